Background: an optimization exercise with open tools, aiming at small area and a short achievable clock period. Do not read the settings as production practice. RTL that was checked went through simulation tests only; none was proved equivalent to the original. Order is by start time. A run may have started before the one above it ended, and the first run may already hold edits. Not every run is shown, and edits may drop behaviour that the tests do not exercise. For run 2, only the layout was checked, not whether the RTL still works. No activity file was given, so power comes from the tool's default toggle rates.

==> flow/design.v <==
module datapath_top (
  input  wire        clk,
  input  wire        rst_n,
  input  wire [4:0]  rs1,
  input  wire [4:0]  rs2,
  input  wire [4:0]  rd,
  input  wire        we,
  input  wire        use_imm,
  input  wire [31:0] imm,
  input  wire [3:0]  ctrl,
  output reg  [31:0] result,
  output reg         zero,
  output reg  [31:0] store_data
);
  reg  [4:0]  rs1_q, rs2_q, rd_q;
  reg         we_q, use_imm_q;
  reg  [31:0] imm_q;
  reg  [3:0]  ctrl_q;
  wire [31:0] res_d, sd_d;
  wire        zero_d;
  always @(posedge clk) begin
    rs1_q      <= rs1;
    rs2_q      <= rs2;
    rd_q       <= rd;
    we_q       <= we;
    use_imm_q  <= use_imm;
    imm_q      <= imm;
    ctrl_q     <= ctrl;
    result     <= res_d;
    zero       <= zero_d;
    store_data <= sd_d;
  end
  datapath u_dp (
    .clk(clk),
    .rst_n(rst_n),
    .rs1(rs1_q),
    .rs2(rs2_q),
    .rd(rd_q),
    .we(we_q),
    .use_imm(use_imm_q),
    .imm(imm_q),
    .ctrl(ctrl_q),
    .result(res_d),
    .zero(zero_d),
    .store_data(sd_d)
  );
endmodule

module ALU (X, Y, RESULTADO, ZERO, CONTROL);
input logic signed [31:0] X, Y;
input logic [3:0] CONTROL;
output logic [31:0] RESULTADO;
output logic ZERO;
logic [31:0] Xu,Yu;
assign Xu = X;
assign Yu = Y;
always_comb
begin
case (CONTROL)
	4'b0000: RESULTADO = X + Y;   
	4'b0111: RESULTADO = X - Y;   
	4'b0100: RESULTADO = (X < Y) ? 1 : 0;  
	4'b1100: RESULTADO = (Xu < Yu) ? 1 : 0;  
	4'b0010: RESULTADO = (X & Y);  
	4'b0001: RESULTADO = (X | Y);  
	4'b1001: RESULTADO = (X ^ Y);  
	4'b0110: RESULTADO = Y;  
	4'b1000: RESULTADO = Xu << Yu;  
	4'b1010: RESULTADO = Xu >> Yu;  
	4'b1110: RESULTADO = X >>> Y;  
	4'b1011: RESULTADO = (X >= Y) ? 1 : 0;  
	4'b1111: RESULTADO = X == Y;  
	default: RESULTADO = 0;  
endcase
end
assign ZERO = (RESULTADO == 0) ? 1 : 0;
endmodule 
module registerbank(read_reg1,read_reg2,write_reg,write_data,reg_write,read_data1,read_data2,clock,RST);
input [4:0] read_reg1,read_reg2,write_reg;
input [31:0] write_data;
input reg_write,clock,RST;
output logic [31:0] read_data1,read_data2;
logic [31:0] [31:0] dato ;  
always @(posedge clock)
	if(!RST)
			dato <= 0;
	else
		if(reg_write)	
			dato[write_reg] <= write_data;
assign read_data1 = dato[read_reg1];
assign read_data2 = dato[read_reg2];
endmodule 
module datapath (
  input  logic        clk,
  input  logic        rst_n,
  input  logic [4:0]  rs1,
  input  logic [4:0]  rs2,
  input  logic [4:0]  rd,
  input  logic        we,
  input  logic        use_imm,
  input  logic [31:0] imm,
  input  logic [3:0]  ctrl,
  output logic [31:0] result,
  output logic        zero,
  output logic [31:0] store_data
);
  logic [31:0] rdata1, rdata2, op_b;
  registerbank u_regs (
    .read_reg1(rs1),
    .read_reg2(rs2),
    .write_reg(rd),
    .write_data(result),
    .reg_write(we),
    .read_data1(rdata1),
    .read_data2(rdata2),
    .clock(clk),
    .RST(rst_n)
  );
  assign op_b = use_imm ? imm : rdata2;
  ALU u_alu (
    .X(rdata1),
    .Y(op_b),
    .RESULTADO(result),
    .ZERO(zero),
    .CONTROL(ctrl)
  );
  assign store_data = rdata2;
endmodule
==> flow/run.sh <==
#!/bin/bash
# synth_recipe.tcl (not shown) runs the flow's synth.tcl, then flattens the netlist and writes it again
# the make line also repeats each setting of config.mk as NAME=value (left out here)
make -C /OpenROAD-flow-scripts/flow DESIGN_CONFIG=/design/flow/config.mk WORK_HOME=/design/flow/orfs CLKGATE_MAP_FILE= SYNTH_SCRIPT=/design/flow/synth_recipe.tcl finish
==> flow/config.mk <==
export PLATFORM = sky130hd
export DESIGN_NAME = datapath_top
export DESIGN_NICKNAME = datapath_top
export VERILOG_FILES = /design/flow/design.v
export SDC_FILE = /design/flow/constraint.sdc
export NUM_CORES = 4
export LEC_CHECK = 0
export CAP_MARGIN = 20
export CORE_MARGIN = 2
export CORE_UTILIZATION = 40
export SLEW_MARGIN = 20
==> flow/constraint.sdc <==
create_clock -name core_clock -period 7.5 [get_ports {clk}]
set_input_delay 1.5000 -clock core_clock [delete_from_list [all_inputs] [get_ports {clk}]]
set_output_delay 1.5000 -clock core_clock [all_outputs]
set_load 0.01 [all_outputs]
==> results of run 1 <==
[power groups by stage]
stage,sequential (mW),clock (mW),combinational (mW)
floorplan,6.46,0,1.89
global placement,6.48,0,3.47
detailed placement,6.49,0,3.46
CTS,6.36,6.80,3.47
global route,6.37,7.04,3.73
finish,6.36,6.73,3.62
[Yosys cell counts, drive strengths merged (36+ instances only)]
cell type	n	area [um^2]
dfxtp	1142	22900
nor2	471	1790
o211a	779	7800
inv	126	483
mux2i	828	8320
nor2b	39	251
nor3	52	275
a21oi	296	1510
nand4	36	231
buf	311	2140
ha	106	1330
nand3	107	546
nor4	51	368
clkbuf	462	1740
and2	84	528
nor3b	129	968
o21ai	223	1120
a22oi	394	2970
nand2	1033	3880
o22ai	37	231
mux4	165	3720
[flip-flops by register name, summed over array words and instances (netlist names)]
name,flops
rd_q,5
use_imm_q,1
result,32
rs2_q,5
zero,1
store_data,32
imm_q,32
ctrl_q,4
rs1_q,5
we_q,1
u_dp.u_regs.dato,1024
[layout make-up]
| cell class | instances | area [um^2] | share of cell area, % |
|---|---|---|---|
| multi-input cells | 5319 | 40600 | 52.9 |
| flip-flops and latches | 1142 | 22900 | 29.8 |
| repair buffers | 612 | 5500 | 7.18 |
| clock buffers | 203 | 4030 | 5.26 |
| well taps | 2204 | 2760 | 3.60 |
| inverters | 127 | 487 | 0.635 |
| clock inverters | 37 | 434 | 0.566 |
| diodes | 3 | 7.51 | 0.00979 |
[timing repair]
item                                    in CTS  in global routing
cloned                                       0                  1
resized for setup                            2                 16
setup buffers                                0                  6
pin swaps                                    0                  2
endpoints found under the setup margin      34                 99
[kinds of logic (layout without fill, tap and decap cells)]
| group | after synthesis | count (layout) | share of synthesized area, % |
|---|---|---|---|
| simple gates | 2097 | 2098 | 14.2 |
| compound gates | 2084 | 2084 | 24.8 |
| flops | 1142 | 1142 | 34.0 |
| mux | 1023 | 1023 | 18.4 |
| buf+inv | 900 | 979 | 6.49 |
| fa+ha+maj | 108 | 108 | 2.03 |
| xor+xnor | 6 | 6 | 0.0782 |
| other cells | 0 | 3 | 0 |
[through the flow]
step	instance area (um^2)	setup TNS, ns	power (mW)
final	76700	0	16.7
after global placement	72000	-7.93	9.95
after global routing	76700	0	17.1
after detailed placement	72000	-7.42	9.95
after CTS	76500	0	16.6
after floorplan	67200	0	8.35
[worst max-delay path: cells and delay by family (launching register included)]
kind | cells | cell delay, ns
simple gates | 7 | 1.37
compound gates | 10 | 2.70
mux | 1 | 0.53
flops | 1 | 0.46
fa+ha+maj | 1 | 0.37
xor+xnor | 1 | 0.36
buf+inv | 6 | 1.48
[per-layer routing]
metal / track usage, % / up-vias / part of all wire, %
met2: 52.9 / 4013 / 43
met4: 21.4 / 8 / 7.0
li1: - / 27200 / -
met1: 45.7 / 31800 / 39
met5: 0 / - / 0.015
met3: 8.17 / 900 / 11
[final timing paths]
check,slack (ns),cells past startpoint,from,end
min,0.47,2,u_dp.u_regs.dato[26]$_SDFFE_PN0P_,u_dp.u_regs.dato[26]$_SDFFE_PN0P_
max,0.08,26,rs1_q[2]$_DFF_P_,u_dp.u_regs.dato[30]$_SDFFE_PN0P_
min reg2reg,0.47,2,u_dp.u_regs.dato[26]$_SDFFE_PN0P_,u_dp.u_regs.dato[26]$_SDFFE_PN0P_
max reg2reg,0.08,26,rs1_q[2]$_DFF_P_,u_dp.u_regs.dato[30]$_SDFFE_PN0P_
==> impl_metrics.json, run 1 <==
{
  "leakage_nw": 38.8,
  "cts_tree": "built",
  "final_common_cell": "dfxtp_1",
  "period_share_pct": 98.9,
  "drcViolationCount": 0,
  "hold_path_class": "flop to flop",
  "mostFrequentLayoutCells": "dfxtp_1, nand2_1, mux2i_1",
  "wirelength_mm": 312,
  "grt_max_degree": 246,
  "required_ns": 8.21,
  "synth_cells": 7360,
  "rsz0062_at_grt": "false",
  "nets": 7503,
  "drive_gt1_share_pct": 14.1,
  "period_needed_ns": 7.42,
  "worstSetupEndpointType": "flop",
  "drtIter0Drc": 9007,
  "rows": 150,
  "via_per_inst": 6.62,
  "dp_worst_setup_slack_ns": -0.258,
  "nFillCells": 16000,
  "dp_cells": 9397,
  "p_int_mw": 11.3,
  "dieArea_mm2": 0.171,
  "hpwl_mm": 211,
  "fin_skew_ns": 0.0530,
  "status": "finished clean",
  "clkTransAtPathRegs_ns": 0.06,
  "floorplan.core_area_mm2": 0.167,
  "cpMostUsedCell": "buf_4",
  "yosysSeqAreaShare_pct": 34.0,
  "powerDensity_mw_per_mm2": 218,
  "postLayoutCoreUtil_pct": 45.9,
  "portBuffers": 119,
  "cts-hold-fix-buffers": 0,
  "wl_per_cell_um": 32.4,
  "io_pins": 120,
  "drt_first_pass_iters": 10,
  "cts_buffers": 138,
  "grt_pass1_wl_mm": 439,
  "synth_edf_count": 0,
  "setup_viol": 0,
  "pwr-share-comb_pct": 21.7,
  "finalHoldViolations": 0,
  "area_growth_pct": 14.1,
  "cpPeakStageDelay_ns": 0.59,
  "yosys_warnings": 3,
  "postRouteAntennaNets": 0,
  "overflow": 0,
  "crit_path_max_fanout": 22,
  "yosysUniqueCellTypes": 112,
  "grt_use_total_pct": 35.2,
  "cp.arrival_ns": 8.13,
  "gp_congestion": 1.08,
  "clock_sink_count": 1142,
  "setup.worst_path.class": "flop to flop",
  "syn_area_mm2": 0.0672,
  "synth_area_per_cell_um2": 9.13,
  "synthArstFlopShare_pct": 0,
  "maxSlewViolCount": 0,
  "fp.dieW_um": 414,
  "die_h_um": 414,
  "crit_slowest_cell": "o41a_2",
  "relSlewSlack_pct": 17.0,
  "synthFlopType": "dfxtp_1",
  "hold_ws_ns": 0.474,
  "num_vias": 63800,
  "pwr-share-clk_pct": 40.3,
  "start_kind": "flop",
  "clk_latency_ns": 0.83,
  "fmax_mhz": 135,
  "cap_viol_max_count": 0,
  "instances_no_fill": 9647,
  "switching_share_pct": 32.3,
  "setup_ws_ns": 0.0816,
  "p_sw_mw": 5.40,
  "grt_pass1_vias": 59900,
  "seqPwrFrac_pct": 38.1,
  "start_util_pct": 40.2,
  "htree_levels": 4,
  "ys_ff_latch": 1142,
  "clock_path_buffers": 3,
  "root_buffer": "clkbuf_16",
  "ir_worst_vdd_uv": 178,
  "tightest_slew_ns": 1.24,
  "antenna_found_initial": 13
}
==> run 2, diff against run 1 <==
==> flow/design.v (replaced) <==
module datapath_top (
  input  wire        clk,
  input  wire        rst_n,
  input  wire [4:0]  rs1,
  input  wire [4:0]  rs2,
  input  wire [4:0]  rd,
  input  wire        we,
  input  wire        use_imm,
  input  wire [31:0] imm,
  input  wire [3:0]  ctrl,
  output reg  [31:0] result,
  output reg         zero,
  output reg  [31:0] store_data
);
  reg  [4:0]  rs1_q, rs2_q, rd_q;
  reg         we_q, use_imm_q;
  reg  [31:0] imm_q;
  reg  [3:0]  ctrl_q;
  wire [31:0] res_d, sd_d;
  wire        zero_d;
  always @(posedge clk) begin
    rs1_q      <= rs1;
    rs2_q      <= rs2;
    rd_q       <= rd;
    we_q       <= we;
    use_imm_q  <= use_imm;
    imm_q      <= imm;
    ctrl_q     <= ctrl;
    result     <= res_d;
    zero       <= zero_d;
    store_data <= sd_d;
  end
  datapath u_dp (
    .clk(clk),
    .rst_n(rst_n),
    .rs1(rs1_q),
    .rs2(rs2_q),
    .rd(rd_q),
    .we(we_q),
    .use_imm(use_imm_q),
    .imm(imm_q),
    .ctrl(ctrl_q),
    .result(res_d),
    .zero(zero_d),
    .store_data(sd_d)
  );
endmodule

module ALU (
  input  logic [31:0] a0, a1, a2,
  input  logic [31:0] b0, b1, b2,
  input  logic [31:0] imm,
  input  logic        use_imm,
  input  logic [3:0]  CONTROL,
  output logic [31:0] RESULTADO,
  output logic        ZERO,
  output logic [31:0] STORE
);
  logic op_add, op_sub, op_slt, op_sltu, op_and, op_or, op_xor, op_b;
  logic op_sll, op_srl, op_sra, op_bge, op_eq, sub, sel_sum;
  logic s_imm, s_pos, s_neg;
  logic [31:0] ix, imm_n;
  alu_dec u_dec (
    .ctrl(CONTROL), .use_imm(use_imm), .imm(imm),
    .op_add(op_add), .op_sub(op_sub), .op_slt(op_slt), .op_sltu(op_sltu),
    .op_and(op_and), .op_or(op_or), .op_xor(op_xor), .op_b(op_b),
    .op_sll(op_sll), .op_srl(op_srl), .op_sra(op_sra), .op_bge(op_bge),
    .op_eq(op_eq), .sub(sub), .sel_sum(sel_sum),
    .s_imm(s_imm), .s_pos(s_pos), .s_neg(s_neg), .ix(ix), .imm_n(imm_n)
  );
  logic [31:0] A, A_n, R2, R2_n, B, t_n, p, g, tt;
  for (genvar i = 0; i < 32; i++) begin : g_op
    c_nor3   u_an (.a(a0[i]), .b(a1[i]), .c(a2[i]), .y(A_n[i]));
    c_or3    u_a  (.a(a0[i]), .b(a1[i]), .c(a2[i]), .y(A[i]));
    c_nor3   u_rn (.a(b0[i]), .b(b1[i]), .c(b2[i]), .y(R2_n[i]));
    c_or3    u_r  (.a(b0[i]), .b(b1[i]), .c(b2[i]), .y(R2[i]));
    c_mux2i  u_b  (.a0(R2_n[i]), .a1(imm_n[i]), .s(use_imm), .y(B[i]));
    c_a222oi u_t  (.a1(s_imm), .a2(ix[i]), .b1(s_pos), .b2(R2_n[i]),
                   .c1(s_neg), .c2(R2[i]), .y(t_n[i]));
    c_xor2   u_p  (.a(A_n[i]), .b(t_n[i]), .y(p[i]));
    c_nand2  u_tt (.a(A_n[i]), .b(t_n[i]), .y(tt[i]));
    if (i == 0) begin : g_cin
      c_gcin u_g (.an(A_n[i]), .tn(t_n[i]), .cin(sub), .y(g[i]));
    end else begin : g_nocin
      c_nor2 u_g (.a(A_n[i]), .b(t_n[i]), .y(g[i]));
    end
  end
  assign STORE = R2;
  logic [31:0] G [0:5];
  logic [31:0] T [0:5];
  assign G[0] = g;
  assign T[0] = tt;
  for (genvar l = 1; l <= 5; l++) begin : g_lvl
    localparam int D = 1 << (l - 1);
    for (genvar i = 0; i < 32; i++) begin : g_i
      if (i < D) begin : g_pass
        c_inv u_g (.a(G[l-1][i]), .y(G[l][i]));
        assign T[l][i] = 1'b0;    
      end else if (l % 2 == 1) begin : g_odd
        c_a21oi u_g (.a1(T[l-1][i]), .a2(G[l-1][i-D]), .b1(G[l-1][i]), .y(G[l][i]));
        if (i >= 2 * D) begin : g_t
          c_nand2 u_t (.a(T[l-1][i]), .b(T[l-1][i-D]), .y(T[l][i]));
        end else begin : g_tn
          assign T[l][i] = 1'b0;  
        end
      end else begin : g_even
        c_o21ai u_g (.a1(T[l-1][i]), .a2(G[l-1][i-D]), .b1(G[l-1][i]), .y(G[l][i]));
        if (i >= 2 * D) begin : g_t
          c_nor2 u_t (.a(T[l-1][i]), .b(T[l-1][i-D]), .y(T[l][i]));
        end else begin : g_tn
          assign T[l][i] = 1'b0;  
        end
      end
    end
  end
  logic [31:0] cn;     
  logic        cout_n;
  assign cn = {G[5][30:0], ~sub};
  assign cout_n = G[5][31];
  logic left, fillbit, big, sel_r, sel_l, bigfill, fill, fill_n;
  assign left = op_sll;
  alu_shctl u_shctl (
    .op_sll(op_sll), .op_srl(op_srl), .op_sra(op_sra), .a31(A[31]), .bhi(B[31:5]),
    .fillbit(fillbit), .big(big), .sel_r(sel_r), .sel_l(sel_l), .bigfill(bigfill)
  );
  assign fill = fillbit;
  c_inv u_filln (.a(fillbit), .y(fill_n));
  logic [31:0] S [0:5];    
  for (genvar i = 0; i < 32; i++) begin : g_ain
    c_mux2i u (.a0(A[i]), .a1(A[31-i]), .s(left), .y(S[0][i]));
  end
  for (genvar k = 1; k <= 5; k++) begin : g_sh
    localparam int D = 1 << (k - 1);
    for (genvar i = 0; i < 32; i++) begin : g_i
      logic hi;
      if (i + D < 32) begin : g_in
        assign hi = S[k-1][i+D];
      end else begin : g_fill
        assign hi = (k % 2 == 1) ? fill_n : fill;
      end
      c_mux2i u (.a0(S[k-1][i]), .a1(hi), .s(B[k-1]), .y(S[k][i]));
    end
  end
  logic [31:0] sh;         
  assign sh = S[5];
  logic [31:0] lu_n, shift_n, arith_n, ssp, sspn;
  logic        cmp_n;
  for (genvar i = 0; i < 32; i++) begin : g_res
    alu_lu u_lu (.a(A[i]), .b(B[i]), .op_and(op_and), .op_or(op_or), .op_xor(op_xor),
                 .op_b(op_b), .bigfill(bigfill), .y_n(lu_n[i]));
    c_a22oi u_sh (.a1(sel_r), .a2(sh[i]), .b1(sel_l), .b2(sh[31-i]), .y(shift_n[i]));
    alu_ss  u_ss (.sel(sel_sum), .p(p[i]), .ssp(ssp[i]), .sspn(sspn[i]));
    c_mux2i u_ar (.a0(sspn[i]), .a1(ssp[i]), .s(cn[i]), .y(arith_n[i]));
    if (i == 0) begin : g_r0
      c_nand4 u_r (.a(arith_n[i]), .b(shift_n[i]), .c(lu_n[i]), .d(cmp_n), .y(RESULTADO[i]));
    end else begin : g_r
      c_nand3 u_r (.a(arith_n[i]), .b(shift_n[i]), .c(lu_n[i]), .y(RESULTADO[i]));
    end
  end
  logic z0n, z1n, c0, c1;
  alu_zero u_zero (
    .p(p), .tt(tt), .lu_n(lu_n), .ain_n(S[0]), .samt(B[4:0]), .big(big),
    .fillbit(fillbit), .a31(A[31]),
    .op_add(op_add), .op_sub(op_sub), .op_slt(op_slt), .op_sltu(op_sltu),
    .op_and(op_and), .op_or(op_or), .op_xor(op_xor), .op_b(op_b),
    .op_sll(op_sll), .op_srl(op_srl), .op_sra(op_sra), .op_bge(op_bge), .op_eq(op_eq),
    .z0n(z0n), .z1n(z1n), .c0(c0), .c1(c1)
  );
  c_mux2i u_zero_m (.a0(z1n), .a1(z0n), .s(cout_n), .y(ZERO));
  c_mux2i u_cmp_m  (.a0(c1), .a1(c0), .s(cout_n), .y(cmp_n));
endmodule
module alu_dec (
  input  logic [3:0]  ctrl,
  input  logic        use_imm,
  input  logic [31:0] imm,
  output logic op_add, op_sub, op_slt, op_sltu, op_and, op_or, op_xor, op_b,
  output logic op_sll, op_srl, op_sra, op_bge, op_eq, sub, sel_sum,
  output logic s_imm, s_pos, s_neg,
  output logic [31:0] ix, imm_n
);
  assign op_add  = ctrl == 4'b0000;
  assign op_sub  = ctrl == 4'b0111;
  assign op_slt  = ctrl == 4'b0100;
  assign op_sltu = ctrl == 4'b1100;
  assign op_and  = ctrl == 4'b0010;
  assign op_or   = ctrl == 4'b0001;
  assign op_xor  = ctrl == 4'b1001;
  assign op_b    = ctrl == 4'b0110;
  assign op_sll  = ctrl == 4'b1000;
  assign op_srl  = ctrl == 4'b1010;
  assign op_sra  = ctrl == 4'b1110;
  assign op_bge  = ctrl == 4'b1011;
  assign op_eq   = ctrl == 4'b1111;
  assign sub     = op_sub | op_slt | op_sltu | op_bge | op_eq;
  assign sel_sum = op_add | op_sub;
  assign s_imm   = use_imm;
  assign s_pos   = !use_imm & sub;
  assign s_neg   = !use_imm & !sub;
  assign ix      = imm ^ {32{sub}};
  assign imm_n   = ~imm;
endmodule
module alu_shctl (
  input  logic        op_sll, op_srl, op_sra, a31,
  input  logic [31:5] bhi,
  output logic        fillbit, big, sel_r, sel_l, bigfill
);
  assign fillbit = op_sra & a31;
  assign big     = |bhi;
  assign sel_r   = (op_srl | op_sra) & !big;
  assign sel_l   = op_sll & !big;
  assign bigfill = op_sra & big & a31;
endmodule
module c_gcin (input logic an, tn, cin, output logic y);
  assign y = cin ? !(an & tn) : !(an | tn);
endmodule
module alu_lu (
  input  logic a, b, op_and, op_or, op_xor, op_b, bigfill,
  output logic y_n
);
  assign y_n = !((op_and & a & b) | (op_or & (a | b)) | (op_xor & (a ^ b)) |
                 (op_b & b) | bigfill);
endmodule
module alu_ss (input logic sel, p, output logic ssp, sspn);
  assign ssp  = sel & p;
  assign sspn = sel & !p;
endmodule
module alu_zero (
  input  logic [31:0] p, tt, lu_n, ain_n,
  input  logic [4:0]  samt,
  input  logic        big, fillbit, a31,
  input  logic        op_add, op_sub, op_slt, op_sltu, op_and, op_or, op_xor, op_b,
  input  logic        op_sll, op_srl, op_sra, op_bge, op_eq,
  output logic        z0n, z1n, c0, c1
);
  logic zadd, eq, lz, shz, zsh;
  assign zadd = &(p ~^ {tt[30:0], 1'b0});
  assign eq   = &p;
  assign lz   = &lu_n;
  logic [31:0] th;
  always_comb
    for (int j = 0; j < 32; j++)
      th[j] = samt > j;
  assign shz = &(ain_n | th);
  assign zsh = big ? !fillbit : shz;
  logic lts1, lts0;    
  assign lts1 = p[31] ? 1'b0 : a31;
  assign lts0 = p[31] ? 1'b1 : a31;
  logic zc;            
  assign zc = op_add ? zadd :
              op_sub ? eq :
              op_eq  ? !eq :
              (op_and | op_or | op_xor | op_b) ? lz :
              (op_sll | op_srl | op_sra) ? zsh : 1'b1;
  logic cmpop;
  assign cmpop = op_slt | op_sltu | op_bge;
  assign z1n = !(cmpop ? ((op_slt & !lts1) | (op_sltu & 1'b1) | (op_bge & lts1)) : zc);
  assign z0n = !(cmpop ? ((op_slt & !lts0) | (op_sltu & 1'b0) | (op_bge & lts0)) : zc);
  assign c1  = (op_slt & lts1) | (op_sltu & 1'b0) | (op_bge & !lts1) | (op_eq & eq);
  assign c0  = (op_slt & lts0) | (op_sltu & 1'b1) | (op_bge & !lts0) | (op_eq & eq);
endmodule
module registerbank (
  input  logic        clock,
  input  logic        RST,           
  input  logic [4:0]  read_reg1,
  input  logic [4:0]  read_reg2,
  input  logic [4:0]  write_reg,
  input  logic [31:0] write_data,
  input  logic        reg_write,
  output logic [31:0] rd1_q0, rd1_q1, rd1_q2,
  output logic [31:0] rd2_q0, rd2_q1, rd2_q2
);
  logic [31:0] dato [0:31];
  logic [31:0] pend;
  logic [4:0]  pend_rd;
  logic        pend_v;
  logic [31:0] load, hold;
  always_comb
    for (int i = 0; i < 32; i++) begin
      load[i] = RST &  (pend_v && pend_rd == i);
      hold[i] = RST & !(pend_v && pend_rd == i);
    end
  logic [31:0] nxt [0:31];
  for (genvar r = 0; r < 32; r++) begin : g_wr
    for (genvar b = 0; b < 32; b++) begin : g_b
      c_a22o u (.a1(dato[r][b]), .a2(hold[r]), .b1(pend[b]), .b2(load[r]), .y(nxt[r][b]));
    end
  end
  always_ff @(posedge clock) begin
    for (int i = 0; i < 32; i++)
      dato[i] <= nxt[i];
    pend    <= write_data;
    pend_rd <= write_reg;
    pend_v  <= reg_write & RST;
  end
  logic [32:0] sel1, sel2;
  rdsel u_sel1 (.rs(read_reg1), .pend_rd(pend_rd), .pend_v(pend_v), .sel(sel1));
  rdsel u_sel2 (.rs(read_reg2), .pend_rd(pend_rd), .pend_v(pend_v), .sel(sel2));
  for (genvar b = 0; b < 32; b++) begin : g_bit
    logic [32:0] d;
    for (genvar r = 0; r < 32; r++) begin : g_r
      assign d[r] = dato[r][b];
    end
    assign d[32] = pend[b];
    rdbit u_rd1 (.d(d), .s(sel1), .q0(rd1_q0[b]), .q1(rd1_q1[b]), .q2(rd1_q2[b]));
    rdbit u_rd2 (.d(d), .s(sel2), .q0(rd2_q0[b]), .q1(rd2_q1[b]), .q2(rd2_q2[b]));
  end
endmodule
module rdsel (
  input  logic [4:0]  rs,
  input  logic [4:0]  pend_rd,
  input  logic        pend_v,
  output logic [32:0] sel
);
  logic hit;
  assign hit = pend_v && (pend_rd == rs);
  always_comb begin
    for (int i = 0; i < 32; i++)
      sel[i] = !hit && (rs == i);
    sel[32] = hit;
  end
endmodule
module rdbit (
  input  logic [32:0] d,
  input  logic [32:0] s,
  output logic        q0, q1, q2
);
  logic [10:0] g;
  for (genvar k = 0; k < 11; k++) begin : g_aoi
    c_a222oi u (.a1(d[3*k]), .a2(s[3*k]), .b1(d[3*k+1]), .b2(s[3*k+1]),
                .c1(d[3*k+2]), .c2(s[3*k+2]), .y(g[k]));
  end
  c_nand4 u_n0 (.a(g[0]), .b(g[1]), .c(g[2]),  .d(g[3]), .y(q0));
  c_nand4 u_n1 (.a(g[4]), .b(g[5]), .c(g[6]),  .d(g[7]), .y(q1));
  c_nand3 u_n2 (.a(g[8]), .b(g[9]), .c(g[10]),          .y(q2));
endmodule
module datapath (
  input  logic        clk,
  input  logic        rst_n,
  input  logic [4:0]  rs1,
  input  logic [4:0]  rs2,
  input  logic [4:0]  rd,
  input  logic        we,
  input  logic        use_imm,
  input  logic [31:0] imm,
  input  logic [3:0]  ctrl,
  output logic [31:0] result,
  output logic        zero,
  output logic [31:0] store_data
);
  logic [31:0] a0, a1, a2, b0, b1, b2;
  registerbank u_regs (
    .clock(clk),
    .RST(rst_n),
    .read_reg1(rs1),
    .read_reg2(rs2),
    .write_reg(rd),
    .write_data(result),
    .reg_write(we),
    .rd1_q0(a0), .rd1_q1(a1), .rd1_q2(a2),
    .rd2_q0(b0), .rd2_q1(b1), .rd2_q2(b2)
  );
  ALU u_alu (
    .a0(a0), .a1(a1), .a2(a2),
    .b0(b0), .b1(b1), .b2(b2),
    .imm(imm),
    .use_imm(use_imm),
    .CONTROL(ctrl),
    .RESULTADO(result),
    .ZERO(zero),
    .STORE(store_data)
  );
endmodule
module c_inv    (input logic a, output logic y); assign y = ~a; endmodule
module c_nand2  (input logic a, b, output logic y); assign y = ~(a & b); endmodule
module c_nor2   (input logic a, b, output logic y); assign y = ~(a | b); endmodule
module c_nand3  (input logic a, b, c, output logic y); assign y = ~(a & b & c); endmodule
module c_nor3   (input logic a, b, c, output logic y); assign y = ~(a | b | c); endmodule
module c_or3    (input logic a, b, c, output logic y); assign y = a | b | c; endmodule
module c_nand4  (input logic a, b, c, d, output logic y); assign y = ~(a & b & c & d); endmodule
module c_xnor2  (input logic a, b, output logic y); assign y = ~(a ^ b); endmodule
module c_xor2   (input logic a, b, output logic y); assign y = a ^ b; endmodule
module c_a21oi  (input logic a1, a2, b1, output logic y); assign y = ~((a1 & a2) | b1); endmodule
module c_o21ai  (input logic a1, a2, b1, output logic y); assign y = ~((a1 | a2) & b1); endmodule
module c_a22o   (input logic a1, a2, b1, b2, output logic y); assign y = (a1 & a2) | (b1 & b2); endmodule
module c_a22oi  (input logic a1, a2, b1, b2, output logic y); assign y = ~((a1 & a2) | (b1 & b2)); endmodule
module c_a222oi (input logic a1, a2, b1, b2, c1, c2, output logic y);
  assign y = ~((a1 & a2) | (b1 & b2) | (c1 & c2));
endmodule
module c_mux2i  (input logic a0, a1, s, output logic y); assign y = ~(s ? a1 : a0); endmodule
--- a/flow/config.mk
+++ b/flow/config.mk
@@ -9,3 +9,5 @@
 export CORE_MARGIN = 2
-export CORE_UTILIZATION = 40
+export CORE_UTILIZATION = 50
+export SETUP_SLACK_MARGIN = 3.5
 export SLEW_MARGIN = 20
+export SYNTH_HIERARCHICAL = 1
==> run 2 against run 1 <==
Net effect: synthesized cell count down 35%; clock-buffer cell count shrank 43; still clean on timing, DRC and antenna; critical path type unchanged; final cell count is 28% lower; sequential share of layout area grew 5.6 points; register-to-register slack better by 1.5 ns; utilization is 17 points higher; maximum frequency up 25%; via count is 14% lower.
==> impl_metrics.json, run 2 <==
{
  "clock_sink_count": 1180,
  "regToRegEndpoint": "zero$_DFF_P_",
  "wl_per_cell_um": 39.1,
  "cts-hold-fix-buffers": 0,
  "area_growth_pct": 24.9,
  "regMostFlops": "u_dp.u_regs.dato",
  "start_util_pct": 50.6,
  "endpoint": "zero$_DFF_P_",
  "required_ns": 8.16,
  "fmax_mhz": 169,
  "cts_tree": "built",
  "cts_buffers": 121,
  "start_kind": "flop",
  "mostFrequentLayoutCells": "dfxtp_1, a22o_1, a222oi_1",
  "clk_latency_ns": 0.76,
  "cap_viol_max_count": 0,
  "yosysMostFrequentCell": "dfxtp_1",
  "grt_use_total_pct": 47.2,
  "status": "finished clean",
  "grt_max_degree": 65,
  "clkTransAtPathRegs_ns": 0.06,
  "powerDensity_mw_per_mm2": 212,
  "drive_gt1_share_pct": 22.3,
  "worstSetupEndpointType": "flop",
  "grt_pass1_vias": 49900,
  "fin_setup_tns_ns": 0,
  "largest_reg_flops": 1024,
  "tightest_slew_ns": 1.29,
  "setup_ws_ns": 1.58,
  "synth_commonest_cells": "dfxtp_1, a22o_1, a222oi_1",
  "leakage_nw": 24.7,
  "r2r_slack_ns": 1.58,
  "ys_ff_latch": 1180,
  "rows": 119,
  "setup_viol": 0,
  "startpoint": "u_dp.u_regs.pend_rd[1]$_DFF_P_",
  "fin_skew_ns": 0.0475,
  "yosysUniqueCellTypes": 67,
  "htree_levels": 3,
  "maxSlewViolCount": 0,
  "drcViolationCount": 0,
  "ir_worst_vdd_uv": 204,
  "portBuffers": 119,
  "num_vias": 55200,
  "hold_path_class": "flop to flop",
  "antenna_found_initial": 12,
  "period_share_pct": 79.0,
  "grt_pass1_wl_mm": 375,
  "period_needed_ns": 5.92,
  "root_buffer": "clkbuf_16",
  "synth_cells": 4775,
  "finalHoldViolations": 0,
  "synth_area_leaders": "dfxtp_1, a22o_1, a222oi_1, mux2i_1, nand4_1",
  "die_h_um": 331,
  "synth_edf_count": 0,
  "overflow": 0,
  "synth_area_per_cell_um2": 11.2,
  "yosys_warnings": 19,
  "drt_first_pass_iters": 15,
  "drtIter0Drc": 13700,
  "rsz0062_at_grt": "true",
  "wirelength_mm": 272,
  "dieArea_mm2": 0.110,
  "dp_worst_setup_slack_ns": 0.297,
  "yosysSeqAreaShare_pct": 44.2,
  "synthFlopType": "dfxtp_1",
  "power.total_mw": 14.1,
  "hpwl_mm": 172,
  "synth_top_area_share_pct": 44.2,
  "final_common_cell": "dfxtp_1",
  "fp.dieW_um": 331,
  "clock_path_buffers": 3,
  "floorplan.core_area_mm2": 0.106,
  "reg2regPathDepth": 25,
  "io_pins": 120,
  "syn_area_mm2": 0.0535,
  "synth_area_leader_cell": "dfxtp_1",
  "relSlewSlack_pct": 14.3,
  "postRouteAntennaNets": 0,
  "postLayoutCoreUtil_pct": 63.2,
  "crit_path_max_fanout": 27,
  "via_per_inst": 7.94,
  "cp.arrival_ns": 6.58,
  "worstReg2RegStart": "u_dp.u_regs.pend_rd[1]$_DFF_P_",
  "synthArstFlopShare_pct": 0,
  "setup.worst_path.class": "flop to flop",
  "gp_congestion": 0.993,
  "nets": 5540
}
-- run 2: layout make-up --
cell class | count | area, um^2
diodes | 3 | 7.51
clock buffers | 160 | 3360
clock inverters | 68 | 891
fillers | 8631 | 38900
inverters | 140 | 526
multi-input cells | 3406 | 31100
flip-flops and latches | 1180 | 23700
well taps | 1391 | 1740
repair buffers | 604 | 5530
-- run 2: stage by stage --
stage                     instance area [um^2]  hold WS (ns)  cells
after floorplan                          53900         0.309   4775
after global placement                   58700         0.311   6429
after detailed placement                 58700         0.313   6429
after CTS                                66500         0.326   6929
after global routing                     66800         0.333   6949
final                                    66800         0.326   6952
-- run 2: cell families after synthesis --
kind of cell	share of synthesized area, %
and+or+nand+nor	9.52
buffers and inverters	1.76
DFF	44.2
xor gates and xnor gates	1.72
adders and majority gates	0.770
muxes	4.87
AOI/OAI and AO/OA	37.2
-- run 2: routing by layer --
layer	vias up	part of all wire (%)	GRT usage, %
met2	4977	40	67.3
met5	-	0.053	0
met1	27000	37	61.8
met4	10	7.7	28.3
li1	22300	-	-
met3	1002	15	15.9
-- run 2: Yosys stat by module (local to each module, per instance), excerpt --
| module | cells inside | area [um^2] | times used |
|---|---|---|---|
| alu_lu | 7 | 67.6 | 32 |
| alu_shctl | 16 | 97.6 | 1 |
| c_a22oi | 1 | 12.5 | 32 |
| c_xor2 | 1 | 8.76 | 32 |
| rdsel | 82 | 536 | 2 |
| c_gcin | 3 | 18.8 | 1 |
| c_nor3 | 1 | 10.0 | 64 |
| c_nand3 | 1 | 5.00 | 95 |
| registerbank | 1164 | 21900 | 1 |
| c_or3 | 1 | 6.26 | 64 |
| c_nand2 | 1 | 3.75 | 86 |
| c_inv | 1 | 3.75 | 32 |
| datapath_top | 118 | 2360 | 1 |
-- run 2: where the power goes --
part | leakage, nW | internal, mW | switching [mW] | total, mW
Combinational | 13.1 | 0.373 | 0.890 | 1.26
Clock | 2.09 | 3.75 | 2.76 | 6.51
Sequential | 9.53 | 6.31 | 0.0579 | 6.37
-- run 2: worst min path at each step --
stage / startpoint / to / slack, ns / depth (start not counted)
finish: rd_q[4]$_DFF_P_ / u_dp.u_regs.pend_rd[4]$_DFF_P_ / 0.33 / 0
global route: rd_q[4]$_DFF_P_ / u_dp.u_regs.pend_rd[4]$_DFF_P_ / 0.33 / 0
CTS: rd_q[4]$_DFF_P_ / u_dp.u_regs.pend_rd[4]$_DFF_P_ / 0.33 / 0
detailed placement: rd_q[4]$_DFF_P_ / u_dp.u_regs.pend_rd[4]$_DFF_P_ / 0.31 / 0
global placement: rd_q[1]$_DFF_P_ / u_dp.u_regs.pend_rd[1]$_DFF_P_ / 0.31 / 0
floorplan: rd_q[0]$_DFF_P_ / u_dp.u_regs.pend_rd[0]$_DFF_P_ / 0.31 / 0
-- run 2: critical path, stage by stage (launching register included) --
cell and delay (ns):
dfxtp_1 0.44, xor2_1 0.27, nor2_4 0.06, buf_12 0.15
buf_16 0.15, buf_4 0.14, a2111oi_4 0.57, buf_6 0.40
a222oi_1 0.15, nand4_1 0.13, buf_4 0.26, nor3_2 0.09
mux2i_1 0.49, inv_1 0.10, ha_1 0.29, and2_0 0.17
a2111oi_4 0.26, nand4_1 0.21, nor4_4 0.43, buf_4 0.17
a2111oi_1 0.07, buf_4 0.19, a211o_1 0.23, o21ai_2 0.14
nand3_1 0.09, mux2i_1 0.14
-- run 2: repair_timing --
| action | 4_1_cts | 5_1_grt |
|---|---|---|
| resized for setup | 215 | 24 |
| cloned | 16 | 1 |
| endpoints found under the hold margin | 0 | 0 |
| endpoints found under the setup margin | 65 | 65 |
| pin swaps | 150 | 34 |
| buffers inserted | 256 | 19 |
==> run 3, diff against run 2 <==
==> flow/design.v (replaced) <==
module datapath_top (
  input  wire        clk,
  input  wire        rst_n,
  input  wire [4:0]  rs1,
  input  wire [4:0]  rs2,
  input  wire [4:0]  rd,
  input  wire        we,
  input  wire        use_imm,
  input  wire [31:0] imm,
  input  wire [3:0]  ctrl,
  output reg  [31:0] result,
  output reg         zero,
  output reg  [31:0] store_data
);
  reg  [4:0]  rs1_q, rs2_q, rd_q;
  reg         we_q, use_imm_q;
  reg  [31:0] imm_q;
  reg  [3:0]  ctrl_q;
  wire [31:0] res_d, sd_d;
  wire        zero_d;
  always @(posedge clk) begin
    rs1_q      <= rs1;
    rs2_q      <= rs2;
    rd_q       <= rd;
    we_q       <= we;
    use_imm_q  <= use_imm;
    imm_q      <= imm;
    ctrl_q     <= ctrl;
    result     <= res_d;
    zero       <= zero_d;
    store_data <= sd_d;
  end
  datapath u_dp (
    .clk(clk),
    .rst_n(rst_n),
    .rs1(rs1_q),
    .rs2(rs2_q),
    .rd(rd_q),
    .we(we_q),
    .use_imm(use_imm_q),
    .imm(imm_q),
    .ctrl(ctrl_q),
    .result(res_d),
    .zero(zero_d),
    .store_data(sd_d)
  );
endmodule

module ALU (
  input  logic [31:0] A,           
  input  logic [31:0] R2,          
  input  logic [31:0] imm,
  input  logic        use_imm,
  input  logic [3:0]  CONTROL,
  output logic [31:0] RESULTADO,
  output logic        ZERO
);
  logic op_slt, op_sltu, op_bge, op_eq, sub, sel_sum, op_sll, op_sra;
  logic sel_add, sel_sub, sel_log, sel_sh, cmpop, ncmpop, sel_r, sel_l;
  logic op_and, op_or, op_xor, op_b;
  logic [31:0] imm_n;
  alu_dec u_dec (
    .ctrl(CONTROL), .imm(imm),
    .op_slt(op_slt), .op_sltu(op_sltu), .op_bge(op_bge), .op_eq(op_eq), .op_sll(op_sll), .op_sra(op_sra),
    .op_and(op_and), .op_or(op_or), .op_xor(op_xor), .op_b(op_b),
    .sub(sub), .sel_sum(sel_sum), .sel_add(sel_add), .sel_sub(sel_sub),
    .sel_log(sel_log), .sel_sh(sel_sh), .cmpop(cmpop), .ncmpop(ncmpop),
    .sel_r(sel_r), .sel_l(sel_l), .imm_n(imm_n)
  );
  logic [31:0] Bn, Bxn, Apn, g, t, p, px;
  for (genvar i = 0; i < 32; i++) begin : g_op
    c_mux2i  u_b  (.a0(R2[i]), .a1(imm[i]), .s(use_imm), .y(Bn[i]));
    c_mux2i  u_bx (.a0(R2[i]), .a1(imm[i]), .s(use_imm), .y(Bxn[i]));
    c_xnor2  u_ap (.a(A[i]), .b(sub), .y(Apn[i]));
    c_nor2   u_g  (.a(Apn[i]), .b(Bxn[i]), .y(g[i]));
    c_nand2  u_t  (.a(Apn[i]), .b(Bxn[i]), .y(t[i]));
    c_xor2   u_p  (.a(Apn[i]), .b(Bxn[i]), .y(p[i]));
    c_xor2   u_px (.a(p[i]), .b(sub), .y(px[i]));
  end
  logic [31:0] G [0:5];
  logic [31:0] T [0:5];
  assign G[0] = g;
  assign T[0] = t;
  for (genvar l = 1; l <= 5; l++) begin : g_lvl
    localparam int D = 1 << (l - 1);
    for (genvar i = 0; i < 32; i++) begin : g_i
      if (i < D) begin : g_pass
        c_inv u_g (.a(G[l-1][i]), .y(G[l][i]));
        assign T[l][i] = 1'b0;    
      end else if (l % 2 == 1) begin : g_odd
        c_a21oi u_g (.a1(T[l-1][i]), .a2(G[l-1][i-D]), .b1(G[l-1][i]), .y(G[l][i]));
        if (i >= 2 * D) begin : g_t
          c_nand2 u_t (.a(T[l-1][i]), .b(T[l-1][i-D]), .y(T[l][i]));
        end else begin : g_tn
          assign T[l][i] = 1'b0;  
        end
      end else begin : g_even
        c_o21ai u_g (.a1(T[l-1][i]), .a2(G[l-1][i-D]), .b1(G[l-1][i]), .y(G[l][i]));
        if (i >= 2 * D) begin : g_t
          c_nor2 u_t (.a(T[l-1][i]), .b(T[l-1][i-D]), .y(T[l][i]));
        end else begin : g_tn
          assign T[l][i] = 1'b0;  
        end
      end
    end
  end
  logic [31:0] cn;       
  logic        cout_n;   
  assign cn     = {G[5][30:0], 1'b1};
  assign cout_n = G[5][31];
  logic fillbit, big, fill, fill_n, shr, shl, bigfill;
  alu_big u_big (.r(R2[31:5]), .imm(imm[31:5]), .use_imm(use_imm), .big(big));
  alu_shctl u_shctl (
    .op_sra(op_sra), .a31(A[31]), .big(big), .sel_r(sel_r), .sel_l(sel_l),
    .fillbit(fillbit), .shr(shr), .shl(shl), .bigfill(bigfill)
  );
  assign fill = fillbit;
  c_inv u_filln (.a(fillbit), .y(fill_n));
  logic [31:0] S [0:5];    
  for (genvar i = 0; i < 32; i++) begin : g_ain
    c_mux2i u (.a0(A[i]), .a1(A[31-i]), .s(op_sll), .y(S[0][i]));
  end
  for (genvar k = 1; k <= 5; k++) begin : g_sh
    localparam int D = 1 << (k - 1);
    for (genvar i = 0; i < 32; i++) begin : g_i
      logic hi;
      if (i + D < 32) begin : g_in
        assign hi = S[k-1][i+D];
      end else begin : g_fill
        assign hi = (k % 2 == 1) ? fill_n : fill;
      end
      c_mux2i u (.a0(hi), .a1(S[k-1][i]), .s(Bn[k-1]), .y(S[k][i]));
    end
  end
  logic [31:0] sh;         
  assign sh = S[5];
  logic k01, k10, k11;
  assign k01 = op_or | op_xor | op_b;
  assign k10 = op_or | op_xor;
  assign k11 = op_and | op_or | op_b;
  logic [31:0] lu_n, shift_n, arith_n, ssp, sspn;
  logic        cmp_n;
  for (genvar i = 0; i < 32; i++) begin : g_res
    logic lu_a1, lu_a0;
    c_mux2  u_lua (.a0(k01), .a1(k11), .s(A[i]), .y(lu_a1));
    c_and2  u_lub (.a(A[i]), .b(k10), .y(lu_a0));
    c_mux2i u_lu  (.a0(lu_a1), .a1(lu_a0), .s(Bn[i]), .y(lu_n[i]));
    c_a22oi u_sh (.a1(shr), .a2(sh[i]), .b1(shl), .b2(sh[31-i]), .y(shift_n[i]));
    alu_ss  u_ss (.sel(sel_sum), .p(px[i]), .bigfill(bigfill), .ssp(ssp[i]), .sspn(sspn[i]));
    if (i == 0) begin : g_r0
      c_inv   u_ar (.a(ssp[i]), .y(arith_n[i]));
      c_nand4 u_r (.a(arith_n[i]), .b(shift_n[i]), .c(lu_n[i]), .d(cmp_n), .y(RESULTADO[i]));
    end else begin : g_r
      c_mux2i u_ar (.a0(sspn[i]), .a1(ssp[i]), .s(cn[i]), .y(arith_n[i]));
      c_nand3 u_r (.a(arith_n[i]), .b(shift_n[i]), .c(lu_n[i]), .y(RESULTADO[i]));
    end
  end
  logic [31:0] x, th;
  logic        zadd, eq, eqn, lz, shz;
  c_inv u_x0 (.a(p[0]), .y(x[0]));
  for (genvar i = 1; i < 32; i++) begin : g_x
    c_xnor2 u (.a(p[i]), .b(t[i-1]), .y(x[i]));
  end
  c_and32 u_zadd (.a(x), .y(zadd));
  c_and32 u_eq (.a(p), .y(eq));
  c_inv   u_eqn (.a(eq), .y(eqn));
  c_and32 u_lz (.a(lu_n), .y(lz));
  alu_thermo u_th (.sn(Bn[4:0]), .th(th));
  c_andor32 u_shz (.a(S[0]), .b(th), .y(shz));
  logic zq1, zq2, nfill, sh_small, sh_big;
  alu_shsel u_shsel (.sel_sh(sel_sh), .big(big), .fillbit(fillbit),
                     .sh_small(sh_small), .sh_big(sh_big), .nfill(nfill));
  c_a222oi u_zq1 (.a1(sel_add), .a2(zadd), .b1(sel_sub), .b2(eq), .c1(op_eq), .c2(eqn), .y(zq1));
  c_a222oi u_zq2 (.a1(sel_log), .a2(lz), .b1(sh_small), .b2(shz), .c1(sh_big), .c2(nfill), .y(zq2));
  logic zn0, zn1, cm0, cm1, rc0, rc1;
  alu_cmp u_cmp (.op_slt(op_slt), .op_sltu(op_sltu), .op_bge(op_bge), .op_eq(op_eq),
                 .px31(px[31]), .a31(A[31]), .eq(eq),
                 .cm0(cm0), .cm1(cm1), .rc0(rc0), .rc1(rc1));
  c_a32o  u_zn0 (.a1(ncmpop), .a2(zq1), .a3(zq2), .b1(cmpop), .b2(cm0), .y(zn0));
  c_a32o  u_zn1 (.a1(ncmpop), .a2(zq1), .a3(zq2), .b1(cmpop), .b2(cm1), .y(zn1));
  c_mux2i u_zero (.a0(zn1), .a1(zn0), .s(cout_n), .y(ZERO));
  c_mux2i u_cmpm (.a0(rc1), .a1(rc0), .s(cout_n), .y(cmp_n));
endmodule
module alu_dec (
  input  logic [3:0]  ctrl,
  input  logic [31:0] imm,
  output logic op_slt, op_sltu, op_bge, op_eq, op_sll, op_sra, op_and, op_or, op_xor, op_b,
  output logic sub, sel_sum, sel_add, sel_sub, sel_log, sel_sh, cmpop, ncmpop,
  output logic sel_r, sel_l,
  output logic [31:0] imm_n
);
  logic op_add, op_sub, op_srl, op_def;
  assign op_add  = ctrl == 4'b0000;
  assign op_sub  = ctrl == 4'b0111;
  assign op_slt  = ctrl == 4'b0100;
  assign op_sltu = ctrl == 4'b1100;
  assign op_and  = ctrl == 4'b0010;
  assign op_or   = ctrl == 4'b0001;
  assign op_xor  = ctrl == 4'b1001;
  assign op_b    = ctrl == 4'b0110;
  assign op_sll  = ctrl == 4'b1000;
  assign op_srl  = ctrl == 4'b1010;
  assign op_sra  = ctrl == 4'b1110;
  assign op_bge  = ctrl == 4'b1011;
  assign op_eq   = ctrl == 4'b1111;
  assign op_def  = !(op_add | op_sub | op_slt | op_sltu | op_and | op_or | op_xor |
                     op_b | op_sll | op_srl | op_sra | op_bge | op_eq);
  assign sub     = op_sub | op_slt | op_sltu | op_bge | op_eq;
  assign sel_sum = op_add | op_sub;
  assign sel_add = op_add;
  assign sel_sub = op_sub;
  assign sel_log = op_and | op_or | op_xor | op_b | op_def;
  assign sel_sh  = op_sll | op_srl | op_sra;
  assign cmpop   = op_slt | op_sltu | op_bge;
  assign ncmpop  = !cmpop;
  assign sel_r   = op_srl | op_sra;
  assign sel_l   = op_sll;
  assign imm_n   = ~imm;
endmodule
module alu_shctl (
  input  logic op_sra, a31, big, sel_r, sel_l,
  output logic fillbit, shr, shl, bigfill
);
  assign fillbit = op_sra & a31;
  assign shr     = sel_r & !big;
  assign shl     = sel_l & !big;
  assign bigfill = fillbit & big;
endmodule
module alu_big (
  input  logic [31:5] r, imm,
  input  logic        use_imm,
  output logic        big
);
  logic [6:0] l1;
  logic [1:0] l2;
  logic       rbig_n, ibig;
  for (genvar k = 0; k < 6; k++) begin : g1
    c_nor4 u (.a(r[5+4*k]), .b(r[6+4*k]), .c(r[7+4*k]), .d(r[8+4*k]), .y(l1[k]));
  end
  c_nor3  u1 (.a(r[29]), .b(r[30]), .c(r[31]), .y(l1[6]));
  c_nand4 u2a (.a(l1[0]), .b(l1[1]), .c(l1[2]), .d(l1[3]), .y(l2[0]));
  c_nand3 u2b (.a(l1[4]), .b(l1[5]), .c(l1[6]), .y(l2[1]));
  c_nor2  u3 (.a(l2[0]), .b(l2[1]), .y(rbig_n));
  assign ibig = |imm;
  alu_bigsel u_sel (.rbig_n(rbig_n), .ibig(ibig), .use_imm(use_imm), .big(big));
endmodule
module alu_bigsel (input logic rbig_n, ibig, use_imm, output logic big);
  assign big = use_imm ? ibig : !rbig_n;
endmodule
module alu_shsel (
  input  logic sel_sh, big, fillbit,
  output logic sh_small, sh_big, nfill
);
  assign sh_small = sel_sh & !big;
  assign sh_big   = sel_sh & big;
  assign nfill    = !fillbit;
endmodule
module alu_ss (input logic sel, p, bigfill, output logic ssp, sspn);
  assign ssp  = (sel & p) | bigfill;
  assign sspn = (sel & !p) | bigfill;
endmodule
module alu_cmp (
  input  logic op_slt, op_sltu, op_bge, op_eq, px31, a31, eq,
  output logic cm0, cm1, rc0, rc1
);
  logic lts0, lts1;
  assign lts0 = px31 ? a31 : 1'b0;
  assign lts1 = px31 ? a31 : 1'b1;
  logic r0, r1;
  assign r0  = (op_slt & lts0) | (op_sltu & 1'b0) | (op_bge & !lts0);
  assign r1  = (op_slt & lts1) | (op_sltu & 1'b1) | (op_bge & !lts1);
  assign cm0 = r0;
  assign cm1 = r1;
  assign rc0 = r0 | (op_eq & eq);
  assign rc1 = r1 | (op_eq & eq);
endmodule
module c_and32 (input logic [31:0] a, output logic y);
  logic [7:0] l1;
  logic [3:0] l2;
  logic [1:0] l3;
  for (genvar k = 0; k < 8; k++) begin : g1
    c_nand4 u (.a(a[4*k]), .b(a[4*k+1]), .c(a[4*k+2]), .d(a[4*k+3]), .y(l1[k]));
  end
  for (genvar k = 0; k < 4; k++) begin : g2
    c_nor2 u (.a(l1[2*k]), .b(l1[2*k+1]), .y(l2[k]));
  end
  for (genvar k = 0; k < 2; k++) begin : g3
    c_nand2 u (.a(l2[2*k]), .b(l2[2*k+1]), .y(l3[k]));
  end
  c_nor2 u4 (.a(l3[0]), .b(l3[1]), .y(y));
endmodule
module c_andor32 (input logic [31:0] a, b, output logic y);
  logic [15:0] l1;
  logic [3:0]  l2;
  logic [1:0]  l3;
  for (genvar k = 0; k < 16; k++) begin : g1
    c_o22ai u (.a1(a[2*k]), .a2(b[2*k]), .b1(a[2*k+1]), .b2(b[2*k+1]), .y(l1[k]));
  end
  for (genvar k = 0; k < 4; k++) begin : g2
    c_nor4 u (.a(l1[4*k]), .b(l1[4*k+1]), .c(l1[4*k+2]), .d(l1[4*k+3]), .y(l2[k]));
  end
  for (genvar k = 0; k < 2; k++) begin : g3
    c_nand2 u (.a(l2[2*k]), .b(l2[2*k+1]), .y(l3[k]));
  end
  c_nor2 u4 (.a(l3[0]), .b(l3[1]), .y(y));
endmodule
module alu_thermo (input logic [4:0] sn, output logic [31:0] th);
  logic [4:0] s;
  assign s = ~sn;
  always_comb
    for (int j = 0; j < 32; j++)
      th[j] = s > j;
endmodule
module registerbank (
  input  logic        clock,
  input  logic        RST,           
  input  logic [4:0]  read_reg1,
  input  logic [4:0]  read_reg2,
  input  logic [4:0]  write_reg,
  input  logic [31:0] write_data,
  input  logic        reg_write,
  output logic [31:0] read_data1,
  output logic [31:0] read_data2
);
  logic [31:0] dato [0:31];
  logic [31:0] pend;
  logic [4:0]  pend_rd;
  logic        pend_v;
  logic [31:0] load, hold;
  always_comb
    for (int i = 0; i < 32; i++) begin
      load[i] = RST &  (pend_v && pend_rd == i);
      hold[i] = RST & !(pend_v && pend_rd == i);
    end
  logic [31:0] nxt [0:31];
  for (genvar r = 0; r < 32; r++) begin : g_wr
    for (genvar b = 0; b < 32; b++) begin : g_b
      c_a22o u (.a1(dato[r][b]), .a2(hold[r]), .b1(pend[b]), .b2(load[r]), .y(nxt[r][b]));
    end
  end
  always_ff @(posedge clock) begin
    for (int i = 0; i < 32; i++)
      dato[i] <= nxt[i];
    pend    <= write_data;
    pend_rd <= write_reg;
    pend_v  <= reg_write & RST;
  end
  logic [31:0] sel1, sel2;
  logic        hit1, hit2;
  rdsel u_sel1 (.rs(read_reg1), .pend_rd(pend_rd), .pend_v(pend_v), .sel(sel1), .hit(hit1));
  rdsel u_sel2 (.rs(read_reg2), .pend_rd(pend_rd), .pend_v(pend_v), .sel(sel2), .hit(hit2));
  for (genvar b = 0; b < 32; b++) begin : g_bit
    logic [31:0] d;
    for (genvar r = 0; r < 32; r++) begin : g_r
      assign d[r] = dato[r][b];
    end
    rdbit u_rd1 (.d(d), .s(sel1), .pend(pend[b]), .hit(hit1), .y(read_data1[b]));
    rdbit u_rd2 (.d(d), .s(sel2), .pend(pend[b]), .hit(hit2), .y(read_data2[b]));
  end
endmodule
module rdsel (
  input  logic [4:0]  rs,
  input  logic [4:0]  pend_rd,
  input  logic        pend_v,
  output logic [31:0] sel,
  output logic        hit
);
  logic [4:0] x, rsn, rsv [0:1];
  logic       pvn, h1, h2;
  for (genvar k = 0; k < 5; k++) begin : g_x
    c_xor2 u_x (.a(rs[k]), .b(pend_rd[k]), .y(x[k]));
    c_inv  u_n (.a(rs[k]), .y(rsn[k]));
  end
  assign rsv[0] = rs;
  assign rsv[1] = rsn;
  c_inv  u_pvn (.a(pend_v), .y(pvn));
  c_nor3 u_h1 (.a(x[0]), .b(x[1]), .c(x[2]), .y(h1));
  c_nor3 u_h2 (.a(x[3]), .b(x[4]), .c(pvn), .y(h2));
  c_and2 u_hit (.a(h1), .b(h2), .y(hit));
  logic [3:0] lo;
  logic [7:0] hi;
  for (genvar k = 0; k < 4; k++) begin : g_lo
    c_nor2 u (.a(rsv[(k >> 1) & 1][1]), .b(rsv[k & 1][0]), .y(lo[k]));
  end
  for (genvar m = 0; m < 8; m++) begin : g_hi
    c_nor3 u (.a(rsv[(m >> 2) & 1][4]), .b(rsv[(m >> 1) & 1][3]), .c(rsv[m & 1][2]), .y(hi[m]));
  end
  for (genvar i = 0; i < 32; i++) begin : g_sel
    c_and2 u (.a(lo[i % 4]), .b(hi[i / 4]), .y(sel[i]));
  end
endmodule
module rdbit (
  input  logic [31:0] d,
  input  logic [31:0] s,
  input  logic        pend,
  input  logic        hit,
  output logic        y
);
  logic [10:0] g;
  for (genvar k = 0; k < 10; k++) begin : g_aoi
    c_a222oi u (.a1(d[3*k]), .a2(s[3*k]), .b1(d[3*k+1]), .b2(s[3*k+1]),
                .c1(d[3*k+2]), .c2(s[3*k+2]), .y(g[k]));
  end
  c_a22oi u_g10 (.a1(d[30]), .a2(s[30]), .b1(d[31]), .b2(s[31]), .y(g[10]));
  logic h0, h1, h2, pn;
  c_a41o  u_h0 (.a1(g[0]), .a2(g[1]), .a3(g[2]), .a4(g[3]), .b1(hit), .y(h0));
  c_a41o  u_h1 (.a1(g[4]), .a2(g[5]), .a3(g[6]), .a4(g[7]), .b1(hit), .y(h1));
  c_a31o  u_h2 (.a1(g[8]), .a2(g[9]), .a3(g[10]), .b1(hit), .y(h2));
  c_nand2 u_pn (.a(pend), .b(hit), .y(pn));
  c_nand4 u_y  (.a(h0), .b(h1), .c(h2), .d(pn), .y(y));
endmodule
module datapath (
  input  logic        clk,
  input  logic        rst_n,
  input  logic [4:0]  rs1,
  input  logic [4:0]  rs2,
  input  logic [4:0]  rd,
  input  logic        we,
  input  logic        use_imm,
  input  logic [31:0] imm,
  input  logic [3:0]  ctrl,
  output logic [31:0] result,
  output logic        zero,
  output logic [31:0] store_data
);
  logic [31:0] rdata1, rdata2;
  registerbank u_regs (
    .clock(clk),
    .RST(rst_n),
    .read_reg1(rs1),
    .read_reg2(rs2),
    .write_reg(rd),
    .write_data(result),
    .reg_write(we),
    .read_data1(rdata1),
    .read_data2(rdata2)
  );
  ALU u_alu (
    .A(rdata1),
    .R2(rdata2),
    .imm(imm),
    .use_imm(use_imm),
    .CONTROL(ctrl),
    .RESULTADO(result),
    .ZERO(zero)
  );
  assign store_data = rdata2;
endmodule
module c_inv    (input logic a, output logic y); assign y = ~a; endmodule
module c_and2   (input logic a, b, output logic y); assign y = a & b; endmodule
module c_nand2  (input logic a, b, output logic y); assign y = ~(a & b); endmodule
module c_nor2   (input logic a, b, output logic y); assign y = ~(a | b); endmodule
module c_nand3  (input logic a, b, c, output logic y); assign y = ~(a & b & c); endmodule
module c_nor3   (input logic a, b, c, output logic y); assign y = ~(a | b | c); endmodule
module c_or3    (input logic a, b, c, output logic y); assign y = a | b | c; endmodule
module c_nand4  (input logic a, b, c, d, output logic y); assign y = ~(a & b & c & d); endmodule
module c_xnor2  (input logic a, b, output logic y); assign y = ~(a ^ b); endmodule
module c_xor2   (input logic a, b, output logic y); assign y = a ^ b; endmodule
module c_a21oi  (input logic a1, a2, b1, output logic y); assign y = ~((a1 & a2) | b1); endmodule
module c_o21ai  (input logic a1, a2, b1, output logic y); assign y = ~((a1 | a2) & b1); endmodule
module c_a22o   (input logic a1, a2, b1, b2, output logic y); assign y = (a1 & a2) | (b1 & b2); endmodule
module c_a41o   (input logic a1, a2, a3, a4, b1, output logic y); assign y = (a1 & a2 & a3 & a4) | b1; endmodule
module c_a31o   (input logic a1, a2, a3, b1, output logic y); assign y = (a1 & a2 & a3) | b1; endmodule
module c_o22ai  (input logic a1, a2, b1, b2, output logic y); assign y = ~((a1 | a2) & (b1 | b2)); endmodule
module c_a32o   (input logic a1, a2, a3, b1, b2, output logic y); assign y = (a1 & a2 & a3) | (b1 & b2); endmodule
module c_nor4   (input logic a, b, c, d, output logic y); assign y = ~(a | b | c | d); endmodule
module c_a221oi (input logic a1, a2, b1, b2, c1, output logic y); assign y = ~((a1 & a2) | (b1 & b2) | c1); endmodule
module c_a22oi  (input logic a1, a2, b1, b2, output logic y); assign y = ~((a1 & a2) | (b1 & b2)); endmodule
module c_a222oi (input logic a1, a2, b1, b2, c1, c2, output logic y);
  assign y = ~((a1 & a2) | (b1 & b2) | (c1 & c2));
endmodule
module c_mux2   (input logic a0, a1, s, output logic y); assign y = s ? a1 : a0; endmodule
module c_mux2i  (input logic a0, a1, s, output logic y); assign y = ~(s ? a1 : a0); endmodule
--- a/flow/config.mk
+++ b/flow/config.mk
@@ -9,5 +9,6 @@
 export CORE_MARGIN = 2
-export CORE_UTILIZATION = 50
-export SETUP_SLACK_MARGIN = 3.5
+export CORE_UTILIZATION = 40
+export SETUP_SLACK_MARGIN = 4.0
 export SLEW_MARGIN = 20
 export SYNTH_HIERARCHICAL = 1
+export TNS_END_PERCENT = 0
==> run 3 against run 2 <==
Net effect: still clean on timing, DRC and antenna; sequential cell count is the same; clock skew shrank 0.0076 ns; clock power grew 3.7%; hold slack gained 0.065 ns; sequential power grew 0.6%; power grew 2.6%; maximum frequency grew 29%; wire length shrank 1.3%; die area grew 23%; register-to-register slack gained 1.3 ns; combinational power grew 8%; synthesized cell count shrank 2.8%.
==> impl_metrics.json, run 3 <==
{
  "fin_skew_ns": 0.0398,
  "drtIter0Drc": 12600,
  "root_buffer": "clkbuf_16",
  "drive_gt1_share_pct": 23.9,
  "setup_viol": 0,
  "required_ns": 8.14,
  "ir_worst_vdd_uv": 171,
  "synth_cells": 4639,
  "mostFrequentLayoutCells": "dfxtp_1, a22o_1, a222oi_1",
  "period_needed_ns": 4.60,
  "leakage_nw": 24.7,
  "clkTransAtPathRegs_ns": 0.06,
  "gp_congestion": 0.978,
  "grt_pass1_wl_mm": 370,
  "grt_pass1_vias": 49000,
  "portBuffers": 119,
  "maxSlewViolCount": 0,
  "postLayoutCoreUtil_pct": 51.0,
  "period_share_pct": 61.4,
  "clk_latency_ns": 0.80,
  "multi_input_area_mm2": 0.0304,
  "worstSetupEndpointType": "flop",
  "hold_path_class": "flop to flop",
  "finalHoldViolations": 0,
  "drt_first_pass_iters": 15,
  "postRouteAntennaNets": 0,
  "nets": 5373,
  "cts_buffers": 133,
  "grt_use_total_pct": 37.1,
  "cts-hold-fix-buffers": 0,
  "crit_path_max_fanout": 7,
  "fp.dieW_um": 367,
  "setup_ws_ns": 2.90,
  "clock_path_buffers": 3,
  "via_per_inst": 7.54,
  "reg2regPathDepth": 18,
  "rsz0062_at_grt": "true",
  "tightest_slew_ns": 1.24,
  "regMostFlops": "u_dp.u_regs.dato",
  "setup.worst_path.class": "flop to flop",
  "start_util_pct": 40.2,
  "nFillCells": 11500,
  "final_common_cell": "dfxtp_1",
  "largest_reg_flops": 1024,
  "floorplan.core_area_mm2": 0.131,
  "overflow": 0,
  "num_vias": 54100,
  "clock_sink_count": 1180,
  "dpl-instance-area_mm2": 0.0577,
  "dp_worst_setup_slack_ns": 1.45,
  "die_h_um": 367,
  "syn_area_mm2": 0.0528,
  "area_growth_pct": 26.8,
  "min_delay_path_depth": 0,
  "io_pins": 120,
  "wirelength_mm": 268,
  "fin_area_mm2": 0.0670,
  "antenna_found_initial": 16,
  "dieArea_mm2": 0.135,
  "yosys_warnings": 21,
  "cp.arrival_ns": 5.24,
  "start_kind": "flop",
  "seq_area_mm2": 0.0237,
  "drcViolationCount": 0,
  "synth_area_per_cell_um2": 11.4,
  "htree_levels": 4,
  "status": "finished clean",
  "cap_viol_max_count": 0,
  "grt_max_degree": 65,
  "relSlewSlack_pct": 17.0,
  "fin_setup_tns_ns": 0,
  "fmax_mhz": 217,
  "powerDensity_mw_per_mm2": 217,
  "rows": 133,
  "wl_per_cell_um": 37.4,
  "cts_tree": "built",
  "hpwl_mm": 159
}
run 3: worst max-delay path: stages, from the launching register on:
cell	delay, ns
dfxtp_4	0.39
clkinvlp_4	0.16
buf_6	0.12
nor3_4	0.04
and2_4	0.18
buf_12	0.14
buf_6	0.12
a222oi_1	0.42
a41o_2	0.45
nand4_1	0.15
buf_6	0.17
nor4_4	0.35
nand4_1	0.33
nor2_4	0.22
o21ai_4	0.15
and3_4	0.32
a21o_2	0.20
mux2i_1	0.33
nand3_1	0.17
run 3: cell type report:
| cell class | count | share of cell area [%] |
|---|---|---|
| repair buffers | 565 | 8.80 |
| multi-input cells | 3348 | 45.4 |
| clock inverters | 40 | 0.798 |
| repair inverters | 1 | 0.00747 |
| diodes | 5 | 0.0187 |
| clock buffers | 195 | 5.81 |
| well taps | 1755 | 3.28 |
| inverters | 89 | 0.527 |
| flip-flops and latches | 1180 | 35.3 |
run 3: path summary, 6_finish.rpt:
kind         slack [ns]             start                        endpoint
max                2.90  rs2_q[3]$_DFF_P_    u_dp.u_regs.pend[20]$_DFF_P_
min                0.39   rd_q[1]$_DFF_P_  u_dp.u_regs.pend_rd[1]$_DFF_P_
max reg2reg        2.90  rs2_q[3]$_DFF_P_    u_dp.u_regs.pend[20]$_DFF_P_
min reg2reg        0.39   rd_q[1]$_DFF_P_  u_dp.u_regs.pend_rd[1]$_DFF_P_
run 3: power breakdown:
part,internal (mW),leakage (nW),switching (mW)
clock,3.93,2.18,2.82
combinational,0.420,13.0,0.939
sequential,6.32,9.54,0.0876
total,10.7,24.7,3.85
run 3: per-layer routing:
layer	GRT usage, %	wire length [um]
met5	0	107
met1	48.3	100000
met2	51.8	107000
met4	24.4	21800
met3	12.5	38700
run 3: through the flow:
step / cells / hold slack [ns] / power [mW]
2_1_floorplan: 4639 / 0.309 / 7.15
3_3_place_gp: 6651 / 0.393 / 7.66
3_5_place_dp: 6651 / 0.387 / 7.66
4_1_cts: 7120 / 0.395 / 14.4
5_1_grt: 7173 / 0.391 / 14.8
6_report: 7178 / 0.391 / 14.5
run 3: repair_timing:
item / in CTS / in global routing
setup endpoints to repair: 86 / 86
cloned: 21 / 12
pin swaps: 134 / 82
setup buffers: 213 / 41
resized for setup: 430 / 109
==> run 4, diff against run 3 <==
--- a/flow/design.v
+++ b/flow/design.v
@@ -51,2 +51,3 @@
   input  logic [31:0] R2,          
+  input  logic [31:0] bh0, bh1, bh2, bpn,    
   input  logic [31:0] imm,
@@ -69,10 +70,14 @@
   );
-  logic [31:0] Bn, Bxn, Apn, g, t, p, px;
+  logic [31:0] B, Bx, Ap, gn, tn, p, px;
+  logic [4:0]  Bs;
+  for (genvar i = 0; i < 5; i++) begin : g_bs
+    c_nand4  u_bs (.a(bh0[i]), .b(bh1[i]), .c(bh2[i]), .d(bpn[i]), .y(Bs[i]));
+  end
   for (genvar i = 0; i < 32; i++) begin : g_op
-    c_mux2i  u_b  (.a0(R2[i]), .a1(imm[i]), .s(use_imm), .y(Bn[i]));
-    c_mux2i  u_bx (.a0(R2[i]), .a1(imm[i]), .s(use_imm), .y(Bxn[i]));
-    c_xnor2  u_ap (.a(A[i]), .b(sub), .y(Apn[i]));
-    c_nor2   u_g  (.a(Apn[i]), .b(Bxn[i]), .y(g[i]));
-    c_nand2  u_t  (.a(Apn[i]), .b(Bxn[i]), .y(t[i]));
-    c_xor2   u_p  (.a(Apn[i]), .b(Bxn[i]), .y(p[i]));
+    c_nand4  u_b  (.a(bh0[i]), .b(bh1[i]), .c(bh2[i]), .d(bpn[i]), .y(B[i]));
+    c_nand4  u_bx (.a(bh0[i]), .b(bh1[i]), .c(bh2[i]), .d(bpn[i]), .y(Bx[i]));
+    c_xor2   u_ap (.a(A[i]), .b(sub), .y(Ap[i]));
+    c_nand2  u_g  (.a(Ap[i]), .b(Bx[i]), .y(gn[i]));
+    c_nor2   u_t  (.a(Ap[i]), .b(Bx[i]), .y(tn[i]));
+    c_xor2   u_p  (.a(Ap[i]), .b(Bx[i]), .y(p[i]));
     c_xor2   u_px (.a(p[i]), .b(sub), .y(px[i]));
@@ -81,4 +86,4 @@
   logic [31:0] T [0:5];
-  assign G[0] = g;
-  assign T[0] = t;
+  assign G[0] = gn;
+  assign T[0] = tn;
   for (genvar l = 1; l <= 5; l++) begin : g_lvl
@@ -89,3 +94,3 @@
         assign T[l][i] = 1'b0;    
-      end else if (l % 2 == 1) begin : g_odd
+      end else if (l % 2 == 0) begin : g_even
         c_a21oi u_g (.a1(T[l-1][i]), .a2(G[l-1][i-D]), .b1(G[l-1][i]), .y(G[l][i]));
@@ -96,3 +101,3 @@
         end
-      end else begin : g_even
+      end else begin : g_odd
         c_o21ai u_g (.a1(T[l-1][i]), .a2(G[l-1][i-D]), .b1(G[l-1][i]), .y(G[l][i]));
@@ -106,7 +111,7 @@
   end
-  logic [31:0] cn;       
-  logic        cout_n;   
-  assign cn     = {G[5][30:0], 1'b1};
-  assign cout_n = G[5][31];
-  logic fillbit, big, fill, fill_n, shr, shl, bigfill;
+  logic [31:0] c;        
+  logic        cout;     
+  assign c    = {G[5][30:0], 1'b0};
+  assign cout = G[5][31];
+  logic fillbit, big, fill, fill_n, shr, shl, bigfill_n;
   alu_big u_big (.r(R2[31:5]), .imm(imm[31:5]), .use_imm(use_imm), .big(big));
@@ -114,3 +119,3 @@
     .op_sra(op_sra), .a31(A[31]), .big(big), .sel_r(sel_r), .sel_l(sel_l),
-    .fillbit(fillbit), .shr(shr), .shl(shl), .bigfill(bigfill)
+    .fillbit(fillbit), .shr(shr), .shl(shl), .bigfill_n(bigfill_n)
   );
@@ -131,3 +136,3 @@
       end
-      c_mux2i u (.a0(hi), .a1(S[k-1][i]), .s(Bn[k-1]), .y(S[k][i]));
+      c_mux2i u (.a0(S[k-1][i]), .a1(hi), .s(Bs[k-1]), .y(S[k][i]));
     end
@@ -136,6 +141,6 @@
   assign sh = S[5];
-  logic k01, k10, k11;
-  assign k01 = op_or | op_xor | op_b;
-  assign k10 = op_or | op_xor;
-  assign k11 = op_and | op_or | op_b;
+  logic k01n, k10, k11n;
+  assign k01n = !(op_or | op_xor | op_b);
+  assign k10  = op_or | op_xor;
+  assign k11n = !(op_and | op_or | op_b);
   logic [31:0] lu_n, shift_n, arith_n, ssp, sspn;
@@ -144,13 +149,15 @@
     logic lu_a1, lu_a0;
-    c_mux2  u_lua (.a0(k01), .a1(k11), .s(A[i]), .y(lu_a1));
+    c_mux2i u_lua (.a0(k01n), .a1(k11n), .s(A[i]), .y(lu_a1));
     c_and2  u_lub (.a(A[i]), .b(k10), .y(lu_a0));
-    c_mux2i u_lu  (.a0(lu_a1), .a1(lu_a0), .s(Bn[i]), .y(lu_n[i]));
+    c_mux2i u_lu  (.a0(lu_a0), .a1(lu_a1), .s(B[i]), .y(lu_n[i]));
     c_a22oi u_sh (.a1(shr), .a2(sh[i]), .b1(shl), .b2(sh[31-i]), .y(shift_n[i]));
-    alu_ss  u_ss (.sel(sel_sum), .p(px[i]), .bigfill(bigfill), .ssp(ssp[i]), .sspn(sspn[i]));
+    alu_ss  u_ss (.sel(sel_sum), .p(px[i]), .ssp(ssp[i]), .sspn(sspn[i]));
     if (i == 0) begin : g_r0
       c_inv   u_ar (.a(ssp[i]), .y(arith_n[i]));
-      c_nand4 u_r (.a(arith_n[i]), .b(shift_n[i]), .c(lu_n[i]), .d(cmp_n), .y(RESULTADO[i]));
+      logic lub_n;
+      c_and2  u_lb (.a(lu_n[i]), .b(bigfill_n), .y(lub_n));
+      c_nand4 u_r (.a(arith_n[i]), .b(shift_n[i]), .c(lub_n), .d(cmp_n), .y(RESULTADO[i]));
     end else begin : g_r
-      c_mux2i u_ar (.a0(sspn[i]), .a1(ssp[i]), .s(cn[i]), .y(arith_n[i]));
-      c_nand3 u_r (.a(arith_n[i]), .b(shift_n[i]), .c(lu_n[i]), .y(RESULTADO[i]));
+      c_mux2i u_ar (.a0(ssp[i]), .a1(sspn[i]), .s(c[i]), .y(arith_n[i]));
+      c_nand4 u_r (.a(arith_n[i]), .b(shift_n[i]), .c(lu_n[i]), .d(bigfill_n), .y(RESULTADO[i]));
     end
@@ -161,3 +168,3 @@
   for (genvar i = 1; i < 32; i++) begin : g_x
-    c_xnor2 u (.a(p[i]), .b(t[i-1]), .y(x[i]));
+    c_xor2 u (.a(p[i]), .b(tn[i-1]), .y(x[i]));
   end
@@ -167,3 +174,3 @@
   c_and32 u_lz (.a(lu_n), .y(lz));
-  alu_thermo u_th (.sn(Bn[4:0]), .th(th));
+  alu_thermo u_th (.s(B[4:0]), .th(th));
   c_andor32 u_shz (.a(S[0]), .b(th), .y(shz));
@@ -180,4 +187,4 @@
   c_a32o  u_zn1 (.a1(ncmpop), .a2(zq1), .a3(zq2), .b1(cmpop), .b2(cm1), .y(zn1));
-  c_mux2i u_zero (.a0(zn1), .a1(zn0), .s(cout_n), .y(ZERO));
-  c_mux2i u_cmpm (.a0(rc1), .a1(rc0), .s(cout_n), .y(cmp_n));
+  c_mux2i u_zero (.a0(zn0), .a1(zn1), .s(cout), .y(ZERO));
+  c_mux2i u_cmpm (.a0(rc0), .a1(rc1), .s(cout), .y(cmp_n));
 endmodule
@@ -221,3 +228,3 @@
   input  logic op_sra, a31, big, sel_r, sel_l,
-  output logic fillbit, shr, shl, bigfill
+  output logic fillbit, shr, shl, bigfill_n
 );
@@ -226,3 +233,3 @@
   assign shl     = sel_l & !big;
-  assign bigfill = fillbit & big;
+  assign bigfill_n = !(fillbit & big);
 endmodule
@@ -235,3 +242,3 @@
   logic [1:0] l2;
-  logic       rbig_n, ibig;
+  logic       ibig;
   for (genvar k = 0; k < 6; k++) begin : g1
@@ -242,8 +249,7 @@
   c_nand3 u2b (.a(l1[4]), .b(l1[5]), .c(l1[6]), .y(l2[1]));
-  c_nor2  u3 (.a(l2[0]), .b(l2[1]), .y(rbig_n));
   assign ibig = |imm;
-  alu_bigsel u_sel (.rbig_n(rbig_n), .ibig(ibig), .use_imm(use_imm), .big(big));
+  alu_bigsel u_sel (.r0(l2[0]), .r1(l2[1]), .ibig(ibig), .use_imm(use_imm), .big(big));
 endmodule
-module alu_bigsel (input logic rbig_n, ibig, use_imm, output logic big);
-  assign big = use_imm ? ibig : !rbig_n;
+module alu_bigsel (input logic r0, r1, ibig, use_imm, output logic big);
+  assign big = use_imm ? ibig : (r0 | r1);
 endmodule
@@ -257,5 +263,5 @@
 endmodule
-module alu_ss (input logic sel, p, bigfill, output logic ssp, sspn);
-  assign ssp  = (sel & p) | bigfill;
-  assign sspn = (sel & !p) | bigfill;
+module alu_ss (input logic sel, p, output logic ssp, sspn);
+  assign ssp  = sel & p;
+  assign sspn = sel & !p;
 endmodule
@@ -306,5 +312,3 @@
 endmodule
-module alu_thermo (input logic [4:0] sn, output logic [31:0] th);
-  logic [4:0] s;
-  assign s = ~sn;
+module alu_thermo (input logic [4:0] s, output logic [31:0] th);
   always_comb
@@ -321,4 +325,7 @@
   input  logic        reg_write,
+  input  logic        use_imm,
+  input  logic [31:0] imm,
   output logic [31:0] read_data1,
-  output logic [31:0] read_data2
+  output logic [31:0] read_data2,
+  output logic [31:0] bh0, bh1, bh2, bpn
 );
@@ -347,6 +354,11 @@
   end
-  logic [31:0] sel1, sel2;
+  logic [31:0] sel1 [0:1];
+  logic [31:0] sel2 [0:1];
   logic        hit1, hit2;
-  rdsel u_sel1 (.rs(read_reg1), .pend_rd(pend_rd), .pend_v(pend_v), .sel(sel1), .hit(hit1));
-  rdsel u_sel2 (.rs(read_reg2), .pend_rd(pend_rd), .pend_v(pend_v), .sel(sel2), .hit(hit2));
+  rdsel u_sel1 (.rs(read_reg1), .pend_rd(pend_rd), .pend_v(pend_v),
+                .sel_lo(sel1[0]), .sel_hi(sel1[1]), .hit(hit1));
+  rdsel u_sel2 (.rs(read_reg2), .pend_rd(pend_rd), .pend_v(pend_v),
+                .sel_lo(sel2[0]), .sel_hi(sel2[1]), .hit(hit2));
+  logic hb2, hit2nu;
+  rd_bctl u_bctl (.hit(hit2), .use_imm(use_imm), .hb(hb2), .hit_nu(hit2nu));
   for (genvar b = 0; b < 32; b++) begin : g_bit
@@ -356,4 +368,6 @@
     end
-    rdbit u_rd1 (.d(d), .s(sel1), .pend(pend[b]), .hit(hit1), .y(read_data1[b]));
-    rdbit u_rd2 (.d(d), .s(sel2), .pend(pend[b]), .hit(hit2), .y(read_data2[b]));
+    rdbit u_rd1 (.d(d), .s(sel1[b / 16]), .pend(pend[b]), .hit(hit1), .y(read_data1[b]));
+    rdbit2 u_rd2 (.d(d), .s(sel2[b / 16]), .pend(pend[b]), .hit(hit2), .hb(hb2),
+                  .y(read_data2[b]), .bh0(bh0[b]), .bh1(bh1[b]), .bh2(bh2[b]));
+    c_a22oi u_bpn (.a1(pend[b]), .a2(hit2nu), .b1(imm[b]), .b2(use_imm), .y(bpn[b]));
   end
@@ -364,3 +378,4 @@
   input  logic        pend_v,
-  output logic [31:0] sel,
+  output logic [31:0] sel_lo,
+  output logic [31:0] sel_hi,
   output logic        hit
@@ -388,3 +403,4 @@
   for (genvar i = 0; i < 32; i++) begin : g_sel
-    c_and2 u (.a(lo[i % 4]), .b(hi[i / 4]), .y(sel[i]));
+    c_and2 u_l (.a(lo[i % 4]), .b(hi[i / 4]), .y(sel_lo[i]));
+    c_and2 u_h (.a(lo[i % 4]), .b(hi[i / 4]), .y(sel_hi[i]));
   end
@@ -411,2 +427,31 @@
 endmodule
+module rdbit2 (
+  input  logic [31:0] d,
+  input  logic [31:0] s,
+  input  logic        pend,
+  input  logic        hit,
+  input  logic        hb,
+  output logic        y,
+  output logic        bh0, bh1, bh2
+);
+  logic [10:0] g;
+  for (genvar k = 0; k < 10; k++) begin : g_aoi
+    c_a222oi u (.a1(d[3*k]), .a2(s[3*k]), .b1(d[3*k+1]), .b2(s[3*k+1]),
+                .c1(d[3*k+2]), .c2(s[3*k+2]), .y(g[k]));
+  end
+  c_a22oi u_g10 (.a1(d[30]), .a2(s[30]), .b1(d[31]), .b2(s[31]), .y(g[10]));
+  logic h0, h1, h2, pn;
+  c_a41o  u_h0 (.a1(g[0]), .a2(g[1]), .a3(g[2]), .a4(g[3]), .b1(hit), .y(h0));
+  c_a41o  u_h1 (.a1(g[4]), .a2(g[5]), .a3(g[6]), .a4(g[7]), .b1(hit), .y(h1));
+  c_a31o  u_h2 (.a1(g[8]), .a2(g[9]), .a3(g[10]), .b1(hit), .y(h2));
+  c_nand2 u_pn (.a(pend), .b(hit), .y(pn));
+  c_nand4 u_y  (.a(h0), .b(h1), .c(h2), .d(pn), .y(y));
+  c_a41o  u_b0 (.a1(g[0]), .a2(g[1]), .a3(g[2]), .a4(g[3]), .b1(hb), .y(bh0));
+  c_a41o  u_b1 (.a1(g[4]), .a2(g[5]), .a3(g[6]), .a4(g[7]), .b1(hb), .y(bh1));
+  c_a31o  u_b2 (.a1(g[8]), .a2(g[9]), .a3(g[10]), .b1(hb), .y(bh2));
+endmodule
+module rd_bctl (input logic hit, use_imm, output logic hb, hit_nu);
+  assign hb     = hit | use_imm;
+  assign hit_nu = hit & !use_imm;
+endmodule
 module datapath (
@@ -425,3 +470,3 @@
 );
-  logic [31:0] rdata1, rdata2;
+  logic [31:0] rdata1, rdata2, bh0, bh1, bh2, bpn;
   registerbank u_regs (
@@ -434,4 +479,7 @@
     .reg_write(we),
+    .use_imm(use_imm),
+    .imm(imm),
     .read_data1(rdata1),
-    .read_data2(rdata2)
+    .read_data2(rdata2),
+    .bh0(bh0), .bh1(bh1), .bh2(bh2), .bpn(bpn)
   );
@@ -440,2 +488,3 @@
     .R2(rdata2),
+    .bh0(bh0), .bh1(bh1), .bh2(bh2), .bpn(bpn),
     .imm(imm),
--- a/flow/config.mk
+++ b/flow/config.mk
@@ -10,2 +10,4 @@
 export CORE_UTILIZATION = 40
+export CTS_CLUSTER_DIAMETER = 100
+export CTS_CLUSTER_SIZE = 20
 export SETUP_SLACK_MARGIN = 4.0
==> run 4 against run 3 <==
Net effect: still clean; sequential power barely moved; maximum frequency down 0.87%; synthesized area up 2.2%; hold slack got worse by 0.060 ns; register-to-register slack worse by 0.04 ns; wire length up 4.9%; sequential cell count did not move; die area increased by 2.1%; clock skew decreased by 0.0026 ns; largest cell class unchanged.
==> impl_metrics.json, run 4 <==
{
  "setup_ws_ns": 2.86,
  "clk_latency_ns": 0.73,
  "start_kind": "flop",
  "cpMostUsedCell": "mux2i_1",
  "path_cells": "clkinvlp_4 > nor3_4 > buf_4 > and2_4 > a222oi_1 > a41o_2 > nand4_1 > buf_12 > mux2i_2 > mux2i_1 > mux2i_1 > mux2i_1 > mux2i_1 > mux2i_1 > a22oi_2 > nand4_1",
  "floorplan.core_area_mm2": 0.134,
  "htree_levels": 3,
  "ir_worst_vdd_uv": 179,
  "final_common_cell": "dfxtp_1",
  "synth_cells": 4815,
  "rows": 134,
  "num_vias": 55800,
  "area_growth_pct": 20.7,
  "drt_first_pass_iters": 14,
  "nets": 5520,
  "required_ns": 8.04,
  "crit_family": "compound AO/OA/AOI/OAI gates",
  "setup_viol": 0,
  "grt_use_total_pct": 38.9,
  "yosys_warnings": 23,
  "grt_pass1_wl_mm": 390,
  "cp.arrival_ns": 5.18,
  "antenna_found_initial": 4,
  "multi_input_area_mm2": 0.0317,
  "setup.worst_path.class": "flop to flop",
  "wl_per_cell_um": 38.8,
  "grt_max_degree": 65,
  "gp_congestion": 1.01,
  "overflow": 0,
  "largest_reg_flops": 1024,
  "clkTransAtPathRegs_ns": 0.09,
  "fp.dieW_um": 371,
  "syn_area_mm2": 0.0540,
  "regMostFlops": "u_dp.u_regs.dato",
  "powerDensity_mw_per_mm2": 181,
  "finalHoldViolations": 0,
  "die_h_um": 371,
  "relSlewSlack_pct": 8.53,
  "crit_slowest_cell": "a222oi_1",
  "leakage_nw": 22.7,
  "cp_num_buf_inv": 3,
  "drive_gt1_share_pct": 21.8,
  "drtIter0Drc": 12500,
  "io_pins": 120,
  "period_needed_ns": 4.64,
  "cpPeakStageDelay_ns": 0.64,
  "hold_path_class": "flop to flop",
  "period_share_pct": 61.9,
  "fin_setup_tns_ns": 0,
  "tightest_slew_ns": 1.37,
  "dieArea_mm2": 0.138,
  "fin_skew_ns": 0.0373,
  "status": "finished clean",
  "synth_area_per_cell_um2": 11.2,
  "via_per_inst": 7.71,
  "rsz0062_at_grt": "true",
  "postLayoutCoreUtil_pct": 48.7,
  "nFillCells": 12100,
  "hpwl_mm": 184,
  "clock_sink_count": 1180,
  "crit_path_max_fanout": 16,
  "worstSetupEndpointType": "flop",
  "root_buffer": "clkbuf_16",
  "maxSlewViolCount": 0,
  "cts_buffers": 70,
  "wirelength_mm": 281,
  "fmax_mhz": 215,
  "cts_tree": "built",
  "cap_viol_max_count": 0,
  "clock_path_buffers": 3,
  "drcViolationCount": 0,
  "seq_area_mm2": 0.0237,
  "postRouteAntennaNets": 0,
  "grt_pass1_vias": 50900,
  "dp_worst_setup_slack_ns": 1.52,
  "portBuffers": 119,
  "start_util_pct": 40.4,
  "mostFrequentLayoutCells": "dfxtp_1, a22o_1, a222oi_1"
}
## run 4: cell types whose count changed in the layout (fill, tap and decap cells not counted), moves of 43 or more
cell	previous run	this run
a41o_1	69	166
and2_4	56	106
xnor2_1	46	0
buf_4	324	408
clkbuf_16	145	70
and2_2	4	47
nand4_1	92	192
## run 4: what timing repair did
action / 4_1_cts / 5_1_grt
buffers inserted: 260 / 13
gates resized for setup: 485 / 22
hold buffers: 0 / 0
cloned: 19 / 0
setup endpoints to repair: 113 / 113
pin swaps: 201 / 13
## run 4: where the power goes
group	leakage [nW]	internal (mW)	switching (mW)	total [mW]
Sequential	9.54	6.31	0.0946	6.41
Combinational	12.2	0.383	0.971	1.35
Clock	0.929	1.71	2.31	4.02
Total	22.7	8.41	3.38	11.8
## run 4: layer usage
layer	wire (um)	global-route usage (%)	share of wire (%)	vias up
met5	47	0	0.017	-
li1	-	-	-	22500
met3	39600	12.2	14	977
met2	111000	54.7	40	5048
met1	107000	51.1	38	27300
met4	23700	25.2	8.4	6
## run 4: worst reg2reg max path, stage by stage (launching register included)
cell,delay [ns]
dfxtp_4,0.40
clkinvlp_4,0.17
nor3_4,0.06
buf_4,0.17
and2_4,0.21
a222oi_1,0.64
a41o_2,0.48
nand4_1,0.19
buf_12,0.20
mux2i_2,0.40
mux2i_1,0.17
mux2i_1,0.26
mux2i_1,0.13
mux2i_1,0.21
mux2i_1,0.16
a22oi_2,0.36
nand4_1,0.24
## run 4: worst paths after layout
check / cells past startpoint / startpoint / slack [ns] / end
setup reg to reg: 16 / rs1_q[2]$_DFF_P_ / 2.86 / u_dp.u_regs.pend[27]$_DFF_P_
setup / recovery: 16 / rs1_q[2]$_DFF_P_ / 2.86 / u_dp.u_regs.pend[27]$_DFF_P_
hold / removal: 0 / rd_q[1]$_DFF_P_ / 0.33 / u_dp.u_regs.pend_rd[1]$_DFF_P_
hold reg to reg: 0 / rd_q[1]$_DFF_P_ / 0.33 / u_dp.u_regs.pend_rd[1]$_DFF_P_
## run 4: per-stage QoR
stage,std cells,hold WS (ns),total power [mW],area (um^2)
final,7244,0.331,11.8,65100
after global routing,7243,0.341,12.0,65100
after CTS,7230,0.335,11.7,64900
after detailed placement,6869,0.321,7.69,59000
after global placement,6869,0.320,7.69,59000
after floorplan,4815,0.309,7.12,54000
## run 4: final cells by class
class,count,share of cell area [%]
diodes,1,0.00384
inverters,59,0.392
repair buffers,594,8.34
multi-input cells,3557,48.6
well taps,1768,3.40
clock inverters,12,0.217
flip-flops and latches,1180,36.3
clock buffers,70,2.69
repair inverters,3,0.0269
==> run 5, diff against run 4 <==
--- a/flow/config.mk
+++ b/flow/config.mk
@@ -10,4 +10,2 @@
 export CORE_UTILIZATION = 40
-export CTS_CLUSTER_DIAMETER = 100
-export CTS_CLUSTER_SIZE = 20
 export SETUP_SLACK_MARGIN = 4.0
==> run 5 against run 4 <==
Net effect: still clean; sequential cell count did not move; cell area grew 3.3%; clock-buffer cell count rose by 111; synthesized cell count is the same; critical path type unchanged; critical endpoint is now zero$_DFF_P_; largest cell class unchanged; highest routed layer unchanged.
==> impl_metrics.json, run 5 <==
{
  "status": "finished clean",
  "start_kind": "flop",
  "grt_pass1_wl_mm": 391,
  "period_share_pct": 62.3,
  "powerDensity_mw_per_mm2": 214,
  "grt_use_total_pct": 39.2,
  "maxSlewViolCount": 0,
  "fp.dieW_um": 371,
  "overflow": 0,
  "gp_congestion": 1.01,
  "setup_viol": 0,
  "nets": 5552,
  "leakage_nw": 23.7,
  "dieArea_mm2": 0.138,
  "crit_path_max_fanout": 15,
  "grt_max_degree": 65,
  "clock_path_buffers": 3,
  "period_needed_ns": 4.67,
  "power.total_mw": 14.4,
  "synth_area_per_cell_um2": 11.2,
  "wirelength_mm": 282,
  "synth_cells": 4815,
  "drt_first_pass_iters": 15,
  "postRouteAntennaNets": 0,
  "final_common_cell": "dfxtp_1",
  "fin_skew_ns": 0.0298,
  "clk_latency_ns": 0.80,
  "cts-hold-fix-buffers": 0,
  "regMostFlops": "u_dp.u_regs.dato",
  "yosys_warnings": 23,
  "antenna_found_initial": 7,
  "mostFrequentLayoutCells": "dfxtp_1, a22o_1, a222oi_1",
  "io_pins": 120,
  "rsz0062_at_grt": "true",
  "root_buffer": "clkbuf_16",
  "required_ns": 8.15,
  "syn_area_mm2": 0.0540,
  "portBuffers": 119,
  "largest_reg_flops": 1024,
  "rows": 134,
  "clkTransAtPathRegs_ns": 0.06,
  "cap_viol_max_count": 0,
  "start_util_pct": 40.4,
  "clock_sink_count": 1180,
  "drcViolationCount": 0,
  "num_vias": 56100,
  "postLayoutCoreUtil_pct": 50.3,
  "crit_family": "simple AND/OR/NAND/NOR gates",
  "floorplan.core_area_mm2": 0.134,
  "cts_buffers": 130,
  "hold_path_class": "flop to flop",
  "drtIter0Drc": 12300,
  "cpPeakStageDelay_ns": 0.52,
  "cts_tree": "built",
  "via_per_inst": 7.62,
  "cp.arrival_ns": 5.33,
  "drive_gt1_share_pct": 23.2,
  "area_growth_pct": 24.7,
  "crit_slowest_cell": "nand4_1",
  "fin_setup_tns_ns": 0,
  "fmax_mhz": 214,
  "hpwl_mm": 184,
  "cp_num_buf_inv": 5,
  "worstSetupEndpointType": "flop",
  "die_h_um": 371,
  "htree_levels": 4,
  "tightest_slew_ns": 1.27,
  "finalHoldViolations": 0,
  "ir_worst_vdd_uv": 185,
  "wl_per_cell_um": 38.3,
  "relSlewSlack_pct": 15.1,
  "grt_pass1_vias": 51300,
  "setup.worst_path.class": "flop to flop",
  "path_cells": "inv_4 > nor2_2 > buf_6 > and2_4 > buf_6 > a222oi_1 > buf_4 > a31o_1 > nand4_1 > nor4_4 > nand4_1 > nor2_2 > o21ai_4 > and2_4 > a222oi_1 > buf_4 > a32o_1 > mux2i_1"
}
==> run 5: cell types whose count changed in the layout (fill, tap and decap cells not counted), moves of 8 or more <==
cell,delta
buf_12,-10
clkbuf_8,+28
bufinv_16,+8
clkbuf_1,+22
xor2_2,+9
buf_4,-20
xor2_1,-10
clkbuf_16,+61
clkinv_2,+18
==> run 5: per-stage QoR <==
stage | setup WS (ns) | hold slack (ns) | instances | area [um^2]
floorplan | 2.03 | 0.309 | 4815 | 54000
CTS | 3.19 | 0.330 | 7356 | 67000
detailed placement | 1.52 | 0.321 | 6869 | 59000
global route | 2.84 | 0.337 | 7365 | 67300
global placement | 1.54 | 0.320 | 6869 | 59000
finish | 2.83 | 0.327 | 7369 | 67300
==> run 5: final timing paths <==
path / from / end / slack (ns) / depth (start not counted)
hold / removal: rd_q[0]$_DFF_P_ / u_dp.u_regs.pend_rd[0]$_DFF_P_ / 0.33 / 0
setup reg to reg: rs2_q[0]$_DFF_P_ / zero$_DFF_P_ / 2.83 / 18
setup / recovery: rs2_q[0]$_DFF_P_ / zero$_DFF_P_ / 2.83 / 18
hold reg to reg: rd_q[0]$_DFF_P_ / u_dp.u_regs.pend_rd[0]$_DFF_P_ / 0.33 / 0
==> run 5: layer usage <==
metal / wire (um) / track usage, % / vias up
met2: 112000 / 54.7 / 4961
met1: 106000 / 50.8 / 27500
li1: - / - / 22700
met3: 40500 / 13.1 / 1017
met5: 28 / 0 / -
met4: 23800 / 26.3 / 4
==> run 5: layout make-up <==
class                   count  area, um^2
fillers                 11900       66300
multi-input cells        3557       31700
flip-flops and latches   1180       23700
repair buffers            566        5110
clock buffers             181        3750
well taps                1768        2210
clock inverters            51         572
inverters                  59         253
repair inverters            3        17.5
diodes                      4        10.0
==> run 5: where the power goes <==
part	switching (mW)	leakage [nW]	internal, mW	total (mW)
clock	2.82	2.13	3.79	6.61
combinational	0.970	12.1	0.381	1.35
sequential	0.0942	9.54	6.32	6.41
total	3.88	23.7	10.5	14.4
==> run 5: repair_timing <==
action,CTS,global route
cloned,17,0
pin swaps,194,31
setup endpoints to repair,113,113
resized for setup,463,40
setup buffers,238,8
==> run 6, diff against run 5 <==
--- a/flow/design.v
+++ b/flow/design.v
@@ -70,6 +70,8 @@
   );
-  logic [31:0] B, Bx, Ap, gn, tn, p, px;
-  logic [4:0]  Bs;
+  logic [31:0] B, Bx, Ap, gn, tn, px;
+  logic [3:0]  Bs [0:4];     
   for (genvar i = 0; i < 5; i++) begin : g_bs
-    c_nand4  u_bs (.a(bh0[i]), .b(bh1[i]), .c(bh2[i]), .d(bpn[i]), .y(Bs[i]));
+    for (genvar q = 0; q < 4; q++) begin : g_q
+      c_nand4  u_bs (.a(bh0[i]), .b(bh1[i]), .c(bh2[i]), .d(bpn[i]), .y(Bs[i][q]));
+    end
   end
@@ -81,4 +83,2 @@
     c_nor2   u_t  (.a(Ap[i]), .b(Bx[i]), .y(tn[i]));
-    c_xor2   u_p  (.a(Ap[i]), .b(Bx[i]), .y(p[i]));
-    c_xor2   u_px (.a(p[i]), .b(sub), .y(px[i]));
   end
@@ -136,3 +136,3 @@
       end
-      c_mux2i u (.a0(S[k-1][i]), .a1(hi), .s(Bs[k-1]), .y(S[k][i]));
+      c_mux2i u (.a0(S[k-1][i]), .a1(hi), .s(Bs[k-1][i / 8]), .y(S[k][i]));
     end
@@ -166,8 +166,14 @@
   logic        zadd, eq, eqn, lz, shz;
-  c_inv u_x0 (.a(p[0]), .y(x[0]));
+  logic [31:0] e, o;
+  for (genvar i = 0; i < 32; i++) begin : g_eo
+    c_xnor2 u_e (.a(A[i]), .b(B[i]), .y(e[i]));
+    c_nor2  u_o (.a(A[i]), .b(B[i]), .y(o[i]));
+    c_inv   u_px (.a(e[i]), .y(px[i]));
+  end
+  assign x[0] = e[0];
   for (genvar i = 1; i < 32; i++) begin : g_x
-    c_xor2 u (.a(p[i]), .b(tn[i-1]), .y(x[i]));
+    c_xnor2 u (.a(e[i]), .b(o[i-1]), .y(x[i]));
   end
   c_and32 u_zadd (.a(x), .y(zadd));
-  c_and32 u_eq (.a(p), .y(eq));
+  c_and32 u_eq (.a(e), .y(eq));
   c_inv   u_eqn (.a(eq), .y(eqn));
@@ -240,16 +246,16 @@
 );
-  logic [6:0] l1;
-  logic [1:0] l2;
+  logic [8:0] l1;
+  logic [2:0] l2;
   logic       ibig;
-  for (genvar k = 0; k < 6; k++) begin : g1
-    c_nor4 u (.a(r[5+4*k]), .b(r[6+4*k]), .c(r[7+4*k]), .d(r[8+4*k]), .y(l1[k]));
+  for (genvar k = 0; k < 9; k++) begin : g1
+    c_nor3 u (.a(r[5+3*k]), .b(r[6+3*k]), .c(r[7+3*k]), .y(l1[k]));
+  end
+  for (genvar k = 0; k < 3; k++) begin : g2
+    c_nand3 u (.a(l1[3*k]), .b(l1[3*k+1]), .c(l1[3*k+2]), .y(l2[k]));
   end
-  c_nor3  u1 (.a(r[29]), .b(r[30]), .c(r[31]), .y(l1[6]));
-  c_nand4 u2a (.a(l1[0]), .b(l1[1]), .c(l1[2]), .d(l1[3]), .y(l2[0]));
-  c_nand3 u2b (.a(l1[4]), .b(l1[5]), .c(l1[6]), .y(l2[1]));
   assign ibig = |imm;
-  alu_bigsel u_sel (.r0(l2[0]), .r1(l2[1]), .ibig(ibig), .use_imm(use_imm), .big(big));
+  alu_bigsel u_sel (.r0(l2[0]), .r1(l2[1]), .r2(l2[2]), .ibig(ibig), .use_imm(use_imm), .big(big));
 endmodule
-module alu_bigsel (input logic r0, r1, ibig, use_imm, output logic big);
-  assign big = use_imm ? ibig : (r0 | r1);
+module alu_bigsel (input logic r0, r1, r2, ibig, use_imm, output logic big);
+  assign big = use_imm ? ibig : (r0 | r1 | r2);
 endmodule
@@ -356,9 +362,10 @@
   logic [31:0] sel2 [0:1];
-  logic        hit1, hit2;
-  rdsel u_sel1 (.rs(read_reg1), .pend_rd(pend_rd), .pend_v(pend_v),
-                .sel_lo(sel1[0]), .sel_hi(sel1[1]), .hit(hit1));
-  rdsel u_sel2 (.rs(read_reg2), .pend_rd(pend_rd), .pend_v(pend_v),
-                .sel_lo(sel2[0]), .sel_hi(sel2[1]), .hit(hit2));
-  logic hb2, hit2nu;
-  rd_bctl u_bctl (.hit(hit2), .use_imm(use_imm), .hb(hb2), .hit_nu(hit2nu));
+  rdsel u_sel1 (.rs(read_reg1), .sel_lo(sel1[0]), .sel_hi(sel1[1]));
+  rdsel u_sel2 (.rs(read_reg2), .sel_lo(sel2[0]), .sel_hi(sel2[1]));
+  logic [3:0] hit1, hit2, hb2, hit2nu;
+  for (genvar q = 0; q < 4; q++) begin : g_hit
+    rdhit u_h1 (.rs(read_reg1), .pend_rd(pend_rd), .pend_v(pend_v), .hit(hit1[q]));
+    rdhit u_h2 (.rs(read_reg2), .pend_rd(pend_rd), .pend_v(pend_v), .hit(hit2[q]));
+    rd_bctl u_bctl (.hit(hit2[q]), .use_imm(use_imm), .hb(hb2[q]), .hit_nu(hit2nu[q]));
+  end
   for (genvar b = 0; b < 32; b++) begin : g_bit
@@ -368,6 +375,6 @@
     end
-    rdbit u_rd1 (.d(d), .s(sel1[b / 16]), .pend(pend[b]), .hit(hit1), .y(read_data1[b]));
-    rdbit2 u_rd2 (.d(d), .s(sel2[b / 16]), .pend(pend[b]), .hit(hit2), .hb(hb2),
+    rdbit u_rd1 (.d(d), .s(sel1[b / 16]), .pend(pend[b]), .hit(hit1[b / 8]), .y(read_data1[b]));
+    rdbit2 u_rd2 (.d(d), .s(sel2[b / 16]), .pend(pend[b]), .hit(hit2[b / 8]), .hb(hb2[b / 8]),
                   .y(read_data2[b]), .bh0(bh0[b]), .bh1(bh1[b]), .bh2(bh2[b]));
-    c_a22oi u_bpn (.a1(pend[b]), .a2(hit2nu), .b1(imm[b]), .b2(use_imm), .y(bpn[b]));
+    c_a22oi u_bpn (.a1(pend[b]), .a2(hit2nu[b / 8]), .b1(imm[b]), .b2(use_imm), .y(bpn[b]));
   end
@@ -376,12 +383,7 @@
   input  logic [4:0]  rs,
-  input  logic [4:0]  pend_rd,
-  input  logic        pend_v,
   output logic [31:0] sel_lo,
-  output logic [31:0] sel_hi,
-  output logic        hit
+  output logic [31:0] sel_hi
 );
-  logic [4:0] x, rsn, rsv [0:1];
-  logic       pvn, h1, h2;
-  for (genvar k = 0; k < 5; k++) begin : g_x
-    c_xor2 u_x (.a(rs[k]), .b(pend_rd[k]), .y(x[k]));
+  logic [4:0] rsn, rsv [0:1];
+  for (genvar k = 0; k < 5; k++) begin : g_n
     c_inv  u_n (.a(rs[k]), .y(rsn[k]));
@@ -390,6 +392,2 @@
   assign rsv[1] = rsn;
-  c_inv  u_pvn (.a(pend_v), .y(pvn));
-  c_nor3 u_h1 (.a(x[0]), .b(x[1]), .c(x[2]), .y(h1));
-  c_nor3 u_h2 (.a(x[3]), .b(x[4]), .c(pvn), .y(h2));
-  c_and2 u_hit (.a(h1), .b(h2), .y(hit));
   logic [3:0] lo;
@@ -407,2 +405,18 @@
 endmodule
+module rdhit (
+  input  logic [4:0] rs,
+  input  logic [4:0] pend_rd,
+  input  logic       pend_v,
+  output logic       hit
+);
+  logic [4:0] x;
+  logic       pvn, h1, h2;
+  for (genvar k = 0; k < 5; k++) begin : g_x
+    c_xor2 u_x (.a(rs[k]), .b(pend_rd[k]), .y(x[k]));
+  end
+  c_inv  u_pvn (.a(pend_v), .y(pvn));
+  c_nor3 u_h1 (.a(x[0]), .b(x[1]), .c(x[2]), .y(h1));
+  c_nor3 u_h2 (.a(x[3]), .b(x[4]), .c(pvn), .y(h2));
+  c_and2 u_hit (.a(h1), .b(h2), .y(hit));
+endmodule
 module rdbit (
--- a/flow/config.mk
+++ b/flow/config.mk
@@ -10,2 +10,4 @@
 export CORE_UTILIZATION = 40
+export CTS_CLUSTER_DIAMETER = 100
+export CTS_CLUSTER_SIZE = 20
 export SETUP_SLACK_MARGIN = 4.0
==> run 6 against run 5 <==
Net effect: wire length grew 2.2%; first-iteration DRC count rose by 6.4%; register-to-register slack better by 0.14 ns; sequential cell count stayed put; sequential share of layout area up 0.69 points.
==> impl_metrics.json, run 6 <==
{
  "status": "finished clean",
  "drive_gt1_share_pct": 22.6,
  "relSlewSlack_pct": 20.9,
  "io_pins": 120,
  "drt_first_pass_iters": 15,
  "crit_path_max_fanout": 16,
  "required_ns": 8.13,
  "syn_area_mm2": 0.0545,
  "clk_latency_ns": 0.74,
  "final_common_cell": "dfxtp_1",
  "grt_pass1_wl_mm": 397,
  "start_kind": "flop",
  "rows": 135,
  "rsz0062_at_grt": "true",
  "r2r_slack_ns": 2.96,
  "cp.arrival_ns": 5.17,
  "overflow": 0,
  "portBuffers": 119,
  "clkTransAtPathRegs_ns": 0.08,
  "drcViolationCount": 0,
  "regMostFlops": "u_dp.u_regs.dato",
  "worstSetupEndpointType": "flop",
  "start_util_pct": 40.3,
  "cts_buffers": 72,
  "fin_setup_tns_ns": 0,
  "period_share_pct": 60.5,
  "setup_viol": 0,
  "drtIter0Drc": 13100,
  "wl_per_cell_um": 38.9,
  "synth_area_per_cell_um2": 11.1,
  "maxSlewViolCount": 0,
  "area_growth_pct": 21.2,
  "hpwl_mm": 189,
  "hold_path_class": "flop to flop",
  "cts_tree": "built",
  "antenna_found_initial": 15,
  "gp_congestion": 1.03,
  "root_buffer": "clkbuf_16",
  "setup_ws_ns": 2.96,
  "htree_levels": 3,
  "dieArea_mm2": 0.139,
  "mostFrequentLayoutCells": "dfxtp_1, a22o_1, a222oi_1",
  "nets": 5667,
  "cap_viol_max_count": 0,
  "cts-hold-fix-buffers": 0,
  "powerDensity_mw_per_mm2": 178,
  "clock_sink_count": 1180,
  "postRouteAntennaNets": 0,
  "wirelength_mm": 289,
  "leakage_nw": 23.2,
  "largest_reg_flops": 1024,
  "power.total_mw": 11.8,
  "clock_path_buffers": 3,
  "finalHoldViolations": 0,
  "tightest_slew_ns": 1.19,
  "yosys_warnings": 24,
  "fp.dieW_um": 373,
  "grt_pass1_vias": 50600,
  "setup.worst_path.class": "flop to flop",
  "grt_use_total_pct": 39.1,
  "num_vias": 56800,
  "fin_skew_ns": 0.0739,
  "die_h_um": 373,
  "period_needed_ns": 4.54,
  "floorplan.core_area_mm2": 0.135,
  "fmax_mhz": 220,
  "dp_worst_setup_slack_ns": 1.34,
  "hold_ws_ns": 0.329,
  "grt_max_degree": 41,
  "synth_cells": 4922,
  "nFillCells": 12200,
  "via_per_inst": 7.67,
  "ir_worst_vdd_uv": 148
}
run 6: critical path, stage by stage (launching register included):
cell and delay, ns:
dfxtp_4 0.40, clkinvlp_4 0.13, buf_4 0.13, nor3_4 0.03, buf_4 0.17, and2_4 0.17, buf_8 0.15, a222oi_1 0.45
a31o_1 0.29, nand4_1 0.25, nor3_4 0.35, nand3_4 0.20, nor4_4 0.56, a21oi_4 0.16, nor2b_4 0.54, a22oi_2 0.23
nand4_1 0.17
run 6: worst paths after layout:
| check | from | end | cells past startpoint |
|---|---|---|---|
| hold reg to reg | rd_q[2]$_DFF_P_ | u_dp.u_regs.pend_rd[2]$_DFF_P_ | 0 |
| hold / removal | rd_q[2]$_DFF_P_ | u_dp.u_regs.pend_rd[2]$_DFF_P_ | 0 |
| setup reg to reg | rs2_q[4]$_DFF_P_ | result[30]$_DFF_P_ | 16 |
| setup / recovery | rs2_q[4]$_DFF_P_ | result[30]$_DFF_P_ | 16 |
run 6: metrics by stage:
stage          std cells  area, um^2  utilization, %
2_1_floorplan       4922       54500               -
3_3_place_gp        6974       59400            43.9
3_5_place_dp        6976       59500            43.9
4_1_cts             7353       65300            48.2
5_1_grt             7405       66000            48.8
6_report            7412       66000            48.8
run 6: where the power goes:
group / switching (mW) / internal [mW] / leakage, nW
combinational: 0.858 / 0.346 / 12.6
sequential: 0.0749 / 6.30 / 9.54
clock: 2.34 / 1.87 / 0.998
run 6: timing repair:
| action | 4_1_cts | 5_1_grt |
|---|---|---|
| endpoints found under the setup margin | 168 | 255 |
| pin swaps | 238 | 97 |
| gates cloned | 9 | 3 |
| setup buffers | 282 | 48 |
| gates resized for setup | 448 | 79 |
run 6: layout make-up:
class	instances	area [um^2]	area share, %
antenna	7	17.5	0.0265
clock inverter	11	183	0.277
clock buffer	75	1860	2.81
sequential	1180	23700	35.9
timing repair buffer	635	5680	8.59
multi-input combinational	3624	32000	48.4
inverter	97	394	0.597
tap	1781	2230	3.37
timing repair inverter	2	12.5	0.0189
run 6: layer usage:
layer / track usage [%] / vias up / routed length [um] / share of wire [%]
li1: - / 23000 / - / -
met1: 50.3 / 27700 / 108000 / 37
met2: 56.1 / 4973 / 116000 / 40
met3: 12.2 / 1139 / 39600 / 14
met4: 25.5 / 8 / 25000 / 8.7
met5: 0 / - / 54 / 0.019
==> run 7, diff against run 6 <==
--- a/flow/design.v
+++ b/flow/design.v
@@ -115,3 +115,3 @@
   assign cout = G[5][31];
-  logic fillbit, big, fill, fill_n, shr, shl, bigfill_n;
+  logic fillbit, big, fill, fill_n, shr_n, shl_n, bigfill_n;
   alu_big u_big (.r(R2[31:5]), .imm(imm[31:5]), .use_imm(use_imm), .big(big));
@@ -119,3 +119,3 @@
     .op_sra(op_sra), .a31(A[31]), .big(big), .sel_r(sel_r), .sel_l(sel_l),
-    .fillbit(fillbit), .shr(shr), .shl(shl), .bigfill_n(bigfill_n)
+    .fillbit(fillbit), .shr_n(shr_n), .shl_n(shl_n), .bigfill_n(bigfill_n)
   );
@@ -123,6 +123,6 @@
   c_inv u_filln (.a(fillbit), .y(fill_n));
-  logic [31:0] S [0:5];    
-  for (genvar i = 0; i < 32; i++) begin : g_ain
-    c_mux2i u (.a0(A[i]), .a1(A[31-i]), .s(op_sll), .y(S[0][i]));
-  end
+  logic [31:0] SR [0:5];   
+  logic [31:0] SL [0:5];
+  assign SR[0] = A;
+  assign SL[0] = A;
   for (genvar k = 1; k <= 5; k++) begin : g_sh
@@ -130,13 +130,21 @@
     for (genvar i = 0; i < 32; i++) begin : g_i
-      logic hi;
-      if (i + D < 32) begin : g_in
-        assign hi = S[k-1][i+D];
-      end else begin : g_fill
-        assign hi = (k % 2 == 1) ? fill_n : fill;
+      logic hr, hl;
+      if (i + D < 32) begin : g_rin
+        assign hr = SR[k-1][i+D];
+      end else begin : g_rfill
+        assign hr = (k % 2 == 1) ? fill : fill_n;
       end
-      c_mux2i u (.a0(S[k-1][i]), .a1(hi), .s(Bs[k-1][i / 8]), .y(S[k][i]));
+      if (i - D >= 0) begin : g_lin
+        assign hl = SL[k-1][i-D];
+      end else begin : g_lfill
+        assign hl = (k % 2 == 1) ? 1'b0 : 1'b1;
+      end
+      c_mux2i u_r (.a0(SR[k-1][i]), .a1(hr), .s(Bs[k-1][i / 8]), .y(SR[k][i]));
+      c_mux2i u_l (.a0(SL[k-1][i]), .a1(hl), .s(Bs[k-1][i / 8]), .y(SL[k][i]));
     end
   end
-  logic [31:0] sh;         
-  assign sh = S[5];
+  logic [31:0] ain_n;
+  for (genvar i = 0; i < 32; i++) begin : g_ain
+    c_mux2i u (.a0(A[i]), .a1(A[31-i]), .s(op_sll), .y(ain_n[i]));
+  end
   logic k01n, k10, k11n;
@@ -145,3 +153,3 @@
   assign k11n = !(op_and | op_or | op_b);
-  logic [31:0] lu_n, shift_n, arith_n, ssp, sspn;
+  logic [31:0] lu_n, shift, arith_n, ssp, sspn;
   logic        cmp_n;
@@ -152,3 +160,3 @@
     c_mux2i u_lu  (.a0(lu_a0), .a1(lu_a1), .s(B[i]), .y(lu_n[i]));
-    c_a22oi u_sh (.a1(shr), .a2(sh[i]), .b1(shl), .b2(sh[31-i]), .y(shift_n[i]));
+    c_o22ai u_sh (.a1(shr_n), .a2(SR[5][i]), .b1(shl_n), .b2(SL[5][i]), .y(shift[i]));
     alu_ss  u_ss (.sel(sel_sum), .p(px[i]), .ssp(ssp[i]), .sspn(sspn[i]));
@@ -158,6 +166,6 @@
       c_and2  u_lb (.a(lu_n[i]), .b(bigfill_n), .y(lub_n));
-      c_nand4 u_r (.a(arith_n[i]), .b(shift_n[i]), .c(lub_n), .d(cmp_n), .y(RESULTADO[i]));
+      c_nand4b u_r (.a_n(shift[i]), .b(arith_n[i]), .c(lub_n), .d(cmp_n), .y(RESULTADO[i]));
     end else begin : g_r
       c_mux2i u_ar (.a0(ssp[i]), .a1(sspn[i]), .s(c[i]), .y(arith_n[i]));
-      c_nand4 u_r (.a(arith_n[i]), .b(shift_n[i]), .c(lu_n[i]), .d(bigfill_n), .y(RESULTADO[i]));
+      c_nand4b u_r (.a_n(shift[i]), .b(arith_n[i]), .c(lu_n[i]), .d(bigfill_n), .y(RESULTADO[i]));
     end
@@ -181,3 +189,3 @@
   alu_thermo u_th (.s(B[4:0]), .th(th));
-  c_andor32 u_shz (.a(S[0]), .b(th), .y(shz));
+  c_andor32 u_shz (.a(ain_n), .b(th), .y(shz));
   logic zq1, zq2, nfill, sh_small, sh_big;
@@ -234,7 +242,7 @@
   input  logic op_sra, a31, big, sel_r, sel_l,
-  output logic fillbit, shr, shl, bigfill_n
+  output logic fillbit, shr_n, shl_n, bigfill_n
 );
   assign fillbit = op_sra & a31;
-  assign shr     = sel_r & !big;
-  assign shl     = sel_l & !big;
+  assign shr_n   = !(sel_r & !big);
+  assign shl_n   = !(sel_l & !big);
   assign bigfill_n = !(fillbit & big);
@@ -248,3 +256,2 @@
   logic [2:0] l2;
-  logic       ibig;
   for (genvar k = 0; k < 9; k++) begin : g1
@@ -255,7 +262,10 @@
   end
-  assign ibig = |imm;
-  alu_bigsel u_sel (.r0(l2[0]), .r1(l2[1]), .r2(l2[2]), .ibig(ibig), .use_imm(use_imm), .big(big));
-endmodule
-module alu_bigsel (input logic r0, r1, r2, ibig, use_imm, output logic big);
-  assign big = use_imm ? ibig : (r0 | r1 | r2);
+  logic rbig_n, ibig_n, nuse;
+  c_nor3 u3 (.a(l2[0]), .b(l2[1]), .c(l2[2]), .y(rbig_n));
+  alu_ibig u_ibig (.imm(imm), .use_imm(use_imm), .ibig_n(ibig_n), .nuse(nuse));
+  c_a22oi u_sel (.a1(use_imm), .a2(ibig_n), .b1(nuse), .b2(rbig_n), .y(big));
+endmodule
+module alu_ibig (input logic [31:5] imm, input logic use_imm, output logic ibig_n, nuse);
+  assign ibig_n = !(|imm);
+  assign nuse   = !use_imm;
 endmodule
@@ -360,6 +370,5 @@
   end
-  logic [31:0] sel1 [0:1];
-  logic [31:0] sel2 [0:1];
-  rdsel u_sel1 (.rs(read_reg1), .sel_lo(sel1[0]), .sel_hi(sel1[1]));
-  rdsel u_sel2 (.rs(read_reg2), .sel_lo(sel2[0]), .sel_hi(sel2[1]));
+  logic [3:0][31:0] sel1, sel2;
+  rdsel u_sel1 (.rs(read_reg1), .sel(sel1));
+  rdsel u_sel2 (.rs(read_reg2), .sel(sel2));
   logic [3:0] hit1, hit2, hb2, hit2nu;
@@ -375,4 +384,4 @@
     end
-    rdbit u_rd1 (.d(d), .s(sel1[b / 16]), .pend(pend[b]), .hit(hit1[b / 8]), .y(read_data1[b]));
-    rdbit2 u_rd2 (.d(d), .s(sel2[b / 16]), .pend(pend[b]), .hit(hit2[b / 8]), .hb(hb2[b / 8]),
+    rdbit u_rd1 (.d(d), .s(sel1[b / 8]), .pend(pend[b]), .hit(hit1[b / 8]), .y(read_data1[b]));
+    rdbit2 u_rd2 (.d(d), .s(sel2[b / 8]), .pend(pend[b]), .hit(hit2[b / 8]), .hb(hb2[b / 8]),
                   .y(read_data2[b]), .bh0(bh0[b]), .bh1(bh1[b]), .bh2(bh2[b]));
@@ -383,4 +392,3 @@
   input  logic [4:0]  rs,
-  output logic [31:0] sel_lo,
-  output logic [31:0] sel_hi
+  output logic [3:0][31:0] sel
 );
@@ -400,5 +408,6 @@
   end
-  for (genvar i = 0; i < 32; i++) begin : g_sel
-    c_and2 u_l (.a(lo[i % 4]), .b(hi[i / 4]), .y(sel_lo[i]));
-    c_and2 u_h (.a(lo[i % 4]), .b(hi[i / 4]), .y(sel_hi[i]));
+  for (genvar q = 0; q < 4; q++) begin : g_q
+    for (genvar i = 0; i < 32; i++) begin : g_sel
+      c_and2 u (.a(lo[i % 4]), .b(hi[i / 4]), .y(sel[q][i]));
+    end
   end
@@ -518,2 +527,3 @@
 module c_or3    (input logic a, b, c, output logic y); assign y = a | b | c; endmodule
+module c_nand4b (input logic a_n, b, c, d, output logic y); assign y = ~(~a_n & b & c & d); endmodule
 module c_nand4  (input logic a, b, c, d, output logic y); assign y = ~(a & b & c & d); endmodule
==> run 7 against run 6 <==
Net effect: hold slack gained 0.011 ns; sequential power is essentially flat; global-route usage shrank 1.2 points; worst setup slack lost 0.22 ns; die area grew 4.2%; sequential share of layout area shrank 1.3 points; synthesized area grew 4.2%; register-to-register slack lost 0.22 ns; utilization shrank 0.37 points; via count grew 4.4%; combinational power grew 13%; critical path depth grew 1; critical path type unchanged; largest power group unchanged; highest routed layer unchanged.
==> impl_metrics.json, run 7 <==
{
  "area_growth_pct": 20.4,
  "portBuffers": 119,
  "via_per_inst": 7.60,
  "drcViolationCount": 0,
  "crit_slowest_cell": "a222oi_1",
  "grt_pass1_wl_mm": 406,
  "relSlewSlack_pct": 14.8,
  "drive_gt1_share_pct": 21.1,
  "htree_levels": 3,
  "fin_setup_tns_ns": 0,
  "maxSlewViolCount": 0,
  "cp.arrival_ns": 5.38,
  "period_needed_ns": 4.76,
  "clock_path_buffers": 3,
  "io_pins": 120,
  "setup.worst_path.class": "flop to flop",
  "ir_worst_vdd_uv": 183,
  "wl_per_cell_um": 37.4,
  "crit_path_max_fanout": 26,
  "fin_skew_ns": 0.0528,
  "regMostFlops": "u_dp.u_regs.dato",
  "dieArea_mm2": 0.145,
  "overflow": 0,
  "path_cells": "nor2_4 > buf_6 > and2_1 > a222oi_1 > a41o_1 > nand4_1 > buf_6 > buf_4 > mux2i_2 > o22ai_1 > nor4_2 > nand2_1 > nor2_4 > a222oi_1 > buf_4 > a32o_2 > mux2i_2",
  "hpwl_mm": 201,
  "status": "finished clean",
  "synth_cells": 5213,
  "hold_ws_ns": 0.340,
  "floorplan.core_area_mm2": 0.141,
  "powerDensity_mw_per_mm2": 174,
  "yosys_warnings": 25,
  "start_kind": "flop",
  "postRouteAntennaNets": 0,
  "antenna_found_initial": 21,
  "required_ns": 8.12,
  "instances_no_fill": 7807,
  "setup_ws_ns": 2.74,
  "drtIter0Drc": 13800,
  "tightest_slew_ns": 1.28,
  "nets": 5946,
  "clkTransAtPathRegs_ns": 0.08,
  "rsz0062_at_grt": "true",
  "root_buffer": "clkbuf_16",
  "drt_first_pass_iters": 20,
  "mostFrequentLayoutCells": "dfxtp_1, a22o_1, a222oi_1",
  "start_util_pct": 40.2,
  "wirelength_mm": 292,
  "period_share_pct": 63.5,
  "hold_path_class": "flop to flop",
  "cts_tree": "built",
  "cap_viol_max_count": 0,
  "grt_max_degree": 64,
  "die_h_um": 381,
  "syn_area_mm2": 0.0568,
  "num_vias": 59300,
  "rows": 138,
  "gp_congestion": 1.03,
  "dp_cells": 7433,
  "power.total_mw": 11.9,
  "fp.dieW_um": 381,
  "cts_buffers": 71,
  "finalHoldViolations": 0,
  "grt_pass1_vias": 53800,
  "largest_reg_flops": 1024,
  "leakage_nw": 23.9,
  "nFillCells": 13000,
  "synth_area_per_cell_um2": 10.9,
  "fmax_mhz": 210,
  "grt_use_total_pct": 37.9,
  "clk_latency_ns": 0.75,
  "dp_worst_setup_slack_ns": 1.52,
  "clock_sink_count": 1180,
  "setup_viol": 0,
  "cpPeakStageDelay_ns": 0.66,
  "final_common_cell": "dfxtp_1",
  "worstSetupEndpointType": "flop"
}
-- run 7: cell types whose count changed in the layout (fill, tap and decap cells not counted), moves of 26 or more --
| cell | previous run | this run |
|---|---|---|
| nor2_4 | 3 | 29 |
| nand4_1 | 206 | 174 |
| a22oi_2 | 128 | 97 |
| and2_1 | 53 | 183 |
| a41o_2 | 45 | 7 |
| and2_4 | 101 | 20 |
| nand4b_1 | 2 | 34 |
| and2_2 | 56 | 130 |
| nor2_1 | 137 | 93 |
| a41o_1 | 146 | 185 |
| conb_1 | 1 | 32 |
| mux2i_1 | 246 | 412 |
| buf_4 | 447 | 415 |
-- run 7: worst max-delay path: cells and delay by family, from the launching register on --
family | cells | cell delay [ns]
and+or+nand+nor | 6 | 1.36
AOI/OAI and AO/OA | 5 | 1.52
DFF | 1 | 0.43
muxes | 2 | 0.44
buffers and inverters | 4 | 0.86
-- run 7: final timing paths --
kind | from | to | slack, ns | depth (start not counted)
worst min-delay path | rd_q[3]$_DFF_P_ | u_dp.u_regs.pend_rd[3]$_DFF_P_ | 0.34 | 0
worst max register to register | rs1_q[1]$_DFF_P_ | zero$_DFF_P_ | 2.74 | 17
worst max-delay path | rs1_q[1]$_DFF_P_ | zero$_DFF_P_ | 2.74 | 17
worst min register to register | rd_q[3]$_DFF_P_ | u_dp.u_regs.pend_rd[3]$_DFF_P_ | 0.34 | 0
-- run 7: metrics by stage --
step           area (um^2)  utilization [%]
2_1_floorplan        56900                -
3_3_place_gp         62300             44.1
3_5_place_dp         62300             44.1
4_1_cts              67100             47.5
5_1_grt              68400             48.4
6_report             68400             48.4
-- run 7: per-layer routing --
metal	vias up	GRT usage [%]	part of all wire, %
li1	24000	-	-
met1	29000	49.8	38
met2	5195	53.7	40
met3	1189	13.1	15
met4	4	21.1	7.2
met5	-	0.0661	0.012
-- run 7: what timing repair did --
| action | 4_1_cts | 5_1_grt |
|---|---|---|
| hold buffers | 0 | 0 |
| endpoints found under the hold margin | 0 | 0 |
| endpoints found under the setup margin | 171 | 198 |
| pin swaps | 159 | 110 |
| buffers inserted | 191 | 71 |
| gates resized for setup | 308 | 187 |
| gates cloned | 9 | 3 |
-- run 7: area by class of cell --
class	count	area, um^2	area share, %
antenna	9	22.5	0.0329
clock buffer	78	1890	2.76
clock inverter	12	150	0.219
inverter	97	393	0.574
multi-input combinational	3943	34600	50.6
sequential	1180	23700	34.6
tap	1890	2360	3.46
timing repair buffer	596	5280	7.72
timing repair inverter	2	12.5	0.0183
-- run 7: where the power goes --
group	total, mW	internal, mW	switching, mW
logic	1.35	0.400	0.952
clock network	4.13	1.82	2.31
registers	6.41	6.30	0.109
==> run 8, diff against run 7 <==
--- a/flow/design.v
+++ b/flow/design.v
@@ -145,6 +145,2 @@
   end
-  logic [31:0] ain_n;
-  for (genvar i = 0; i < 32; i++) begin : g_ain
-    c_mux2i u (.a0(A[i]), .a1(A[31-i]), .s(op_sll), .y(ain_n[i]));
-  end
   logic k01n, k10, k11n;
@@ -172,4 +168,4 @@
   end
-  logic [31:0] x, th;
-  logic        zadd, eq, eqn, lz, shz;
+  logic [31:0] x;
+  logic        zadd, eq, eqn, lz;
   logic [31:0] e, o;
@@ -188,9 +184,16 @@
   c_and32 u_lz (.a(lu_n), .y(lz));
-  alu_thermo u_th (.s(B[4:0]), .th(th));
-  c_andor32 u_shz (.a(ain_n), .b(th), .y(shz));
-  logic zq1, zq2, nfill, sh_small, sh_big;
-  alu_shsel u_shsel (.sel_sh(sel_sh), .big(big), .fillbit(fillbit),
-                     .sh_small(sh_small), .sh_big(sh_big), .nfill(nfill));
+  logic [31:0] thn, arev;
+  logic        shzr, shzl;
+  alu_thermo u_th (.s(B[4:0]), .thn(thn));
+  for (genvar j = 0; j < 32; j++) begin : g_arev
+    assign arev[j] = A[31-j];
+  end
+  c_noraa32 u_shzr (.a(A), .b(thn), .y(shzr));
+  c_noraa32 u_shzl (.a(arev), .b(thn), .y(shzl));
+  logic zq1, zq2, zq3, nfill, shr_s, shl_s, sh_big;
+  alu_shsel u_shsel (.sel_r(sel_r), .sel_l(sel_l), .big(big), .fillbit(fillbit),
+                     .shr_s(shr_s), .shl_s(shl_s), .sh_big(sh_big), .nfill(nfill));
   c_a222oi u_zq1 (.a1(sel_add), .a2(zadd), .b1(sel_sub), .b2(eq), .c1(op_eq), .c2(eqn), .y(zq1));
-  c_a222oi u_zq2 (.a1(sel_log), .a2(lz), .b1(sh_small), .b2(shz), .c1(sh_big), .c2(nfill), .y(zq2));
+  c_a222oi u_zq2 (.a1(sel_log), .a2(lz), .b1(shr_s), .b2(shzr), .c1(shl_s), .c2(shzl), .y(zq2));
+  c_nand2  u_zq3 (.a(sh_big), .b(nfill), .y(zq3));
   logic zn0, zn1, cm0, cm1, rc0, rc1;
@@ -199,4 +202,4 @@
                  .cm0(cm0), .cm1(cm1), .rc0(rc0), .rc1(rc1));
-  c_a32o  u_zn0 (.a1(ncmpop), .a2(zq1), .a3(zq2), .b1(cmpop), .b2(cm0), .y(zn0));
-  c_a32o  u_zn1 (.a1(ncmpop), .a2(zq1), .a3(zq2), .b1(cmpop), .b2(cm1), .y(zn1));
+  c_a41o  u_zn0 (.a1(ncmpop), .a2(zq1), .a3(zq2), .a4(zq3), .b1(cm0), .y(zn0));
+  c_a41o  u_zn1 (.a1(ncmpop), .a2(zq1), .a3(zq2), .a4(zq3), .b1(cm1), .y(zn1));
   c_mux2i u_zero (.a0(zn0), .a1(zn1), .s(cout), .y(ZERO));
@@ -272,8 +275,9 @@
 module alu_shsel (
-  input  logic sel_sh, big, fillbit,
-  output logic sh_small, sh_big, nfill
+  input  logic sel_r, sel_l, big, fillbit,
+  output logic shr_s, shl_s, sh_big, nfill
 );
-  assign sh_small = sel_sh & !big;
-  assign sh_big   = sel_sh & big;
-  assign nfill    = !fillbit;
+  assign shr_s  = sel_r & !big;
+  assign shl_s  = sel_l & !big;
+  assign sh_big = (sel_r | sel_l) & big;
+  assign nfill  = !fillbit;
 endmodule
@@ -313,3 +317,3 @@
 endmodule
-module c_andor32 (input logic [31:0] a, b, output logic y);
+module c_noraa32 (input logic [31:0] a, b, output logic y);
   logic [15:0] l1;
@@ -318,16 +322,16 @@
   for (genvar k = 0; k < 16; k++) begin : g1
-    c_o22ai u (.a1(a[2*k]), .a2(b[2*k]), .b1(a[2*k+1]), .b2(b[2*k+1]), .y(l1[k]));
+    c_a22oi u (.a1(a[2*k]), .a2(b[2*k]), .b1(a[2*k+1]), .b2(b[2*k+1]), .y(l1[k]));
   end
   for (genvar k = 0; k < 4; k++) begin : g2
-    c_nor4 u (.a(l1[4*k]), .b(l1[4*k+1]), .c(l1[4*k+2]), .d(l1[4*k+3]), .y(l2[k]));
+    c_nand4 u (.a(l1[4*k]), .b(l1[4*k+1]), .c(l1[4*k+2]), .d(l1[4*k+3]), .y(l2[k]));
   end
   for (genvar k = 0; k < 2; k++) begin : g3
-    c_nand2 u (.a(l2[2*k]), .b(l2[2*k+1]), .y(l3[k]));
+    c_nor2 u (.a(l2[2*k]), .b(l2[2*k+1]), .y(l3[k]));
   end
-  c_nor2 u4 (.a(l3[0]), .b(l3[1]), .y(y));
+  c_and2 u4 (.a(l3[0]), .b(l3[1]), .y(y));
 endmodule
-module alu_thermo (input logic [4:0] s, output logic [31:0] th);
+module alu_thermo (input logic [4:0] s, output logic [31:0] thn);
   always_comb
     for (int j = 0; j < 32; j++)
-      th[j] = s > j;
+      thn[j] = s <= j;
 endmodule
@@ -370,5 +374,6 @@
   end
-  logic [3:0][31:0] sel1, sel2;
-  rdsel u_sel1 (.rs(read_reg1), .sel(sel1));
-  rdsel u_sel2 (.rs(read_reg2), .sel(sel2));
+  logic [31:0] sel1 [0:1];
+  logic [31:0] sel2 [0:1];
+  rdsel u_sel1 (.rs(read_reg1), .sel_lo(sel1[0]), .sel_hi(sel1[1]));
+  rdsel u_sel2 (.rs(read_reg2), .sel_lo(sel2[0]), .sel_hi(sel2[1]));
   logic [3:0] hit1, hit2, hb2, hit2nu;
@@ -384,4 +389,4 @@
     end
-    rdbit u_rd1 (.d(d), .s(sel1[b / 8]), .pend(pend[b]), .hit(hit1[b / 8]), .y(read_data1[b]));
-    rdbit2 u_rd2 (.d(d), .s(sel2[b / 8]), .pend(pend[b]), .hit(hit2[b / 8]), .hb(hb2[b / 8]),
+    rdbit u_rd1 (.d(d), .s(sel1[b / 16]), .pend(pend[b]), .hit(hit1[b / 8]), .y(read_data1[b]));
+    rdbit2 u_rd2 (.d(d), .s(sel2[b / 16]), .pend(pend[b]), .hit(hit2[b / 8]), .hb(hb2[b / 8]),
                   .y(read_data2[b]), .bh0(bh0[b]), .bh1(bh1[b]), .bh2(bh2[b]));
@@ -392,3 +397,4 @@
   input  logic [4:0]  rs,
-  output logic [3:0][31:0] sel
+  output logic [31:0] sel_lo,
+  output logic [31:0] sel_hi
 );
@@ -408,6 +414,5 @@
   end
-  for (genvar q = 0; q < 4; q++) begin : g_q
-    for (genvar i = 0; i < 32; i++) begin : g_sel
-      c_and2 u (.a(lo[i % 4]), .b(hi[i / 4]), .y(sel[q][i]));
-    end
+  for (genvar i = 0; i < 32; i++) begin : g_sel
+    c_and2 u_l (.a(lo[i % 4]), .b(hi[i / 4]), .y(sel_lo[i]));
+    c_and2 u_h (.a(lo[i % 4]), .b(hi[i / 4]), .y(sel_hi[i]));
   end
==> run 8 against run 7 <==
Net effect: power shrank 0.81%; die area is 1.4% lower; non-clock buffer count is 53 higher; still clean.
==> impl_metrics.json, run 8 <==
{
  "path_cells": "clkinvlp_4 > nor3_4 > buf_6 > and2_4 > buf_4 > a222oi_1 > a41o_1 > nand4_1 > buf_6 > xor2_1 > nor2_2 > nor2_2 > nand2_1 > nor2_1 > a21oi_4 > inv_2 > mux2i_1 > nand4b_1",
  "fin_setup_tns_ns": 0,
  "die_h_um": 378,
  "synth_area_per_cell_um2": 11.1,
  "worstSetupEndpointType": "flop",
  "maxSlewViolCount": 0,
  "start_util_pct": 40.2,
  "clkTransAtPathRegs_ns": 0.09,
  "setup_viol": 0,
  "period_needed_ns": 4.63,
  "wl_per_cell_um": 37.5,
  "cts_tree": "built",
  "htree_levels": 3,
  "leakage_nw": 23.7,
  "regMostFlops": "u_dp.u_regs.dato",
  "via_per_inst": 7.59,
  "floorplan.core_area_mm2": 0.139,
  "yosys_warnings": 27,
  "min_delay_path_depth": 0,
  "clock_path_buffers": 3,
  "crit_family": "simple AND/OR/NAND/NOR gates",
  "hpwl_mm": 190,
  "cap_viol_max_count": 0,
  "cp.arrival_ns": 5.13,
  "largest_reg_flops": 1024,
  "fin_skew_ns": 0.0392,
  "hold_path_class": "flop to flop",
  "finalHoldViolations": 0,
  "dp_cells": 7274,
  "status": "finished clean",
  "synth_cells": 5067,
  "drive_gt1_share_pct": 22.1,
  "tightest_slew_ns": 1.22,
  "final_common_cell": "dfxtp_1",
  "crit_cells": 18,
  "setup.worst_path.class": "flop to flop",
  "drtIter0Drc": 13100,
  "powerDensity_mw_per_mm2": 175,
  "grt_pass1_wl_mm": 402,
  "clk_latency_ns": 0.73,
  "cts_buffers": 71,
  "nets": 5855,
  "cp_num_buf_inv": 5,
  "reg2regPathDepth": 18,
  "grt_max_degree": 64,
  "start_kind": "flop",
  "required_ns": 8.00,
  "gp_congestion": 1.02,
  "hold_ws_ns": 0.346,
  "portBuffers": 119,
  "postRouteAntennaNets": 0,
  "wirelength_mm": 289,
  "instances_no_fill": 7698,
  "drt_first_pass_iters": 14,
  "rsz0062_at_grt": "true",
  "area_growth_pct": 20.6,
  "relSlewSlack_pct": 18.4,
  "drcViolationCount": 0,
  "crit_slowest_cell": "a222oi_1",
  "cpPeakStageDelay_ns": 0.86,
  "fp.dieW_um": 378,
  "crit_path_max_fanout": 8,
  "syn_area_mm2": 0.0560,
  "rows": 137,
  "dieArea_mm2": 0.143,
  "overflow": 0,
  "grt_pass1_vias": 53500,
  "ir_worst_vdd_uv": 173,
  "postLayoutCoreUtil_pct": 48.5,
  "period_share_pct": 61.7,
  "antenna_found_initial": 13,
  "fmax_mhz": 216,
  "root_buffer": "clkbuf_16",
  "mostFrequentLayoutCells": "dfxtp_1, a22o_1, a222oi_1",
  "io_pins": 120,
  "clock_sink_count": 1180,
  "num_vias": 58400,
  "grt_use_total_pct": 38.4,
  "power.total_mw": 11.8
}
## run 8: worst paths after layout
| kind | slack [ns] | startpoint | endpoint |
|---|---|---|---|
| worst min-delay path | 0.35 | rd_q[2]$_DFF_P_ | u_dp.u_regs.pend_rd[2]$_DFF_P_ |
| worst max register to register | 2.87 | rs1_q[3]$_DFF_P_ | result[9]$_DFF_P_ |
| worst max-delay path | 2.87 | rs1_q[3]$_DFF_P_ | result[9]$_DFF_P_ |
| worst min register to register | 0.35 | rd_q[2]$_DFF_P_ | u_dp.u_regs.pend_rd[2]$_DFF_P_ |
## run 8: final cells by class
type                            count  area, um^2
Tap cell                         1876        2350
Sequential cell                  1180       23700
Clock inverter                     11         138
Multi-Input combinational cell   3801       33500
Antenna cell                        9        22.5
Inverter                           97         389
Fill cell                       12900       71700
Timing Repair Buffer              649        5650
Clock buffer                       75        1840
## run 8: routing by layer
layer	GRT usage, %	part of all wire, %	vias to the layer above
li1	-	-	23600
met1	48.4	37	28900
met2	56.4	41	4945
met3	15.6	15	971
met4	19.1	6.3	10
met5	0	0.022	-
## run 8: through the flow
stage	setup WS, ns	area [um^2]
after global routing	2.96	67500
final	2.87	67500
after global placement	1.50	61300
after CTS	3.29	67100
after floorplan	3.52	56100
after detailed placement	1.42	61400
## run 8: what timing repair did
item | CTS | global route
gates cloned | 11 | 0
hold buffers | 0 | 0
setup buffers | 297 | 21
resized for setup | 452 | 49
endpoints found under the setup margin | 112 | 136
pin swaps | 212 | 48
## run 8: power breakdown
| part | switching, mW | internal [mW] |
|---|---|---|
| registers | 0.0798 | 6.30 |
| clock network | 2.32 | 1.81 |
| logic | 0.899 | 0.379 |
==> run 9, diff against run 8 <==
==> flow/design.v: back to that of run 6 <==
--- a/flow/config.mk
+++ b/flow/config.mk
@@ -9,3 +9,3 @@
 export CORE_MARGIN = 2
-export CORE_UTILIZATION = 40
+export CORE_UTILIZATION = 45
 export CTS_CLUSTER_DIAMETER = 100
==> run 9 against run 8 <==
Net effect: still clean on timing, DRC and antenna; power is 1.4% lower; sequential share of layout area rose by 1.5 points; hold slack better by 0.011 ns; wire length decreased by 3.0%; critical endpoint is now zero$_DFF_P_.
==> impl_metrics.json, run 9 <==
{
  "die_h_um": 352,
  "period_share_pct": 61.7,
  "portBuffers": 119,
  "grt_pass1_vias": 50500,
  "drtIter0Drc": 13100,
  "hold_ws_ns": 0.357,
  "num_vias": 56000,
  "overflow": 0,
  "hpwl_mm": 183,
  "nets": 5588,
  "fp.dieW_um": 352,
  "drcViolationCount": 0,
  "tightest_slew_ns": 1.27,
  "cts-hold-fix-buffers": 0,
  "htree_levels": 3,
  "gp_congestion": 1.04,
  "area_growth_pct": 18.8,
  "dieArea_mm2": 0.124,
  "clock_path_buffers": 3,
  "nFillCells": 10600,
  "regMostFlops": "u_dp.u_regs.dato",
  "status": "finished clean",
  "worstSetupEndpointType": "flop",
  "wirelength_mm": 280,
  "cp.arrival_ns": 5.22,
  "setup.worst_path.class": "flop to flop",
  "root_buffer": "clkbuf_16",
  "crit_slowest_cell": "a222oi_1",
  "setup_ws_ns": 2.87,
  "maxSlewViolCount": 0,
  "fin_skew_ns": 0.0386,
  "via_per_inst": 7.83,
  "hold_path_class": "flop to flop",
  "relSlewSlack_pct": 15.1,
  "io_pins": 120,
  "mostFrequentLayoutCells": "dfxtp_1, a22o_1, a222oi_1",
  "powerDensity_mw_per_mm2": 180,
  "synth_area_per_cell_um2": 11.1,
  "cts_buffers": 70,
  "rows": 127,
  "antenna_found_initial": 14,
  "grt_max_degree": 41,
  "synth_cells": 4922,
  "postRouteAntennaNets": 0,
  "leakage_nw": 22.6,
  "fin_setup_tns_ns": 0,
  "cpPeakStageDelay_ns": 0.66,
  "floorplan.core_area_mm2": 0.120,
  "ir_worst_vdd_uv": 159,
  "path_cells": "nor2_1 > buf_4 > and2_4 > a222oi_1 > a41o_1 > nand4_1 > nor3_2 > nand3_4 > nor4_4 > a21oi_4 > buf_4 > and2b_2 > a222oi_1 > buf_4 > a32o_1 > mux2i_1",
  "syn_area_mm2": 0.0545,
  "drt_first_pass_iters": 17,
  "clk_latency_ns": 0.70,
  "crit_path_max_fanout": 16,
  "final_common_cell": "dfxtp_1",
  "setup_viol": 0,
  "cpMostUsedCell": "buf_4",
  "period_needed_ns": 4.63,
  "clock_sink_count": 1180,
  "start_util_pct": 45.4,
  "grt_use_total_pct": 42.6,
  "yosys_warnings": 24,
  "fmax_mhz": 216,
  "drive_gt1_share_pct": 21.3,
  "multi_input_area_mm2": 0.0317,
  "required_ns": 8.10,
  "dp_worst_setup_slack_ns": 1.29,
  "clkTransAtPathRegs_ns": 0.09,
  "wl_per_cell_um": 39.1,
  "grt_pass1_wl_mm": 388,
  "start_kind": "flop",
  "largest_reg_flops": 1024,
  "rsz0062_at_grt": "true",
  "finalHoldViolations": 0,
  "cts_tree": "built",
  "seq_area_mm2": 0.0237,
  "cap_viol_max_count": 0
}
[run 9: per-layer routing]
layer  part of all wire, %  track usage (%)
met3                    14             16.0
met5                  0.11            0.385
met4                   8.0             27.0
met1                    37             54.3
met2                    40             60.3
[run 9: final timing paths]
path	startpoint	slack (ns)	depth (start not counted)	end
hold reg to reg	rd_q[2]$_DFF_P_	0.36	0	u_dp.u_regs.pend_rd[2]$_DFF_P_
setup reg to reg	rs2_q[0]$_DFF_P_	2.87	16	zero$_DFF_P_
setup / recovery	rs2_q[0]$_DFF_P_	2.87	16	zero$_DFF_P_
hold / removal	rd_q[2]$_DFF_P_	0.36	0	u_dp.u_regs.pend_rd[2]$_DFF_P_
[run 9: final cells by class]
cell class	count	share of cell area (%)
multi-input cells	3622	49.0
flip-flops and latches	1180	36.6
repair buffers	560	7.64
well taps	1612	3.12
clock buffers	74	2.84
inverters	97	0.609
clock inverters	9	0.164
repair inverters	2	0.0193
diodes	4	0.0155
[run 9: critical path: cells and delay by family (launching register included)]
family,cells,cell delay [ns]
compound gates,5,1.49
buf+inv,3,0.56
flops,1,0.45
mux,1,0.22
simple gates,7,1.80
[run 9: power by group]
group          switching [mW]  internal, mW
clock                    2.28          1.80
combinational           0.844         0.330
sequential             0.0692          6.30
total                    3.19          8.44
[run 9: metrics by stage]
step           power, mW  instance area (um^2)  util [%]  cells
6_report            11.6                 64700      54.0   7160
5_1_grt             11.9                 64700      53.9   7156
4_1_cts             11.6                 64400      53.7   7127
3_5_place_dp        7.52                 59000      49.2   6782
3_3_place_gp        7.52                 59000      49.2   6781
2_1_floorplan       7.03                 54500         -   4922
[run 9: what timing repair did]
action                     CTS  global route
setup endpoints to repair  152           192
buffers inserted           254            29
gates cloned                 8             0
pin swaps                  171            35
resized for setup          415            28
==> run 10, diff against run 9 <==
--- a/flow/config.mk
+++ b/flow/config.mk
@@ -7,5 +7,5 @@
 export LEC_CHECK = 0
-export CAP_MARGIN = 20
+export CAP_MARGIN = 10
 export CORE_MARGIN = 2
-export CORE_UTILIZATION = 45
+export CORE_UTILIZATION = 40
 export CTS_CLUSTER_DIAMETER = 100
@@ -13,3 +13,3 @@
 export SETUP_SLACK_MARGIN = 4.0
-export SLEW_MARGIN = 20
+export SLEW_MARGIN = 10
 export SYNTH_HIERARCHICAL = 1
==> run 10 against run 9 <==
Net effect: clock skew is 0.0037 ns higher; still clean; final cell count is 2.8% higher; worst setup slack better by 0.059 ns; largest power group unchanged; sequential power hardly changed; largest cell class unchanged; first-iteration DRC count is 1.7% higher; maximum frequency is 1.3% higher; critical path depth is 1 higher.
==> impl_metrics.json, run 10 <==
{
  "postLayoutCoreUtil_pct": 48.3,
  "mostFrequentLayoutCells": "dfxtp_1, a22o_1, a222oi_1",
  "worstSetupEndpointType": "flop",
  "largest_reg_flops": 1024,
  "clock_sink_count": 1180,
  "wirelength_mm": 288,
  "htree_levels": 3,
  "gp_congestion": 1.03,
  "hold_path_class": "flop to flop",
  "path_cells": "clkinvlp_4 > nor3_4 > buf_6 > and2_4 > a222oi_1 > a41o_1 > nand4_1 > buf_12 > mux2i_2 > mux2i_1 > mux2i_1 > buf_4 > mux2i_1 > mux2i_1 > mux2i_1 > a22oi_2 > nand4_1",
  "leakage_nw": 22.8,
  "power.total_mw": 11.8,
  "hold_ws_ns": 0.330,
  "crit_path_max_fanout": 16,
  "required_ns": 8.06,
  "setup.worst_path.class": "flop to flop",
  "floorplan.core_area_mm2": 0.135,
  "clk_latency_ns": 0.72,
  "cts-hold-fix-buffers": 0,
  "setup_ws_ns": 2.93,
  "die_h_um": 373,
  "syn_area_mm2": 0.0545,
  "yosys_warnings": 24,
  "area_growth_pct": 19.9,
  "maxSlewViolCount": 0,
  "start_kind": "flop",
  "antenna_found_initial": 14,
  "synth_area_per_cell_um2": 11.1,
  "period_share_pct": 60.9,
  "start_util_pct": 40.3,
  "cap_viol_max_count": 0,
  "cts_tree": "built",
  "grt_pass1_wl_mm": 399,
  "synth_cells": 4922,
  "postRouteAntennaNets": 0,
  "tightest_slew_ns": 1.35,
  "r2r_slack_ns": 2.93,
  "setup_viol": 0,
  "rows": 135,
  "drcViolationCount": 0,
  "crit_family": "compound AO/OA/AOI/OAI gates",
  "cpPeakStageDelay_ns": 0.73,
  "finalHoldViolations": 0,
  "relSlewSlack_pct": 10.3,
  "clock_path_buffers": 3,
  "status": "finished clean",
  "drt_first_pass_iters": 15,
  "cp.arrival_ns": 5.13,
  "overflow": 0,
  "powerDensity_mw_per_mm2": 180,
  "root_buffer": "clkbuf_16",
  "crit_slowest_cell": "a222oi_1",
  "via_per_inst": 7.65,
  "period_needed_ns": 4.57,
  "cpMostUsedCell": "mux2i_1",
  "num_vias": 56300,
  "drive_gt1_share_pct": 21.4,
  "ir_worst_vdd_uv": 138,
  "clkTransAtPathRegs_ns": 0.08,
  "grt_use_total_pct": 39.2,
  "wl_per_cell_um": 39.2,
  "io_pins": 120,
  "portBuffers": 119,
  "fin_setup_tns_ns": 0,
  "nets": 5617,
  "final_common_cell": "dfxtp_1",
  "fmax_mhz": 219,
  "grt_max_degree": 41,
  "grt_pass1_vias": 50800,
  "dieArea_mm2": 0.139,
  "dp_worst_setup_slack_ns": 1.33,
  "cp_num_buf_inv": 4,
  "fp.dieW_um": 373,
  "regMostFlops": "u_dp.u_regs.dato",
  "cts_buffers": 72,
  "hpwl_mm": 189,
  "fin_skew_ns": 0.0423,
  "rsz0062_at_grt": "true",
  "drtIter0Drc": 13400
}
run 10: repair_timing:
item                       CTS  global route
cloned                      15             0
setup endpoints to repair  175           276
pin swaps                  240             0
resized for setup          457             0
hold endpoints to repair     0             0
buffers inserted           279             0
run 10: path summary, 6_finish.rpt:
| path | from | endpoint | depth (start not counted) |
|---|---|---|---|
| setup reg to reg | rs1_q[2]$_DFF_P_ | u_dp.u_regs.pend[24]$_DFF_P_ | 17 |
| hold / removal | rd_q[2]$_DFF_P_ | u_dp.u_regs.pend_rd[2]$_DFF_P_ | 0 |
| setup / recovery | rs1_q[2]$_DFF_P_ | u_dp.u_regs.pend[24]$_DFF_P_ | 17 |
| hold reg to reg | rd_q[2]$_DFF_P_ | u_dp.u_regs.pend_rd[2]$_DFF_P_ | 0 |
run 10: area by class of cell:
class                           count  area (um^2)
Sequential cell                  1180        23700
Clock inverter                     11          145
Multi-Input combinational cell   3629        31900
Timing Repair inverter              2         12.5
Antenna cell                        3         7.51
Clock buffer                       78         1900
Inverter                           97          394
Timing Repair Buffer              580         5130
Fill cell                       12300        69900
Tap cell                         1781         2230
run 10: worst reg2reg max path, stage by stage (launching register included):
cell        delay (ns)
dfxtp_4           0.39
clkinvlp_4        0.18
nor3_4            0.07
buf_6             0.14
and2_4            0.21
a222oi_1          0.73
a41o_1            0.45
nand4_1           0.21
buf_12            0.21
mux2i_2           0.29
mux2i_1           0.18
mux2i_1           0.18
buf_4             0.14
mux2i_1           0.10
mux2i_1           0.23
mux2i_1           0.17
a22oi_2           0.38
nand4_1           0.15
run 10: where the power goes:
group | switching (mW) | internal (mW) | total [mW] | leakage (nW)
registers | 0.0744 | 6.30 | 6.38 | 9.54
clock network | 2.33 | 1.87 | 4.20 | 1.00
logic | 0.853 | 0.331 | 1.18 | 12.3
run 10: metal layers:
metal	up-vias	wire length, um	global-route usage [%]	share of wire, %
li1	22800	-	-	-
met5	-	67	0	0.023
met2	4852	117000	56.2	40
met1	27600	108000	50.9	38
met4	10	24200	26.1	8.4
met3	1019	39100	11.6	14
run 10: through the flow:
step | instance area (um^2) | instances
2_1_floorplan | 54500 | 4922
3_3_place_gp | 59400 | 6974
3_5_place_dp | 59400 | 6974
4_1_cts | 65300 | 7357
5_1_grt | 65300 | 7358
6_report | 65400 | 7361

==> what the ideal ports hide <==
Ports are ideal in the flow. The routed layouts listed here were re-timed in OpenROAD.
Step 1 assumes that a clkbuf_16 drives the clock port and a buf_2 every other input.
Step 2, shift: input delay + t, output delay - t, t = (earliest + latest rising clock arrival at the registers) / 2. This alone moves slack from input paths to output paths.
a / b / c = ideal / step 1 / step 2; a / b = the first two.
| run | t (ns) | slack for setup (ns) | worst hold slack (ns) | latest minus earliest clock arrival (ns) | worst slew at a driven data input, ns |
|---|---|---|---|---|---|
| run 1 | 0.887 | 0.082 / 0.082 / 0.082 | 0.474 / 0.474 / 0.474 | 0.053 / 0.053 | 0.06 |
| run 2 | 0.821 | 1.577 / 1.577 / 1.577 | 0.326 / 0.326 / 0.326 | 0.047 / 0.048 | 0.10 |
| run 3 | 0.863 | 2.896 / 2.896 / 2.896 | 0.391 / 0.391 / 0.391 | 0.040 / 0.040 | 0.05 |
| run 4 | 0.795 | 2.856 / 2.856 / 2.856 | 0.331 / 0.331 / 0.331 | 0.053 / 0.054 | 0.05 |
| run 5 | 0.861 | 2.825 / 2.825 / 2.825 | 0.327 / 0.327 / 0.327 | 0.030 / 0.030 | 0.05 |
| run 6 | 0.785 | 2.962 / 2.962 / 2.651 | 0.329 / 0.329 / 0.329 | 0.078 / 0.078 | 0.14 |
| run 7 | 0.809 | 2.740 / 2.740 / 2.740 | 0.340 / 0.340 / 0.340 | 0.062 / 0.062 | 0.04 |
| run 8 | 0.798 | 2.874 / 2.874 / 2.874 | 0.346 / 0.346 / 0.346 | 0.041 / 0.042 | 0.08 |
| run 9 | 0.761 | 2.874 / 2.874 / 2.596 | 0.357 / 0.357 / 0.357 | 0.038 / 0.038 | 0.05 |
| run 10 | 0.792 | 2.933 / 2.933 / 2.574 | 0.330 / 0.330 / 0.330 | 0.048 / 0.048 | 0.13 |
After both steps setup and hold are still met in every run listed. The setup slack of run 10, which loses most, moves by 0.000 ns with the drivers and by -0.359 ns with both steps.
